This design comes from an exercise in tuning for small area on the open sky130 flow, not from production work.
At most, simulation tests tie the RTL to the original design; equivalence was not proved.
The runs stand in the order in which they began. Some may have run side by side, so a run need not build on the results above it, and the first need not be the original design.
The series may have gaps, and a smaller design here may also do less where the tests do not look.
The RTL of runs 15 and 16 was laid out without a check of its function. The flow treats the clock pin as an ideal source, which a real chip does not have.

$ cat flow/config.mk
export PLATFORM = sky130hd
export DESIGN_NAME = ether_echo
export DESIGN_NICKNAME = ether_echo
export VERILOG_FILES = /design/flow/design.v
export SDC_FILE = /design/flow/constraint.sdc
export NUM_CORES = 4
export LEC_CHECK = 0
export CAP_MARGIN = 20
export CORE_MARGIN = 2
export CORE_UTILIZATION = 40
export SLEW_MARGIN = 20
$ cat flow/constraint.sdc
create_clock -name core_clock -period 4.0 [get_ports {clk}]
set_input_delay 0.8000 -clock core_clock [delete_from_list [all_inputs] [get_ports {clk}]]
set_output_delay 0.8000 -clock core_clock [all_outputs]
set_load 0.01 [all_outputs]
$ cat flow/design.v
`default_nettype none
module fifo_16_1024_ft
  (
   input wire        clk,
   input wire        srst,
   input wire [15:0] din,
   input wire        wr_en,
   input wire        rd_en,
   output wire [15:0] dout,
   output wire       full,
   output reg        overflow,
   output wire       empty,
   output wire       valid,
   output reg        underflow,
   output wire       wr_rst_busy,
   output wire       rd_rst_busy
   );
    localparam DEPTH_LOG2 = 4;
    reg [15:0] mem [0:(1<<DEPTH_LOG2)-1];
    reg [DEPTH_LOG2:0] wp;
    reg [DEPTH_LOG2:0] rp;
    assign empty = (wp == rp);
    assign full = (wp[DEPTH_LOG2] != rp[DEPTH_LOG2]) &&
                  (wp[DEPTH_LOG2-1:0] == rp[DEPTH_LOG2-1:0]);
    assign valid = ~empty;
    assign dout = mem[rp[DEPTH_LOG2-1:0]];
    assign wr_rst_busy = 1'b0;
    assign rd_rst_busy = 1'b0;
    always @(posedge clk) begin
	if(wr_en == 1'b1 && full == 1'b0) begin
	    mem[wp[DEPTH_LOG2-1:0]] <= din;
	end
    end
    always @(posedge clk) begin
	if(srst == 1'b1) begin
	    wp <= 0;
	    rp <= 0;
	    overflow <= 1'b0;
	    underflow <= 1'b0;
	end else begin
	    if(wr_en == 1'b1 && full == 1'b0) begin
		wp <= wp + 1'b1;
	    end
	    if(rd_en == 1'b1 && empty == 1'b0) begin
		rp <= rp + 1'b1;
	    end
	    overflow <= wr_en & full;
	    underflow <= rd_en & empty;
	end
    end
endmodule  
`default_nettype wire
`default_nettype none
module ether_rx#(parameter APP_KEY=16'h6000)
(
input wire clk,
input wire reset,
input wire [511:0] recv_data,
input wire recv_valid,
input wire recv_sop,
input wire recv_eop,
input wire [7:0] recv_mty,
output reg [111:0] ether_header_data,
output reg ether_header_valid,
output reg [511:0] ether_data_data,
output reg ether_data_valid,
output reg ether_data_sop,
output reg ether_data_eop,
output reg [7:0] ether_data_mty
);
    enum {IDLE, RECV_ALL, LAST_ONE} state;
    reg [399:0] recv_buf;
    reg [7:0] recv_mty_reg;
    reg ether_data_sop_reg;
    always @(posedge clk) begin
	if(reset == 1'b1) begin
	    state <= IDLE;
	    ether_header_data <= 112'd0;
	    ether_header_valid <= 1'b0;
	    ether_data_data <= 512'd0;
	    ether_data_valid <= 1'b0;
	    ether_data_sop <= 1'b0;
	    ether_data_eop <= 1'b0;
	    ether_data_mty <= 8'd0;
	    recv_buf <= 400'd0;
	    recv_mty_reg <= 8'd0;
	    ether_data_sop_reg <= 1'b0;
	end else begin
	case(state)
	    IDLE: begin
		if(recv_sop == 1'b1 && recv_valid == 1'b1 && recv_data[415:400] == APP_KEY) begin
		    ether_header_data <= recv_data[511:400];
		    ether_header_valid <= 1'b1;
		    if(recv_eop == 1'b1) begin
			ether_data_data <= {recv_data[399:0], 112'd0};
			ether_data_eop <= 1'b1;
			ether_data_sop <= 1'b1;
			ether_data_valid <= 1'b1;
			ether_data_mty <= recv_mty + 14;
			state <= IDLE;
		    end else begin
			ether_data_valid <= 1'b0;
			ether_data_sop_reg <= 1'b1;
			recv_buf <= recv_data[399:0];
			state <= RECV_ALL;
		    end
		end else begin
		    ether_header_data <= 112'd0;
		    ether_header_valid <= 1'b0;
		    ether_data_data <= 512'd0;
		    ether_data_valid <= 1'b0;
		    ether_data_sop <= 1'b0;
		    ether_data_eop <= 1'b0;
		    ether_data_mty <= 8'd0;
		    recv_buf <= 400'd0;
		    recv_mty_reg <= 8'd0;
		    ether_data_sop_reg <= 1'b0;
		end
	    end
	    RECV_ALL: begin
		if(recv_valid == 1'b1) begin
		    ether_data_data <= {recv_buf[399:0], recv_data[511:400]};
		    ether_data_valid <= 1'b1;
		    ether_data_sop <= ether_data_sop_reg;
		    ether_data_sop_reg <= 1'b0;
		    recv_buf <= recv_data[399:0];
		    if(recv_eop == 1'b1) begin
			if(recv_mty >= 50) begin
			    ether_data_mty <= recv_mty - 50;
			    ether_data_eop <= 1'b1;
			    state <= IDLE;
			end else begin
			    ether_data_eop <= 1'b0;
			    recv_mty_reg <= recv_mty + 14;
			    state <= LAST_ONE;
			end
		    end
		end else begin
		    ether_data_valid <= 1'b0;
		end
	    end
	    LAST_ONE: begin
		ether_data_data <= {recv_buf, 112'h0};
		ether_data_valid <= 1'b1;
		ether_data_eop <= 1'b1;
		ether_data_sop <= 1'b0;
		ether_data_mty <= recv_mty_reg;
		state <= IDLE;
	    end
	    default: begin
		state <= IDLE;
	    end
	endcase
	end
    end
endmodule  
`default_nettype wire
`default_nettype none
module ether_tx
(
input wire clk,
input wire reset,
input wire [111:0] ether_header_data,
input wire ether_header_valid,
input wire [511:0] ether_data_data,
input wire ether_data_valid,
input wire ether_data_sop,
input wire ether_data_eop,
input wire [7:0] ether_data_mty,
output reg [511:0] send_data,
output reg send_valid,
output reg send_sop,
output reg send_eop,
output reg [7:0] send_mty
);
    enum {IDLE, RECV_ALL, LAST_ONE} state;
    reg [399:0] send_buf;
    reg [7:0] send_mty_reg;
    always @(posedge clk) begin
	if(reset == 1'b1) begin
	    state <= IDLE;
	    send_data <= 512'd0;
	    send_valid <= 1'b0;
	    send_sop <= 1'b0;
	    send_eop <= 1'b0;
	    send_mty <= 8'd0;
	    send_buf <= 112'd0;
	    send_mty_reg <= 8'd0;
	end else begin
	case(state)
	    IDLE: begin
		if(ether_header_valid == 1'b1 && ether_data_sop == 1'b1 && ether_data_valid == 1'b1) begin
		    send_data <= {ether_header_data, ether_data_data[511:112]};
		    send_valid <= 1'b1;
		    send_sop <= 1'b1;
		    send_buf <= ether_data_data[111:0];
		    if(ether_data_eop == 1'b1) begin
			if(ether_data_mty >= 14) begin
			    send_mty <= ether_data_mty - 14;
			    send_eop <= 1'b1;
			    state <= IDLE;
			end else begin
			    send_mty_reg <= ether_data_mty + 50;
			    send_eop <= 1'b0;
			    state <= LAST_ONE;
			end
		    end else begin
			send_eop <= 1'b0;
			state <= RECV_ALL;
		    end
		end else begin
		    send_data <= 512'd0;
		    send_valid <= 1'b0;
		    send_sop <= 1'b0;
		    send_eop <= 1'b0;
		    send_mty <= 8'd0;
		    send_buf <= 112'd0;
		    send_mty_reg <= 8'd0;
		end
	    end
	    RECV_ALL: begin
		if(ether_data_valid == 1'b1) begin
		    send_data <= {send_buf, ether_data_data[511:112]};
		    send_valid <= 1'b1;
		    send_sop <= 1'b0;
		    send_buf <= ether_data_data[111:0];
		    if(ether_data_eop == 1'b1) begin
			if(ether_data_mty >= 14) begin
			    send_mty <= ether_data_mty - 14;
			    send_eop <= 1'b1;
			    state <= IDLE;
			end else begin
			    send_mty_reg <= ether_data_mty + 50;
			    send_eop <= 1'b0;
			    state <= LAST_ONE;
			end
		    end
		end else begin
		    send_valid <= 1'b0;
		end
	    end
	    LAST_ONE: begin
		send_data <= {send_buf, 400'd0};
		send_valid <= 1'b1;
		send_eop <= 1'b1;
		send_sop <= 1'b0;
		send_mty <= send_mty_reg;
		state <= IDLE;
	    end
	    default: begin
		state <= IDLE;
	    end
	endcase
	end
    end
endmodule  
`default_nettype wire
`default_nettype none
module cmac_usplus_emitter
  (
   input wire clk,
   input wire reset,
   input wire [511:0] din_data,
   input wire din_valid,
   input wire din_sop,
   input wire din_eop,
   input wire [7:0] din_mty,
   output reg [511:0] dout_data,
   output reg dout_valid,
   output wire dout_kick,
   output wire [13:0] dout_bytes,
   input wire cmac_busy,
   input wire cmac_done,
   input wire cmac_tx_rdy
   );
    reg[7:0] data_ready_state;
    reg dout_ready;
    reg [15:0] dout_count;
    always @(posedge clk) begin
	if(reset == 1'b1) begin
	    dout_valid <= 1'b0;
	    dout_ready <= 1'b0;
	    dout_count <= 16'd0;
	    data_ready_state <= 8'd0;
	end else begin
	    dout_data <= din_data;
	    dout_valid <= din_valid;
	    if(data_ready_state == 0) begin
		if(din_valid == 1 && din_sop == 1) begin
		    if(din_eop == 1) begin
			dout_ready <= 1;
			dout_count <= 64 - din_mty;
		    end else begin
			dout_ready <= 0;
			dout_count <= 64;
			data_ready_state <= data_ready_state + 1;
		    end
		end else begin
		    dout_ready <= 0;
		end
	    end else if(data_ready_state == 1) begin
		if(din_valid == 1) begin
		    if(din_eop == 1) begin
			dout_ready <= 1;
			dout_count <= dout_count + (64 - din_mty);
			data_ready_state <= 0;
		    end else begin
			dout_ready <= 0;
			dout_count <= dout_count + 64;
		    end
		end else begin
		    dout_ready <= 0;
		end
	    end else begin
		dout_ready <= 0;
	    end
	end
    end
    reg fifo_rd;
    wire [15:0] fifo_q;
    wire fifo_full, fifo_empty;
    wire fifo_valid;
    wire fifo_overflow, fifo_underflow;
    wire fifo_wr_rst_busy, fifo_rd_rst_busy;
    fifo_16_1024_ft fifo_i(.clk(clk),
			   .srst(reset),
			   .din(dout_count),
			   .wr_en(dout_ready),
			   .rd_en(fifo_rd),
			   .dout(fifo_q),
			   .full(fifo_full),
			   .overflow(fifo_overflow),
			   .empty(fifo_empty),
			   .valid(fifo_valid),
			   .underflow(fifo_underflow),
			   .wr_rst_busy(fifo_wr_rst_busy),
			   .rd_rst_busy(fifo_rd_rst_busy));
    reg [7:0] kick_state;
    reg kick_reg;
    reg [13:0] bytes_reg;
    assign dout_kick = kick_reg;
    assign dout_bytes = bytes_reg;
    always @(posedge clk) begin
	if(reset == 1'b1) begin
	    kick_reg <= 1'b0;
	    bytes_reg <= 14'd0;
	    kick_state <= 8'd0;
	    fifo_rd <= 1'b0;
	end else begin
	    case(kick_state)
		0 : begin
		    if(fifo_valid && cmac_tx_rdy) begin
			kick_reg <= 1'b1;
			kick_state <= kick_state + 1;
			bytes_reg <= fifo_q[13:0];
			fifo_rd <= 1'b1;
		    end else begin
			kick_reg <= 1'b0;
			fifo_rd <= 1'b0;
		    end
		end
		1 : begin
		    fifo_rd <= 1'b0;
		    if(cmac_busy == 1'b1) begin  
			kick_reg <= 1'b0;
			kick_state <= kick_state + 1;
		    end
		end
		2 : begin
		    if(cmac_done == 1'b1) begin  
			kick_state <= 0;
		    end
		end
		default: begin
		    kick_state <= 0;
		    kick_reg <= 1'b0;
		    fifo_rd <= 1'b0;
		end
	    endcase  
	end
    end
endmodule  
`default_nettype wire
`default_nettype none
module ether_echo
  (
   input wire         clk,
   input wire         reset,
   input wire [127:0] rx_dataout0,
   input wire [127:0] rx_dataout1,
   input wire [127:0] rx_dataout2,
   input wire [127:0] rx_dataout3,
   input wire         rx_enaout0,
   input wire         rx_sopout0,
   input wire         rx_eopout0,
   input wire         rx_eopout1,
   input wire         rx_eopout2,
   input wire         rx_eopout3,
   input wire [3:0]   rx_mtyout0,
   input wire [3:0]   rx_mtyout1,
   input wire [3:0]   rx_mtyout2,
   input wire [3:0]   rx_mtyout3,
   output wire [511:0] send_data,
   output wire         send_valid,
   output wire         send_sop,
   output wire         send_eop,
   output wire [7:0]   send_mty,
   output wire         tx_kick,
   output wire [13:0]  tx_bytes,
   input wire          cmac_busy,
   input wire          cmac_done,
   input wire          cmac_tx_rdy
   );
    wire [7:0] recv_mty = rx_eopout3 == 1'b1 ? rx_mtyout3
	       : rx_eopout2 == 1'b1 ? rx_mtyout2 + 8'd16
	       : rx_eopout1 == 1'b1 ? rx_mtyout1 + 8'd32
	       : rx_eopout0 == 1'b1 ? rx_mtyout0 + 8'd48
               : 8'd0;
    wire [111:0] ether_header_data;
    wire         ether_header_valid;
    wire [511:0] ether_data_data;
    wire         ether_data_valid;
    wire         ether_data_sop;
    wire         ether_data_eop;
    wire [7:0]   ether_data_mty;
    ether_rx#(.APP_KEY(16'h3434)) ether_rx_i
      (
       .clk(clk),
       .reset(reset),
       .recv_data({rx_dataout0, rx_dataout1, rx_dataout2, rx_dataout3}),
       .recv_valid(rx_enaout0),
       .recv_sop(rx_sopout0),
       .recv_eop(rx_eopout0 || rx_eopout1 || rx_eopout2 || rx_eopout3),
       .recv_mty(recv_mty),
       .ether_header_data(ether_header_data),
       .ether_header_valid(ether_header_valid),
       .ether_data_data(ether_data_data),
       .ether_data_valid(ether_data_valid),
       .ether_data_sop(ether_data_sop),
       .ether_data_eop(ether_data_eop),
       .ether_data_mty(ether_data_mty)
       );
    ether_tx ether_tx_i
      (
       .clk(clk),
       .reset(reset),
       .ether_header_data({ether_header_data[63:16], ether_header_data[111:64], ether_header_data[15:0]}),  
       .ether_header_valid(ether_header_valid),
       .ether_data_data(ether_data_data),
       .ether_data_valid(ether_data_valid),
       .ether_data_sop(ether_data_sop),
       .ether_data_eop(ether_data_eop),
       .ether_data_mty(ether_data_mty),
       .send_data(send_data),
       .send_valid(send_valid),
       .send_sop(send_sop),
       .send_eop(send_eop),
       .send_mty(send_mty)
       );
    cmac_usplus_emitter cmac_usplus_emitter_i
      (
       .clk(clk),
       .reset(reset),
       .din_data(send_data),
       .din_valid(send_valid),
       .din_sop(send_sop),
       .din_eop(send_eop),
       .din_mty(send_mty),
       .dout_data(),
       .dout_valid(),
       .dout_kick(tx_kick),
       .dout_bytes(tx_bytes),
       .cmac_busy(cmac_busy),
       .cmac_done(cmac_done),
       .cmac_tx_rdy(cmac_tx_rdy)
       );
endmodule  
`default_nettype wire
$ cat flow/run.sh
#!/bin/bash
# synth_recipe.tcl (not shown) runs the flow's synth.tcl, then flattens the netlist and writes it again
# the make line also repeats each setting of config.mk as NAME=value (left out here)
make -C /OpenROAD-flow-scripts/flow DESIGN_CONFIG=/design/flow/config.mk WORK_HOME=/design/flow/orfs CLKGATE_MAP_FILE= SYNTH_SCRIPT=/design/flow/synth_recipe.tcl finish
==> results of run 1 <==
[path summary, 6_finish.rpt]
kind                                   start                              endpoint  slack (ps)  depth (start not counted)
max                   ether_tx_i.send_mty[0]  cmac_usplus_emitter_i.dout_count[13]         340                         12
min                                    reset   cmac_usplus_emitter_i.dout_count[2]         410                          2
max reg2reg           ether_tx_i.send_mty[0]  cmac_usplus_emitter_i.dout_count[13]         340                         12
min reg2reg  ether_rx_i.ether_data_data[477]             ether_tx_i.send_data[365]         420                          2
[routing by layer]
metal  GRT usage  up-vias
li1            -    29100
met1       0.328    31400
met4       0.179       38
met3      0.0541      603
met5           0        -
met2       0.430     2213
[layout by cell type, fill, tap and decap left out, types with 83 or more instances in the layout]
master           count
a221oi_1           305
a22o_1              97
nor2_1            1032
clkdlybuf4s50_1   1075
nand2_1            668
nand3_1            515
nor3_2             373
dfxtp_1           1746
clkbuf_16          208
a22oi_1            625
buf_4              113
a221oi_2           110
buf_12              83
a21oi_1            661
edfxtp_1           224
[final cells by class]
| cell class | count | area, sq um |
|---|---|---|
| antenna | 77 | 193 |
| multi-input combinational | 4857 | 30600 |
| fill | 17000 | 91500 |
| clock buffer | 297 | 6010 |
| timing repair buffer | 1272 | 13300 |
| clock inverter | 86 | 1190 |
| tap | 2495 | 3120 |
| sequential | 1972 | 41700 |
| inverter | 35 | 131 |
[worst reg2reg max path: cells and delay by family, from the launching register on]
| family | cells | cell delay [ps] |
|---|---|---|
| adder cells (fa/ha/maj) | 2 | 630 |
| buffers and inverters | 1 | 140 |
| XOR/XNOR | 1 | 170 |
| AO/OA/AOI/OAI | 6 | 1430 |
| AND/OR/NAND/NOR | 2 | 740 |
| flip-flops | 1 | 390 |
[cell families after synthesis]
logic type,synth area share
AO/OA/AOI/OAI,0.187
multiplexers,0.0249
other,0.0000496
adder cells (fa/ha/maj),0.00655
buffers and inverters,0.0457
AND/OR/NAND/NOR,0.180
flip-flops,0.552
XOR/XNOR,0.00417
[stage by stage]
stage | worst slack [ps] | hold slack (ps)
global placement | 33.8 | 433
detailed placement | -37.9 | 437
global route | 72.3 | 440
CTS | 318 | 424
finish | 340 | 415
floorplan | 811 | 425
==> notes.md, run 1 <==
Outcome:
- The run finished with no timing, DRC or antenna violations.

Critical path:
- The worst setup path is captured at a flip-flop.
- Broken down by cell family, the worst path's largest delay share belongs to compound AO/OA/AOI/OAI gates.
- STA puts the critical path data arrival time at 4360 ps.
- Data on the critical path is required at its endpoint by 4700 ps.
- Of all nets on the critical path, the largest fanout is 9.
- For this run, the slowest stage of the critical path takes 480 ps.
- Counting both buffers and inverters, the worst setup path holds a total of 1.
- The most common cell type on the critical path is ha_1.
- The critical path start-end classification is flip-flop to flip-flop.
- The signal on the critical path passes through inv_1, ha_1, or3b_2, nor3_1, o21bai_1, ha_1, a21oi_1, o221ai_1, a21o_1, a221o_1, xnor2_1, a41oi_1.
- The worst setup path is launched from a flip-flop.
- The slowest stage of the critical path is the or3b_2 cell.

Routing:
- The total wirelength of the detailed-routed design is 270 mm.
- The sum of met3 wire segment lengths after detailed routing is 16.5 mm.
- The routed wirelength normalized by instance count is 24.3 um.
- For this block, wires on met1 add up to 106 mm.
- Dividing the detail-routed via count by the number of cells gives 5.71.
- In the routed design, unresolved DRC markers number 0.
- The number of search-and-repair iterations in the first detailed-routing pass is 26.
- The topmost layer with routed signal wires is met5.
- The routed length on met2 is 129 mm.
- The detailed router placed 63400 vias in this run.
- The remaining number of nets flagged by the antenna check after routing is 0.
- The number of DRC markers in iteration 0 is 5027.

Clocking:
- The clock drives 1972 sinks.
- The clock-pin slew reported for the worst setup and hold paths after clock tree synthesis is 60 ps.
- The post-CTS setup-driven buffer insertion count is 0.
- The cell sitting at the root of the clock tree is a clkbuf_16.
- In this run the number of H-tree levels came out at 4.
- Once the clock tree was built, the resizer swapped 0 gates to a different size.
- The clock latency on the worst-skew pair is 880 ps.
- The TritonCTS clock tree is yes.
- The clock passes through at most 3 buffers.
- The number of buffers added to fix hold violations after cts is 0.
- Clock tree synthesis inserted a total of 205 buffers.

Synthesis:
- For this run, the register share of the synthesized area comes to 0.552.
- Of all flip-flops after synthesis, the portion carrying an async set or reset was 0.
- Counting instances in the post-synthesis netlist gives the leading cell types as 1748 x dfxtp_1, 1038 x nor2_1, 668 x nand2_1, 662 x a21oi_1, 625 x a22oi_1.
- The count of flip-flops with a built-in enable after synthesis is 224.
- The biggest area contributor in the post-synthesis netlist is dfxtp_1.
- The post-synth design cell area is 0.0756 sq mm.
- During synthesis, Yosys emitted a total of 4 warnings.
- Ranked by total cell area, the synthesized netlist is headed by dfxtp_1 46%, edfxtp_1 8.9%, a22oi_1 6.2%, nor2_1 5.2%, nor3_2 4.9%.
- The dominant synthesized flop cell is dfxtp_1.
- dfxtp_1 is the most common cell in the netlist.
- The synthesized netlist cell count is 7603.
- The synthesized netlist contains 75 unique library cells.
- The per-instance average area after synthesis is 9.95 sq um.
- The synthesized flop and latch total is 1972.
- The top cell type's share of synthesized area is 0.463.

Run:
- Max-cap violations in this run came to 0.

Placed design:
- The number of instances in the placed design is 10600.
- After detailed placement, the total cell area comes to 0.0889 sq mm.
- The wire-length estimate of the detail-placed layout is 178 mm.
- The congestion estimate from routability-driven global placement came to 0.886.
- The count of buffers from port buffering is 1076.

STA:
- The routed design could run at a clock period as short as 3660 ps.
- The upper clock frequency limit is 273 MHz.
- Setup repair after global routing left no endpoint under its margin.
- The final number of max-transition violations is 0.
- At the pin with the least slew margin, the transition time is 1060 ps.
- The final count of negative-setup-slack endpoints is 0.
- The worst clock skew is 57.5 ps.
- Measured against its own limit, the worst slew margin works out to 0.295.
- The count of endpoints failing hold in the final timing report was 0.
- The setup TNS is 0 ps.
- Dividing the final minimum period by the clock period gives 0.915.

GRT:
- The pin count of the biggest net entering global routing is 160.
- After global routing the overflow that remains totals 0.
- In the global route stage, overall resource usage came out at 0.269.
- The first global-routing pass estimated 399 mm of wire.
- The via count of the first global-routing pass came to 61100.
- The number of antenna violations at the first check in global routing is 95.

Floorplanning:
- The total core area is 0.188 sq mm.
- The die outline width is 439 um.
- The die covers 0.193 sq mm.
- In this run the vertical extent of the chip is 439 um.
- The starting density of the core is 0.403.
- Row generation in the floorplan step produced 159 rows.
- In this run the count of I/O pins placed on the die edge is 1077.

Finish:
- The number of nets in the layout is 8921.
- After the flow finishes, the layout carries non-filler instances totaling 11100.
- The largest registers in the layout are ether_rx_i.ether_data_data (512), ether_tx_i.send_data (512), ether_rx_i.recv_buf (400).
- The area added between synthesis and finish is 27.3%.
- After routing the design area is 0.0963 sq mm.
- The core utilization of the finished layout is 0.513.
- In the final layout, the share of cells above drive strength 1 is 0.132.

Hold path:
- The class of the tightest hold or removal check is input port to flip-flop.
Power of run 1 is not shown: the default activity estimate is doubtful for this run.
==> run 2, diff against run 1 <==
==> flow/design.v (replaced) <==
`default_nettype none
module fifo_16_1024_ft
  (
   input wire        clk,
   input wire        srst,
   input wire [13:0] din,
   input wire        wr_en,
   input wire        rd_en,
   output wire [13:0] dout,
   output wire       valid
   );
    localparam DEPTH_LOG2 = 4;
    reg [13:0] mem [0:(1<<DEPTH_LOG2)-1];
    reg [DEPTH_LOG2:0] wp;
    reg [DEPTH_LOG2:0] rp;
    wire empty = (wp == rp);
    wire full = (wp[DEPTH_LOG2] != rp[DEPTH_LOG2]) &&
                (wp[DEPTH_LOG2-1:0] == rp[DEPTH_LOG2-1:0]);
    assign valid = ~empty;
    assign dout = mem[rp[DEPTH_LOG2-1:0]];
    always @(posedge clk) begin
	if(wr_en == 1'b1 && full == 1'b0) begin
	    mem[wp[DEPTH_LOG2-1:0]] <= din;
	end
    end
    always @(posedge clk) begin
	if(srst == 1'b1) begin
	    wp <= 0;
	    rp <= 0;
	end else begin
	    if(wr_en == 1'b1 && full == 1'b0) begin
		wp <= wp + 1'b1;
	    end
	    if(rd_en == 1'b1 && empty == 1'b0) begin
		rp <= rp + 1'b1;
	    end
	end
    end
endmodule  
`default_nettype wire
`default_nettype none
module cmac_usplus_emitter
  (
   input wire clk,
   input wire reset,
   input wire din_valid,
   input wire din_sop,
   input wire din_eop,
   input wire [5:0] din_mty,
   output wire dout_kick,
   output wire [13:0] dout_bytes,
   input wire cmac_busy,
   input wire cmac_done,
   input wire cmac_tx_rdy
   );
    reg [7:0] beats;
    reg       dout_ready;
    always @(posedge clk) begin
	if(din_valid == 1'b1)
	    beats <= din_sop ? 8'd1 : beats + 8'd1;
    end
    always @(posedge clk) begin
	if(reset == 1'b1)
	    dout_ready <= 1'b0;
	else
	    dout_ready <= din_valid & din_eop;
    end
    reg fifo_rd;
    wire [13:0] fifo_q;
    wire fifo_valid;
    fifo_16_1024_ft fifo_i(.clk(clk),
			   .srst(reset),
			   .din({beats, 6'd0} - {8'd0, din_mty}),
			   .wr_en(dout_ready),
			   .rd_en(fifo_rd),
			   .dout(fifo_q),
			   .valid(fifo_valid));
    reg kick_reg, wait_done;
    reg [13:0] bytes_reg;
    assign dout_kick = kick_reg;
    assign dout_bytes = bytes_reg;
    wire start = !kick_reg && !wait_done && fifo_valid && cmac_tx_rdy;
    always @(posedge clk) begin
	if(start == 1'b1)
	    bytes_reg <= fifo_q;
    end
    always @(posedge clk) begin
	if(reset == 1'b1) begin
	    kick_reg <= 1'b0;
	    wait_done <= 1'b0;
	    fifo_rd <= 1'b0;
	end else begin
	    fifo_rd <= start;
	    if(start == 1'b1)
		kick_reg <= 1'b1;
	    else if(kick_reg == 1'b1 && cmac_busy == 1'b1) begin
		kick_reg <= 1'b0;
		wait_done <= 1'b1;
	    end else if(wait_done == 1'b1 && cmac_done == 1'b1)
		wait_done <= 1'b0;
	end
    end
endmodule  
`default_nettype wire
`default_nettype none
module ether_echo
  (
   input wire         clk,
   input wire         reset,
   input wire [127:0] rx_dataout0,
   input wire [127:0] rx_dataout1,
   input wire [127:0] rx_dataout2,
   input wire [127:0] rx_dataout3,
   input wire         rx_enaout0,
   input wire         rx_sopout0,
   input wire         rx_eopout0,
   input wire         rx_eopout1,
   input wire         rx_eopout2,
   input wire         rx_eopout3,
   input wire [3:0]   rx_mtyout0,
   input wire [3:0]   rx_mtyout1,
   input wire [3:0]   rx_mtyout2,
   input wire [3:0]   rx_mtyout3,
   output reg  [511:0] send_data,
   output reg          send_valid,
   output reg          send_sop,
   output reg          send_eop,
   output wire [7:0]   send_mty,
   output wire         tx_kick,
   output wire [13:0]  tx_bytes,
   input wire          cmac_busy,
   input wire          cmac_done,
   input wire          cmac_tx_rdy
   );
    localparam [15:0] APP_KEY = 16'h3434;
    wire [5:0] recv_mty = rx_eopout3 == 1'b1 ? {2'd0, rx_mtyout3}
	       : rx_eopout2 == 1'b1 ? {2'd1, rx_mtyout2}
	       : rx_eopout1 == 1'b1 ? {2'd2, rx_mtyout1}
	       : rx_eopout0 == 1'b1 ? {2'd3, rx_mtyout0}
               : 6'd0;
    wire recv_eop = rx_eopout0 | rx_eopout1 | rx_eopout2 | rx_eopout3;
    wire [511:0] recv_data = {rx_dataout0, rx_dataout1, rx_dataout2, rx_dataout3};
    reg in_frame;
    wire first = !in_frame && rx_enaout0 && rx_sopout0 && recv_data[415:400] == APP_KEY;
    wire acc = first || (in_frame && rx_enaout0);
    always @(posedge clk) begin
	if(reset == 1'b1)
	    in_frame <= 1'b0;
	else if(first && !recv_eop)
	    in_frame <= 1'b1;
	else if(in_frame && rx_enaout0 && recv_eop)
	    in_frame <= 1'b0;
    end
    reg [511:0] din_q;
    reg         acc_q, first_q, last_q;
    reg [5:0]   mty_q;
    wire swap = !in_frame && rx_sopout0;
    always @(posedge clk) begin
	din_q <= swap ? {recv_data[463:416], recv_data[511:464], recv_data[415:0]} : recv_data;
	mty_q <= recv_mty;
	first_q <= first;
	last_q <= recv_eop;
    end
    always @(posedge clk) begin
	if(reset == 1'b1)
	    acc_q <= 1'b0;
	else
	    acc_q <= acc;
    end
    reg [511:0] hold_q;
    reg         pend, hold_first, hold_last;
    reg [5:0]   hold_mty;
    wire single = acc_q && first_q && last_q;
    wire flush = !acc_q && pend && hold_last;
    always @(posedge clk) begin
	if(acc_q == 1'b1) begin
	    hold_q <= din_q;
	    hold_first <= first_q;
	    hold_last <= last_q;
	    hold_mty <= mty_q;
	end
    end
    always @(posedge clk) begin
	if(reset == 1'b1)
	    pend <= 1'b0;
	else if(acc_q == 1'b1)
	    pend <= !single;
	else if(flush == 1'b1)
	    pend <= 1'b0;
    end
    reg [5:0] send_mty_q;
    assign send_mty = {2'd0, send_mty_q};
    always @(posedge clk) begin
	send_data <= single ? din_q : hold_q;
	send_sop <= single ? 1'b1 : hold_first;
	send_eop <= single ? 1'b1 : flush;
	if(single)
	    send_mty_q <= mty_q;
	else if(flush)
	    send_mty_q <= hold_mty;
    end
    always @(posedge clk) begin
	if(reset == 1'b1)
	    send_valid <= 1'b0;
	else
	    send_valid <= single || flush || (acc_q && pend);
    end
    cmac_usplus_emitter cmac_usplus_emitter_i
      (
       .clk(clk),
       .reset(reset),
       .din_valid(send_valid),
       .din_sop(send_sop),
       .din_eop(send_eop),
       .din_mty(send_mty_q),
       .dout_kick(tx_kick),
       .dout_bytes(tx_bytes),
       .cmac_busy(cmac_busy),
       .cmac_done(cmac_done),
       .cmac_tx_rdy(cmac_tx_rdy)
       );
endmodule  
`default_nettype wire
==> notes.md, run 2 <==
Outcome:
- The run finished with no timing, DRC or antenna violations.

Finish:
- The share of layout cells above drive strength 1 is 0.208.
- The area added between synthesis and finish is 35.0%.
- The number of nets in the layout is 4797.
- The largest registers in the layout are din_q (512), hold_q (512), send_data (512).
- Leaving out fill and tap cells, the most frequent cell in the layout is clkdlybuf4s50_1.
- The library cells used most frequently in the layout, excluding fill and tap cells, are 1074 x clkdlybuf4s50_1, 1048 x dfxtp_1, 772 x edfxtp_1, 518 x mux2_2, 306 x nand2_1.
- The post-route non-filler standard cell count is 6200.

Synthesis:
- The biggest area consumer among synthesized cells is edfxtp_1.
- For this run, the number of Yosys warnings is 3.
- The share of the Yosys chip area taken by registers is 0.809.
- Synthesis handed over a netlist of 3057 instances.
- The top cell type's share of synthesized area is 0.424.
- Ranked by total cell area, the synthesized netlist is headed by edfxtp_1 42%, dfxtp_1 39%, mux2_2 11%, mux4_2 2.3%, nand2_1 2.1%.
- After synthesis, the most frequently instantiated cells are 1052 x dfxtp_1, 772 x edfxtp_1, 518 x mux2_2, 306 x nand2_1, 56 x mux4_2.
- The number of different library cells used by synthesis comes to 47.
- The dominant synthesized flop cell is dfxtp_1.
- The post-synth design cell area is 0.0547 sq mm.
- The synthesized flop and latch total is 1824.
- Counting flops with a built-in enable in the synthesized netlist gives 772.
- Dividing the synthesized area by the synthesized cell count gives 17.9 sq um.
- In the post-synthesis netlist, the cell with the most instances is dfxtp_1.
- The share of synthesized flip-flops with an asynchronous set or reset is 0.

Routing:
- The count of vias placed by the detailed router is 29300.
- The average via count per standard cell is 4.73.
- Signal routing reaches up to met5.
- The routed wirelength normalized by instance count is 25.2 um.
- The pre-antenna-repair detailed-routing pass consisted of 5 iterations.
- The sum of met3 wire segment lengths after detailed routing is 13.4 mm.
- In the detailed route, the total length drawn on met2 is 78.1 mm.
- The number of remaining DRC errors is 0.
- For this block, wires on met1 add up to 60.6 mm.
- In this run the remaining antenna-violating nets after routing total 0.
- The number of DRC markers in iteration 0 is 1884.
- The total wirelength of the detailed-routed design is 156 mm.

STA:
- The setup TNS is 0 ps.
- The final number of max-transition violations was 0.
- At the pin with the least slew margin, the transition time is 1090 ps.
- The clock period minus worst slack is 3080 ps.
- Setup repair after global routing left no endpoint under its margin.
- The ratio of final minimum period to clock period is 0.770.
- The normalized max-slew margin is 0.269.
- The worst clock skew is 21.6 ps.
- The count of endpoints failing hold in the final timing report is 0.
- The final count of negative-setup-slack endpoints is 0.
- Timing would allow up to 325 MHz.

Floorplanning:
- The row count is 135.
- The die outline width is 374 um.
- In this run the count of I/O pins placed on the die edge is 1077.
- The total core area is 0.136 sq mm.
- For this configuration, the core starts out at a cell density of 0.403.
- The die covers 0.140 sq mm.
- The floorplan step set the die height to 374 um.

Placed design:
- The count of buffers from port buffering is 1074.
- The placer congestion estimate is 0.849.
- The number of instances in the placed design is 5846.
- The half-perimeter wire length of the detailed placement result is 115 mm.

Critical path:
- STA puts the critical path data arrival time at 2280 ps.
- The largest delay contributor family on the critical path is buffers and inverters.
- Together, buffers and inverters on the worst path number 1.
- The signal on the critical path passes through clkdlybuf4s50_1.
- Of all nets on the critical path, the largest fanout is 20.
- STA puts the critical path data required time at 3200 ps.
- The slowest cell on the critical path is clkdlybuf4s50_1.
- For this run, the slowest stage of the critical path takes 810 ps.
- STA classifies the critical path startpoint as a flip-flop.
- The type of destination of the critical path is a primary output.
- The critical path is of the flip-flop to primary output type.

Clocking:
- In this run the clock root is driven by a clkbuf_16.
- The TritonCTS clock tree is yes.
- The clock passes through at most 3 buffers.
- Counting the buffers created by CTS gives 183.
- Gates resized during post-CTS repair numbered 0.
- The number of clock sinks is 1824.
- After clock tree synthesis, the flow added hold-fix buffers numbering 0.
- The count of H-tree levels built during CTS is 4.
- After clock tree synthesis, the clock-pin slew on the worst setup and hold paths is 60 ps.
- For the worst-skew pair, the clock arrives at the later sink with an insertion delay of 770 ps.
- The post-CTS setup-driven buffer insertion count is 0.

GRT:
- The pin count of the biggest net entering global routing is 132.
- The first-pass GRT wire length is 216 mm.
- The global router's overall resource usage is 0.218.
- The final global-route overflow total is 0.
- The via count of the first global-routing pass is 28800.
- The number of antenna violations at the first check in global routing is 54.

Run:
- The number of max-cap violations is 0.

Hold path:
- The class of the tightest hold or removal check is flip-flop to flip-flop.
==> run 2: cell count changes after synthesis, sizes merged, moves of 518 or more <==
cell	delta
edfxtp	+548
dfxtp	-696
a21oi	-638
nor2	-1012
mux2	+518
a22oi	-625
==> run 2: kinds of logic after synthesis <==
logic type	share of synthesized area
flip-flops	0.809
adder cells (fa/ha/maj)	0.00183
AND/OR/NAND/NOR	0.0330
AO/OA/AOI/OAI	0.00764
other	0.0000686
XOR/XNOR	0.00384
multiplexers	0.133
buffers and inverters	0.0115
==> run 2: cell type report <==
type                       count  area, sq um
fill                       10900        61800
sequential                  1824        44300
timing repair buffer        1123        11200
multi-input combinational   1106         9920
clock buffer                 291         5530
tap                         1781         2230
clock inverter                53          611
inverter                      12         45.0
antenna                       10         25.0
==> run 2: worst paths after layout <==
kind / startpoint / end / slack, ps / cells past startpoint
worst max-delay path: send_mty_q[0] / send_mty[0] / 920 / 1
worst min-delay path: din_q[488] / hold_q[488] / 410 / 0
worst max register to register: send_mty_q[0] / cmac_usplus_emitter_i.fifo_i.mem[0][13] / 1400 / 4
worst min register to register: din_q[488] / hold_q[488] / 410 / 0
==> run 2: per-layer routing <==
metal	track usage	vias to the layer above
met3	0.0838	270
met2	0.373	945
met5	0	-
met4	0.0544	72
li1	-	13400
met1	0.257	14600
==> run 2: through the flow <==
step	utilization	area, sq um	setup WS (ps)	hold WS, ps
after floorplan	-	54700	-1110	401
final	0.544	73800	921	409
after global placement	0.498	67600	1180	405
after global routing	0.544	73800	748	399
after detailed placement	0.498	67600	1100	412
after CTS	0.544	73700	811	379
Power of run 2 is not shown: the default activity estimate is doubtful for this run.
==> run 3, diff against run 2 <==
==> flow/flow/run.sh (new file) <==
#!/bin/bash
# Standard ORFS layout (standard.sh: the standard flow's synthesis, floorplan, power grid
# and tap cells unchanged), with two changes to how the layout is built:
#  - port buffers are buf_1 cells instead of the default clkdlybuf4s50_1
#  - clock tree synthesis inserts no dummy loads
set -euo pipefail
cd "$(dirname "$0")/.."
bash standard.sh \
  "BUFFER_PORTS_ARGS=-buffer_cell sky130_fd_sc_hd__buf_1" \
  "CTS_ARGS=-sink_clustering_enable -repair_clock_nets -dont_use_dummy_load" \
  finish > flow_standard.log 2>&1
==> flow/standard.sh (new file) <==
#!/bin/bash
# synth_recipe.tcl (not shown) runs the flow's synth.tcl, then flattens the netlist and writes it again
# the make line also repeats each setting of config.mk as NAME=value (left out here)
make -C /OpenROAD-flow-scripts/flow DESIGN_CONFIG=/design/flow/config.mk WORK_HOME=/design/flow/orfs CLKGATE_MAP_FILE= SYNTH_SCRIPT=/design/flow/synth_recipe.tcl "${@:-finish}"
removed: flow/run.sh
==> notes.md, run 3 <==
Outcome:
- The flow ran to the end and the layout has no timing, DRC or antenna violations.

Routing:
- The routed design has 148 mm of wire.
- The detailed router finished its first iteration with 1891 violations.
- The final route contains 28900 vias.
- The remaining number of nets flagged by the antenna check after routing is 0.
- After detailed routing, the number of remaining DRC violations is 0.
- For this run, the detailed router's first-pass iteration total came to 5.
- The routed wirelength normalized by instance count is 24.6 um.
- The average via count per standard cell is 4.80.

Synthesis:
- Synthesis instantiated 47 different standard cells from the library.
- In this run the mean area of a mapped cell was 17.9 sq um.
- Of the total synthesized cell area, the portion taken by XOR and XNOR cells is 0.00384.
- In this run the cell area of the synthesized design comes to 0.0547 sq mm.
- By area the synthesized netlist is led by edfxtp_1 42%, dfxtp_1 39%, mux2_2 11%, mux4_2 2.3%, nand2_1 2.1%.
- The share of synthesized flip-flops with an asynchronous set or reset is 0.
- The share of cell area taken by muxes after synthesis is 0.133.
- The synthesized netlist cell count is 3057.
- The most used flip-flop cell after synthesis is dfxtp_1.
- Of the total synthesized cell area, the portion taken by AND, OR, NAND and NOR gates is 0.0330.
- edfxtp_1 takes more of the synthesized area than any other cell.
- The main combinational cell family by area after synthesis is multiplexers.
- Synthesis inferred 1824 register bits.
- The fraction of the mapped netlist area in adder cells is 0.00183.
- The share of the Yosys chip area taken by registers is 0.809.
- The count of warnings emitted by yosys is 3.
- Yosys mapped a number of flops with a built-in enable equal to 772.
- The share of synthesized area in the top cell type comes to 0.424.
- The most used standard cell by instance count after synthesis is dfxtp_1.
- By count the netlist is led by 1052 x dfxtp_1, 772 x edfxtp_1, 518 x mux2_2, 306 x nand2_1, 56 x mux4_2.
- The share of the synthesized area in compound gates (AO/OA/AOI/OAI) is 0.00764.

GRT:
- The final global-route overflow total is 0.
- The via count of the first global-routing pass was 28500.
- The global router's overall resource usage is 0.206.
- The number of antenna violations at the first check in global routing is 56.
- The first-pass GRT wire length is 206 mm.
- Entering global routing, the biggest net connects 132 pins.

Placed design:
- Once detailed placement completed, the half-perimeter wirelength came to 109 mm.
- At the end of routability-driven placement, the weighted congestion stood at 0.850.
- In this run the tool buffered the top-level ports with 1074 buffer cells.
- The worst-case setup slack after placement is 1220 ps.
- The placed instances occupy a cell area of 0.0609 sq mm.

Clocking:
- The buffer depth of the longest clock path is 3.
- Clock tree synthesis found a total of 1824 sinks.
- The number of clock buffers inserted by TritonCTS is 178.
- TritonCTS built the clock tree.
- The post-CTS setup-driven buffer insertion count is 0.
- For this design, the CTS-stage hold fixing added 0 buffers.
- The clock-pin slew reported for the worst setup and hold paths after clock tree synthesis is 70 ps.
- The H-tree was split into 4 levels.
- The cell at the root of the clock tree is clkbuf_16.
- At the later pin of the worst-skew pair, clock insertion delay measures 780 ps.
- After clock tree synthesis, the repair step resized 0 gates.

Critical path:
- The type of destination of the critical path is a flip-flop.
- The terminus of the critical flop-to-flop path is cmac_usplus_emitter_i.fifo_i.mem[11][9].
- The required time at the worst-slack endpoint is 4350 ps.
- In this run the register-to-register setup slack is 1220 ps.
- For this run, the slowest stage of the critical path takes 830 ps.
- The critical path start-end classification is flip-flop to flip-flop.
- For the worst setup path, the data arrival time is 3120 ps.
- The highest net fanout along the worst path is 23.
- The worst path buffer plus inverter count is 0.
- Traced cell by cell, the critical path runs through xnor2_1, and4_1, a21oi_4, and4_1.
- STA classifies the critical path startpoint as a flip-flop.
- The slowest cell on the critical path is and4_1.
- The largest delay contributor family on the critical path is simple AND/OR/NAND/NOR gates.
- The most common cell type on the critical path is and4_1.
- The beginning of the worst register-to-register path is cmac_usplus_emitter_i.fifo_i.rp[0].
- The number of cells traversed by the worst register-to-register path is 4.

Hold path:
- Counting instances, the worst hold path has a depth of 1.
- The tightest min-delay check is of the input port to flip-flop type.
- The worst hold path terminates at din_q[113].
- The worst hold path begins at rx_dataout3[113].

STA:
- The worst clock skew is 94.4 ps.
- The clock period minus worst slack is 2780 ps.
- At the pin with the least slew margin, the transition time is 1080 ps.
- On the final layout, the worst hold slack is 98.9 ps.
- The count of endpoints failing hold in the final timing report is 0.
- Setup repair after global routing left no endpoint under its margin.
- For this run, the top clock speed supported by timing is 360 MHz.
- The final number of max-transition violations is 0.
- The final count of negative-setup-slack endpoints is 0.
- Of the available clock period, the critical path in the final layout requires 0.694.
- The normalized max-slew margin is 0.277.
- The final worst slack is 1220 ps.

Finish:
- The top cell types in the final layout, fill and taps aside, are 1074 x buf_1, 1048 x dfxtp_1, 772 x edfxtp_1, 518 x mux2_2, 306 x nand2_1.
- The post-route cell area is 0.0654 sq mm.
- From synthesis to final layout, the design area changed by 19.5%.
- The share of layout cells above drive strength 1 is 0.189.
- In the final layout, the registers with the most flip-flops are din_q (512), hold_q (512), send_data (512).
- The library cell used most frequently in the layout, excluding fill and tap cells, is buf_1.
- In the final design database the tool counted 4777 nets.
- The core utilization of the finished layout is 0.482.

Floorplanning:
- The die is 374 um wide.
- The floorplan step set the die height to 374 um.
- The row count is 135.
- For this configuration, the core starts out at a cell density of 0.403.
- Pin placement for this block handled 1077 I/O pins.
- The total core area is 0.136 sq mm.
- The area of the die is 0.140 sq mm.

Run:
- The tool flagged a number of max-cap violations equal to 0.
[run 3: cell types whose count changed in the layout (fill, tap and decap cells not counted), sizes merged]
cell and delta:
inv -8, diode +1, clkbuf -113, clkdlybuf4s50 -1074
clkinvlp -2, buf +1059, bufinv -7, clkinv -36
[run 3: how the worst max path moves through the flow]
stage                     cells after the start                                 endpoint  slack (ps)                          startpoint
after CTS                                     4  cmac_usplus_emitter_i.fifo_i.mem[13][5]        1180  cmac_usplus_emitter_i.fifo_i.rp[0]
after global routing                          4  cmac_usplus_emitter_i.fifo_i.mem[13][5]        1050  cmac_usplus_emitter_i.fifo_i.rp[0]
after detailed placement                      4  cmac_usplus_emitter_i.fifo_i.mem[10][9]        1220  cmac_usplus_emitter_i.fifo_i.rp[0]
after global placement                        4  cmac_usplus_emitter_i.fifo_i.mem[10][9]        1260  cmac_usplus_emitter_i.fifo_i.rp[0]
final                                         4  cmac_usplus_emitter_i.fifo_i.mem[11][9]        1220  cmac_usplus_emitter_i.fifo_i.rp[0]
after floorplan                               5                            send_mty_q[0]       -1110                               acc_q
[run 3: metal layers]
layer | routed length [um] | share of wire | global-route usage
met1 | 58800 | 0.40 | 0.253
met5 | 425 | 0.0029 | 0
met3 | 12700 | 0.086 | 0.0753
met4 | 3180 | 0.021 | 0.0515
met2 | 73100 | 0.49 | 0.346
[run 3: cell type report]
cell class              instances  area (sq um)
diodes                         11          27.5
inverters                      12          45.0
fillers                     11600         70300
well taps                    1781          2230
clock buffers                 178          4450
flip-flops and latches       1824         44300
repair buffers               1108          4460
multi-input cells            1106          9890
[run 3: per-stage QoR]
stage	cells	setup TNS (ps)
after global placement	5830	0
final	6020	0
after global routing	6014	0
after floorplan	3058	-633880
after detailed placement	5831	0
after CTS	6009	0
[run 3: logic make-up (layout without fill, tap and decap cells)]
kind of cell | after synthesis | count (layout)
muxes | 593 | 593
buffers and inverters | 128 | 1298
other | 1 | 13
AOI/OAI and AO/OA | 62 | 62
DFF | 1824 | 1824
and+or+nand+nor | 417 | 417
adders and majority gates | 8 | 8
xor gates and xnor gates | 24 | 24
Power of run 3 is not shown: the default activity estimate is doubtful for this run.
==> run 4, diff against run 3 <==
--- a/flow/flow/run.sh
+++ b/flow/flow/run.sh
@@ -9,3 +9,3 @@
   "BUFFER_PORTS_ARGS=-buffer_cell sky130_fd_sc_hd__buf_1" \
-  "CTS_ARGS=-sink_clustering_enable -repair_clock_nets -dont_use_dummy_load" \
+  "CTS_ARGS=-sink_clustering_enable -repair_clock_nets -dont_use_dummy_load -buf_list sky130_fd_sc_hd__clkbuf_8 -sink_clustering_size 20 -sink_clustering_max_diameter 60" \
   finish > flow_standard.log 2>&1
==> notes.md, run 4 <==
Critical path:
- The beginning of the worst register-to-register path is cmac_usplus_emitter_i.fifo_i.rp[0].
- The most critical setup path has its startpoint at cmac_usplus_emitter_i.fifo_i.rp[0].
- The sort of element at the start of the critical path is a flip-flop.
- The worst setup path is of the flip-flop to flip-flop kind.
- Data on the critical path is required at its endpoint by 4390 ps.
- The worst setup path is captured at a flip-flop.
- Of all nets on the critical path, the largest fanout is 23.
- The worst path arrival time is 3200 ps.

Run:
- Max-cap violations in this run came to 0.

Synthesis:
- The mapped netlist covers 0.0547 sq mm.
- By area the synthesized netlist is led by edfxtp_1 42%, dfxtp_1 39%, mux2_2 11%, mux4_2 2.3%, nand2_1 2.1%.
- The per-instance average area after synthesis is 17.9 sq um.
- The proportion of synthesized chip area in sequential cells is 0.809.
- The synthesized netlist cell count is 3057.
- The count of warnings emitted by yosys is 3.
- Yosys instantiated no cell more often than dfxtp_1.
- The biggest area consumer among synthesized cells is edfxtp_1.
- Counting flops and latches in the post-synthesis netlist gives 1824.
- The top cell type's share of synthesized area is 0.424.
- In the synthesized netlist the dominant register cell turns out to be dfxtp_1.
- After synthesis, the most frequently instantiated cells are 1052 x dfxtp_1, 772 x edfxtp_1, 518 x mux2_2, 306 x nand2_1, 56 x mux4_2.
- The share of synthesized flip-flops with an asynchronous set or reset is 0.
- Yosys mapped the design onto 47 distinct sky130hd cell types.
- The count of flip-flops with a built-in enable after synthesis is 772.

GRT:
- The via count of the first global-routing pass is 30100.
- The first-pass GRT wire length is 211 mm.
- The pin count of the biggest net entering global routing is 132.
- In the global route stage, overall resource usage came out at 0.209.
- The final global-route overflow total is 0.
- The number of antenna violations at the first check in global routing is 49.

Hold path:
- The class of the tightest hold or removal check is input port to flip-flop.
- The startpoint identified for the worst hold timing path is rx_dataout1[3].

Floorplanning:
- The floorplan step defined a die boundary enclosing 0.140 sq mm.
- The floorplan step defined a core boundary enclosing 0.136 sq mm.
- The die is 374 um tall.
- The initial utilization of the core area, before any placement, comes to 0.403.
- After floorplanning, the core was divided into 135 placement rows.
- The die outline width is 374 um.
- The number of top-level pins is 1077.

STA:
- The slew at the pin closest to its max-slew limit is 1110 ps.
- The clock period minus worst slack is 2810 ps.
- The final count of negative-setup-slack endpoints is 0.
- Setup repair after global routing left no endpoint under its margin.
- Based on the critical path, the design can be clocked at up to 355 MHz.
- Clock skew on the completed layout was measured at 97.8 ps.
- The ratio of final minimum period to clock period is 0.704.
- Headroom to the max-slew limit came out at 0.262.
- The final-layout worst hold slack is 95.0 ps.
- The final number of max-transition violations came to 0.
- The count of endpoints failing hold in the final timing report is 0.

Placed design:
- The congestion estimate from routability-driven global placement came to 0.850.
- In this run the cell area measured after placement is 0.0609 sq mm.
- Port buffering added 1074 buffers.
- Detailed placement ended at an HPWL of 109 mm.

Routing:
- The number of search-and-repair iterations in the first detailed-routing pass is 6.
- For this block, the via count after detailed routing is 30100.
- The routed wirelength normalized by instance count is 23.6 um.
- The remaining number of nets flagged by the antenna check after routing is 0.
- The first routing iteration left 1903 violations.
- After detailed routing, the number of vias per cell comes to 4.73.
- The number of remaining DRC errors is 0.
- Summed over all layers, the routed wires come to 150 mm.

Clocking:
- The quantity of gates resized following cts is 0.
- The clock passes through at most 3 buffers.
- The post-CTS setup-driven buffer insertion count is 0.
- The cell at the root of the clock tree is clkbuf_8.
- The tree built by TritonCTS fans out to 1824 sinks.
- The number of clock buffers added by TritonCTS is 136.
- The count of H-tree levels built during CTS is 4.
- TritonCTS built the clock tree.
- After clock tree synthesis, the clock-pin slew on the worst setup and hold paths is 120 ps.
- Clock latency on the worst-skew pair, taken at its later pin, is 830 ps.

Finish:
- Compared with the post-synthesis result, the final layout area differs by 21.7%.
- The share of layout cells above drive strength 1 is 0.166.
- The largest registers in the layout are din_q (512), hold_q (512), send_data (512).
- Measured on the finished design, the core utilization comes to 0.491.
- The post-route cell area is 0.0666 sq mm.
- The top cell types in the final layout, fill and taps aside, are 1074 x buf_1, 1048 x dfxtp_1, 772 x edfxtp_1, 518 x mux2_2, 380 x dlygate4sd3_1.
- In the final design database the tool counted 5115 nets.
- The commonest non-fill, non-tap cell in the layout is buf_1.

Outcome:
- The flow ran to the end and the layout has no timing, DRC or antenna violations.
run 4: cell counts after synthesis:
Identical to the previous run, type by type.
run 4: worst paths after layout:
| kind | end | slack (ps) | depth (start not counted) |
|---|---|---|---|
| max | cmac_usplus_emitter_i.fifo_i.mem[14][3] | 1190 | 4 |
| min | din_q[259] | 90 | 1 |
| max reg2reg | cmac_usplus_emitter_i.fifo_i.mem[14][3] | 1190 | 4 |
| min reg2reg | hold_q[80] | 340 | 0 |
run 4: cell families after synthesis:
logic type / synth area share
AO/OA/AOI/OAI: 0.00764
flip-flops: 0.809
adder cells (fa/ha/maj): 0.00183
other: 0.0000686
AND/OR/NAND/NOR: 0.0330
buffers and inverters: 0.0115
XOR/XNOR: 0.00384
multiplexers: 0.133
run 4: critical path: stages, from the launching register on:
cell     delay [ps]
dfxtp_4         680
xnor2_1         160
and4_1          290
a21oi_4         390
and4_1          840
run 4: per-stage QoR:
| step | setup TNS (ps) | setup slack [ps] | std cells |
|---|---|---|---|
| floorplan | -633880 | -1110 | 3058 |
| global placement | 0 | 1260 | 5830 |
| detailed placement | 0 | 1220 | 5831 |
| CTS | 0 | 1150 | 6347 |
| global route | 0 | 1020 | 6353 |
| finish | 0 | 1190 | 6359 |
run 4: layout make-up:
cell class / count / area (sq um)
clock buffer: 136 / 1870
multi-input combinational: 1106 / 9890
timing repair buffer: 1488 / 8270
inverter: 12 / 45.0
tap: 1781 / 2230
antenna: 12 / 30.0
sequential: 1824 / 44300
fill: 11600 / 69100
run 4: timing repair:
item | 4_1_cts | 5_1_grt
hold endpoints to repair | 380 | 0
setup endpoints to repair | 0 | 0
hold buffers | 380 | 0
run 4: layer usage:
layer  vias up  track usage  share of wire
met5         -            0         0.0026
met4        60       0.0641          0.031
met3       286       0.0666          0.077
met2       910        0.348           0.49
met1     15000        0.259           0.40
li1      13800            -              -
Power of run 4 is not shown: the default activity estimate is doubtful for this run.
==> run 5, diff against run 4 <==
--- a/flow/flow/run.sh
+++ b/flow/flow/run.sh
@@ -9,3 +9,3 @@
   "BUFFER_PORTS_ARGS=-buffer_cell sky130_fd_sc_hd__buf_1" \
-  "CTS_ARGS=-sink_clustering_enable -repair_clock_nets -dont_use_dummy_load -buf_list sky130_fd_sc_hd__clkbuf_8 -sink_clustering_size 20 -sink_clustering_max_diameter 60" \
+  "CTS_ARGS=-sink_clustering_enable -repair_clock_nets -dont_use_dummy_load -buf_list sky130_fd_sc_hd__clkbuf_16 -sink_clustering_size 25 -sink_clustering_max_diameter 100" \
   finish > flow_standard.log 2>&1
==> notes.md, run 5 <==
GRT:
- The number of antenna violations at the first check in global routing is 60.
- The global-route layer with the greatest usage is met2.
- The first-pass GRT wire length is 203 mm.
- Entering global routing, the biggest net connects 132 pins.
- The met2 track demand over resource is 0.344.
- The via count of the first global-routing pass is 27700.
- Summed over all layers, the global routing overflow is 0.
- The met3 global-route usage is 0.0661.
- The routing usage on met1 is 0.253.
- Across every metal layer, demand over resource in global routing totals 0.203.

STA:
- The count of endpoints failing hold in the final timing report was 0.
- Setup repair after global routing left no endpoint under its margin.
- The clock period minus worst slack is 2830 ps.
- The ratio of final minimum period to clock period is 0.709.
- The worst clock skew is 88.0 ps.
- The slew at the pin closest to its max-slew limit is 1080 ps.
- Headroom to the max-slew limit came out at 0.277.
- The final number of max-transition violations came to 0.
- The final-layout worst hold slack is 149 ps.
- Setup violations remaining at the end of the flow were counted as 0.
- Derived from the worst setup path, the maximum achievable clock frequency is 353 MHz.

Hold path:
- The class of the tightest hold or removal check is input port to flip-flop.
- Along the worst hold path, the cell count comes to 1.

Clocking:
- CTS saw 1824 sinks.
- Buffers inserted during clock tree synthesis total 86.
- Clock latency on the worst-skew pair, taken at its later pin, is 730 ps.
- The buffer depth of the longest clock path is 3.
- The tree is rooted in a clkbuf_16.
- The clock-pin slew reported for the worst setup and hold paths after clock tree synthesis is 100 ps.
- For this design, the CTS-stage hold fixing added 0 buffers.
- Post-CTS timing repair inserted 0 buffers for setup.
- The TritonCTS clock tree is yes.
- The quantity of gates resized following cts is 0.
- The H-tree generated during clock tree synthesis spans 3 levels.

Finish:
- The area growth from synthesis to layout is 15.3%.
- The number of nets in the layout is 4685.
- The post-route non-filler standard cell count is 5928.
- Of the cells placed in the final design, the portion with a size suffix greater than 1 is 0.171.
- The largest registers in the layout are din_q (512), hold_q (512), send_data (512).
- The commonest non-fill, non-tap cell in the layout is buf_1.
- In the layout the commonest cells are 1074 x buf_1, 1048 x dfxtp_1, 772 x edfxtp_1, 518 x mux2_2, 306 x nand2_1.
- The final-layout fill cell count is 11800.
- For this run, the share of the core covered by cells in the final layout is 0.465.

Floorplanning:
- The die outline width is 374 um.
- The starting density of the core is 0.403.
- In this run the count of I/O pins placed on the die edge is 1077.
- The die is 374 um tall.
- The core region is 0.136 sq mm.
- The row count is 135.
- The area of the die is 0.140 sq mm.

Synthesis:
- The count of warnings emitted by yosys is 3.
- In the synthesized netlist the dominant register cell turns out to be dfxtp_1.
- In the synthesized netlist the async set-or-reset flop fraction comes to 0.
- Sorting the synthesized cells by area gives the leading types as edfxtp_1 42%, dfxtp_1 39%, mux2_2 11%, mux4_2 2.3%, nand2_1 2.1%.
- The top cell type's share of synthesized area is 0.424.
- The synthesized design contains 772 enable-type register cells.
- The share of the Yosys chip area taken by registers is 0.809.
- The number of distinct standard cells referenced by the synthesized netlist is 47.
- After synthesis, the mean cell area works out to 17.9 sq um.
- The most used standard cell by instance count after synthesis is dfxtp_1.
- By count the netlist is led by 1052 x dfxtp_1, 772 x edfxtp_1, 518 x mux2_2, 306 x nand2_1, 56 x mux4_2.
- The synthesized netlist cell count is 3057.
- After synthesis the netlist holds a flip-flop and latch count of 1824.
- Summed over all instances, the cell type with the most area after synthesis is edfxtp_1.
- The post-synth design cell area is 0.0547 sq mm.

Critical path:
- The highest net fanout along the worst path is 23.
- The type of destination of the critical path is a flip-flop.
- By startpoint and endpoint, the worst setup path is classified as flip-flop to flip-flop.
- The required time at the worst-slack endpoint is 4260 ps.
- The worst path arrival time is 3100 ps.
- The number of cells traversed by the worst register-to-register path is 4.
- STA classifies the critical path startpoint as a flip-flop.

Routing:
- The routed wirelength normalized by instance count is 24.7 um.
- The count of vias placed by the detailed router is 28300.
- The number of search-and-repair iterations in the first detailed-routing pass is 5.
- The number of DRC markers in iteration 0 is 1887.
- Dividing the detail-routed via count by the number of cells gives 4.77.
- The remaining number of nets flagged by the antenna check after routing is 0.
- The number of remaining DRC errors is 0.
- The final layout contains routed wiring with a total length of 146 mm.

Placed design:
- The HPWL after detailed placement is 109 mm.
- Buffers placed on the I/O ports in this run total 1074.
- In this run, placement finished with an instance count of 5831.
- The placer congestion estimate is 0.850.

Outcome:
- The flow ran to the end and the layout has no timing, DRC or antenna violations.

Run:
- The tool flagged a number of max-cap violations equal to 0.
## run 5: cell types whose count changed in the layout (fill, tap and decap cells not counted)
cell / previous run / this run
clkbuf_8: 136 / 0
diode_2: 12 / 11
dlygate4sd3_1: 380 / 0
clkbuf_16: 0 / 86
## run 5: routing by layer
layer / up-vias / wire [um] / part of all wire
met4: 74 / 2760 / 0.019
met5: - / 434 / 0.0030
li1: 13000 / - / -
met2: 823 / 72800 / 0.50
met3: 216 / 11800 / 0.081
met1: 14200 / 58500 / 0.40
## run 5: worst max-delay path, cell delays in order, from the launching register on
cell and delay (ps):
dfxtp_4 680, xnor2_1 170, and4_1 300, a21oi_4 410, and4_1 840
## run 5: cell families after synthesis
group                      Yosys count  share of synthesized area
muxes                              593                      0.133
other                                1                  0.0000686
adders and majority gates            8                    0.00183
xor gates and xnor gates            24                    0.00384
and+or+nand+nor                    417                     0.0330
DFF                               1824                      0.809
buffers and inverters              128                     0.0115
AOI/OAI and AO/OA                   62                    0.00764
## run 5: final timing paths
kind | start | endpoint | slack [ps]
min reg2reg | din_q[466] | hold_q[466] | 390
min | rx_dataout2[105] | din_q[233] | 150
max | cmac_usplus_emitter_i.fifo_i.rp[0] | cmac_usplus_emitter_i.fifo_i.mem[14][3] | 1170
max reg2reg | cmac_usplus_emitter_i.fifo_i.rp[0] | cmac_usplus_emitter_i.fifo_i.mem[14][3] | 1170
## run 5: per-stage QoR
stage          instance area, sq um  setup slack [ps]  TNS (ps)
2_1_floorplan                 54700             -1110   -633880
3_5_place_dp                  60900              1220         0
6_report                      63100              1170         0
3_3_place_gp                  60800              1260         0
4_1_cts                       63000              1170         0
5_1_grt                       63000              1030         0
## run 5: cell type report
type,instances,area (sq um),share of cell area
Antenna cell,11,27.5,0.000437
Clock buffer,86,2150,0.0341
Inverter,12,45.0,0.000714
Multi-Input combinational cell,1106,9890,0.157
Sequential cell,1824,44300,0.702
Tap cell,1781,2230,0.0353
Timing Repair Buffer,1108,4460,0.0708
Power of run 5 is not shown: the default activity estimate is doubtful for this run.
==> run 6, diff against run 5 <==
--- a/flow/flow/run.sh
+++ b/flow/flow/run.sh
@@ -9,3 +9,3 @@
   "BUFFER_PORTS_ARGS=-buffer_cell sky130_fd_sc_hd__buf_1" \
-  "CTS_ARGS=-sink_clustering_enable -repair_clock_nets -dont_use_dummy_load -buf_list sky130_fd_sc_hd__clkbuf_16 -sink_clustering_size 25 -sink_clustering_max_diameter 100" \
+  "CTS_ARGS=-sink_clustering_enable -repair_clock_nets -dont_use_dummy_load -buf_list sky130_fd_sc_hd__clkbuf_16 -sink_clustering_size 30 -sink_clustering_max_diameter 80" \
   finish > flow_standard.log 2>&1
--- a/flow/config.mk
+++ b/flow/config.mk
@@ -9,3 +9,3 @@
 export CORE_MARGIN = 2
-export CORE_UTILIZATION = 40
+export CORE_UTILIZATION = 60
 export SLEW_MARGIN = 20
==> notes.md, run 6 <==
Outcome:
- The run finished with no timing, DRC or antenna violations.

Placed design:
- The placer congestion estimate is 0.888.
- OpenSTA, run right after detailed placement, puts the worst setup slack at 1110 ps.
- The count of buffers from port buffering is 1074.
- Once detailed placement completed, the half-perimeter wirelength came to 111 mm.
- The placed instances occupy a cell area of 0.0601 sq mm.

GRT:
- The number of antenna violations at the first check in global routing was 62.
- The via count of the first global-routing pass was 27200.
- The global router's overall resource usage is 0.303.
- The final global-route overflow total is 0.
- The pin count of the biggest net entering global routing is 152.
- The first global-routing pass estimated 199 mm of wire.

Critical path:
- The required time at the worst-slack endpoint is 4390 ps.
- For the worst setup path, the data arrival time is 3180 ps.
- The sort of element at the start of the critical path is a flip-flop.
- The critical path start-end classification is flip-flop to flip-flop.
- The worst register-to-register path has a depth of 5.
- The type of destination of the critical path is a flip-flop.
- The highest net fanout along the worst path is 35.

STA:
- The final number of max-transition violations is 0.
- Hold timing on the final database bottoms out at a slack of 206 ps.
- The smallest clock period supported by the final layout is computed as 2790 ps.
- In the finished design, the share of the clock period the worst path needs comes to 0.698.
- The final worst slack is 1210 ps.
- For the pin with the worst max-slew slack, the measured transition is 1090 ps.
- Static timing analysis puts the maximum clock frequency at 358 MHz.
- The count of endpoints failing hold in the final timing report came to 0.
- Setup repair after global routing left no endpoint under its margin.
- Setup violations remaining at the end of the flow were counted as 0.
- The normalized max-slew margin is 0.269.
- Across the routed clock network, the largest skew measured is 45.6 ps.

Synthesis:
- Each instance of the synthesized netlist takes up on average 17.9 sq um.
- The synthesized netlist cell count is 3057.
- By instance count, the leading cell after synthesis is dfxtp_1.
- The dominant synthesized flop cell is dfxtp_1.
- The commonest cells after synthesis are 1052 x dfxtp_1, 772 x edfxtp_1, 518 x mux2_2, 306 x nand2_1, 56 x mux4_2.
- The share of synthesized flip-flops with an asynchronous set or reset is 0.
- The top cell type's share of synthesized area is 0.424.
- The post-synth design cell area is 0.0547 sq mm.
- The biggest area consumer among synthesized cells is edfxtp_1.
- The proportion of synthesized chip area in sequential cells is 0.809.
- For this run, the number of Yosys warnings is 3.
- Counting flops and latches in the post-synthesis netlist gives 1824.
- The number of distinct standard cells referenced by the synthesized netlist is 47.
- Ranked by total cell area, the synthesized netlist is headed by edfxtp_1 42%, dfxtp_1 39%, mux2_2 11%, mux4_2 2.3%, nand2_1 2.1%.
- Yosys mapped a number of flops with a built-in enable equal to 772.

Routing:
- The total wirelength of the detailed-routed design is 145 mm.
- The final route contains 28900 vias.
- Dividing the detail-routed wire length by the instance count gives 27.2 um.
- The number of remaining DRC errors is 0.
- For this run, the detailed router's first-pass iteration total came to 5.
- In the routed layout, each cell is associated on average with a via count of 5.42.
- In this run, the number of DRC markers left after iteration 0 of detailed routing was 2852.
- In this run the remaining antenna-violating nets after routing total 0.

Finish:
- The area added between synthesis and finish is 13.4%.
- The share of layout cells above drive strength 1 is 0.169.
- Once layout is done, the placed cells without fillers occupy 0.0620 sq mm.
- Leaving out fill and tap cells, the most frequent cell in the layout is buf_1.
- The largest registers in the layout are din_q (512), hold_q (512), send_data (512).
- The library cells used most frequently in the layout, excluding fill and tap cells, are 1074 x buf_1, 1048 x dfxtp_1, 772 x edfxtp_1, 518 x mux2_2, 306 x nand2_1.
- The core utilization of the finished layout is 0.688.
- At the end of the flow, the number of nets in the layout was 4675.

Clocking:
- CTS placed an instance of clkbuf_16 at the clock tree root.
- Clock-pin slew was measured on the worst setup and hold paths at 110 ps.
- The number of clock buffers inserted by TritonCTS is 71.
- TritonCTS built the clock tree.
- The post-CTS setup-driven buffer insertion count is 0.
- In this run, post-CTS hold repair placed 0 buffers.
- In this run, post-CTS repair resized a total of 0 instances.
- CTS saw 1824 sinks.
- The buffer depth of the longest clock path is 3.
- The count of H-tree levels built during CTS is 3.
- For the worst-skew pair, the clock arrives at the later sink with an insertion delay of 670 ps.

Floorplanning:
- For this design the top-level I/O count stands at 1077.
- The die covers 0.0936 sq mm.
- The initialized floorplan defines 110 standard-cell rows.
- The height of the die is 306 um.
- The starting density of the core is 0.607.
- The total core area is 0.0901 sq mm.
- The die outline width is 306 um.

Run:
- The number of max-cap violations is 0.

Hold path:
- The count of cells along the worst hold path is 1.
- The min-delay analysis places its worst path in the category input port to flip-flop.
[run 6: cells by family after synthesis]
kind of cell / Yosys count / share of synthesized area
muxes: 593 / 0.133
xor gates and xnor gates: 24 / 0.00384
and+or+nand+nor: 417 / 0.0330
AOI/OAI and AO/OA: 62 / 0.00764
buffers and inverters: 128 / 0.0115
other: 1 / 0.0000686
DFF: 1824 / 0.809
adders and majority gates: 8 / 0.00183
[run 6: through the flow]
stage,setup TNS [ps],std cells
2_1_floorplan,-633880,3058
3_3_place_gp,0,5231
3_5_place_dp,0,5231
4_1_cts,0,5302
5_1_grt,0,5315
6_report,0,5336
[run 6: final cells by class]
type / count / area (sq um)
flip-flops and latches: 1824 / 44300
diodes: 34 / 85.1
repair buffers: 1113 / 4470
clock buffers: 71 / 1780
well taps: 1176 / 1470
multi-input cells: 1106 / 9890
fillers: 6414 / 28200
inverters: 12 / 45.0
[run 6: worst max-delay path, cell delays in order, from the launching register on]
cell,delay [ps]
dfxtp_4,690
buf_4,640
mux4_2,590
nor2b_1,140
a211oi_1,370
a21oi_1,70
[run 6: path summary, 6_finish.rpt]
path	start	endpoint	slack, ps
worst max register to register	cmac_usplus_emitter_i.fifo_i.rp[0]	cmac_usplus_emitter_i.bytes_reg[6]	1210
worst max-delay path	cmac_usplus_emitter_i.fifo_i.rp[0]	cmac_usplus_emitter_i.bytes_reg[6]	1210
worst min-delay path	rx_dataout3[5]	din_q[5]	210
worst min register to register	din_q[19]	hold_q[19]	390
[run 6: routing by layer]
metal / part of all wire / global-route usage
met5: 0.0020 / 0
met4: 0.024 / 0.0789
met3: 0.10 / 0.0966
met2: 0.48 / 0.488
met1: 0.40 / 0.403
Power of run 6 is not shown: the default activity estimate is doubtful for this run.
==> run 7, diff against run 6 <==
--- a/flow/flow/run.sh
+++ b/flow/flow/run.sh
@@ -9,3 +9,3 @@
   "BUFFER_PORTS_ARGS=-buffer_cell sky130_fd_sc_hd__buf_1" \
-  "CTS_ARGS=-sink_clustering_enable -repair_clock_nets -dont_use_dummy_load -buf_list sky130_fd_sc_hd__clkbuf_16 -sink_clustering_size 30 -sink_clustering_max_diameter 80" \
+  "CTS_ARGS=-sink_clustering_enable -repair_clock_nets -dont_use_dummy_load -buf_list sky130_fd_sc_hd__clkbuf_16 -sink_clustering_size 35 -sink_clustering_max_diameter 80" \
   finish > flow_standard.log 2>&1
--- a/flow/config.mk
+++ b/flow/config.mk
@@ -9,3 +9,3 @@
 export CORE_MARGIN = 2
-export CORE_UTILIZATION = 60
+export CORE_UTILIZATION = 70
 export SLEW_MARGIN = 20
==> notes.md, run 7 <==
Synthesis:
- The top cell type's share of synthesized area is 0.424.
- The synthesized netlist contains 47 unique library cells.
- In the synthesized netlist, the cells that appear most often are 1052 x dfxtp_1, 772 x edfxtp_1, 518 x mux2_2, 306 x nand2_1, 56 x mux4_2.
- The synthesized-area fraction occupied by and/or/nand/nor cells is 0.0330.
- The share of synthesized flip-flops with an asynchronous set or reset is 0.
- The main combinational cell family by area after synthesis is multiplexers.
- The mapped netlist covers 0.0547 sq mm.
- The most common cell in the synthesized netlist is dfxtp_1.
- After synthesis the netlist holds a flip-flop and latch count of 1824.
- During synthesis, Yosys emitted a total of 3 warnings.
- The synthesized netlist cell count is 3057.
- Of the total synthesized cell area, the portion taken by XOR and XNOR cells is 0.00384.
- The synthesized design spends more area on one cell type than any other, namely edfxtp_1.
- Of the total synthesized cell area, the portion taken by full adders, half adders and majority gates is 0.00183.
- In the post-synthesis netlist, the biggest area contributors are edfxtp_1 42%, dfxtp_1 39%, mux2_2 11%, mux4_2 2.3%, nand2_1 2.1%.
- After synthesis, the share of cell area in mux cells is 0.133.
- The per-instance average area after synthesis is 17.9 sq um.
- The dominant synthesized flop cell is dfxtp_1.
- The proportion of synthesized chip area in sequential cells is 0.809.
- The share of the synthesized area in compound gates (AO/OA/AOI/OAI) was 0.00764.
- Counting flops with a built-in enable in the synthesized netlist gives 772.

Floorplanning:
- The starting density of the core is 0.706.
- The row count is 102.
- From bottom edge to top edge, the die measures 284 um.
- The die outline width is 284 um.

Outcome:
- The flow halted during 3_2_place_iop.
- The run stopped with a tool error.
- The first error in the log reads "[ERROR PPL-0024] Number of IO pins (1077) exceeds maximum number of available positions (1022). Increase the die perimeter from 1134.10um to 1464.72um".
[run 7: cell counts after synthesis]
No cell type changed its count.
[run 7: cell families after synthesis]
logic type	after synthesis
flip-flops	1824
multiplexers	593
AND/OR/NAND/NOR	417
buffers and inverters	128
AO/OA/AOI/OAI	62
XOR/XNOR	24
adder cells (fa/ha/maj)	8
other	1
==> run 8, diff against run 7 <==
==> flow/flow/run.sh (replaced) <==
#!/bin/bash
# Standard ORFS layout (standard.sh: the standard flow's synthesis, floorplan, power grid
# and tap cells unchanged), with two changes to how the layout is built:
#  - port buffers are buf_1 cells instead of the default clkdlybuf4s50_1
#  - clock tree synthesis inserts no dummy loads and clusters more sinks
#    per clkbuf_16 leaf buffer
set -euo pipefail
cd "$(dirname "$0")/.."
bash standard.sh \
  "BUFFER_PORTS_ARGS=-buffer_cell sky130_fd_sc_hd__buf_1" \
  "CTS_ARGS=-sink_clustering_enable -repair_clock_nets -dont_use_dummy_load -buf_list sky130_fd_sc_hd__clkbuf_16 -sink_clustering_size 25 -sink_clustering_max_diameter 100" \
  finish > flow_standard.log 2>&1
--- a/flow/config.mk
+++ b/flow/config.mk
@@ -9,3 +9,3 @@
 export CORE_MARGIN = 2
-export CORE_UTILIZATION = 70
+export CORE_UTILIZATION = 40
 export SLEW_MARGIN = 20
==> notes.md, run 8 <==
Outcome:
- The flow ran to the end and the layout has no timing, DRC or antenna violations.

Critical path:
- The slowest cell on the critical path is and4_1.
- The number of cells on the worst reg-to-reg path is 4.
- The worst path buffer plus inverter count is 0.
- The required time at the worst-slack endpoint is 4260 ps.
- The largest incremental delay on the critical path is 840 ps.
- The worst path arrival time is 3100 ps.
- The terminus of the critical flop-to-flop path is cmac_usplus_emitter_i.fifo_i.mem[14][3].
- The beginning of the worst register-to-register path is cmac_usplus_emitter_i.fifo_i.rp[0].
- The highest net fanout along the worst path is 23.
- The most common cell type on the critical path is and4_1.
- The type of destination of the critical path is a flip-flop.
- The critical path is of the flip-flop to flip-flop type.
- Setup slack on the worst reg-to-reg path comes out at 1170 ps.
- The critical path goes through xnor2_1, and4_1, a21oi_4, and4_1.
- Among cell families on the critical path, the largest total delay comes from simple AND/OR/NAND/NOR gates.
- The sort of element at the start of the critical path is a flip-flop.

Synthesis:
- edfxtp_1 takes more of the synthesized area than any other cell.
- The share of synthesized flip-flops with an asynchronous set or reset is 0.
- After synthesis, the most frequently instantiated cells are 1052 x dfxtp_1, 772 x edfxtp_1, 518 x mux2_2, 306 x nand2_1, 56 x mux4_2.
- Of the synthesized area, sequential elements account for 0.809.
- Ranked by total cell area, the synthesized netlist is headed by edfxtp_1 42%, dfxtp_1 39%, mux2_2 11%, mux4_2 2.3%, nand2_1 2.1%.
- The share of the synthesized area in compound gates (AO/OA/AOI/OAI) is 0.00764.
- The per-instance average area after synthesis is 17.9 sq um.
- By area, the combinational part of the netlist is dominated by multiplexers.
- For this run, the number of Yosys warnings is 3.
- The synthesized design contains 772 enable-type register cells.
- The parity-gate share of the synthesized area counting xor and xnor cells is 0.00384.
- The synthesized netlist cell count is 3057.
- Of the total synthesized cell area, the portion taken by AND, OR, NAND and NOR gates is 0.0330.
- The share of synthesized area in the top cell type comes to 0.424.
- Among all flip-flop cells after synthesis, the most frequent one is dfxtp_1.
- The synthesized flop and latch total is 1824.
- The portion of synthesized area spent on multiplexers is 0.133.
- The most used standard cell by instance count after synthesis is dfxtp_1.
- The fraction of the mapped netlist area in adder cells is 0.00183.
- After synthesis, the netlist uses 47 different library cells.
- The post-synth design cell area is 0.0547 sq mm.

Placed design:
- In this run the tool buffered the top-level ports with 1074 buffer cells.
- At the end of routability-driven placement, the weighted congestion stood at 0.850.
- Once detailed placement completed, the half-perimeter wirelength came to 109 mm.

Clocking:
- After clock tree synthesis, the clock-pin slew on the worst setup and hold paths is 100 ps.
- The clock passes through at most 3 buffers.
- The count of H-tree levels built during CTS is 3.
- The post-CTS setup-driven buffer insertion count is 0.
- In this run, CTS created clock tree buffers numbering 86.
- The number of buffers added to fix hold violations after cts is 0.
- The quantity of gates resized following cts is 0.
- In this run the clock root is driven by a clkbuf_16.
- TritonCTS built the clock tree.
- Counting every sink on the clock net gives 1824.
- The later pin in the worst-skew pair is clocked with a latency of 730 ps.

Finish:
- Leaving out fill and tap cells, the most frequent cell in the layout is buf_1.
- For this run, the share of the core covered by cells in the final layout is 0.465.
- In the layout the commonest cells are 1074 x buf_1, 1048 x dfxtp_1, 772 x edfxtp_1, 518 x mux2_2, 306 x nand2_1.
- After the last flow step, the layout net total stands at 4685.
- From synthesis to final layout, the design area changed by 15.3%.
- In the final layout, the registers with the most flip-flops are din_q (512), hold_q (512), send_data (512).
- The share of layout cells above drive strength 1 is 0.171.

STA:
- Hold is met by 149 ps.
- Of the available clock period, the critical path in the final layout requires 0.709.
- Setup repair after global routing left no endpoint under its margin.
- The count of endpoints failing hold in the final timing report is 0.
- For the finished layout, the period the worst path requires is 2830 ps.
- The final number of max-transition violations is 0.
- The upper clock frequency limit is 353 MHz.
- The worst clock skew is 88.0 ps.
- The normalized max-slew margin is 0.277.
- Setup violations remaining at the end of the flow were counted as 0.
- The slew at the pin closest to its max-slew limit is 1080 ps.

Floorplanning:
- The total core area is 0.136 sq mm.
- For this configuration, the core starts out at a cell density of 0.403.
- The floorplan step set the die height to 374 um.
- The die is 374 um wide.
- For this design the top-level I/O count stands at 1077.
- The die covers 0.140 sq mm.
- The row count is 135.

Hold path:
- In this run the most critical hold path is launched from rx_dataout2[105].
- The capture endpoint of the worst hold path is din_q[233].
- The class of the tightest hold or removal check is input port to flip-flop.
- The count of cells along the worst hold path is 1.

Routing:
- Using the TritonRoute via totals, the vias-per-cell ratio works out to 4.77.
- The remaining number of nets flagged by the antenna check after routing is 0.
- The number of DRC markers in iteration 0 is 1887.
- Before antenna repair, the detailed router went through 5 iterations.
- For this block, the routed nets add up to 146 mm of wire.
- The routed wirelength normalized by instance count is 24.7 um.
- The count of vias placed by the detailed router is 28300.
- The number of remaining DRC errors is 0.

GRT:
- The final global-route overflow total is 0.
- The via count of the first global-routing pass came to 27700.
- Entering global routing, the biggest net connects 132 pins.
- In the global route stage, overall resource usage came out at 0.203.
- The first global-routing pass estimated 203 mm of wire.
- The number of antenna violations at the first check in global routing was 60.

Run:
- The number of max-cap violations is 0.
-- run 8: worst max path at each step --
stage | startpoint | cells after the start | slack (ps) | to
6_report | cmac_usplus_emitter_i.fifo_i.rp[0] | 4 | 1170 | cmac_usplus_emitter_i.fifo_i.mem[14][3]
5_1_grt | cmac_usplus_emitter_i.fifo_i.rp[0] | 4 | 1030 | cmac_usplus_emitter_i.fifo_i.mem[14][3]
4_1_cts | cmac_usplus_emitter_i.fifo_i.rp[0] | 4 | 1170 | cmac_usplus_emitter_i.fifo_i.mem[14][3]
3_5_place_dp | cmac_usplus_emitter_i.fifo_i.rp[0] | 4 | 1220 | cmac_usplus_emitter_i.fifo_i.mem[10][9]
3_3_place_gp | cmac_usplus_emitter_i.fifo_i.rp[0] | 4 | 1260 | cmac_usplus_emitter_i.fifo_i.mem[10][9]
2_1_floorplan | acc_q | 5 | -1110 | send_mty_q[0]
-- run 8: through the flow --
| stage | cells | setup TNS (ps) | instance area (sq um) | setup WS, ps |
|---|---|---|---|---|
| 2_1_floorplan | 3058 | -633880 | 54700 | -1110 |
| 3_3_place_gp | 5830 | 0 | 60800 | 1260 |
| 3_5_place_dp | 5831 | 0 | 60900 | 1220 |
| 4_1_cts | 5917 | 0 | 63000 | 1170 |
| 5_1_grt | 5922 | 0 | 63000 | 1030 |
| 6_report | 5928 | 0 | 63100 | 1170 |
-- run 8: cells by family (layout without fill, tap and decap cells) --
group,Yosys count,after routing
adders and majority gates,8,8
and+or+nand+nor,417,417
other,1,13
buffers and inverters,128,1206
DFF,1824,1824
muxes,593,593
AOI/OAI and AO/OA,62,62
xor gates and xnor gates,24,24
-- run 8: layout make-up --
type                            instances  area (sq um)
Multi-Input combinational cell       1106          9890
Inverter                               12          45.0
Antenna cell                           11          27.5
Fill cell                           11800         72600
Timing Repair Buffer                 1108          4460
Clock buffer                           86          2150
Tap cell                             1781          2230
Sequential cell                      1824         44300
-- run 8: routing by layer --
metal,vias up,part of all wire,wire [um],track usage
met5,-,0.0030,434,0
met3,216,0.081,11800,0.0661
li1,13000,-,-,-
met1,14200,0.40,58500,0.253
met4,74,0.019,2760,0.0446
met2,823,0.50,72800,0.344
-- run 8: worst reg2reg max path: stages, from the launching register on --
cell	delay (ps)
dfxtp_4	680
xnor2_1	180
and4_1	300
a21oi_4	410
and4_1	840
Power of run 8 is not shown: the default activity estimate is doubtful for this run.
==> run 9, diff against run 8 <==
==> flow/flow/run.sh (replaced) <==
#!/bin/bash
# Standard ORFS layout (standard.sh: the standard flow's synthesis, floorplan, power grid
# and tap cells unchanged), with two changes to how the layout is built:
#  - port buffers are buf_1 cells instead of the default clkdlybuf4s50_1
#  - clock tree synthesis inserts no dummy loads
set -euo pipefail
cd "$(dirname "$0")/.."
bash standard.sh \
  "BUFFER_PORTS_ARGS=-buffer_cell sky130_fd_sc_hd__buf_1" \
  "CTS_ARGS=-sink_clustering_enable -repair_clock_nets -dont_use_dummy_load -buf_list sky130_fd_sc_hd__clkbuf_16 -sink_clustering_size 30 -sink_clustering_max_diameter 60" \
  finish > flow_standard.log 2>&1
--- a/flow/config.mk
+++ b/flow/config.mk
@@ -9,3 +9,3 @@
 export CORE_MARGIN = 2
-export CORE_UTILIZATION = 40
+export CORE_UTILIZATION = 60
 export SLEW_MARGIN = 20
==> notes.md, run 9 <==
Critical path:
- The beginning of the worst register-to-register path is cmac_usplus_emitter_i.fifo_i.rp[0].
- The worst path arrival time is 3230 ps.
- The critical path start-end classification is flip-flop to flip-flop.
- The type of destination of the critical path is a flip-flop.
- Along the worst path, the maximum fanout reaches 35.
- The required time at the worst-slack endpoint is 4410 ps.
- The worst setup path is launched from a flip-flop.
- The worst reg-to-reg setup slack is 1180 ps.
- In this run the worst setup path begins at cmac_usplus_emitter_i.fifo_i.rp[0].

Routing:
- After detailed routing, the number of remaining DRC violations is 0.
- In the routed layout, each cell is associated on average with a via count of 5.41.
- The routed design has 146 mm of wire.
- The remaining number of nets flagged by the antenna check after routing is 0.
- The number of DRC markers in iteration 0 is 2701.
- The number of search-and-repair iterations in the first detailed-routing pass is 7.
- The routed layout has 29100 vias.
- The routed wirelength normalized by instance count is 27.2 um.

Finish:
- The largest registers in the layout are din_q (512), hold_q (512), send_data (512).
- The share of layout cells above drive strength 1 is 0.176.
- The area growth from synthesis to layout is 14.9%.
- The final layout contains 4710 nets.
- The post-route cell area is 0.0629 sq mm.
- The commonest non-fill, non-tap cell in the layout is buf_1.
- The final-layout fill cell count is 6315.
- The top cell types in the final layout, fill and taps aside, are 1074 x buf_1, 1048 x dfxtp_1, 772 x edfxtp_1, 518 x mux2_2, 306 x nand2_1.
- The core utilization of the finished layout is 0.697.

STA:
- For the final database, setup skew stands at 75.7 ps.
- The slew at the pin closest to its max-slew limit is 1080 ps.
- The count of endpoints failing hold in the final timing report was 0.
- The worst pin sits at a relative slew slack of 0.277.
- Setup repair after global routing left no endpoint under its margin.
- The upper clock frequency limit is 355 MHz.
- Dividing the final minimum period by the clock period gives 0.705.
- The final count of negative-setup-slack endpoints is 0.
- The setup TNS is 0 ps.
- The final number of max-transition violations came to 0.
- The worst path needs 2820 ps of the cycle, external delays included.

Placed design:
- Detailed placement finished with a half-perimeter wire length of 111 mm.
- After detailed placement, the total cell area comes to 0.0601 sq mm.
- The placer congestion estimate is 0.888.
- Input and output buffers added on the ports amount to 1074.

Clocking:
- In this run, post-CTS hold repair placed 0 buffers.
- TritonCTS created 106 clock buffers.
- After clock tree synthesis, the clock-pin slew on the worst setup and hold paths is 100 ps.
- Post-CTS repair changed the size of 0 cells.
- TritonCTS built the clock tree.
- At the later pin of the worst-skew pair, clock insertion delay measures 710 ps.
- The number of clock sinks is 1824.
- Post-CTS timing repair inserted 0 buffers for setup.
- Counting along the longest clock path gives a buffer depth of 3.
- In this run the clock root is driven by a clkbuf_16.
- The count of H-tree levels built during CTS is 3.

Synthesis:
- The synthesized netlist cell count is 3057.
- The count of flip-flops with a built-in enable after synthesis is 772.
- The post-synth design cell area is 0.0547 sq mm.
- In the post-synthesis netlist, the biggest area contributors are edfxtp_1 42%, dfxtp_1 39%, mux2_2 11%, mux4_2 2.3%, nand2_1 2.1%.
- The most used standard cell by instance count after synthesis is dfxtp_1.
- For this run, the leading register cell type out of synthesis is dfxtp_1.
- Of the post-synthesis cell area, the dominant cell type holds 0.424.
- A synthesized cell averages 17.9 sq um.
- Yosys printed 3 warnings.
- For this run, the register share of the synthesized area comes to 0.809.
- The share of synthesized flip-flops with an asynchronous set or reset is 0.
- Synthesis inferred 1824 register bits.
- The commonest cells after synthesis are 1052 x dfxtp_1, 772 x edfxtp_1, 518 x mux2_2, 306 x nand2_1, 56 x mux4_2.
- The largest total area in the synthesized netlist belongs to edfxtp_1.
- The number of distinct standard cells referenced by the synthesized netlist is 47.

GRT:
- The via count of the first global-routing pass is 27500.
- The final global-route overflow total is 0.
- For met2 alone, demand over resource in global routing was 0.489.
- For met3 alone, demand over resource in global routing was 0.105.
- The global router's overall resource usage is 0.306.
- The routing usage on met1 is 0.401.
- The number of antenna violations at the first check in global routing is 63.
- Entering global routing, the biggest net connects 152 pins.
- The first global-routing pass estimated 200 mm of wire.
- The global-route layer with the greatest usage is met2.

Outcome:
- The flow ran to the end and the layout has no timing, DRC or antenna violations.

Floorplanning:
- The region available for standard cell placement spans 0.0901 sq mm.
- The die outline width is 306 um.
- The number of top-level pins is 1077.
- The height of the die is 306 um.
- The area of the die is 0.0936 sq mm.
- The row count is 110.
- The initial utilization of the core area, before any placement, comes to 0.607.

Hold path:
- The startpoint of the lowest-slack hold path is rx_dataout2[74].
- The class of the tightest hold or removal check is input port to flip-flop.

Run:
- Max-cap violations in this run came to 0.
-- run 9: layer usage --
layer / part of all wire / up-vias / wire [um]
met2: 0.48 / 1193 / 69900
met3: 0.11 / 197 / 15900
met5: 0.0018 / - / 259
li1: - / 13100 / -
met4: 0.023 / 38 / 3380
met1: 0.39 / 14600 / 56700
-- run 9: path summary, 6_finish.rpt --
kind	endpoint	cells after the start
min reg2reg	hold_q[446]	0
min	din_q[202]	1
max	cmac_usplus_emitter_i.bytes_reg[6]	5
max reg2reg	cmac_usplus_emitter_i.bytes_reg[6]	5
-- run 9: area by class of cell --
class | count | area (sq um) | area share
diodes | 33 | 82.6 | 0.00131
multi-input cells | 1106 | 9890 | 0.157
well taps | 1176 | 1470 | 0.0234
flip-flops and latches | 1824 | 44300 | 0.704
repair buffers | 1113 | 4470 | 0.0712
inverters | 12 | 45.0 | 0.000716
clock buffers | 106 | 2650 | 0.0422
-- run 9: critical path, cell delays in order, from the launching register on --
cell	delay [ps]
dfxtp_4	700
buf_4	640
mux4_2	590
nor2b_1	140
a211oi_1	360
a21oi_1	70
-- run 9: logic make-up after synthesis --
family	count (synthesis)	share of synthesized area
buffers and inverters	128	0.0115
and+or+nand+nor	417	0.0330
xor gates and xnor gates	24	0.00384
adders and majority gates	8	0.00183
muxes	593	0.133
other	1	0.0000686
DFF	1824	0.809
AOI/OAI and AO/OA	62	0.00764
-- run 9: stage by stage --
stage	hold slack (ps)	std cells	worst slack, ps
after floorplan	401	3058	-1110
after global placement	405	5231	1160
after detailed placement	411	5231	1110
after CTS	111	5337	1090
after global routing	105	5350	966
final	155	5370	1180
Power of run 9 is not shown: the default activity estimate is doubtful for this run.
==> run 10, diff against run 9 <==
--- a/flow/flow/run.sh
+++ b/flow/flow/run.sh
@@ -9,3 +9,3 @@
   "BUFFER_PORTS_ARGS=-buffer_cell sky130_fd_sc_hd__buf_1" \
-  "CTS_ARGS=-sink_clustering_enable -repair_clock_nets -dont_use_dummy_load -buf_list sky130_fd_sc_hd__clkbuf_16 -sink_clustering_size 30 -sink_clustering_max_diameter 60" \
+  "CTS_ARGS=-sink_clustering_enable -repair_clock_nets -dont_use_dummy_load -buf_list sky130_fd_sc_hd__clkbuf_16 -sink_clustering_size 35 -sink_clustering_max_diameter 60" \
   finish > flow_standard.log 2>&1
--- a/flow/config.mk
+++ b/flow/config.mk
@@ -10,2 +10,3 @@
 export CORE_UTILIZATION = 60
+export PLACE_DENSITY = 0.85
 export SLEW_MARGIN = 20
==> notes.md, run 10 <==
Finish:
- The post-route non-filler standard cell count is 5362.
- The share of layout cells above drive strength 1 is 0.175.
- The core utilization of the finished layout is 0.697.
- The final layout contains 4706 nets.
- In the final layout, the registers with the most flip-flops are din_q (512), hold_q (512), send_data (512).
- The area added between synthesis and finish is 14.8%.
- After filler insertion, the fill cell instance count of the layout stands at 5838.
- The top cell types in the final layout, fill and taps aside, are 1074 x buf_1, 1048 x dfxtp_1, 772 x edfxtp_1, 518 x mux2_2, 306 x nand2_1.
- The library cell used most frequently in the layout, excluding fill and tap cells, is buf_1.

Critical path:
- The critical path start-end classification is flip-flop to flip-flop.
- The highest net fanout along the worst path is 29.
- STA puts the critical path data arrival time at 3170 ps.
- Together, buffers and inverters on the worst path number 0.
- The largest delay contributor family on the critical path is simple AND/OR/NAND/NOR gates.
- The required time at the worst-slack endpoint is 4260 ps.
- Setup slack on the worst reg-to-reg path comes out at 1100 ps.
- STA classifies the critical path endpoint as a flip-flop.
- The signal on the critical path passes through xnor2_1, and4_1, a21oi_4, and3_1.
- On the worst path, the slowest cell contributes a delay of 800 ps.
- The slowest cell on the critical path is dfxtp_2.
- The worst setup path is launched from a flip-flop.

Floorplanning:
- The total core area is 0.0901 sq mm.
- The floorplan has 110 rows.
- The number of top-level pins is 1077.
- The height of the die is 306 um.
- The die covers 0.0936 sq mm.
- The starting density of the core is 0.607.
- The die is 306 um wide.

Synthesis:
- The share of synthesized flip-flops with an asynchronous set or reset is 0.
- The dominant synthesized flop cell is dfxtp_1.
- In the post-synthesis netlist, the cell with the most instances is dfxtp_1.
- Synthesis handed over a netlist of 3057 instances.
- A synthesized cell averages 17.9 sq um.
- The biggest area consumer among synthesized cells is edfxtp_1.
- For this run, the register share of the synthesized area comes to 0.809.
- The synthesized netlist contains 47 unique library cells.
- By area the synthesized netlist is led by edfxtp_1 42%, dfxtp_1 39%, mux2_2 11%, mux4_2 2.3%, nand2_1 2.1%.
- The share of synthesized area in the top cell type comes to 0.424.
- By count the netlist is led by 1052 x dfxtp_1, 772 x edfxtp_1, 518 x mux2_2, 306 x nand2_1, 56 x mux4_2.
- The count of flip-flops with a built-in enable after synthesis is 772.
- The post-synth design cell area is 0.0547 sq mm.
- The synthesized flop and latch total is 1824.
- During synthesis, Yosys emitted a total of 3 warnings.

STA:
- Setup repair after global routing left no endpoint under its margin.
- The final worst slack is 1100 ps.
- The worst path in the final design needs a cycle of 2900 ps, including I/O delays and setup.
- The count of endpoints failing hold in the final timing report came to 0.
- The normalized max-slew margin is 0.161.
- Timing would allow up to 344 MHz.
- The ratio of final minimum period to clock period is 0.726.
- The worst clock skew is 96.2 ps.
- The slew at the pin closest to its max-slew limit is 1260 ps.
- The final number of max-transition violations is 0.
- Setup violations remaining at the end of the flow were counted as 0.
- Adding up every negative setup slack in the final design gives 0 ps.

Routing:
- The routed design has 154 mm of wire.
- After detailed routing, the average wire length per cell comes to 28.7 um.
- The remaining number of nets flagged by the antenna check after routing is 0.
- Using the TritonRoute via totals, the vias-per-cell ratio works out to 5.58.
- After the first detailed-routing iteration, the DRC count stood at 3313.
- The number of search-and-repair iterations in the first detailed-routing pass is 5.
- In the routed design, unresolved DRC markers number 0.
- The count of vias placed by the detailed router is 29900.

Clocking:
- TritonCTS built the clock tree.
- The quantity of gates resized following cts is 0.
- After clock tree synthesis, the flow added hold-fix buffers numbering 0.
- The longest clock path from root to sink contains 3 buffers.
- The post-CTS setup-driven buffer insertion count is 0.
- The number of clock sinks is 1824.
- The cell at the root of the clock tree is clkbuf_16.
- TritonCTS created 107 clock buffers.
- The clock-pin slew reported for the worst setup and hold paths after clock tree synthesis is 120 ps.
- The clock latency on the worst-skew pair is 750 ps.
- In this run the number of H-tree levels came out at 3.

Outcome:
- The flow ran to the end and the layout has no timing, DRC or antenna violations.

Hold path:
- The class of the tightest hold or removal check is input port to flip-flop.

GRT:
- The final global-route overflow total is 0.
- For this run, the total global-route usage over all layers was measured as 0.320.
- The number of antenna violations at the first check in global routing is 71.
- The first global-routing pass estimated 209 mm of wire.
- The pin count of the biggest net entering global routing is 153.
- The via count of the first global-routing pass is 29100.

Placed design:
- Counting tap cells, the placed design contains a total of 5226 instances.
- Timing analysis after detailed placement gives a worst setup slack of 1140 ps.
- The congestion estimate from routability-driven global placement came to 0.954.
- Summed over all nets, the half-perimeter wirelength after detailed placement is 116 mm.
- Port buffering added 1074 buffers.

Run:
- Across the run, the number of max-cap violations was 0.
[run 10: worst paths after layout]
kind,from,end,cells after the start
max,cmac_usplus_emitter_i.fifo_i.rp[1],cmac_usplus_emitter_i.fifo_i.mem[2][9],4
min reg2reg,din_q[310],hold_q[310],0
min,rx_dataout3[18],din_q[18],1
max reg2reg,cmac_usplus_emitter_i.fifo_i.rp[1],cmac_usplus_emitter_i.fifo_i.mem[2][9],4
[run 10: routing by layer]
metal,global-route usage,part of all wire,vias up
met5,0,0.0026,-
met2,0.473,0.44,1636
li1,-,-,13100
met3,0.163,0.15,317
met1,0.406,0.37,14800
met4,0.120,0.041,60
[run 10: cells by family (layout without fill, tap and decap cells)]
family	count (synthesis)	count (layout)	share of synthesized area
buf+inv	128	1227	0.0115
simple gates	417	417	0.0330
mux	593	593	0.133
fa+ha+maj	8	8	0.00183
flops	1824	1824	0.809
compound gates	62	62	0.00764
other cells	1	31	0.0000686
xor+xnor	24	24	0.00384
[run 10: layout make-up]
type,instances,area [sq um],area share
diodes,29,72.6,0.00116
clock buffers,107,2680,0.0426
inverters,12,45.0,0.000717
multi-input cells,1106,9890,0.157
flip-flops and latches,1824,44300,0.704
well taps,1176,1470,0.0234
repair buffers,1108,4410,0.0702
[run 10: per-stage QoR]
step	hold slack, ps	area [sq um]
6_report	131	62800
5_1_grt	90.1	62800
4_1_cts	87.1	62700
3_5_place_dp	412	60100
3_3_place_gp	403	60100
2_1_floorplan	401	54700
Power of run 10 is not shown: the default activity estimate is doubtful for this run.
==> run 11, diff against run 10 <==
--- a/flow/design.v
+++ b/flow/design.v
@@ -142,19 +142,23 @@
     wire [511:0] recv_data = {rx_dataout0, rx_dataout1, rx_dataout2, rx_dataout3};
-    reg in_frame;
+    reg in_frame, idle;
     wire first = !in_frame && rx_enaout0 && rx_sopout0 && recv_data[415:400] == APP_KEY;
     wire acc = first || (in_frame && rx_enaout0);
-    always @(posedge clk) begin
-	if(reset == 1'b1)
+    wire in_frame_next = (first && !recv_eop) || (in_frame && !(rx_enaout0 && recv_eop));
+    always @(posedge clk) begin
+	if(reset == 1'b1) begin
 	    in_frame <= 1'b0;
-	else if(first && !recv_eop)
-	    in_frame <= 1'b1;
-	else if(in_frame && rx_enaout0 && recv_eop)
-	    in_frame <= 1'b0;
+	    idle <= 1'b1;
+	end else begin
+	    in_frame <= in_frame_next;
+	    idle <= !in_frame_next;
+	end
     end
     reg [511:0] din_q;
-    reg         acc_q, first_q, last_q;
+    reg         acc_q, hold_q_keep, first_q, last_q, single_q;
     reg [5:0]   mty_q;
-    wire swap = !in_frame && rx_sopout0;
-    always @(posedge clk) begin
-	din_q <= swap ? {recv_data[463:416], recv_data[511:464], recv_data[415:0]} : recv_data;
+    wire [95:0] recv_macs = recv_data[511:416];
+    wire [95:0] recv_swapped = {recv_macs[47:0], recv_macs[95:48]};
+    always @(posedge clk) begin
+	din_q[511:416] <= ({96{idle}} & recv_swapped) | ({96{in_frame}} & recv_macs);
+	din_q[415:0] <= recv_data[415:0];
 	mty_q <= recv_mty;
@@ -164,6 +168,11 @@
     always @(posedge clk) begin
-	if(reset == 1'b1)
+	if(reset == 1'b1) begin
 	    acc_q <= 1'b0;
-	else
+	    hold_q_keep <= 1'b1;
+	    single_q <= 1'b0;
+	end else begin
 	    acc_q <= acc;
+	    hold_q_keep <= !acc;
+	    single_q <= first && recv_eop;
+	end
     end
@@ -172,7 +181,8 @@
     reg [5:0]   hold_mty;
-    wire single = acc_q && first_q && last_q;
     wire flush = !acc_q && pend && hold_last;
     always @(posedge clk) begin
+	hold_q <= ({512{acc_q}} & din_q) | ({512{hold_q_keep}} & hold_q);
+    end
+    always @(posedge clk) begin
 	if(acc_q == 1'b1) begin
-	    hold_q <= din_q;
 	    hold_first <= first_q;
@@ -186,3 +196,3 @@
 	else if(acc_q == 1'b1)
-	    pend <= !single;
+	    pend <= !single_q;
 	else if(flush == 1'b1)
@@ -193,9 +203,6 @@
     always @(posedge clk) begin
-	send_data <= single ? din_q : hold_q;
-	send_sop <= single ? 1'b1 : hold_first;
-	send_eop <= single ? 1'b1 : flush;
-	if(single)
-	    send_mty_q <= mty_q;
-	else if(flush)
-	    send_mty_q <= hold_mty;
+	send_data <= ({512{single_q}} & din_q) | ({512{pend}} & hold_q);
+	send_sop <= single_q | hold_first;
+	send_eop <= single_q | flush;
+	send_mty_q <= single_q ? mty_q : hold_mty;
     end
@@ -205,3 +212,3 @@
 	else
-	    send_valid <= single || flush || (acc_q && pend);
+	    send_valid <= single_q || flush || (acc_q && pend);
     end
==> flow/flow/run.sh (replaced) <==
#!/bin/bash
# Standard ORFS layout (standard.sh: the standard flow's synthesis, floorplan, power grid
# and tap cells unchanged), with two changes to how the layout is built:
#  - port buffers are buf_1 cells instead of the default clkdlybuf4s50_1
#  - clock tree synthesis inserts no dummy loads and clusters more sinks
#    per clkbuf_16 leaf buffer
set -euo pipefail
cd "$(dirname "$0")/.."
bash standard.sh \
  "BUFFER_PORTS_ARGS=-buffer_cell sky130_fd_sc_hd__buf_1" \
  "CTS_ARGS=-sink_clustering_enable -repair_clock_nets -dont_use_dummy_load -buf_list sky130_fd_sc_hd__clkbuf_16 -sink_clustering_size 25 -sink_clustering_max_diameter 100" \
  finish > flow_standard.log 2>&1
--- a/flow/config.mk
+++ b/flow/config.mk
@@ -9,4 +9,3 @@
 export CORE_MARGIN = 2
-export CORE_UTILIZATION = 60
-export PLACE_DENSITY = 0.85
+export CORE_UTILIZATION = 40
 export SLEW_MARGIN = 20
==> notes.md, run 11 <==
STA:
- The upper clock frequency limit is 354 MHz.
- The final count of negative-setup-slack endpoints is 0.
- Of the available clock period, the critical path in the final layout requires 0.707.
- The final number of max-transition violations is 0.
- Setup repair after global routing left no endpoint under its margin.
- In this run the tightest slew margin relative to its limit is 0.332.
- The worst clock skew is 65.0 ps.
- Final hold analysis gives a worst-case slack of 157 ps.
- The setup TNS is 0 ps.
- The count of endpoints failing hold in the final timing report is 0.
- The clock period could shrink to 2830 ps.
- At the pin with the least slew margin, the transition time is 1000 ps.

Finish:
- The share of layout cells above drive strength 1 is 0.0542.
- Leaving out fill and tap cells, the most frequent cell in the layout is dfxtp_1.
- The core utilization of the finished layout is 0.465.
- The number of nets in the layout is 5049.
- The area added between synthesis and finish is 15.3%.
- The post-route cell area is 0.0613 sq mm.
- Leaving out fill and tap cells, the most frequent cells in the layout are 1564 x dfxtp_1, 1120 x a22o_1, 1073 x buf_1, 254 x edfxtp_1, 85 x clkbuf_16.
- The largest registers in the layout are din_q (512), hold_q (512), send_data (512).

Critical path:
- The slowest cell on the critical path is dfxtp_4.
- The number of cells traversed by the worst register-to-register path is 4.
- Data arrives at the worst endpoint at 3130 ps.
- The critical path ends at cmac_usplus_emitter_i.fifo_i.mem[5][6].
- The startpoint identified for the worst register-to-register timing path is cmac_usplus_emitter_i.fifo_i.rp[0].
- The worst setup path is captured at a flip-flop.
- At the worst endpoint, the required time is 4300 ps.
- The worst setup path startpoint is cmac_usplus_emitter_i.fifo_i.rp[0].
- The signal on the critical path passes through xnor2_1, and4_1, a21oi_4, and3_1.
- The highest net fanout along the worst path is 34.
- STA classifies the critical path startpoint as a flip-flop.
- Setup slack on the worst reg-to-reg path comes out at 1170 ps.
- The setup path with the least slack is of type flip-flop to flip-flop.
- The largest incremental delay on the critical path is 780 ps.
- The endpoint identified for the worst register-to-register timing path is cmac_usplus_emitter_i.fifo_i.mem[5][6].

Placed design:
- Input and output buffers added on the ports amount to 1074.
- The placer congestion estimate is 0.909.
- In this run the cell area measured after placement is 0.0590 sq mm.
- The half-perimeter wire length of the detailed placement result is 111 mm.

Clocking:
- In this run, CTS created clock tree buffers numbering 85.
- The post-CTS setup-driven buffer insertion count is 0.
- The count of H-tree levels built during CTS is 3.
- The clock latency on the worst-skew pair is 720 ps.
- The clock passes through at most 3 buffers.
- The clock-pin slew reported for the worst setup and hold paths after clock tree synthesis is 100 ps.
- Hold repair after CTS inserted 0 buffers.
- The cell at the root of the clock tree is clkbuf_16.
- The quantity of gates resized following cts is 0.
- TritonCTS built the clock tree.
- Counting every sink on the clock net gives 1827.

Hold path:
- In this run the worst hold path is classified as input port to flip-flop.
- The startpoint of the lowest-slack hold path is rx_dataout2[3].

Synthesis:
- Dividing the synthesized area by the synthesized cell count gives 14.9 sq um.
- The commonest cells after synthesis are 1573 x dfxtp_1, 1120 x a22o_1, 254 x edfxtp_1, 239 x clkbuf_1, 56 x mux4_2.
- The most used flip-flop cell after synthesis is dfxtp_1.
- dfxtp_1 takes more of the synthesized area than any other cell.
- For this run, asynchronously set or reset flops after synthesis account for 0.
- In the post-synthesis netlist, the biggest area contributors are dfxtp_1 59%, a22o_1 18%, edfxtp_1 14%, mux4_2 2.4%, clkbuf_1 1.7%.
- For this run, the register share of the synthesized area comes to 0.736.
- The count of warnings emitted by yosys is 3.
- The post-synth design cell area is 0.0531 sq mm.
- The count of flip-flops with a built-in enable after synthesis is 254.
- After synthesis the netlist holds a flip-flop and latch count of 1827.
- The share of synthesized area in the top cell type comes to 0.593.
- The number of distinct standard cells referenced by the synthesized netlist is 47.
- Yosys instantiated no cell more often than dfxtp_1.
- The cell count after synthesis came out at 3556.

GRT:
- The number of antenna violations at the first check in global routing is 39.
- The global router's overall resource usage is 0.219.
- For this run the aggregate overflow at the end of global routing stands at 0.
- Entering global routing, the biggest net connects 100 pins.
- The via count of the first global-routing pass is 32300.
- The first-pass GRT wire length is 222 mm.

Outcome:
- The flow ran to the end and the layout has no timing, DRC or antenna violations.

Floorplanning:
- From left edge to right edge, the die measures 368 um.
- The starting density of the core is 0.404.
- The number of top-level pins is 1077.
- In this run the vertical extent of the chip is 368 um.
- The total area inside the core boundary comes to 0.132 sq mm.
- The die covers 0.136 sq mm.
- After floorplanning, the core was divided into 133 placement rows.

Routing:
- The remaining number of nets flagged by the antenna check after routing is 0.
- Dividing the detail-routed wire length by the instance count gives 24.8 um.
- The average via count per standard cell is 5.32.
- The final layout contains routed wiring with a total length of 156 mm.
- For this block, the initial DRC count from the detailed router was 2490.
- Before antenna repair, the detailed router went through 5 iterations.
- The detailed router placed 33400 vias in this run.
- The number of remaining DRC errors is 0.

Run:
- The tool flagged a number of max-cap violations equal to 0.
[run 11: cell types whose count changed after synthesis, moves of 7 or more]
cell,before,now
a22o_1,0,1120
dfxtp_1,1052,1573
edfxtp_1,772,254
mux2_2,518,6
nand2_1,306,18
clkbuf_1,41,239
buf_2,55,11
buf_1,2,25
buf_4,15,8
[run 11: cells by family after synthesis]
logic type,Yosys count,share of synthesized area
compound gates,1184,0.193
xor+xnor,24,0.00396
fa+ha+maj,8,0.00188
buf+inv,303,0.0230
flops,1827,0.736
mux,81,0.0287
other cells,1,0.0000706
simple gates,128,0.0138
[run 11: through the flow]
step	instances	worst slack [ps]
final	6278	1170
after global routing	6275	963
after CTS	6255	1090
after detailed placement	6170	1060
after global placement	6169	1070
after floorplan	3557	1790
[run 11: how the worst min path moves through the flow]
stage | endpoint | slack, ps | cells past startpoint
6_report | din_q[131] | 160 | 1
2_1_floorplan | hold_first | 390 | 0
5_1_grt | din_q[399] | 110 | 1
3_3_place_gp | hold_first | 400 | 0
4_1_cts | din_q[127] | 100 | 1
3_5_place_dp | hold_first | 390 | 0
[run 11: area by class of cell]
class                      instances  area (sq um)
fill                           11900         70400
sequential                      1827         39100
multi-input combinational       1427         12900
timing repair buffer            1147          4820
tap                             1755          2200
clock buffer                      85          2130
antenna                           23          57.6
inverter                          14          52.6
[run 11: metal layers]
layer  track usage  share of wire  vias to the layer above
li1              -              -                    15200
met1         0.288           0.42                    16700
met2         0.346           0.46                     1225
met3        0.0658          0.084                      235
met4        0.0717          0.032                       20
met5             0        0.00083                        -
[run 11: critical path, delay by kind of cell, from the launching register on]
family	cells	cell delay, ps
compound gates	1	400
flops	1	780
simple gates	2	1090
xor+xnor	1	180
Power of run 11 is not shown: the default activity estimate is doubtful for this run.
==> run 12, diff against run 11 <==
--- a/flow/flow/run.sh
+++ b/flow/flow/run.sh
@@ -10,3 +10,3 @@
   "BUFFER_PORTS_ARGS=-buffer_cell sky130_fd_sc_hd__buf_1" \
-  "CTS_ARGS=-sink_clustering_enable -repair_clock_nets -dont_use_dummy_load -buf_list sky130_fd_sc_hd__clkbuf_16 -sink_clustering_size 25 -sink_clustering_max_diameter 100" \
+  "CTS_ARGS=-sink_clustering_enable -repair_clock_nets -dont_use_dummy_load -buf_list sky130_fd_sc_hd__clkbuf_16 -sink_clustering_size 30 -sink_clustering_max_diameter 80" \
   finish > flow_standard.log 2>&1
--- a/flow/config.mk
+++ b/flow/config.mk
@@ -9,3 +9,3 @@
 export CORE_MARGIN = 2
-export CORE_UTILIZATION = 40
+export CORE_UTILIZATION = 60
 export SLEW_MARGIN = 20
==> notes.md, run 12 <==
STA:
- The slew at the pin closest to its max-slew limit is 1090 ps.
- Final hold analysis gives a worst-case slack of 202 ps.
- Setup violations remaining at the end of the flow were counted as 0.
- Measured against its own limit, the worst slew margin works out to 0.276.
- For this run, the top clock speed supported by timing is 351 MHz.
- The final number of max-transition violations is 0.
- The clock period minus worst slack is 2850 ps.
- The count of endpoints failing hold in the final timing report is 0.
- Setup slack on the critical path of the routed design comes to 1150 ps.
- The setup TNS is 0 ps.
- Setup repair after global routing left no endpoint under its margin.
- The worst clock skew is 63.8 ps.
- Of the available clock period, the critical path in the final layout requires 0.713.

Clocking:
- The H-tree was split into 3 levels.
- After clock tree synthesis, the flow added hold-fix buffers numbering 0.
- The post-CTS setup-driven buffer insertion count is 0.
- The buffer depth of the longest clock path is 3.
- The TritonCTS clock tree is yes.
- The number of clock buffers inserted by TritonCTS is 71.
- The tree is rooted in a clkbuf_16.
- The clock-pin slew reported for the worst setup and hold paths after clock tree synthesis is 110 ps.
- Gates resized during post-CTS repair numbered 0.
- At the later pin of the worst-skew pair, clock insertion delay measures 680 ps.
- The clock net in this run drives a total of 1827 sinks.

Synthesis:
- In this run the cell area of the synthesized design comes to 0.0531 sq mm.
- The proportion of synthesized chip area in sequential cells is 0.736.
- A synthesized cell averages 14.9 sq um.
- The share of synthesized flip-flops with an asynchronous set or reset is 0.
- Synthesis inferred 1827 register bits.
- The dominant synthesized flop cell is dfxtp_1.
- Counting flops with a built-in enable in the synthesized netlist gives 254.
- By area the synthesized netlist is led by dfxtp_1 59%, a22o_1 18%, edfxtp_1 14%, mux4_2 2.4%, clkbuf_1 1.7%.
- Ranked by instance count, the synthesized netlist is headed by 1573 x dfxtp_1, 1120 x a22o_1, 254 x edfxtp_1, 239 x clkbuf_1, 56 x mux4_2.
- The count of warnings emitted by yosys is 3.
- The share of synthesized area in the top cell type comes to 0.593.
- The synthesized netlist cell count is 3556.
- The most common cell in the synthesized netlist is dfxtp_1.
- After synthesis, the netlist uses 47 different library cells.
- The synthesized design spends more area on one cell type than any other, namely dfxtp_1.

Routing:
- The count of nets left with antenna violations once routing finished came out at 0.
- The total wirelength of the detailed-routed design is 158 mm.
- The count of vias placed by the detailed router is 34100.
- In the final routed layout, each cell accounts on average for 27.9 um.
- In this run, the number of DRC markers left after iteration 0 of detailed routing was 3424.
- After detailed routing, the number of remaining DRC violations is 0.
- The number of search-and-repair iterations in the first detailed-routing pass is 6.
- The average via count per standard cell is 6.01.

Finish:
- In the final layout, the share of cells above drive strength 1 is 0.0468.
- The area added between synthesis and finish is 13.1%.
- The commonest non-fill, non-tap cell in the layout is dfxtp_1.
- The final-layout fill cell count is 6459.
- The largest registers in the layout are din_q (512), hold_q (512), send_data (512).
- The sequential cells in the finished layout cover a total of 0.0391 sq mm.
- For this run, the post-layout net count is 5018.
- Summing all multi-input logic gate instances after layout gives 0.0128 sq mm.
- The library cells used most frequently in the layout, excluding fill and tap cells, are 1564 x dfxtp_1, 1120 x a22o_1, 1074 x buf_1, 254 x edfxtp_1, 71 x clkbuf_16.

GRT:
- For this run the aggregate overflow at the end of global routing stands at 0.
- The number of antenna violations at the first check in global routing is 70.
- For this run, the total global-route usage over all layers was measured as 0.332.
- The via count of the first global-routing pass is 31300.
- The first-pass GRT wire length is 219 mm.
- The pin count of the biggest net entering global routing is 134.

Floorplanning:
- The row count is 109.
- After floorplanning, the core was sized to cover 0.0881 sq mm.
- The initial utilization of the core area, before any placement, comes to 0.603.
- The die is 302 um wide.
- The die covers 0.0910 sq mm.
- The number of top-level pins is 1077.
- The height of the die is 302 um.

Critical path:
- The largest incremental delay on the critical path is 850 ps.
- On the critical path, the stage with the largest delay is an instance of and4_1.
- The critical path contains buffers and inverters numbering 0 combined.
- The highest net fanout along the worst path is 30.
- The critical path start-end classification is flip-flop to flip-flop.
- The worst setup path is launched from a flip-flop.
- The type of destination of the critical path is a flip-flop.
- Among cell families on the critical path, the largest total delay comes from simple AND/OR/NAND/NOR gates.
- The critical path goes through xnor2_1, and4_1, a21oi_4, and4_1.
- STA puts the critical path data required time at 4250 ps.
- Among the stages of the critical path, the cell type that occurs most often is and4_1.
- For the worst setup path, the data arrival time is 3100 ps.

Placed design:
- The half-perimeter wire length of the detailed placement result is 115 mm.
- The worst-case setup slack after placement is 1100 ps.
- Port buffering added 1074 buffers.
- At the end of routability-driven placement, the weighted congestion stood at 0.923.

Outcome:
- The run finished with no timing, DRC or antenna violations.

Run:
- Max-cap violations in this run came to 0.

Hold path:
- The tightest min-delay check is of the input port to flip-flop type.
## run 12: cell counts after synthesis
Identical to the previous run, type by type.
## run 12: area by class of cell
| type | count | area share |
|---|---|---|
| diodes | 35 | 0.00146 |
| clock buffers | 71 | 0.0296 |
| inverters | 14 | 0.000874 |
| multi-input cells | 1427 | 0.214 |
| flip-flops and latches | 1827 | 0.651 |
| well taps | 1165 | 0.0242 |
| repair buffers | 1130 | 0.0792 |
## run 12: metrics by stage
stage                     instances  cell area (sq um)  utilization
after CTS                      5634              60000        0.681
after detailed placement       5563              58200        0.661
after global routing           5658              60100        0.682
after global placement         5563              58200        0.661
after floorplan                3557              53100            -
final                          5669              60100        0.682
## run 12: cell families (layout without fill, tap and decap cells)
kind of cell               after synthesis  after routing  synth area share
xor gates and xnor gates                24             24           0.00396
buffers and inverters                  303           1215            0.0230
and+or+nand+nor                        128            128            0.0138
muxes                                   81             81            0.0287
AOI/OAI and AO/OA                     1184           1184             0.193
DFF                                   1827           1827             0.736
adders and majority gates                8              8           0.00188
other                                    1             37         0.0000706
## run 12: final timing paths
check                           cells past startpoint                                      end                               start  slack (ps)
worst max-delay path                                4  cmac_usplus_emitter_i.fifo_i.mem[12][7]  cmac_usplus_emitter_i.fifo_i.rp[0]        1150
worst max register to register                      4  cmac_usplus_emitter_i.fifo_i.mem[12][7]  cmac_usplus_emitter_i.fifo_i.rp[0]        1150
worst min register to register                      1                           send_data[437]                         hold_q[437]         410
worst min-delay path                                1                               din_q[109]                    rx_dataout3[109]         200
## run 12: metal layers
metal | GRT usage | part of all wire
met1 | 0.449 | 0.40
met2 | 0.493 | 0.45
met3 | 0.125 | 0.12
met4 | 0.114 | 0.034
met5 | 0 | 0.0015
Power of run 12 is not shown: the default activity estimate is doubtful for this run.
==> run 13, diff against run 12 <==
--- a/flow/config.mk
+++ b/flow/config.mk
@@ -7,5 +7,5 @@
 export LEC_CHECK = 0
-export CAP_MARGIN = 20
+export CAP_MARGIN = 0
 export CORE_MARGIN = 2
 export CORE_UTILIZATION = 60
-export SLEW_MARGIN = 20
+export SLEW_MARGIN = 0
==> notes.md, run 13 <==
Synthesis:
- The proportion of synthesized chip area in sequential cells is 0.736.
- The dominant synthesized flop cell is dfxtp_1.
- Counting flops with a built-in enable in the synthesized netlist gives 254.
- The parity-gate share of the synthesized area counting xor and xnor cells is 0.00396.
- Ranked by total cell area, the synthesized netlist is headed by dfxtp_1 59%, a22o_1 18%, edfxtp_1 14%, mux4_2 2.4%, clkbuf_1 1.7%.
- The main combinational cell family by area after synthesis is compound AO/OA/AOI/OAI gates.
- Of the post-synthesis cell area, the dominant cell type holds 0.593.
- In the synthesized netlist, the cells that appear most often are 1573 x dfxtp_1, 1120 x a22o_1, 254 x edfxtp_1, 239 x clkbuf_1, 56 x mux4_2.
- The synthesized netlist cell count is 3556.
- In this run the mean area of a mapped cell was 14.9 sq um.
- The biggest area contributor in the post-synthesis netlist is dfxtp_1.
- After synthesis, the share of flip-flops with an asynchronous set or reset is 0.
- Of the total synthesized cell area, the portion taken by AND, OR, NAND and NOR gates is 0.0138.
- The most used standard cell by instance count after synthesis is dfxtp_1.
- The fraction of the mapped netlist area in adder cells is 0.00188.
- After synthesis the netlist holds a flip-flop and latch count of 1827.
- The cell area that synthesis handed to floorplanning was 0.0531 sq mm.
- The share of cell area taken by muxes after synthesis is 0.0287.
- Yosys printed 3 warnings.
- The number of different library cells used by synthesis comes to 47.
- The share of the synthesized area in compound gates (AO/OA/AOI/OAI) is 0.193.

Clocking:
- Clock latency on the worst-skew pair, taken at its later pin, is 660 ps.
- The TritonCTS clock tree is yes.
- The cell at the root of the clock tree is clkbuf_16.
- The count of H-tree levels built during CTS is 3.
- The tree built by TritonCTS fans out to 1827 sinks.
- The number of clock buffers inserted by TritonCTS is 71.
- Post-CTS timing repair inserted 0 buffers for setup.
- The longest clock path from root to sink contains 3 buffers.
- The quantity of gates resized following cts is 0.
- The number of buffers added to fix hold violations after cts is 0.
- The clock-pin slew reported for the worst setup and hold paths after clock tree synthesis is 110 ps.

Routing:
- The number of search-and-repair iterations in the first detailed-routing pass is 5.
- The count of vias placed by the detailed router is 34000.
- The number of remaining DRC errors is 0.
- The routed wirelength normalized by instance count is 27.8 um.
- The remaining number of nets flagged by the antenna check after routing is 0.
- The routed design has 158 mm of wire.
- In the routed layout, each cell is associated on average with a via count of 5.99.
- The number of DRC markers in iteration 0 is 3403.

Critical path:
- STA classifies the critical path startpoint as a flip-flop.
- The most numerous cell type found on the critical path is and4_1.
- The type of destination of the critical path is a flip-flop.
- The slowest cell on the critical path is and4_1.
- The setup check on the worst reg-to-reg path leaves a slack of 1150 ps.
- On the worst path, the slowest cell contributes a delay of 860 ps.
- Counting cells, the worst reg-to-reg path comes to 4.
- The critical path start-end classification is flip-flop to flip-flop.
- The worst path buffer plus inverter count is 0.
- The required time at the worst-slack endpoint is 4260 ps.
- The signal on the critical path passes through xnor2_1, and4_1, a21oi_4, and4_1.
- The largest delay contributor family on the critical path is simple AND/OR/NAND/NOR gates.
- The cell depth of the worst setup path is 4.
- The worst path arrival time is 3120 ps.
- The highest net fanout along the worst path is 30.

Floorplanning:
- The floorplan has 109 rows.
- The floorplan step set the die height to 302 um.
- The starting density of the core is 0.603.
- The die covers 0.0910 sq mm.
- The floorplan step set the die width to 302 um.
- The number of top-level pins is 1077.
- The total core area is 0.0881 sq mm.

GRT:
- The number of antenna violations at the first check in global routing is 74.
- The global router's overall resource usage is 0.332.
- The via count of the first global-routing pass was 31400.
- The first-pass GRT wire length is 218 mm.
- The pin count of the biggest net entering global routing is 134.
- After global routing the overflow that remains totals 0.

Finish:
- The largest registers in the layout are din_q (512), hold_q (512), send_data (512).
- In the final layout, the share of cells above drive strength 1 is 0.0461.
- The area growth from synthesis to layout is 13.1%.
- The net count of the finished layout is 5018.
- The post-route non-filler standard cell count is 5675.
- The commonest non-fill, non-tap cell in the layout is dfxtp_1.
- The final-layout fill cell count is 6492.
- The core utilization of the finished layout is 0.682.
- The library cells used most frequently in the layout, excluding fill and tap cells, are 1564 x dfxtp_1, 1120 x a22o_1, 1074 x buf_1, 254 x edfxtp_1, 71 x clkbuf_16.

STA:
- Timing would allow up to 350 MHz.
- The count of endpoints failing hold in the final timing report was 0.
- For the pin with the worst max-slew slack, the measured transition is 1160 ps.
- Dividing the final minimum period by the clock period gives 0.714.
- The final count of negative-setup-slack endpoints is 0.
- Setup repair after global routing left no endpoint under its margin.
- The setup TNS is 0 ps.
- The final number of max-transition violations is 0.
- After layout, the minimum clock period comes to 2850 ps.
- On the final layout, the worst clock skew is 54.7 ps.
- The worst pin sits at a relative slew slack of 0.226.

Placed design:
- Routability-driven placement finished with a final weighted congestion of 0.923.
- The count of buffers from port buffering is 1074.
- After detailed placement, the design holds a cell count of 5563.
- The half-perimeter wire length of the detailed placement result is 115 mm.

Hold path:
- The class of the tightest hold or removal check is input port to flip-flop.
- The count of cells along the worst hold path is 1.

Run:
- The number of max-cap violations is 0.

Outcome:
- The run finished with no timing, DRC or antenna violations.
==> run 13: cell counts after synthesis <==
No cell type changed its count.
==> run 13: final timing paths <==
kind                                                          from                                       end
worst max register to register  cmac_usplus_emitter_i.fifo_i.rp[0]  cmac_usplus_emitter_i.fifo_i.mem[12][13]
worst min register to register                           din_q[17]                                hold_q[17]
worst max-delay path            cmac_usplus_emitter_i.fifo_i.rp[0]  cmac_usplus_emitter_i.fifo_i.mem[12][13]
worst min-delay path                               rx_dataout2[17]                                din_q[145]
==> run 13: layout make-up <==
class | count | area (sq um) | area share
sequential | 1827 | 39100 | 0.651
inverter | 14 | 52.6 | 0.000874
antenna | 41 | 103 | 0.00171
clock buffer | 71 | 1780 | 0.0296
timing repair buffer | 1130 | 4760 | 0.0793
multi-input combinational | 1427 | 12800 | 0.213
tap | 1165 | 1460 | 0.0242
==> run 13: per-layer routing <==
metal	track usage	wire, um	up-vias
li1	-	-	15200
met1	0.446	62600	16900
met2	0.489	70200	1546
met3	0.128	19100	265
met4	0.123	5760	30
met5	0	195	-
==> run 13: kinds of logic after synthesis <==
logic type | count (synthesis)
AOI/OAI and AO/OA | 1184
xor gates and xnor gates | 24
adders and majority gates | 8
buffers and inverters | 303
DFF | 1827
muxes | 81
other | 1
and+or+nand+nor | 128
==> run 13: per-stage QoR <==
stage	instance area [sq um]	setup slack, ps	hold slack (ps)
2_1_floorplan	53100	1790	386
3_3_place_gp	58200	1170	410
3_5_place_dp	58200	1110	415
4_1_cts	60000	1100	188
5_1_grt	60100	981	190
6_report	60100	1150	217
Power of run 13 is not shown: the default activity estimate is doubtful for this run.
==> run 14, diff against run 13 <==
--- a/flow/design.v
+++ b/flow/design.v
@@ -6,3 +6,3 @@
    input wire [13:0] din,
-   input wire        wr_en,
+   input wire        wr_en_next,
    input wire        rd_en,
@@ -11,15 +11,17 @@
    );
-    localparam DEPTH_LOG2 = 4;
-    reg [13:0] mem [0:(1<<DEPTH_LOG2)-1];
-    reg [DEPTH_LOG2:0] wp;
-    reg [DEPTH_LOG2:0] rp;
-    wire empty = (wp == rp);
-    wire full = (wp[DEPTH_LOG2] != rp[DEPTH_LOG2]) &&
-                (wp[DEPTH_LOG2-1:0] == rp[DEPTH_LOG2-1:0]);
+    reg [13:0] mem [0:15];
+    reg [4:0]  count;
+    reg        wr, keep;
+    wire empty = (count == 5'd0);
+    wire rd = rd_en & ~empty;
+    wire [4:0] count_next = count + {4'd0, wr} - {4'd0, rd};
+    wire wr_next = wr_en_next & (count_next != 5'd16);
     assign valid = ~empty;
-    assign dout = mem[rp[DEPTH_LOG2-1:0]];
-    always @(posedge clk) begin
-	if(wr_en == 1'b1 && full == 1'b0) begin
-	    mem[wp[DEPTH_LOG2-1:0]] <= din;
-	end
+    wire [3:0] head = count[3:0] - 4'd1;
+    assign dout = mem[head];
+    integer i;
+    always @(posedge clk) begin
+	mem[0] <= ({14{wr}} & din) | ({14{keep}} & mem[0]);
+	for(i = 1; i < 16; i = i + 1)
+	    mem[i] <= ({14{wr}} & mem[i-1]) | ({14{keep}} & mem[i]);
     end
@@ -27,11 +29,9 @@
 	if(srst == 1'b1) begin
-	    wp <= 0;
-	    rp <= 0;
-	end else begin
-	    if(wr_en == 1'b1 && full == 1'b0) begin
-		wp <= wp + 1'b1;
-	    end
-	    if(rd_en == 1'b1 && empty == 1'b0) begin
-		rp <= rp + 1'b1;
-	    end
+	    count <= 5'd0;
+	    wr <= 1'b0;
+	    keep <= 1'b1;
+	end else begin
+	    count <= count_next;
+	    wr <= wr_next;
+	    keep <= ~wr_next;
 	end
@@ -56,3 +56,2 @@
     reg [7:0] beats;
-    reg       dout_ready;
     always @(posedge clk) begin
@@ -60,8 +59,2 @@
 	    beats <= din_sop ? 8'd1 : beats + 8'd1;
-    end
-    always @(posedge clk) begin
-	if(reset == 1'b1)
-	    dout_ready <= 1'b0;
-	else
-	    dout_ready <= din_valid & din_eop;
     end
@@ -73,3 +66,3 @@
 			   .din({beats, 6'd0} - {8'd0, din_mty}),
-			   .wr_en(dout_ready),
+			   .wr_en_next(din_valid & din_eop),
 			   .rd_en(fifo_rd),
--- a/flow/config.mk
+++ b/flow/config.mk
@@ -7,5 +7,5 @@
 export LEC_CHECK = 0
-export CAP_MARGIN = 0
+export CAP_MARGIN = 20
 export CORE_MARGIN = 2
 export CORE_UTILIZATION = 60
-export SLEW_MARGIN = 0
+export SLEW_MARGIN = 20
==> notes.md, run 14 <==
Synthesis:
- Counting flops and latches in the post-synthesis netlist gives 1823.
- Sorting the synthesized cells by how often they occur yields 1793 x dfxtp_1, 1336 x a22o_1, 294 x clkbuf_1, 79 x nand2_1, 37 x a21oi_1.
- The count of flip-flops with a built-in enable after synthesis is 30.
- The synthesized design spends more area on one cell type than any other, namely dfxtp_1.
- The dominant synthesized flop cell is dfxtp_1.
- The number of distinct standard cells referenced by the synthesized netlist is 68.
- The synthesized netlist occupies a cell area of 0.0528 sq mm.
- The count of warnings emitted by yosys is 4.
- Counting flops with an async set or reset pin after synthesis yields a share of 0.
- The share of synthesized area in the top cell type comes to 0.680.
- In the post-synthesis netlist, the biggest area contributors are dfxtp_1 68%, a22o_1 22%, clkbuf_1 2.1%, edfxtp_1 1.7%, nand2_1 0.56%.
- The most used standard cell by instance count after synthesis is dfxtp_1.
- The synthesized netlist cell count is 3948.
- For this run, the register share of the synthesized area comes to 0.697.
- The per-instance average area after synthesis is 13.4 sq um.

Placed design:
- The count of buffers added on input and output ports is 1074.
- The placer congestion estimate is 0.957.
- The half-perimeter wire length of the detailed placement result is 119 mm.

STA:
- Setup repair after global routing left no endpoint under its margin.
- The normalized max-slew margin is 0.327.
- Derived from the worst setup path, the maximum achievable clock frequency is 312 MHz.
- The final count of negative-setup-slack endpoints is 0.
- Clock skew on the completed layout was measured at 49.5 ps.
- Of the available clock period, the critical path in the final layout requires 0.802.
- The final number of max-transition violations is 0.
- The routed design could run at a clock period as short as 3210 ps.
- After routing, the total negative slack on setup checks comes to 0 ps.
- The slew at the pin closest to its max-slew limit is 1010 ps.
- The count of endpoints failing hold in the final timing report is 0.

Floorplanning:
- The number of top-level pins is 1077.
- The height of the die is 301 um.
- The total core area is 0.0870 sq mm.
- The die is 301 um wide.
- The die covers 0.0904 sq mm.
- Row generation in the floorplan step produced 108 rows.
- The initial utilization of the core area, before any placement, comes to 0.607.

Finish:
- Compared with the post-synthesis result, the final layout area differs by 12.7%.
- The final-layout fill cell count is 6634.
- In the layout the commonest cells are 1785 x dfxtp_1, 1336 x a22o_1, 1073 x buf_1, 79 x nand2_1, 71 x clkbuf_16.
- The number of nets in the layout is 5356.
- The core utilization of the finished layout is 0.684.
- The library cell used most frequently in the layout, excluding fill and tap cells, is dfxtp_1.
- In the final layout, the registers with the most flip-flops are din_q (512), hold_q (512), send_data (512).
- In the final layout, the share of cells above drive strength 1 is 0.0333.

Routing:
- The number of search-and-repair iterations in the first detailed-routing pass is 7.
- The number of remaining DRC errors is 0.
- The routed wirelength normalized by instance count is 27.7 um.
- In this run the remaining antenna-violating nets after routing total 0.
- Dividing the detail-routed via count by the number of cells gives 6.14.
- The first routing iteration left 4157 violations.
- The routed design has 166 mm of wire.
- For this block, the via count after detailed routing is 36800.

Critical path:
- The sort of element at the start of the critical path is a flip-flop.
- The type of destination of the critical path is a flip-flop.
- The required time at the worst-slack endpoint is 4530 ps.
- The worst path arrival time is 3740 ps.
- Traced cell by cell, the critical path runs through inv_1, ha_1, nor4b_1, nor2b_1, ha_1, inv_1, ha_1, inv_1, fa_1, o21bai_1, a21oi_1, xnor2_1, nand4_1, and4b_1.
- On the critical path the largest part of the delay comes from adder cells.
- On the worst path, the slowest cell contributes a delay of 450 ps.
- In this run the register-to-register setup slack is 790 ps.
- The highest net fanout along the worst path is 5.
- The slowest stage of the critical path is the dfxtp_1 cell.
- The critical path start-end classification is flip-flop to flip-flop.
- The worst path buffer plus inverter count is 3.

GRT:
- Entering global routing, the biggest net connects 212 pins.
- The first global-routing pass estimated 232 mm of wire.
- The via count of the first global-routing pass was 33500.
- The number of antenna violations at the first check in global routing was 59.
- For this run, the total global-route usage over all layers was measured as 0.350.
- The final global-route overflow total is 0.

Clocking:
- The clock tree synthesis step divided the H-tree into 3 levels.
- Clock-pin slew was measured on the worst setup and hold paths at 110 ps.
- The number of buffers added to fix hold violations after cts is 0.
- The clock drives 1823 sinks.
- The buffer depth of the longest clock path is 3.
- For the worst-skew pair, the clock arrives at the later sink with an insertion delay of 670 ps.
- The cell at the root of the clock tree is clkbuf_16.
- The number of clock buffers inserted by TritonCTS is 71.
- The quantity of gates resized following cts is 0.
- The TritonCTS clock tree is yes.
- After clock tree synthesis, the setup repair step added 0 buffers.

Run:
- Across the run, the number of max-cap violations was 0.

Hold path:
- The class of the tightest hold or removal check is input port to flip-flop.

Outcome:
- The flow ran to the end and the layout has no timing, DRC or antenna violations.
[run 14: changes by cell type after synthesis, sizes merged, moves of 23 or more]
| cell | delta |
|---|---|
| mux4 | -52 |
| a22o | +216 |
| dfxtp | +220 |
| clkbuf | +53 |
| edfxtp | -224 |
| o21ai | +23 |
| nand2 | +61 |
[run 14: stage by stage]
step	setup WS (ps)	hold WS (ps)	area (sq um)	instances
detailed placement	905	390	57600	5886
global route	578	180	59500	5985
CTS	862	181	59400	5957
finish	791	210	59500	5987
global placement	911	387	57600	5886
floorplan	1030	386	52800	3949
[run 14: routing by layer]
layer	wire length, um	global-route usage
met1	69200	0.490
met2	71200	0.503
met3	19800	0.129
met4	5500	0.115
met5	157	0
[run 14: kinds of logic after synthesis]
group	share of synthesized area
AND/OR/NAND/NOR	0.0194
AO/OA/AOI/OAI	0.239
adder cells (fa/ha/maj)	0.00322
multiplexers	0.0105
other	0.0000710
XOR/XNOR	0.00457
flip-flops	0.697
buffers and inverters	0.0261
[run 14: worst paths after layout]
path | from | to | cells after the start
worst max-delay path | cmac_usplus_emitter_i.fifo_i.count[3] | cmac_usplus_emitter_i.fifo_i.wr | 14
worst min-delay path | rx_dataout1[123] | din_q[379] | 1
worst max register to register | cmac_usplus_emitter_i.fifo_i.count[3] | cmac_usplus_emitter_i.fifo_i.wr | 14
worst min register to register | last_q | hold_last | 0
[run 14: worst reg2reg max path: stages, from the launching register on]
cell and delay, ps:
dfxtp_1 450, inv_1 200, ha_1 190, nor4b_1 410, nor2b_1 100, ha_1 280, inv_1 50, ha_1 160
inv_1 60, fa_1 420, o21bai_1 150, a21oi_1 90, xnor2_1 190, nand4_1 150, and4b_1 200
[run 14: cell type report]
cell class	count	area, sq um	share of cell area
diodes	30	75.1	0.00126
clock buffers	71	1780	0.0299
inverters	18	67.6	0.00114
multi-input cells	1770	14600	0.246
flip-flops and latches	1823	36800	0.619
well taps	1155	1450	0.0243
repair buffers	1120	4650	0.0782
Power of run 14 is not shown: the default activity estimate is doubtful for this run.
==> run 15, diff against run 14 <==
--- a/flow/design.v
+++ b/flow/design.v
@@ -182,4 +182,5 @@
 	    hold_last <= last_q;
+	end
+	if(acc_q == 1'b1 && last_q == 1'b1)
 	    hold_mty <= mty_q;
-	end
     end
@@ -193,4 +194,3 @@
     end
-    reg [5:0] send_mty_q;
-    assign send_mty = {2'd0, send_mty_q};
+    assign send_mty = {2'd0, hold_mty};
     always @(posedge clk) begin
@@ -199,3 +199,2 @@
 	send_eop <= single_q | flush;
-	send_mty_q <= single_q ? mty_q : hold_mty;
     end
@@ -214,3 +213,3 @@
        .din_eop(send_eop),
-       .din_mty(send_mty_q),
+       .din_mty(hold_mty),
        .dout_kick(tx_kick),
--- a/flow/flow/run.sh
+++ b/flow/flow/run.sh
@@ -10,3 +10,3 @@
   "BUFFER_PORTS_ARGS=-buffer_cell sky130_fd_sc_hd__buf_1" \
-  "CTS_ARGS=-sink_clustering_enable -repair_clock_nets -dont_use_dummy_load -buf_list sky130_fd_sc_hd__clkbuf_16 -sink_clustering_size 30 -sink_clustering_max_diameter 80" \
+  "CTS_ARGS=-sink_clustering_enable -repair_clock_nets -dont_use_dummy_load -buf_list sky130_fd_sc_hd__clkbuf_16 -sink_clustering_size 30 -sink_clustering_max_diameter 70" \
   finish > flow_standard.log 2>&1
--- a/flow/config.mk
+++ b/flow/config.mk
@@ -10,2 +10,3 @@
 export CORE_UTILIZATION = 60
+export PLACE_DENSITY = 0.8
 export SLEW_MARGIN = 20
==> notes.md, run 15 <==
Clocking:
- The TritonCTS clock tree is yes.
- The clock-pin slew reported for the worst setup and hold paths after clock tree synthesis is 100 ps.
- The number of clock sinks is 1817.
- Once the clock tree was built, the setup fixing pass inserted 0 buffers.
- The cell at the root of the clock tree is clkbuf_16.
- For the worst-skew pair, the clock arrives at the later sink with an insertion delay of 680 ps.
- In this run, CTS created clock tree buffers numbering 76.
- The clock tree synthesis step divided the H-tree into 3 levels.
- After clock tree synthesis, the flow added hold-fix buffers numbering 0.
- The buffer depth of the longest clock path is 3.
- The quantity of gates resized following cts is 0.

Routing:
- For this block, the initial DRC count from the detailed router was 4368.
- In the routed layout, each cell is associated on average with a via count of 6.20.
- The number of remaining DRC errors is 0.
- Detailed routing placed a total of 70.6 mm of wire on met2.
- The detailed router put a total of 70.3 mm of wire on met1.
- Once detail routing completed, the nets flagged for antenna violations numbered 0.
- After detailed routing, the average wire length per cell comes to 28.5 um.
- Summed over all nets, wire length on met3 after detailed routing comes to 23.2 mm.
- The count of vias placed by the detailed router is 37200.
- The total wirelength of the detailed-routed design is 171 mm.
- The detailed router used layers up to and including met5.
- The first detailed-routing pass took 6 iterations.

GRT:
- After global routing the overflow that remains totals 0.
- Across every metal layer, demand over resource in global routing totals 0.363.
- Entering global routing, the biggest net connects 134 pins.
- The via count of the first global-routing pass is 34400.
- The first global-routing pass estimated 240 mm of wire.
- The number of antenna violations at the first check in global routing is 73.

STA:
- The worst clock skew is 74.2 ps.
- The final number of max-transition violations is 0.
- Setup violations remaining at the end of the flow were counted as 0.
- The slew at the pin closest to its max-slew limit is 1170 ps.
- Hold timing on the final database bottoms out at a slack of 202 ps.
- In this run the tightest slew margin relative to its limit is 0.221.
- In the finished design, the share of the clock period the worst path needs comes to 0.849.
- The count of endpoints failing hold in the final timing report is 0.
- Based on the critical path, the design can be clocked at up to 294 MHz.
- The clock period minus worst slack is 3400 ps.
- Adding up every negative setup slack in the final design gives 0 ps.
- Setup repair after global routing left no endpoint under its margin.

Synthesis:
- In the synthesized netlist the dominant register cell turns out to be dfxtp_1.
- The most used standard cell by instance count after synthesis is dfxtp_1.
- The commonest cells after synthesis are 1787 x dfxtp_1, 1329 x a22o_1, 273 x clkbuf_1, 85 x nand2_1, 38 x a21oi_1.
- The synthesized netlist cell count is 3944.
- The synthesized design spends more area on one cell type than any other, namely dfxtp_1.
- The top cell type's share of synthesized area is 0.679.
- Yosys attributes the largest share of cell area to dfxtp_1 68%, a22o_1 22%, clkbuf_1 1.9%, edfxtp_1 1.7%, nand2_1 0.61%.
- The synthesized design contains 30 enable-type register cells.
- During synthesis, Yosys emitted a total of 4 warnings.
- The number of distinct standard cells referenced by the synthesized netlist is 70.
- The share of the Yosys chip area taken by registers is 0.696.
- The synthesized flop and latch total is 1817.
- The post-synth design cell area is 0.0527 sq mm.
- Dividing the synthesized area by the synthesized cell count gives 13.4 sq um.
- The share of synthesized flip-flops with an asynchronous set or reset is 0.

Hold path:
- The tightest min-delay check is of the input port to flip-flop type.

Finish:
- The number of nets in the layout is 5366.
- Leaving out fill and tap cells, the most frequent cells in the layout are 1778 x dfxtp_1, 1329 x a22o_1, 1074 x buf_1, 85 x nand2_1, 76 x clkbuf_16.
- The area growth from synthesis to layout is 13.0%.
- The commonest non-fill, non-tap cell in the layout is dfxtp_1.
- Once layout is done, the placed cells without fillers occupy 0.0595 sq mm.
- The largest registers in the layout are din_q (512), hold_q (512), send_data (512).
- Of the cells placed in the final design, the portion with a size suffix greater than 1 is 0.0345.

Floorplanning:
- The row count is 108.
- The starting density of the core is 0.606.
- The total core area is 0.0869 sq mm.
- From bottom edge to top edge, the die measures 300 um.
- The die covers 0.0902 sq mm.
- The floorplan step set the die width to 300 um.
- The number of top-level pins is 1077.

Placed design:
- The half-perimeter wire length of the detailed placement result is 126 mm.
- The count of buffers added on input and output ports is 1074.
- The post-detailed-placement cell area is 0.0575 sq mm.
- Routability-driven placement finished with a final weighted congestion of 0.970.

Critical path:
- STA classifies the critical path endpoint as a flip-flop.
- The required time at the worst-slack endpoint is 4390 ps.
- The highest net fanout along the worst path is 23.
- The critical path in this run is classified as flip-flop to flip-flop.
- The worst setup path is launched from a flip-flop.
- For the worst setup path, the data arrival time is 3790 ps.

Outcome:
- The run finished with no timing, DRC or antenna violations.

Run:
- Across the run, the number of max-cap violations was 0.
run 15: worst paths after layout:
check / start / end / slack [ps] / cells after the start
min: rx_dataout2[108] / din_q[236] / 200 / 1
max reg2reg: cmac_usplus_emitter_i.fifo_i.count[1] / cmac_usplus_emitter_i.bytes_reg[6] / 600 / 7
max: cmac_usplus_emitter_i.fifo_i.count[1] / cmac_usplus_emitter_i.bytes_reg[6] / 600 / 7
min reg2reg: din_q[500] / hold_q[500] / 410 / 1
run 15: logic make-up (layout without fill, tap and decap cells):
kind of cell / after synthesis / in the layout / synth area share
buf+inv: 357 / 1224 / 0.0267
compound gates: 1472 / 1472 / 0.238
mux: 47 / 47 / 0.0109
simple gates: 211 / 211 / 0.0195
flops: 1817 / 1817 / 0.696
xor+xnor: 26 / 26 / 0.00475
other cells: 1 / 39 / 0.0000712
fa+ha+maj: 13 / 13 / 0.00323
run 15: cell type report:
class,count,area (sq um)
flip-flops and latches,1817,36700
fillers,6409,27400
multi-input cells,1771,14600
repair buffers,1126,4700
clock buffers,76,1900
well taps,1155,1450
diodes,37,92.6
inverters,22,82.6
run 15: stage by stage:
stage	instances	util	setup slack, ps
3_3_place_gp	5891	0.662	756
2_1_floorplan	3945	-	1000
6_report	6004	0.685	603
3_5_place_dp	5891	0.662	680
5_1_grt	5995	0.685	456
4_1_cts	5967	0.684	654
run 15: metal layers:
metal,up-vias,track usage
li1,16500,-
met1,18400,0.506
met2,2001,0.502
met3,369,0.155
met4,44,0.127
met5,-,0
run 15: worst max-delay path, stage by stage (launching register included):
cell and delay (ps):
dfxtp_1 340, buf_4 220, clkinv_1 320, ha_1 440, xor2_2 960, o21ai_0 230, a211o_1 340, o32a_1 280
Power of run 15 is not shown: the default activity estimate is doubtful for this run.
==> run 16, diff against run 15 <==
--- a/flow/flow/run.sh
+++ b/flow/flow/run.sh
@@ -10,3 +10,3 @@
   "BUFFER_PORTS_ARGS=-buffer_cell sky130_fd_sc_hd__buf_1" \
-  "CTS_ARGS=-sink_clustering_enable -repair_clock_nets -dont_use_dummy_load -buf_list sky130_fd_sc_hd__clkbuf_16 -sink_clustering_size 30 -sink_clustering_max_diameter 70" \
+  "CTS_ARGS=-sink_clustering_enable -repair_clock_nets -dont_use_dummy_load -buf_list sky130_fd_sc_hd__clkbuf_16 -sink_clustering_size 30 -sink_clustering_max_diameter 80" \
   finish > flow_standard.log 2>&1
--- a/flow/config.mk
+++ b/flow/config.mk
@@ -10,3 +10,2 @@
 export CORE_UTILIZATION = 60
-export PLACE_DENSITY = 0.8
 export SLEW_MARGIN = 20
==> notes.md, run 16 <==
Placed design:
- The count of buffers from port buffering is 1074.
- The half-perimeter wire length of the detailed placement result is 119 mm.
- The congestion estimate from routability-driven global placement came to 0.931.
- The post-detailed-placement cell area is 0.0576 sq mm.

Hold path:
- The worst hold path belongs to the class input port to flip-flop.

Synthesis:
- Of the total synthesized cell area, the portion taken by XOR and XNOR cells is 0.00475.
- After synthesis, the largest family of logic cells by area is compound AO/OA/AOI/OAI gates.
- Sorting the synthesized cells by how often they occur yields 1787 x dfxtp_1, 1329 x a22o_1, 273 x clkbuf_1, 85 x nand2_1, 38 x a21oi_1.
- The share of the synthesized area in compound gates (AO/OA/AOI/OAI) was 0.238.
- After synthesis the netlist holds a flip-flop and latch count of 1817.
- The number of distinct standard cells referenced by the synthesized netlist is 70.
- Of the synthesized area, sequential elements account for 0.696.
- The post-synth design cell area is 0.0527 sq mm.
- The biggest area consumer among synthesized cells is dfxtp_1.
- By instance count, the leading cell after synthesis is dfxtp_1.
- The share of synthesized area in the top cell type comes to 0.679.
- The share of synthesized flip-flops with an asynchronous set or reset is 0.
- Counting flops with a built-in enable in the synthesized netlist gives 30.
- Of the total synthesized cell area, the portion taken by full adders, half adders and majority gates is 0.00323.
- Counting every instance in the synthesized netlist gives 3944.
- The count of warnings emitted by yosys is 4.
- Of the post-synthesis cell area, the part taken by muxes is 0.0109.
- After synthesis, the cell types taking the most area are dfxtp_1 68%, a22o_1 22%, clkbuf_1 1.9%, edfxtp_1 1.7%, nand2_1 0.61%.
- The dominant synthesized flop cell is dfxtp_1.
- In this run the mean area of a mapped cell was 13.4 sq um.
- The synthesized-area fraction occupied by and/or/nand/nor cells is 0.0195.

Routing:
- The detailed router finished its first iteration with 3478 violations.
- After detailed routing, the average wire length per cell comes to 27.3 um.
- The number of remaining DRC errors is 0.
- In this run the remaining antenna-violating nets after routing total 0.
- The average via count per standard cell is 6.05.
- The count of vias placed by the detailed router is 36400.
- The total wirelength of the detailed-routed design is 164 mm.
- The number of search-and-repair iterations in the first detailed-routing pass is 7.

Finish:
- The area added between synthesis and finish is 12.9%.
- Registers take 0.0367 sq mm.
- The net count of the finished layout is 5368.
- The final-layout fill cell count is 6619.
- The library cells used most frequently in the layout, excluding fill and tap cells, are 1778 x dfxtp_1, 1329 x a22o_1, 1074 x buf_1, 85 x nand2_1, 71 x clkbuf_16.
- The largest registers in the layout are din_q (512), hold_q (512), send_data (512).
- Summing all non-filler instances in the final layout gives an area of 0.0594 sq mm.
- Leaving out fill and tap cells, the most frequent cell in the layout is dfxtp_1.
- In the final layout, the multi-input gates occupy 0.0146 sq mm.
- In the final layout, the share of cells above drive strength 1 is 0.0349.

Run:
- Across the run, the number of max-cap violations was 0.

STA:
- The clock period minus worst slack is 3350 ps.
- Setup repair after global routing left no endpoint under its margin.
- The final number of max-transition violations came to 0.
- For the pin with the worst max-slew slack, the measured transition is 1130 ps.
- Of the available clock period, the critical path in the final layout requires 0.838.
- The count of endpoints failing hold in the final timing report is 0.
- Static timing analysis puts the maximum clock frequency at 298 MHz.
- The worst clock skew is 49.1 ps.
- The final count of negative-setup-slack endpoints is 0.
- The setup TNS is 0 ps.
- Headroom to the max-slew limit came out at 0.244.

Clocking:
- The clock-pin slew reported for the worst setup and hold paths after clock tree synthesis is 110 ps.
- Once the clock tree was built, the resizer swapped 0 gates to a different size.
- The clock net in this run drives a total of 1817 sinks.
- The cell at the root of the clock tree is clkbuf_16.
- The buffer depth of the longest clock path is 3.
- The clock latency on the worst-skew pair is 660 ps.
- The number of clock buffers inserted by TritonCTS is 71.
- CTS built an H-tree with a depth of 3.
- In this run the post-CTS setup repair buffer count came out at 0.
- The number of buffers added to fix hold violations after cts is 0.
- The TritonCTS clock tree is yes.

Critical path:
- The most common cell type on the critical path is buf_4.
- The worst path arrival time is 3720 ps.
- The required time at the worst-slack endpoint is 4370 ps.
- The largest delay contributor family on the critical path is XOR/XNOR gates.
- Together, buffers and inverters on the worst path number 4.
- The highest net fanout along the worst path is 28.
- The largest incremental delay on the critical path is 850 ps.
- The sort of element at the start of the critical path is a flip-flop.
- Walking the worst path, the cells encountered are buf_4, clkinv_1, buf_4, ha_1, xnor2_4, buf_12, mux2i_1, o221ai_1, o32a_1.
- The slowest cell on the critical path is xnor2_4.
- The type of destination of the critical path is a flip-flop.
- The critical path start-end classification is flip-flop to flip-flop.

Floorplanning:
- The core region is 0.0869 sq mm.
- The floorplan step set the die height to 300 um.
- The die covers 0.0902 sq mm.
- 1077 I/O pins were placed.
- The die outline width is 300 um.
- The initialized floorplan defines 108 standard-cell rows.
- The starting density of the core is 0.606.

GRT:
- The first-pass GRT wire length is 232 mm.
- The via count of the first global-routing pass is 33700.
- The number of antenna violations at the first check in global routing is 64.
- Entering global routing, the biggest net connects 117 pins.
- The global router's overall resource usage is 0.346.
- The final global-route overflow total is 0.

Outcome:
- The run finished with no timing, DRC or antenna violations.
## run 16: final cells by class
class	count	area share
Inverter	22	0.00139
Sequential cell	1817	0.617
Clock buffer	71	0.0299
Multi-Input combinational cell	1771	0.246
Timing Repair Buffer	1133	0.0797
Tap cell	1155	0.0243
Antenna cell	38	0.00160
## run 16: cell families (layout without fill, tap and decap cells)
group                      count (synthesis)  count (layout)
AOI/OAI and AO/OA                       1472            1472
xor gates and xnor gates                  26              26
adders and majority gates                 13              13
buffers and inverters                    357            1226
DFF                                     1817            1817
muxes                                     47              47
other                                      1              40
and+or+nand+nor                          211             211
## run 16: final timing paths
path	from	endpoint	slack, ps	cells after the start
max reg2reg	cmac_usplus_emitter_i.fifo_i.count[1]	cmac_usplus_emitter_i.bytes_reg[4]	650	9
max	cmac_usplus_emitter_i.fifo_i.count[1]	cmac_usplus_emitter_i.bytes_reg[4]	650	9
min	rx_dataout2[1]	din_q[129]	210	1
min reg2reg	mty_q[4]	hold_mty[4]	420	0
## run 16: routing by layer
metal | GRT usage | wire (um) | share of wire | vias to the layer above
met5 | 0 | 250 | 0.0015 | -
met4 | 0.153 | 7900 | 0.048 | 38
met3 | 0.108 | 15700 | 0.096 | 314
met2 | 0.540 | 75700 | 0.46 | 1536
met1 | 0.443 | 64600 | 0.39 | 18000
li1 | - | - | - | 16400
## run 16: through the flow
stage                     worst slack (ps)  hold WS, ps  cells  utilization
final                                  648          214   6007        0.684
after floorplan                       1000          386   3945            -
after global placement                 796          386   5898        0.663
after global routing                   516          198   5990        0.684
after detailed placement               719          390   5898        0.663
after CTS                              691          192   5969        0.683
## run 16: worst register-to-register path, stage by stage, from the launching register on
cell and delay [ps]:
dfxtp_1 360, buf_4 270, clkinv_1 100, buf_4 210
ha_1 320, xnor2_4 850, buf_12 280, mux2i_1 210
o221ai_1 140, o32a_1 350
Power of run 16 is not shown: the default activity estimate is doubtful for this run.
==> run 17, diff against run 16 <==
--- a/flow/design.v
+++ b/flow/design.v
@@ -149,3 +149,3 @@
     reg [511:0] din_q;
-    reg         acc_q, hold_q_keep, first_q, last_q, single_q;
+    reg         acc_q, first_q, last_q, single_q;
     reg [5:0]   mty_q;
@@ -160,2 +160,7 @@
     end
+    reg [511:0] hold_q;
+    reg         hold_load, hold_keep;
+    reg         pend, hold_first, hold_last;
+    reg [5:0]   hold_mty;
+    wire hold_load_next = acc && !(first && recv_eop);
     always @(posedge clk) begin
@@ -163,16 +168,15 @@
 	    acc_q <= 1'b0;
-	    hold_q_keep <= 1'b1;
 	    single_q <= 1'b0;
+	    hold_load <= 1'b0;
+	    hold_keep <= 1'b0;
 	end else begin
 	    acc_q <= acc;
-	    hold_q_keep <= !acc;
 	    single_q <= first && recv_eop;
-	end
-    end
-    reg [511:0] hold_q;
-    reg         pend, hold_first, hold_last;
-    reg [5:0]   hold_mty;
+	    hold_load <= hold_load_next;
+	    hold_keep <= !hold_load_next && !(hold_load && last_q);
+	end
+    end
     wire flush = !acc_q && pend && hold_last;
     always @(posedge clk) begin
-	hold_q <= ({512{acc_q}} & din_q) | ({512{hold_q_keep}} & hold_q);
+	hold_q <= ({512{hold_load}} & din_q) | ({512{hold_keep}} & hold_q);
     end
@@ -196,3 +200,3 @@
     always @(posedge clk) begin
-	send_data <= ({512{single_q}} & din_q) | ({512{pend}} & hold_q);
+	send_data <= ({512{single_q}} & din_q) | hold_q;
 	send_sop <= single_q | hold_first;
==> notes.md, run 17 <==
Synthesis:
- The proportion of synthesized chip area in sequential cells is 0.707.
- The count of flip-flops with a built-in enable after synthesis is 30.
- The per-instance average area after synthesis is 13.3 sq um.
- The synthesized netlist cell count is 3896.
- The post-synth design cell area is 0.0519 sq mm.
- The share of synthesized flip-flops with an asynchronous set or reset is 0.
- By area the synthesized netlist is led by dfxtp_1 69%, a22o_1 14%, a21o_1 7.4%, edfxtp_1 1.7%, clkbuf_1 1.7%.
- The most used flip-flop cell after synthesis is dfxtp_1.
- The synthesized flop and latch total is 1818.
- In the synthesized netlist, the cells that appear most often are 1788 x dfxtp_1, 818 x a22o_1, 514 x a21o_1, 233 x clkbuf_1.
- The biggest area contributor in the post-synthesis netlist is dfxtp_1.
- The most common cell in the synthesized netlist is dfxtp_1.
- The count of warnings emitted by yosys is 4.
- The share of synthesized area in the top cell type comes to 0.690.
- After synthesis, the netlist uses 70 different library cells.

Outcome:
- The stage where the run came to a stop is 3_2_place_iop.
- The run stopped with a tool error.
- The first error in the log reads "[ERROR PPL-0024] Number of IO pins (1077) exceeds maximum number of available positions (1074). Increase the die perimeter from 1192.48um to 1464.72um".

Floorplanning:
- The die is 298 um tall.
- The row count is 107.
- The initial utilization of the core area, before any placement, comes to 0.608.
- The die is 298 um wide.
## run 17: cell families after synthesis
group | synth area share
flops | 0.707
compound gates | 0.231
buf+inv | 0.0232
simple gates | 0.0200
mux | 0.0103
xor+xnor | 0.00504
fa+ha+maj | 0.00328
other cells | 0.0000722
==> run 18, diff against run 17 <==
--- a/flow/config.mk
+++ b/flow/config.mk
@@ -9,3 +9,3 @@
 export CORE_MARGIN = 2
-export CORE_UTILIZATION = 60
+export CORE_UTILIZATION = 55
 export SLEW_MARGIN = 20
==> notes.md, run 18 <==
Outcome:
- The flow ran to the end and the layout has no timing, DRC or antenna violations.

Floorplanning:
- The die covers 0.0968 sq mm.
- For this design the top-level I/O count stands at 1077.
- The height of the die is 311 um.
- The row count is 112.
- The die is 311 um wide.
- The floorplan step defined a core boundary enclosing 0.0935 sq mm.
- The initial utilization of the core area, before any placement, comes to 0.555.

Routing:
- In this run the remaining antenna-violating nets after routing total 0.
- The count of vias placed by the detailed router is 34900.
- Wires add up to 165 mm.
- The number of DRC markers in iteration 0 is 3249.
- The average via count per standard cell is 5.73.
- The number of remaining DRC errors is 0.
- After detailed routing, the average wire length per cell comes to 27.0 um.
- The pre-antenna-repair detailed-routing pass consisted of 6 iterations.

Finish:
- The area occupied by registers is 0.0367 sq mm.
- The number of nets in the layout is 5359.
- The library cell used most frequently in the layout, excluding fill and tap cells, is dfxtp_1.
- The combined area of the multi-input logic cells is 0.0140 sq mm.
- From synthesis to final layout, the design area changed by 13.4%.
- The largest registers in the layout are din_q (512), hold_q (512), send_data (512).
- The library cells used most frequently in the layout, excluding fill and tap cells, are 1780 x dfxtp_1, 1074 x buf_1, 818 x a22o_1, 514 x a21o_1, 71 x clkbuf_16.
- In the final layout, the share of cells above drive strength 1 is 0.0329.
- The final-layout fill cell count is 7700.

Synthesis:
- The average instance in the mapped netlist occupies 13.3 sq um.
- Of the synthesized area, sequential elements account for 0.707.
- dfxtp_1 takes more of the synthesized area than any other cell.
- The share of synthesized area in the top cell type comes to 0.690.
- The dominant synthesized flop cell is dfxtp_1.
- By area the synthesized netlist is led by dfxtp_1 69%, a22o_1 14%, a21o_1 7.4%, edfxtp_1 1.7%, clkbuf_1 1.7%.
- For this run, asynchronously set or reset flops after synthesis account for 0.
- The count of warnings emitted by yosys is 4.
- The count of flip-flops with a built-in enable after synthesis is 30.
- The post-synth design cell area is 0.0519 sq mm.
- By count the netlist is led by 1788 x dfxtp_1, 818 x a22o_1, 514 x a21o_1, 233 x clkbuf_1.
- The number of distinct standard cells referenced by the synthesized netlist is 70.
- Counting every instance in the synthesized netlist gives 3896.
- Among all cell types in the netlist, the one instantiated most often is dfxtp_1.
- The synthesized flop and latch total is 1818.

Clocking:
- Clock-pin slew was measured on the worst setup and hold paths at 110 ps.
- The quantity of gates resized following cts is 0.
- The clock passes through at most 3 buffers.
- Buffers added to address setup during post-CTS repair amount to 0.
- Clock tree synthesis found a total of 1818 sinks.
- The cell at the root of the clock tree is clkbuf_16.
- After clock tree synthesis, the flow added hold-fix buffers numbering 0.
- The H-tree was split into 3 levels.
- The clock latency on the worst-skew pair is 670 ps.
- The number of clock buffers inserted by TritonCTS is 71.
- The TritonCTS clock tree is yes.

STA:
- On the final layout, the worst hold slack is 202 ps.
- The final number of max-transition violations is 0.
- The worst clock skew is 37.7 ps.
- Of the available clock period, the critical path in the final layout requires 0.825.
- The setup TNS is 0 ps.
- The worst pin sits at a relative slew slack of 0.294.
- The count of endpoints failing hold in the final timing report is 0.
- For the pin with the worst max-slew slack, the measured transition is 1060 ps.
- Setup violations remaining at the end of the flow were counted as 0.
- The clock period minus worst slack is 3300 ps.
- Static timing analysis puts the maximum clock frequency at 303 MHz.
- Setup repair after global routing left no endpoint under its margin.

GRT:
- The final global-route overflow total is 0.
- Entering global routing, the biggest net connects 116 pins.
- For this run, the total global-route usage over all layers was measured as 0.327.
- The first global-routing pass estimated 232 mm of wire.
- The via count of the first global-routing pass is 32300.
- The number of antenna violations at the first check in global routing is 64.

Critical path:
- Among all stages on the critical path, the largest delay is contributed by xnor2_4.
- The type of destination of the critical path is a flip-flop.
- The most common cell type on the critical path is buf_4.
- The largest delay contributor family on the critical path is buffers and inverters.
- Walking the worst path, the cells encountered are buf_4, inv_2, ha_1, and2b_4, xnor2_4, buf_4, nand2_2, o22ai_1, o21ai_0.
- The largest incremental delay on the critical path is 640 ps.
- The sort of element at the start of the critical path is a flip-flop.
- The worst path arrival time is 3680 ps.
- STA puts the critical path data required time at 4380 ps.
- Counting both buffers and inverters, the worst setup path holds a total of 3.
- The highest net fanout along the worst path is 21.
- The critical path start-end classification is flip-flop to flip-flop.

Run:
- The number of max-cap violations is 0.

Placed design:
- Port buffering added 1074 buffers.
- The placer congestion estimate is 0.947.
- The half-perimeter wire length of the detailed placement result is 122 mm.

Hold path:
- The class of the tightest hold or removal check is input port to flip-flop.
==> run 18: cell counts after synthesis <==
Identical to the previous run, type by type.
==> run 18: area by class of cell <==
class | count | area share
Sequential cell | 1818 | 0.624
Multi-Input combinational cell | 1777 | 0.238
Inverter | 18 | 0.00115
Tap cell | 1254 | 0.0267
Antenna cell | 33 | 0.00140
Timing Repair Buffer | 1121 | 0.0783
Clock buffer | 71 | 0.0302
==> run 18: final timing paths <==
path | startpoint | end | slack (ps) | cells past startpoint
max | cmac_usplus_emitter_i.fifo_i.count[1] | cmac_usplus_emitter_i.bytes_reg[3] | 700 | 9
min | rx_dataout3[118] | din_q[118] | 200 | 1
max reg2reg | cmac_usplus_emitter_i.fifo_i.count[1] | cmac_usplus_emitter_i.bytes_reg[3] | 700 | 9
min reg2reg | mty_q[1] | hold_mty[1] | 410 | 0
==> run 18: routing by layer <==
| layer | GRT usage | share of wire |
|---|---|---|
| met5 | 0 | 0.0012 |
| met1 | 0.450 | 0.42 |
| met2 | 0.483 | 0.44 |
| met4 | 0.0963 | 0.029 |
| met3 | 0.120 | 0.11 |
==> run 18: metrics by stage <==
stage,instance area [sq um],util,instances,setup slack [ps]
after global placement,57000,0.609,5987,835
after global routing,58800,0.629,6078,581
after CTS,58700,0.628,6058,795
final,58800,0.630,6092,701
after detailed placement,57000,0.609,5987,803
after floorplan,51900,-,3897,867
==> run 18: kinds of logic after synthesis <==
logic type | count (synthesis) | share of synthesized area
compound gates | 1479 | 0.231
buf+inv | 302 | 0.0232
flops | 1818 | 0.707
xor+xnor | 26 | 0.00504
other cells | 1 | 0.0000722
mux | 44 | 0.0103
fa+ha+maj | 13 | 0.00328
simple gates | 213 | 0.0200
Power of run 18 is not shown: the default activity estimate is doubtful for this run.
==> run 19, diff against run 18 <==
--- a/flow/config.mk
+++ b/flow/config.mk
@@ -9,3 +9,3 @@
 export CORE_MARGIN = 2
-export CORE_UTILIZATION = 55
+export CORE_UTILIZATION = 58
 export SLEW_MARGIN = 20
==> notes.md, run 19 <==
Finish:
- The area added between synthesis and finish is 13.1%.
- For this run, the post-layout net count is 5354.
- Leaving out fill and tap cells, the most frequent cell in the layout is dfxtp_1.
- The share of layout cells above drive strength 1 is 0.0321.
- In the final layout, the registers with the most flip-flops are din_q (512), hold_q (512), send_data (512).
- The library cells used most frequently in the layout, excluding fill and tap cells, are 1780 x dfxtp_1, 1074 x buf_1, 818 x a22o_1, 514 x a21o_1, 71 x clkbuf_16.
- The post-route non-filler standard cell count is 6007.

Placed design:
- The placer congestion estimate is 0.938.
- The count of buffers from port buffering is 1074.
- The number of instances in the placed design is 5893.
- Detailed placement ended at an HPWL of 124 mm.

Floorplanning:
- The number of top-level pins is 1077.
- In this run the vertical extent of the chip is 303 um.
- The row count is 109.
- The total area inside the core boundary comes to 0.0885 sq mm.
- The die covers 0.0919 sq mm.
- The starting density of the core is 0.586.
- From left edge to right edge, the die measures 303 um.

Clocking:
- CTS built an H-tree with a depth of 3.
- The root buffer cell chosen for the clock tree is clkbuf_16.
- The clock passes through at most 3 buffers.
- The number of clock sinks is 1818.
- The TritonCTS clock tree is yes.
- After clock tree synthesis, the setup repair step added 0 buffers.
- After clock tree synthesis, the clock-pin slew on the worst setup and hold paths is 110 ps.
- The later pin in the worst-skew pair is clocked with a latency of 660 ps.
- Hold repair after CTS inserted 0 buffers.
- Once the clock tree was built, the resizer swapped 0 gates to a different size.
- The number of clock buffers inserted by TritonCTS is 71.

STA:
- The upper clock frequency limit is 309 MHz.
- For the final routed database, the setup TNS stands at 0 ps.
- The clock period minus worst slack is 3240 ps.
- The final count of negative-setup-slack endpoints is 0.
- At the pin with the least slew margin, the transition time is 1120 ps.
- The final number of max-transition violations is 0.
- On the final layout, the worst clock skew is 40.0 ps.
- Setup repair after global routing left no endpoint under its margin.
- The count of endpoints failing hold in the final timing report came to 0.
- The worst pin sits at a relative slew slack of 0.250.
- The ratio of final minimum period to clock period is 0.809.

Routing:
- For this run, the detailed router's first-pass iteration total came to 5.
- The total wirelength of the detailed-routed design is 167 mm.
- Across all layers, the routed design uses 35100 vias.
- The routed wirelength normalized by instance count is 27.8 um.
- After detailed routing, the number of remaining DRC violations is 0.
- For this block, the initial DRC count from the detailed router was 3931.
- The average via count per standard cell is 5.84.
- The remaining number of nets flagged by the antenna check after routing is 1.

GRT:
- The met2 track demand over resource is 0.492.
- For this run, global-route usage on met1 was measured as 0.484.
- For met3 alone, demand over resource in global routing was 0.127.
- Entering global routing, the biggest net connects 116 pins.
- The number of antenna violations at the first check in global routing is 88.
- The final global-route overflow total is 0.
- In the global route stage, overall resource usage came out at 0.345.
- The via count of the first global-routing pass was 31700.
- The first global-routing pass estimated 228 mm of wire.
- The global-route layer with the greatest usage is met2.

Outcome:
- The run finished, with violations left.
- The run did not pass the layout checks because of antenna violations.

Critical path:
- In this run the critical register-to-register path is launched from cmac_usplus_emitter_i.fifo_i.count[2].
- The terminus of the critical flop-to-flop path is cmac_usplus_emitter_i.bytes_reg[3].
- By startpoint and endpoint, the worst setup path is classified as flip-flop to flip-flop.
- The highest net fanout along the worst path is 32.
- The worst setup path is launched from a flip-flop.
- The worst path arrival time is 3640 ps.
- The type of destination of the critical path is a flip-flop.
- The required time at the worst-slack endpoint is 4400 ps.
- The end of the critical path is cmac_usplus_emitter_i.bytes_reg[3].
- The setup check on the worst reg-to-reg path leaves a slack of 760 ps.
- The worst setup path startpoint is cmac_usplus_emitter_i.fifo_i.count[2].
- The number of cells traversed by the worst register-to-register path is 8.

Synthesis:
- The synthesized netlist cell count is 3896.
- The proportion of synthesized chip area in sequential cells is 0.707.
- The commonest cells after synthesis are 1788 x dfxtp_1, 818 x a22o_1, 514 x a21o_1, 233 x clkbuf_1.
- The number of distinct standard cells referenced by the synthesized netlist is 70.
- The biggest area consumer among synthesized cells is dfxtp_1.
- The dominant synthesized flop cell is dfxtp_1.
- Yosys mapped a number of flops with a built-in enable equal to 30.
- Counting flops and latches in the post-synthesis netlist gives 1818.
- The count of warnings emitted by yosys is 4.
- Sorting the synthesized cells by area gives the leading types as dfxtp_1 69%, a22o_1 14%, a21o_1 7.4%, edfxtp_1 1.7%, clkbuf_1 1.7%.
- The top cell type's share of synthesized area is 0.690.
- The share of synthesized flip-flops with an asynchronous set or reset is 0.
- The post-synth design cell area is 0.0519 sq mm.
- dfxtp_1 is the most common cell in the netlist.
- The per-instance average area after synthesis is 13.3 sq um.

Run:
- The number of max-cap violations is 0.

Hold path:
- The class of the tightest hold or removal check is input port to flip-flop.
- The count of cells along the worst hold path is 1.
- The worst hold path begins at rx_dataout1[28].
-- run 19: cell counts after synthesis --
No cell type changed its count.
-- run 19: how the worst min path moves through the flow --
stage / to
3_5_place_dp: hold_mty[2]
4_1_cts: din_q[12]
6_report: din_q[284]
5_1_grt: din_q[54]
3_3_place_gp: hold_mty[0]
2_1_floorplan: hold_first
-- run 19: metal layers --
layer / part of all wire / vias to the layer above
met5: 0.0017 / -
met4: 0.034 / 46
met3: 0.12 / 289
met2: 0.43 / 1634
met1: 0.41 / 17200
li1: - / 16000
-- run 19: metrics by stage --
| stage | area (sq um) | utilization | hold WS, ps | setup WS (ps) |
|---|---|---|---|---|
| after floorplan | 51900 | - | 386 | 867 |
| after global placement | 56800 | 0.641 | 388 | 949 |
| after detailed placement | 56800 | 0.641 | 389 | 919 |
| after CTS | 58600 | 0.662 | 180 | 896 |
| after global routing | 58700 | 0.663 | 179 | 611 |
| final | 58700 | 0.663 | 216 | 762 |
-- run 19: cell families (layout without fill, tap and decap cells) --
kind of cell | after synthesis | in the layout | synth area share
flops | 1818 | 1818 | 0.707
compound gates | 1479 | 1479 | 0.231
buf+inv | 302 | 1205 | 0.0232
simple gates | 213 | 213 | 0.0200
mux | 44 | 44 | 0.0103
xor+xnor | 26 | 26 | 0.00504
fa+ha+maj | 13 | 13 | 0.00328
other cells | 1 | 44 | 0.0000722
-- run 19: area by class of cell --
class	instances	area [sq um]
flip-flops and latches	1818	36700
fillers	6931	29800
multi-input cells	1777	14000
repair buffers	1116	4550
clock buffers	71	1780
well taps	1165	1460
diodes	42	105
inverters	18	67.6
-- run 19: critical path, stage by stage, from the launching register on --
cell	delay [ps]
dfxtp_2	340
inv_2	40
buf_4	220
ha_1	300
and2b_4	250
xnor2_4	870
nand2_2	540
o22ai_1	300
o21ai_0	100
Power of run 19 is not shown: the default activity estimate is doubtful for this run.
==> run 20, diff against run 19 <==
--- a/flow/flow/run.sh
+++ b/flow/flow/run.sh
@@ -10,3 +10,3 @@
   "BUFFER_PORTS_ARGS=-buffer_cell sky130_fd_sc_hd__buf_1" \
-  "CTS_ARGS=-sink_clustering_enable -repair_clock_nets -dont_use_dummy_load -buf_list sky130_fd_sc_hd__clkbuf_16 -sink_clustering_size 30 -sink_clustering_max_diameter 80" \
+  "CTS_ARGS=-sink_clustering_enable -repair_clock_nets -dont_use_dummy_load -buf_list sky130_fd_sc_hd__clkbuf_16 -sink_clustering_size 30 -sink_clustering_max_diameter 90" \
   finish > flow_standard.log 2>&1
--- a/flow/config.mk
+++ b/flow/config.mk
@@ -9,3 +9,3 @@
 export CORE_MARGIN = 2
-export CORE_UTILIZATION = 58
+export CORE_UTILIZATION = 55
 export SLEW_MARGIN = 20
==> notes.md, run 20 <==
Outcome:
- The flow ran to the end and the layout has no timing, DRC or antenna violations.

Finish:
- The area added between synthesis and finish is 13.3%.
- The library cells used most frequently in the layout, excluding fill and tap cells, are 1780 x dfxtp_1, 1074 x buf_1, 818 x a22o_1, 514 x a21o_1, 71 x clkbuf_16.
- After the last flow step, the layout net total stands at 5358.
- The final-layout fill cell count is 7692.
- In the final layout, the share of cells above drive strength 1 is 0.0327.
- Summing all flip-flop and latch instances after layout gives 0.0367 sq mm.
- The combined area of the multi-input logic cells is 0.0140 sq mm.
- The post-route cell area is 0.0588 sq mm.
- The library cell used most frequently in the layout, excluding fill and tap cells, is dfxtp_1.
- The largest registers in the layout are din_q (512), hold_q (512), send_data (512).

Floorplanning:
- The total core area is 0.0935 sq mm.
- The initial utilization of the core area, before any placement, comes to 0.555.
- The die covers 0.0968 sq mm.
- The die outline width is 311 um.
- In this run the count of I/O pins placed on the die edge is 1077.
- The height of the die is 311 um.
- In this run the core area contains 112 standard-cell rows.

Synthesis:
- After technology mapping, the gate count stands at 3896.
- The commonest cells after synthesis are 1788 x dfxtp_1, 818 x a22o_1, 514 x a21o_1, 233 x clkbuf_1.
- The proportion of synthesized chip area in sequential cells is 0.707.
- The count of flip-flops with a built-in enable after synthesis is 30.
- The post-synth design cell area is 0.0519 sq mm.
- Dividing the synthesized area by the synthesized cell count gives 13.3 sq um.
- Of all cell types, the one taking the most synthesized area is dfxtp_1.
- The number of distinct standard cells referenced by the synthesized netlist is 70.
- The share of synthesized flip-flops with an asynchronous set or reset is 0.
- In the post-synthesis netlist, the cell with the most instances is dfxtp_1.
- The synthesized flop and latch total is 1818.
- The most used flip-flop cell after synthesis is dfxtp_1.
- The top cell type's share of synthesized area is 0.690.
- In the post-synthesis netlist, the biggest area contributors are dfxtp_1 69%, a22o_1 14%, a21o_1 7.4%, edfxtp_1 1.7%, clkbuf_1 1.7%.
- The count of warnings emitted by yosys is 4.

Critical path:
- The required time at the worst-slack endpoint is 4390 ps.
- The worst reg-to-reg setup slack is 740 ps.
- The sort of element at the start of the critical path is a flip-flop.
- The worst register-to-register path begins at cmac_usplus_emitter_i.fifo_i.count[1].
- The worst setup path startpoint is cmac_usplus_emitter_i.fifo_i.count[1].
- The critical path start-end classification is flip-flop to flip-flop.
- STA puts the critical path data arrival time at 3650 ps.
- STA classifies the critical path endpoint as a flip-flop.
- Along the worst path, the maximum fanout reaches 21.
- The terminus of the critical flop-to-flop path is cmac_usplus_emitter_i.bytes_reg[3].
- The number of cells traversed by the worst register-to-register path is 9.

Clocking:
- Clock latency on the worst-skew pair, taken at its later pin, is 690 ps.
- The clock-pin slew reported for the worst setup and hold paths after clock tree synthesis is 110 ps.
- TritonCTS built the clock tree.
- The quantity of gates resized following cts is 0.
- Clock tree synthesis inserted a total of 71 buffers.
- Counting along the longest clock path gives a buffer depth of 3.
- In this run, post-CTS hold repair placed 0 buffers.
- The cell at the root of the clock tree is clkbuf_16.
- In this run the post-CTS setup repair buffer count came out at 0.
- The tree built by TritonCTS fans out to 1818 sinks.
- The count of H-tree levels built during CTS is 3.

Routing:
- In the final routed layout, each cell accounts on average for 27.1 um.
- Summed over all layers, the routed wires come to 165 mm.
- The average via count per standard cell is 5.72.
- The first routing iteration left 3431 violations.
- The number of remaining DRC errors is 0.
- The number of search-and-repair iterations in the first detailed-routing pass is 5.
- For this block, the via count after detailed routing is 34800.
- The remaining number of nets flagged by the antenna check after routing is 0.

GRT:
- The via count of the first global-routing pass is 32300.
- Entering global routing, the biggest net connects 116 pins.
- The first global-routing pass estimated 232 mm of wire.
- The number of antenna violations at the first check in global routing is 66.
- For this run, the total global-route usage over all layers was measured as 0.327.
- Summed over all layers, the global routing overflow is 0.

STA:
- The final count of negative-setup-slack endpoints is 0.
- Setup repair after global routing left no endpoint under its margin.
- The count of endpoints failing hold in the final timing report came to 0.
- The ratio of final minimum period to clock period is 0.816.
- Once routing completed, OpenROAD measured the worst setup slack at 735 ps.
- The final number of max-transition violations was 0.
- For the pin with the worst max-slew slack, the measured transition is 1060 ps.
- The worst clock skew is 52.2 ps.
- Based on the critical path, the design can be clocked at up to 306 MHz.
- Counting I/O delays and the setup requirement, the final critical path takes 3260 ps.
- Headroom to the max-slew limit came out at 0.296.
- The setup TNS is 0 ps.

Hold path:
- The worst hold path belongs to the class input port to flip-flop.
- The count of cells along the worst hold path is 1.
- The startpoint of the lowest-slack hold path is rx_dataout0[7].
- The worst hold path terminates at din_q[391].

Placed design:
- Buffers placed on the I/O ports in this run total 1074.
- The half-perimeter wire length of the detailed placement result is 122 mm.
- The worst-case setup slack after placement is 803 ps.
- The post-detailed-placement cell area is 0.0570 sq mm.
- The congestion estimate from routability-driven global placement came to 0.947.

Run:
- The number of max-cap violations is 0.
==> run 20: cell counts after synthesis <==
Identical to the previous run, type by type.
==> run 20: layer usage <==
layer	up-vias	wire, um	GRT usage
li1	15900	-	-
met1	17200	70200	0.455
met2	1451	72200	0.483
met3	236	17300	0.113
met4	30	4790	0.0968
met5	-	191	0
==> run 20: cell type report <==
cell class	count	share of cell area
Sequential cell	1818	0.625
Multi-Input combinational cell	1777	0.238
Timing Repair Buffer	1120	0.0779
Clock buffer	71	0.0302
Tap cell	1254	0.0267
Inverter	18	0.00115
Antenna cell	27	0.00115
==> run 20: worst max path at each step <==
stage / slack, ps / cells past startpoint / endpoint
finish: 740 / 9 / cmac_usplus_emitter_i.bytes_reg[3]
detailed placement: 800 / 9 / cmac_usplus_emitter_i.bytes_reg[3]
floorplan: 870 / 16 / cmac_usplus_emitter_i.fifo_i.wr
global route: 570 / 9 / cmac_usplus_emitter_i.bytes_reg[3]
CTS: 790 / 9 / cmac_usplus_emitter_i.bytes_reg[3]
global placement: 840 / 14 / cmac_usplus_emitter_i.fifo_i.wr
==> run 20: kinds of logic after synthesis <==
kind of cell | count (synthesis) | synth area share
muxes | 44 | 0.0103
AOI/OAI and AO/OA | 1479 | 0.231
adders and majority gates | 13 | 0.00328
DFF | 1818 | 0.707
buffers and inverters | 302 | 0.0232
other | 1 | 0.0000722
xor gates and xnor gates | 26 | 0.00504
and+or+nand+nor | 213 | 0.0200
==> run 20: metrics by stage <==
stage,hold WS [ps],utilization,instances
CTS,152,0.628,6058
finish,196,0.629,6085
detailed placement,391,0.609,5987
floorplan,386,-,3897
global placement,389,0.609,5987
global route,158,0.629,6076
==> run 20: critical path, stage by stage, from the launching register on <==
cell	delay (ps)
dfxtp_1	370
buf_4	340
inv_2	100
ha_1	290
and2b_4	230
xnor2_4	630
buf_4	340
nand2_2	280
o22ai_1	270
o21ai_0	130
Power of run 20 is not shown: the default activity estimate is doubtful for this run.
==> run 21, diff against run 20 <==
--- a/flow/flow/run.sh
+++ b/flow/flow/run.sh
@@ -10,3 +10,3 @@
   "BUFFER_PORTS_ARGS=-buffer_cell sky130_fd_sc_hd__buf_1" \
-  "CTS_ARGS=-sink_clustering_enable -repair_clock_nets -dont_use_dummy_load -buf_list sky130_fd_sc_hd__clkbuf_16 -sink_clustering_size 30 -sink_clustering_max_diameter 90" \
+  "CTS_ARGS=-sink_clustering_enable -repair_clock_nets -dont_use_dummy_load -buf_list sky130_fd_sc_hd__clkbuf_16 -sink_clustering_size 30 -sink_clustering_max_diameter 80" \
   finish > flow_standard.log 2>&1
--- a/flow/config.mk
+++ b/flow/config.mk
@@ -10,2 +10,3 @@
 export CORE_UTILIZATION = 55
+export GPL_TIMING_DRIVEN = 0
 export SLEW_MARGIN = 20
==> notes.md, run 21 <==
Synthesis:
- Yosys attributes the largest share of cell area to dfxtp_1 69%, a22o_1 14%, a21o_1 7.4%, edfxtp_1 1.7%, clkbuf_1 1.7%.
- The count of warnings emitted by yosys is 4.
- Counting instances in the post-synthesis netlist gives the leading cell types as 1788 x dfxtp_1, 818 x a22o_1, 514 x a21o_1, 233 x clkbuf_1.
- The number of distinct standard cells referenced by the synthesized netlist is 70.
- The synthesized design contains 1818 register bits.
- In the synthesized netlist the dominant register cell turns out to be dfxtp_1.
- The per-instance average area after synthesis is 13.3 sq um.
- After technology mapping, the gate count stands at 3896.
- The share of the Yosys chip area taken by registers is 0.707.
- The biggest area consumer among synthesized cells is dfxtp_1.
- By instance count, the leading cell after synthesis is dfxtp_1.
- The share of synthesized area in the top cell type comes to 0.690.
- The post-synth design cell area is 0.0519 sq mm.
- The share of synthesized flip-flops with an asynchronous set or reset is 0.
- Yosys mapped a number of flops with a built-in enable equal to 30.

Floorplanning:
- The floorplan has 112 rows.
- In this run the standard cell core region covers 0.0935 sq mm.
- The floorplan step set the die height to 311 um.
- The starting density of the core is 0.555.
- The die covers 0.0968 sq mm.
- During I/O placement, the number of pins put on the boundary was 1077.
- The die outline width is 311 um.

Placed design:
- The count of buffers from port buffering is 1073.
- Detailed placement finished with a half-perimeter wire length of 145 mm.
- At the end of routability-driven placement, the weighted congestion stood at 1.04.

Finish:
- The largest registers in the layout are din_q (512), hold_q (512), send_data (512).
- In the final layout, the share of cells above drive strength 1 is 0.0260.
- In the layout the commonest cells are 1788 x dfxtp_1, 1098 x buf_1, 818 x a22o_1, 514 x a21o_1, 230 x clkbuf_1.
- At the end of the flow, the number of nets in the layout was 5593.
- The final-layout fill cell count is 7558.
- The area added between synthesis and finish is 14.4%.
- The commonest non-fill, non-tap cell in the layout is dfxtp_1.

STA:
- The final count of negative-setup-slack endpoints is 0.
- The upper clock frequency limit is 280 MHz.
- Setup repair after global routing left no endpoint under its margin.
- Clock skew on the completed layout was measured at 61.9 ps.
- Dividing the final minimum period by the clock period gives 0.893.
- The count of endpoints failing hold in the final timing report came to 0.
- Hold is met by 184 ps.
- The slew at the pin closest to its max-slew limit is 1150 ps.
- The normalized max-slew margin is 0.231.
- The final number of max-transition violations was 0.
- Counting I/O delays and the setup requirement, the final critical path takes 3570 ps.

GRT:
- The first-pass GRT wire length is 256 mm.
- Global routing finished with a remaining overflow of 0.
- The number of antenna violations at the first check in global routing came to 81.
- The via count of the first global-routing pass is 34500.
- The global router's overall resource usage is 0.367.
- Entering global routing, the biggest net connects 31 pins.

Clocking:
- The cell at the root of the clock tree is clkbuf_16.
- Counting along the longest clock path gives a buffer depth of 3.
- After clock tree synthesis, the clock-pin slew on the worst setup and hold paths is 110 ps.
- For this design, the sink count on the clock tree is 1818.
- TritonCTS created 71 clock buffers.
- The H-tree was split into 3 levels.
- Post-CTS timing repair inserted 0 buffers for setup.
- The later pin in the worst-skew pair is clocked with a latency of 700 ps.
- TritonCTS built the clock tree.

Critical path:
- The slowest cell on the critical path is nor4b_1.
- The required time at the worst-slack endpoint is 4530 ps.
- The worst setup path is captured at a flip-flop.
- STA classifies the critical path startpoint as a flip-flop.
- Of all nets on the critical path, the largest fanout is 19.
- The setup path with the least slack is of type flip-flop to flip-flop.
- Data arrives at the worst endpoint at 4110 ps.
- Traced cell by cell, the critical path runs through buf_4, inv_2, ha_1, nor4b_1, nor2b_1, ha_1, inv_1, ha_1, inv_1, fa_1, o21bai_1, a21oi_1, xnor2_1, nand4_1, and4b_1.
- The most common cell type on the critical path is ha_1.
- The largest single stage delay on the critical path is 420 ps.

Routing:
- After detailed routing, the number of vias per cell comes to 5.83.
- The routed wirelength normalized by instance count is 29.1 um.
- The number of search-and-repair iterations in the first detailed-routing pass is 5.
- The number of DRC markers in iteration 0 is 3959.
- The remaining number of nets flagged by the antenna check after routing is 0.
- In the routed design, unresolved DRC markers number 0.
- After detailed routing, the total wire length is 184 mm.
- The count of vias placed by the detailed router is 36900.

Run:
- The number of max-cap violations is 0.

Hold path:
- The class of the tightest hold or removal check is input port to flip-flop.

Outcome:
- The run finished with no timing, DRC or antenna violations.
[run 21: cell type report]
class	count	area, sq um	share of cell area
Antenna cell	29	72.6	0.00122
Sequential cell	1818	36700	0.618
Multi-Input combinational cell	1777	14000	0.236
Clock buffer	71	1780	0.0299
Buffer	282	1130	0.0191
Inverter	18	67.6	0.00114
Timing Repair Buffer	1073	4030	0.0678
Tap cell	1254	1570	0.0264
[run 21: kinds of logic after synthesis]
logic type | after synthesis | share of synthesized area
xor+xnor | 26 | 0.00504
compound gates | 1479 | 0.231
buf+inv | 302 | 0.0232
other cells | 1 | 0.0000722
flops | 1818 | 0.707
mux | 44 | 0.0103
fa+ha+maj | 13 | 0.00328
simple gates | 213 | 0.0200
[run 21: layer usage]
metal,track usage,vias up,share of wire
met2,0.539,1815,0.43
met4,0.130,42,0.038
li1,-,16400,-
met3,0.133,319,0.11
met1,0.500,18200,0.42
met5,0,-,0.0015
[run 21: stage by stage]
| stage | util | setup TNS [ps] | instance area, sq um | cells | setup slack [ps] |
|---|---|---|---|---|---|
| 2_1_floorplan | - | 0 | 51900 | 3897 | 867 |
| 3_3_place_gp | 0.615 | -213 | 57500 | 6224 | -199 |
| 3_5_place_dp | 0.615 | -150 | 57500 | 6224 | -150 |
| 4_1_cts | 0.634 | 0 | 59300 | 6294 | 37.7 |
| 5_1_grt | 0.635 | 0 | 59400 | 6318 | 186 |
| 6_report | 0.635 | 0 | 59400 | 6322 | 428 |
[run 21: repair_timing]
item	CTS	global route
hold buffers	0	0
resized for setup	1	0
setup endpoints to repair	1	2
endpoints found under the hold margin	0	0
[run 21: worst paths after layout]
kind                                                            start                               to  slack (ps)  cells past startpoint
worst min register to register                               mty_q[3]                      hold_mty[3]         410                      0
worst max-delay path            cmac_usplus_emitter_i.fifo_i.count[2]  cmac_usplus_emitter_i.fifo_i.wr         430                     15
worst max register to register  cmac_usplus_emitter_i.fifo_i.count[2]  cmac_usplus_emitter_i.fifo_i.wr         430                     15
worst min-delay path                                 rx_dataout3[103]                       din_q[103]         180                      1
[run 21: critical path, delay by kind of cell (launching register included)]
family	cells	cell delay, ps
buffers and inverters	4	680
adder cells (fa/ha/maj)	4	1070
AND/OR/NAND/NOR	4	900
flip-flops	1	330
AO/OA/AOI/OAI	2	250
XOR/XNOR	1	190
Power of run 21 is not shown: the default activity estimate is doubtful for this run.
==> run 22, diff against run 21 <==
--- a/flow/design.v
+++ b/flow/design.v
@@ -135,3 +135,3 @@
     wire [511:0] recv_data = {rx_dataout0, rx_dataout1, rx_dataout2, rx_dataout3};
-    reg in_frame, idle;
+    reg in_frame;
     wire first = !in_frame && rx_enaout0 && rx_sopout0 && recv_data[415:400] == APP_KEY;
@@ -140,9 +140,6 @@
     always @(posedge clk) begin
-	if(reset == 1'b1) begin
+	if(reset == 1'b1)
 	    in_frame <= 1'b0;
-	    idle <= 1'b1;
-	end else begin
+	else
 	    in_frame <= in_frame_next;
-	    idle <= !in_frame_next;
-	end
     end
@@ -151,7 +148,4 @@
     reg [5:0]   mty_q;
-    wire [95:0] recv_macs = recv_data[511:416];
-    wire [95:0] recv_swapped = {recv_macs[47:0], recv_macs[95:48]};
-    always @(posedge clk) begin
-	din_q[511:416] <= ({96{idle}} & recv_swapped) | ({96{in_frame}} & recv_macs);
-	din_q[415:0] <= recv_data[415:0];
+    always @(posedge clk) begin
+	din_q <= recv_data;
 	mty_q <= recv_mty;
@@ -161,3 +155,3 @@
     reg [511:0] hold_q;
-    reg         hold_load, hold_keep;
+    reg         hold_load, hold_keep, hold_load_first, hold_load_rest;
     reg         pend, hold_first, hold_last;
@@ -170,2 +164,4 @@
 	    hold_load <= 1'b0;
+	    hold_load_first <= 1'b0;
+	    hold_load_rest <= 1'b0;
 	    hold_keep <= 1'b0;
@@ -175,2 +171,4 @@
 	    hold_load <= hold_load_next;
+	    hold_load_first <= hold_load_next && first;
+	    hold_load_rest <= hold_load_next && !first;
 	    hold_keep <= !hold_load_next && !(hold_load && last_q);
@@ -178,5 +176,9 @@
     end
+    wire [511:0] din_swapped = {din_q[463:416], din_q[511:464], din_q[415:0]};
     wire flush = !acc_q && pend && hold_last;
     always @(posedge clk) begin
-	hold_q <= ({512{hold_load}} & din_q) | ({512{hold_keep}} & hold_q);
+	hold_q[511:416] <= ({96{hold_load_first}} & din_swapped[511:416])
+			   | ({96{hold_load_rest}} & din_q[511:416])
+			   | ({96{hold_keep}} & hold_q[511:416]);
+	hold_q[415:0] <= ({416{hold_load}} & din_q[415:0]) | ({416{hold_keep}} & hold_q[415:0]);
     end
@@ -200,3 +202,3 @@
     always @(posedge clk) begin
-	send_data <= ({512{single_q}} & din_q) | hold_q;
+	send_data <= ({512{single_q}} & din_swapped) | hold_q;
 	send_sop <= single_q | hold_first;
--- a/flow/config.mk
+++ b/flow/config.mk
@@ -10,3 +10,2 @@
 export CORE_UTILIZATION = 55
-export GPL_TIMING_DRIVEN = 0
 export SLEW_MARGIN = 20
==> notes.md, run 22 <==
Finish:
- In the layout the commonest cells are 1781 x dfxtp_1, 1074 x buf_1, 626 x a22o_1, 514 x a21o_1, 114 x inv_1.
- The commonest non-fill, non-tap cell in the layout is dfxtp_1.
- From synthesis to final layout, the design area changed by 13.4%.
- The largest registers in the layout are din_q (512), hold_q (512), send_data (512).
- The core utilization of the finished layout is 0.628.
- For this run, the post-layout net count is 5352.
- With fillers left out, the area of the finished cells amounts to 0.0584 sq mm.
- The share of layout cells above drive strength 1 is 0.0304.

Routing:
- For this block, the routed nets add up to 166 mm of wire.
- The average via count per standard cell is 5.69.
- The pre-antenna-repair detailed-routing pass consisted of 8 iterations.
- After detailed routing, the average wire length per cell comes to 27.4 um.
- The count of vias placed by the detailed router is 34600.
- The remaining number of nets flagged by the antenna check after routing is 0.
- The number of DRC markers in iteration 0 is 4046.
- The number of remaining DRC errors is 0.

Synthesis:
- Sorting the synthesized cells by how often they occur yields 1789 x dfxtp_1, 626 x a22o_1, 514 x a21o_1, 226 x clkbuf_1, 114 x inv_1.
- In the synthesized netlist the async set-or-reset flop fraction comes to 0.
- The number of distinct standard cells referenced by the synthesized netlist is 72.
- The share of synthesized area in the top cell type comes to 0.695.
- A synthesized cell averages 13.3 sq um.
- The dominant synthesized flop cell is dfxtp_1.
- The biggest area consumer among synthesized cells is dfxtp_1.
- The most used standard cell by instance count after synthesis is dfxtp_1.
- During synthesis, Yosys emitted a total of 4 warnings.
- Counting flops with a built-in enable in the synthesized netlist gives 30.
- The post-synth design cell area is 0.0515 sq mm.
- Ranked by total cell area, the synthesized netlist is headed by dfxtp_1 70%, a22o_1 11%, a21o_1 7.5%, a222oi_1 1.9%, edfxtp_1 1.7%.
- The synthesized flop and latch total is 1819.
- The proportion of synthesized chip area in sequential cells is 0.713.
- The synthesized netlist cell count is 3884.

GRT:
- Across every metal layer, demand over resource in global routing totals 0.330.
- The first-pass GRT wire length is 229 mm.
- The via count of the first global-routing pass is 32000.
- The final global-route overflow total is 0.
- Entering global routing, the biggest net connects 210 pins.
- The number of antenna violations at the first check in global routing is 63.

STA:
- The clock period minus worst slack is 3410 ps.
- The count of endpoints failing hold in the final timing report is 0.
- The upper clock frequency limit is 293 MHz.
- Of the available clock period, the critical path in the final layout requires 0.854.
- The worst clock skew is 59.6 ps.
- Setup violations remaining at the end of the flow were counted as 0.
- The final number of max-transition violations is 0.
- The setup TNS is 0 ps.
- At the pin with the least slew margin, the transition time is 1120 ps.
- The worst pin sits at a relative slew slack of 0.255.
- Setup repair after global routing left no endpoint under its margin.

Critical path:
- On the worst path, the slowest cell contributes a delay of 730 ps.
- The terminus of the critical flop-to-flop path is cmac_usplus_emitter_i.bytes_reg[5].
- The worst path arrival time is 3850 ps.
- At the worst endpoint, the required time is 4440 ps.
- The type of destination of the critical path is a flip-flop.
- For flop-to-flop paths, the worst setup slack is 590 ps.
- The critical path start-end classification is flip-flop to flip-flop.
- The highest net fanout along the worst path is 26.
- The worst register-to-register path begins at cmac_usplus_emitter_i.fifo_i.count[2].
- The sort of element at the start of the critical path is a flip-flop.
- The slowest cell on the critical path is nand2_1.
- The number of cells on the worst reg-to-reg path is 8.
- The critical path goes through inv_1, buf_4, ha_1, and2b_4, xnor2_4, nand2_1, o2111ai_1, nand3_1.

Clocking:
- Clock-pin slew was measured on the worst setup and hold paths at 120 ps.
- In this run the post-CTS setup repair buffer count came out at 0.
- Once the clock tree was built, the resizer swapped 0 gates to a different size.
- The count of H-tree levels built during CTS is 3.
- The TritonCTS clock tree is yes.
- The tree is rooted in a clkbuf_16.
- The clock latency on the worst-skew pair is 680 ps.
- The number of hold buffers added after CTS was 0.
- The longest clock path from root to sink contains 3 buffers.
- The tree built by TritonCTS fans out to 1819 sinks.
- Clock tree synthesis inserted a total of 71 buffers.

Floorplanning:
- The total core area is 0.0930 sq mm.
- The area of the die is 0.0961 sq mm.
- In this run the horizontal extent of the chip is 310 um.
- The height of the die is 310 um.
- The row count is 112.
- The starting density of the core is 0.554.
- 1077 I/O pins were placed.

Outcome:
- The run finished with no timing, DRC or antenna violations.

Placed design:
- The post-detailed-placement cell area is 0.0566 sq mm.
- The count of buffers from port buffering is 1074.
- The half-perimeter wire length of the detailed placement result is 124 mm.
- The congestion estimate from routability-driven global placement came to 0.963.

Hold path:
- The startpoint identified for the worst hold timing path is rx_dataout2[76].
- The capture endpoint of the worst hold path is din_q[204].
- Counting instances, the worst hold path has a depth of 1.
- The path class of the tightest hold or removal check is input port to flip-flop.

Run:
- Max-cap violations in this run came to 0.
[run 22: changes by cell type after synthesis, moves of 18 or more]
cell | before | now
a22o_1 | 818 | 626
inv_1 | 16 | 114
a222oi_1 | 0 | 96
nor2_1 | 55 | 35
nand2_1 | 55 | 73
[run 22: worst max-delay path by stage]
stage	cells past startpoint	endpoint	from	slack [ps]
CTS	8	cmac_usplus_emitter_i.bytes_reg[5]	cmac_usplus_emitter_i.fifo_i.count[2]	650
global route	14	cmac_usplus_emitter_i.fifo_i.wr	cmac_usplus_emitter_i.fifo_i.count[3]	460
floorplan	16	cmac_usplus_emitter_i.fifo_i.wr	cmac_usplus_emitter_i.fifo_i.count[2]	880
finish	8	cmac_usplus_emitter_i.bytes_reg[5]	cmac_usplus_emitter_i.fifo_i.count[2]	590
detailed placement	8	cmac_usplus_emitter_i.bytes_reg[5]	cmac_usplus_emitter_i.fifo_i.count[2]	660
global placement	8	cmac_usplus_emitter_i.bytes_reg[5]	cmac_usplus_emitter_i.fifo_i.count[2]	730
[run 22: cells by family (layout without fill, tap and decap cells)]
| family | count (synthesis) | after routing | share of synthesized area |
|---|---|---|---|
| other | 1 | 27 | 0.0000728 |
| buffers and inverters | 388 | 1301 | 0.0299 |
| xor gates and xnor gates | 26 | 26 | 0.00493 |
| DFF | 1819 | 1819 | 0.713 |
| adders and majority gates | 13 | 13 | 0.00330 |
| and+or+nand+nor | 210 | 210 | 0.0201 |
| muxes | 46 | 46 | 0.00993 |
| AOI/OAI and AO/OA | 1381 | 1381 | 0.219 |
[run 22: per-stage QoR]
step           cells  hold WS [ps]  setup slack, ps
3_3_place_gp    5980           391              726
2_1_floorplan   3885           386              885
6_report        6077           202              585
4_1_cts         6051           166              649
5_1_grt         6071           167              456
3_5_place_dp    5980           391              659
[run 22: metal layers]
| metal | vias up | track usage | part of all wire |
|---|---|---|---|
| li1 | 15800 | - | - |
| met1 | 17000 | 0.438 | 0.41 |
| met2 | 1415 | 0.514 | 0.46 |
| met3 | 277 | 0.0948 | 0.091 |
| met4 | 38 | 0.121 | 0.038 |
| met5 | - | 0 | 0.0015 |
[run 22: worst max-delay path, delay by kind of cell, from the launching register on]
family / cells / cell delay, ps
compound gates: 1 / 430
xor+xnor: 1 / 720
buf+inv: 2 / 270
simple gates: 3 / 1080
flops: 1 / 340
fa+ha+maj: 1 / 320
[run 22: layout make-up]
cell class	count	area, sq um
Clock buffer	71	1780
Sequential cell	1819	36700
Inverter	116	435
Fill cell	7641	34600
Antenna cell	25	62.6
Multi-Input combinational cell	1678	13300
Tap cell	1254	1570
Timing Repair Buffer	1114	4530
Power of run 22 is not shown: the default activity estimate is doubtful for this run.
==> run 23, diff against run 22 <==
--- a/flow/flow/run.sh
+++ b/flow/flow/run.sh
@@ -10,3 +10,3 @@
   "BUFFER_PORTS_ARGS=-buffer_cell sky130_fd_sc_hd__buf_1" \
-  "CTS_ARGS=-sink_clustering_enable -repair_clock_nets -dont_use_dummy_load -buf_list sky130_fd_sc_hd__clkbuf_16 -sink_clustering_size 30 -sink_clustering_max_diameter 80" \
+  "CTS_ARGS=-sink_clustering_enable -repair_clock_nets -dont_use_dummy_load -buf_list sky130_fd_sc_hd__clkbuf_16 -sink_clustering_size 28 -sink_clustering_max_diameter 80" \
   finish > flow_standard.log 2>&1
==> notes.md, run 23 <==
Outcome:
- The run finished with no timing, DRC or antenna violations.

Clocking:
- After clock tree synthesis, the setup repair step added 0 buffers.
- The number of clock buffers added by TritonCTS is 75.
- Clock-pin slew was measured on the worst setup and hold paths at 100 ps.
- The TritonCTS clock tree is yes.
- CTS saw 1819 sinks.
- The later pin in the worst-skew pair is clocked with a latency of 670 ps.
- Clock tree synthesis selected as its root buffer the cell clkbuf_16.
- Post-CTS repair changed the size of 0 cells.
- The H-tree generated during clock tree synthesis spans 3 levels.
- In this run, post-CTS hold repair placed 0 buffers.
- The buffer depth of the longest clock path is 3.

Critical path:
- The beginning of the worst register-to-register path is cmac_usplus_emitter_i.fifo_i.count[2].
- The required time at the worst-slack endpoint is 4390 ps.
- The type of destination of the critical path is a flip-flop.
- The worst setup path is of the flip-flop to flip-flop kind.
- The largest incremental delay on the critical path is 710 ps.
- The sort of element at the start of the critical path is a flip-flop.
- Data on the critical path arrives at its endpoint at 3760 ps.
- The highest net fanout along the worst path is 26.
- Tracing the worst setup path back leads to its startpoint at cmac_usplus_emitter_i.fifo_i.count[2].
- Traced cell by cell, the critical path runs through inv_1, buf_4, ha_1, and2b_4, xnor2_4, nand2_1, o2111ai_1, nand3_1.
- The slowest cell on the critical path is xnor2_4.

Run:
- The number of max-cap violations is 0.

GRT:
- The global router's overall resource usage is 0.331.
- The first global-routing pass estimated 230 mm of wire.
- The number of antenna violations at the first check in global routing came to 65.
- The final global-route overflow total is 0.
- The via count of the first global-routing pass was 32100.
- Entering global routing, the biggest net connects 210 pins.

STA:
- The count of endpoints failing hold in the final timing report came to 0.
- The final count of negative-setup-slack endpoints is 0.
- In the finished design, the share of the clock period the worst path needs comes to 0.844.
- Setup repair after global routing left no endpoint under its margin.
- Between clock sinks in the finished design, the worst skew comes to 50.1 ps.
- The final-layout worst hold slack is 189 ps.
- The clock period minus worst slack is 3380 ps.
- Adding up every negative setup slack in the final design gives 0 ps.
- The slew at the pin closest to its max-slew limit is 1110 ps.
- The final number of max-transition violations was 0.
- The upper clock frequency limit is 296 MHz.
- Measured against its own limit, the worst slew margin works out to 0.259.

Finish:
- The largest registers in the layout are din_q (512), hold_q (512), send_data (512).
- The filler cells instantiated in the layout total 7652.
- The share of layout cells above drive strength 1 is 0.0310.
- The number of nets in the layout is 5356.
- Once layout is complete, the cells apart from fillers number 6085.
- Leaving out fill and tap cells, the most frequent cell in the layout is dfxtp_1.
- The library cells used most frequently in the layout, excluding fill and tap cells, are 1781 x dfxtp_1, 1074 x buf_1, 626 x a22o_1, 514 x a21o_1, 114 x inv_1.
- The area growth from synthesis to layout is 13.6%.
- The combined area of the multi-input logic cells is 0.0133 sq mm.
- The area occupied by registers is 0.0367 sq mm.

Floorplanning:
- The starting density of the core is 0.554.
- The die outline width is 310 um.
- The area of the die is 0.0961 sq mm.
- The total core area is 0.0930 sq mm.
- The row count is 112.
- The number of top-level pins is 1077.
- The height of the die is 310 um.

Placed design:
- The placer congestion estimate is 0.963.
- The count of buffers from port buffering is 1074.
- After detailed placement, the design holds a cell count of 5980.
- The wire-length estimate of the detail-placed layout is 124 mm.

Synthesis:
- Of the post-synthesis cell area, the dominant cell type holds 0.695.
- In the post-synthesis netlist, the biggest area contributors are dfxtp_1 70%, a22o_1 11%, a21o_1 7.5%, a222oi_1 1.9%, edfxtp_1 1.7%.
- After synthesis, the share of flip-flops with an asynchronous set or reset is 0.
- The commonest cells after synthesis are 1789 x dfxtp_1, 626 x a22o_1, 514 x a21o_1, 226 x clkbuf_1, 114 x inv_1.
- The dominant synthesized flop cell is dfxtp_1.
- Each instance of the synthesized netlist takes up on average 13.3 sq um.
- The synthesized netlist cell count is 3884.
- The most used standard cell by instance count after synthesis is dfxtp_1.
- Summed over all instances, the cell type with the most area after synthesis is dfxtp_1.
- The synthesized netlist occupies a cell area of 0.0515 sq mm.
- The synthesized netlist contains 72 unique library cells.
- The count of warnings emitted by yosys is 4.
- The proportion of synthesized chip area in sequential cells is 0.713.
- Counting flops with a built-in enable in the synthesized netlist gives 30.
- After synthesis the netlist holds a flip-flop and latch count of 1819.

Hold path:
- In this run the most critical hold path is launched from rx_dataout2[25].
- The min-delay analysis places its worst path in the category input port to flip-flop.

Routing:
- The average via count per standard cell is 5.69.
- Before antenna repair, the detailed router went through 9 iterations.
- The detail route stage leaves a number of antenna-violating nets equal to 0.
- The number of remaining DRC errors is 0.
- After detailed routing, the average wire length per cell comes to 27.4 um.
- Summed over all layers, the routed wires come to 167 mm.
- The number of DRC markers in iteration 0 is 3960.
- The final route contains 34600 vias.
[run 23: cell families (layout without fill, tap and decap cells)]
family,Yosys count,count (layout),synth area share
fa+ha+maj,13,13,0.00330
xor+xnor,26,26,0.00493
other cells,1,31,0.0000728
mux,46,46,0.00993
flops,1819,1819,0.713
buf+inv,388,1305,0.0299
compound gates,1381,1381,0.219
simple gates,210,210,0.0201
[run 23: routing by layer]
layer	up-vias	global-route usage	part of all wire
met5	-	0	0.0011
met4	28	0.129	0.040
met3	294	0.0999	0.091
met2	1456	0.513	0.46
met1	17000	0.434	0.41
li1	15800	-	-
[run 23: worst paths after layout]
| path | to | slack (ps) | depth (start not counted) |
|---|---|---|---|
| setup / recovery | cmac_usplus_emitter_i.bytes_reg[5] | 620 | 8 |
| hold / removal | din_q[153] | 190 | 1 |
| setup reg to reg | cmac_usplus_emitter_i.bytes_reg[5] | 620 | 8 |
| hold reg to reg | send_data[157] | 420 | 1 |
[run 23: stage by stage]
stage	utilization	instance area [sq um]	worst slack, ps
CTS	0.628	58400	589
global placement	0.608	56600	726
detailed placement	0.608	56600	659
floorplan	-	51500	885
finish	0.629	58500	624
global route	0.629	58500	426
[run 23: area by class of cell]
type                            instances  area share
Sequential cell                      1819       0.628
Clock buffer                           75      0.0321
Antenna cell                           29     0.00124
Multi-Input combinational cell       1678       0.227
Tap cell                             1254      0.0268
Inverter                              116     0.00744
Timing Repair Buffer                 1114      0.0776
[run 23: worst max-delay path: cells and delay by family, from the launching register on]
family | cells | cell delay (ps)
compound gates | 1 | 390
fa+ha+maj | 1 | 320
xor+xnor | 1 | 710
buf+inv | 2 | 260
simple gates | 3 | 1040
flops | 1 | 340
Power of run 23 is not shown: the default activity estimate is doubtful for this run.

## port drivers added, routing unchanged
How much do the figures lean on ideal ports? The routed layouts below were timed once more, with nothing changed but the port constraints. Step 1, drivers: a clkbuf_16 drives clk and a buf_2 each remaining input, both assumed. Step 2 adds t to the input delays and takes it off the output delays; t is the mean of the earliest and latest rising clock arrival at the registers after step 1. Input paths then give back, and output paths get back, about the clock's delay inside the block. Three values: no drivers, after step 1, after step 2; two values: the first two.
run	t, ns	setup WS [ns]	worst setup path at the end	worst register clock-pin slew, ns	worst data-port slew with drivers (ns)
run 1	0.943	0.340 / 0.340 / -0.147	input to register	0.07 / 0.07	0.23
run 2	0.841	0.921 / 0.841 / 1.108	input to register	0.07 / 0.07	0.22
run 3	0.812	1.225 / 1.225 / 1.225	register to register	0.07 / 0.07	0.22
run 4	0.891	1.186 / 1.186 / 1.186	register to register	0.12 / 0.12	0.22
run 5	0.767	1.166 / 1.166 / 1.166	register to register	0.10 / 0.10	0.21
run 6	0.725	1.209 / 1.209 / 1.209	register to register	0.11 / 0.11	0.27
run 8	0.767	1.166 / 1.166 / 1.166	register to register	0.10 / 0.10	0.21
run 9	0.756	1.180 / 1.180 / 1.180	register to register	0.11 / 0.11	0.27
run 10	0.763	1.097 / 1.097 / 1.097	register to register	0.12 / 0.12	0.32
run 11	0.766	1.173 / 1.173 / 1.173	register to register	0.10 / 0.10	0.19
run 12	0.716	1.148 / 1.148 / 1.148	register to register	0.11 / 0.11	0.16
run 13	0.709	1.146 / 1.146 / 1.146	register to register	0.11 / 0.11	0.17
run 14	0.713	0.791 / 0.791 / 0.791	register to register	0.11 / 0.11	0.20
run 15	0.714	0.603 / 0.603 / 0.603	register to register	0.11 / 0.11	0.21
run 16	0.709	0.648 / 0.648 / 0.648	register to register	0.11 / 0.11	0.21
run 18	0.731	0.701 / 0.701 / 0.701	register to register	0.12 / 0.12	0.20
run 19	0.712	0.762 / 0.762 / 0.762	register to register	0.11 / 0.11	0.20
run 20	0.735	0.735 / 0.735 / 0.735	register to register	0.12 / 0.12	0.20
run 21	0.736	0.428 / 0.428 / 0.428	register to register	0.12 / 0.12	0.20
run 22	0.722	0.585 / 0.585 / 0.585	register to register	0.12 / 0.12	0.22
run 23	0.726	0.624 / 0.624 / 0.624	register to register	0.11 / 0.11	0.21
Met with ideal ports but missed after step 2: setup timing in run 1. The setup slack of run 1, which loses most, moves by 0.000 ns with the drivers and by -0.487 ns with both steps.
